This design comes from an exercise in tuning for small area on the open sky130 flow, not from production work. RTL that was checked went through simulation tests only; none was proved equivalent to the original. Runs are listed by start time; runs that overlapped did not see each other's results, and the first one shown may already differ from the original design. Some runs may be left out. An edit can pass the tests and still lose a function that they never use. Function not checked in run 1: the RTL went through the layout flow alone. The clock cells of runs 17 and 19 to 24 come from the design's own scripts or RTL, not from TritonCTS. The clock input has no modelled driver; a real chip could not lean on it and would need a root buffer or a full tree. Power figures rest on the tool's default switching activity, not on a simulated workload.

==> flow/design.v <==
module PIEZO_reality_and_damedame(RESETN,CLK_1MHZ,A,T,SONG );
input RESETN,CLK_1MHZ,A,T;
output SONG;
reg SONG;
reg BUFF,BUFF2;
reg [10:0] freq,freq2;
reg [31:0] CNT_SOUND,CNT_SOUND2;
integer CLK_COUNT,CLK_COUNT2;
integer scale,scale2;
always @(*)
begin
if(A&&~T)
	SONG = BUFF;
else if(~A&&T)
	SONG = BUFF2;	
else 
	SONG =0;
end
always @( posedge CLK_1MHZ)
begin
	case(scale)
		-2: freq <= 0;
		-1: freq <= 0;
		0: freq <= 1012;	 
		1:	freq <= 1516;	  
		2:	freq <= 955;		  
		3: freq <= 1012;	  
		4: freq <= 1136;	  
		5: freq <= 1275;	  
		6: freq <= 1012;	  
		7: freq <= 0;	     
		8: freq <= 1607;	  
		9: freq <= 955;		  
		10: freq <= 1012;	  
		11: freq <= 1136;	  
		12: freq <= 1275;	  
		13: freq <= 1012;	  
		14: freq <= 675;	  
		15: freq <= 758;	  
		16: freq <= 1012;	  
		17: freq <= 0;	 	  
		18: freq <= 1516;	  
		19: freq <= 1351;	  
		20: freq <= 1275;	  
		21: freq <= 1012;	  
		22: freq <= 1136;	  
		23: freq <= 1204;	  
		24: freq <= 1136;	  
		25: freq <= 0;	  
		26: freq <= 1516;	  
		27: freq <= 758;	  
		28: freq <= 851;	  
		29: freq <= 902;	  
		30: freq <= 851;	  
		31: freq <= 0;	  
		32: freq <= 1275;	  
		33: freq <= 851;	  
		34: freq <= 955;	  
		35: freq <= 1012;	  
		36: freq <= 955;	  
		37: freq <= 1012;	  
		38: freq <= 1136;	  
		39: freq <= 0;	 	  
		40: freq <= 1012;	  
		41: freq <= 1516;	  
		42: freq <= 955;	  
		43: freq <= 1012;	  
		44: freq <= 1136;	  
		45: freq <= 1275;	  
		46: freq <= 1012;	  
		47: freq <= 0;	     
		48: freq <= 1607;	  
		49: freq <= 955;	 
		50: freq <= 1012;	  
		51: freq <= 1136;	  
		52: freq <= 1275;	  
		53: freq <= 1012;	  
		54: freq <= 675;	  
		55: freq <= 758;	  
		56: freq <= 1012;	  
		57: freq <= 0;	 	  
		58: freq <= 1516;	  
		59: freq <= 1351;	  
		60: freq <= 1275;	  
		61: freq <= 1012;	  
		62: freq <= 1136;	  
		63: freq <= 1204;	  
		64: freq <= 1136;	  
		65: freq <= 0;	  
		66: freq <= 1516;	  
		67: freq <= 758;	  
		68: freq <= 851;	  
		69: freq <= 902;	  
		70: freq <= 851;	  
		71: freq <= 0;	  
		72: freq <= 1275;	  
		73: freq <= 851;	  
		74: freq <= 955;	  
		75: freq <= 1012;	  
		76: freq <= 1136;	  
		77: freq <= 1275;	  
		78: freq <= 1275;	  
		79: freq <= 0;       
		default: freq <= 0;
	endcase
	case(scale2)
		-2: freq2 <= 0;
		-1: freq2 <= 0;	 
		0: freq2 <= 955;	  
		1: freq2 <= 851;	  
		2: freq2 <= 955;	  
		3: freq2 <= 758;	  
		4: freq2 <= 758;	  
		5: freq2 <= 758;	  
		6: freq2 <= 758;	  
		7: freq2 <= 758;	  
		8: freq2 <= 0;	  
		8: freq2 <= 0;	  
		9: freq2 <= 955;	  
		10: freq2 <= 955;	  
		11: freq2 <= 1012;	
		12: freq2 <= 1012;	
		13: freq2 <= 1012;	
		14: freq2 <= 1012;	
		15: freq2 <= 955;	 
		16: freq2 <= 955;	 
		17: freq2 <= 851;	 
		18: freq2 <= 851;	 
		19: freq2 <= 1136;	  
		20: freq2 <= 1275;	  
		21: freq2 <= 1275;	 
		22: freq2 <= 1275;	 
		23: freq2 <= 1275;	 
		24: freq2 <= 1275;	 
		25: freq2 <= 1275;	 
		26: freq2 <= 1275;	 
		27: freq2 <= 0;	  
		28: freq2 <= 0;	  
		29: freq2 <= 0;	  
		30: freq2 <= 0;	  
		31: freq2 <= 1275;	  
		32: freq2 <= 1431;	  
		33: freq2 <= 1516;	  
		34: freq2 <= 1431;	  
		35: freq2 <= 1431;	  
		36: freq2 <= 1431;	  
		37: freq2 <= 1431;	  
		38: freq2 <= 1431;	  
		39: freq2 <= 0;	  
		40: freq2 <= 0;	  
		41: freq2 <= 1136;	  
		42: freq2 <= 1136;	  
		43: freq2 <= 1012;	 
		44: freq2 <= 1012;	 
		45: freq2 <= 1012;	 
		46: freq2<= 1012;	 
		47: freq2<= 758;	  
		48: freq2 <= 758;	  
		49: freq2 <= 1012;	 
		50: freq2 <= 1012;	 
		51: freq2 <= 851;	 
		52:	freq2 <= 955;	 
		53:	freq2 <= 955;	 
		54:	freq2 <= 955;	 
		55:	freq2 <= 955;	 
		56:	freq2 <= 955;	 
		57:	freq2 <= 955;	 
		58:	freq2 <= 955;	 
		59:	freq2 <= 0;	  
		60:	freq2 <= 0;	  
		61:	freq2 <= 0;	  
		62:	freq2 <= 0;	  
		63:	freq2 <= 955;	 
		64:	freq2 <= 851;	 
		65:	freq2 <= 955;	 
		66:	freq2 <= 758;	  
		67:	freq2 <= 758;	  
		68:	freq2 <= 758;	  
		69:	freq2 <= 758;	  
		70:	freq2 <= 758;	  
		71:	freq2 <= 0;	  
		72:	freq2 <= 0;	  
		73:	freq2 <= 1136;	  
		74:	freq2 <= 1012;	 
		75:	freq2 <= 955;	 
		76:	freq2 <= 955;	 
		77:	freq2 <= 955;	 
		78:	freq2 <= 955;	 
		79:	freq2 <= 851;	 
		80:	freq2 <= 851;	 
		81:	freq2 <= 851;	 
		82:	freq2 <= 851;	 
		83:	freq2 <= 1275;	  
		84:	freq2 <= 1275;	  
		85:	freq2 <= 851;	 
		86:	freq2 <= 851;	 
		87:	freq2 <= 955;	 
		88:	freq2 <= 955;	 
		89:	freq2 <= 955;	 
		90:	freq2 <= 955;	 
		91:	freq2 <= 955;	 
		92:	freq2 <= 955;	 
		93:	freq2 <= 0;	  
		94:	freq2 <= 0;	  
		95:	freq2<= 0;	  
		96:	freq2<= 0;	  
		97:	freq2 <= 1516;	  
		98:	freq2 <= 1431;	  
		99:	freq2 <= 1275;	  
	100:	freq2 <= 1431;	  
	101:	freq2 <= 955;	 
	102:	freq2 <= 955;	 
	103:	freq2 <= 955;	 
	104:	freq2 <= 955;	 
	105:	freq2 <= 955;	 
	106:	freq2 <= 955;	 
	107:	freq2 <= 0;	  
	108:	freq2 <= 0;	  
	109:	freq2 <= 0;	  
	110:	freq2 <= 0;	  
	111:	freq2 <= 0;	  
	112:	freq2 <= 0;	  
	113:	freq2 <= 1516;	 
	114:	freq2<= 1431;	 
	115:	freq2 <= 1275;	  
	116:	freq2 <= 1431;	  
	117:	freq2 <= 851;	 
	118:	freq2 <= 851;	 
	119:	freq2 <= 851;	 
	120:	freq2 <= 851;	 
	121:	freq2 <= 851;	 
	122:	freq2 <= 851;	 
	123:	freq2 <= 0;	  
	124:	freq2 <= 0;	  
	125:	freq2 <= 0;	  
	126:	freq2 <= 0;	  
	127:	freq2 <= 851;	 
	128:	freq2 <= 955;	 
	129:	freq2 <= 1012;	 
	130:	freq2<= 955;	 
	default: freq <= 0;
	endcase		
end
always @(negedge RESETN or posedge CLK_1MHZ)
begin
	if(RESETN==1'b0)
		begin
				scale <= -2;
				BUFF <= 0;
				CNT_SOUND <= 0;
				CLK_COUNT <= 0;
		end
	else
		begin
			if(A)
				begin
					if( scale== -2 || scale == -1||
						 scale == 1|| scale == 2|| scale == 4|| scale == 5 || scale == 7 ||
						 scale == 8|| scale == 9|| scale == 11|| scale == 12|| scale == 15||
						 scale == 17|| scale == 18|| scale == 19|| scale == 20|| scale == 21||
						 scale ==23|| scale ==25|| scale == 26|| scale == 27|| scale == 29||
						 scale ==31|| scale ==32|| scale ==33|| scale ==35 || scale ==37 ||
						 scale ==41|| scale ==42|| scale == 44|| scale == 45|| scale == 47||
						 scale == 48|| scale == 49|| scale == 51|| scale == 52|| scale == 55||
						 scale ==57|| scale ==58|| scale == 59|| scale == 60|| scale == 61||
						 scale ==63|| scale ==65|| scale == 66|| scale == 67|| scale == 69||
						 scale ==71|| scale ==72|| scale == 73|| scale == 75 )
						 begin
								if( (CLK_COUNT < 300000) )         
									begin
										if(CNT_SOUND >= freq)   
											begin
												CNT_SOUND <= 0;   
												BUFF <= ~BUFF;					
												CLK_COUNT <= CLK_COUNT+1; 
											end				
										else   
											begin
												CNT_SOUND <=CNT_SOUND +1;  
												CLK_COUNT <= CLK_COUNT+1;
											end
									end						
								else  
									begin
										CLK_COUNT <= 0;	
										CNT_SOUND <= 0;	
										scale <= scale + 1;
									end
						end
					else if(scale == 3|| scale == 6|| scale ==10|| scale ==22 || scale ==24 ||
						 scale ==28|| scale ==30|| scale == 34|| scale == 39|| scale == 43||
						 scale == 46|| scale == 50|| scale == 62|| scale == 64|| scale == 68 ||scale == 70||
						 scale ==74|| scale ==77|| scale == 79)
							begin
								if( (CLK_COUNT < 600000) )         
									begin
										if(CNT_SOUND >= freq)   
											begin
												CNT_SOUND <= 0;   
												BUFF <= ~BUFF;					
												CLK_COUNT <= CLK_COUNT+1; 
											end				
										else   
											begin
												CNT_SOUND <=CNT_SOUND +1;  
												CLK_COUNT <= CLK_COUNT+1;
											end
									end						
								else  
									begin
										CLK_COUNT <= 0;	
										CNT_SOUND <= 0;
										scale <= scale + 1;
									end
							end	
					else if(scale == 0|| scale ==14|| scale ==36|| scale ==40 || scale ==54 ||
						 scale ==76)
						 begin
								if( (CLK_COUNT < 900000) )         
									begin
										if(CNT_SOUND >= freq)   
											begin
												CNT_SOUND <= 0;   
												BUFF <= ~BUFF;					
												CLK_COUNT <= CLK_COUNT+1; 
											end				
										else   
											begin
												CNT_SOUND <=CNT_SOUND +1;  
												CLK_COUNT <= CLK_COUNT+1;
											end
									end						
								else  
									begin
										CLK_COUNT <= 0;	
										CNT_SOUND <= 0;	
										scale <= scale + 1;
									end
							end
					else if(scale == 13|| scale ==16|| scale ==38|| scale ==53 || scale ==56 ||
						 scale ==78)
						 begin
								if( (CLK_COUNT < 1200000) )         
									begin
										if(CNT_SOUND >= freq)   
											begin
												CNT_SOUND <= 0;   
												BUFF <= ~BUFF;					
												CLK_COUNT <= CLK_COUNT+1; 
											end				
										else   
											begin
												CNT_SOUND <=CNT_SOUND +1;  
												CLK_COUNT <= CLK_COUNT+1;
											end
									end						
								else  
									begin
										CLK_COUNT <= 0;	
										CNT_SOUND <= 0;	
										scale <= scale + 1;
									end
						 end
					else       
						begin
							scale <= -2;
							BUFF  <= 0;
							CNT_SOUND <= 0;
							CLK_COUNT <= 0;
						end
				end
				else 
					begin
							scale <= -2;
							BUFF  <= 0;
							CNT_SOUND <= 0;
							CLK_COUNT <= 0;
					end
			end
end
always @(negedge RESETN or posedge CLK_1MHZ)
begin
	if(RESETN==1'b0)
		begin
				scale2<= -2;
				BUFF2 <= 0;
				CNT_SOUND2 <= 0;
				CLK_COUNT2 <= 0;
		end
	else
		begin	
			if(T)
				begin
					if(scale2 < 131) 
						begin
							if( (CLK_COUNT2 < 250000) )        
											begin
												if(CNT_SOUND2 >= freq2)   
													begin
														CNT_SOUND2 <= 0;   
														BUFF2 <= ~BUFF2;					
														CLK_COUNT2 <= CLK_COUNT2+1; 
													end				
												else   
													begin
														CNT_SOUND2 <=CNT_SOUND2 +1;  
														CLK_COUNT2 <= CLK_COUNT2+1;
													end
												end						
							else 
								begin
									CLK_COUNT2 <= 0;	
									CNT_SOUND2 <= 0;	
									scale2 <= scale2 + 1;
								end
						end
					else
						begin
							CLK_COUNT2 <= 0;	
							CNT_SOUND2 <= 0;	
							scale2 <= -2;
						end
				end
				else
					begin
						scale2<= -2;
						BUFF2 <= 0;
						CNT_SOUND2 <= 0;
						CLK_COUNT2 <= 0;
					end
	  end
end
endmodule
==> flow/run.sh <==
#!/bin/bash
# synth_recipe.tcl (not shown) runs the flow's synth.tcl, then flattens the netlist and writes it again
# the make line also repeats each setting of config.mk as NAME=value (left out here)
make -C /OpenROAD-flow-scripts/flow DESIGN_CONFIG=/design/flow/config.mk WORK_HOME=/design/flow/orfs CLKGATE_MAP_FILE= SYNTH_SCRIPT=/design/flow/synth_recipe.tcl finish
==> flow/config.mk <==
export PLATFORM = sky130hd
export DESIGN_NAME = PIEZO_reality_and_damedame
export DESIGN_NICKNAME = PIEZO_reality_and_damedame
export VERILOG_FILES = /design/flow/design.v
export SDC_FILE = /design/flow/constraint.sdc
export NUM_CORES = 4
export LEC_CHECK = 0
export CAP_MARGIN = 20
export CORE_MARGIN = 2
export CORE_UTILIZATION = 40
export SLEW_MARGIN = 20
==> flow/constraint.sdc <==
create_clock -name core_clock -period 10.0 [get_ports {CLK_1MHZ}]
set_input_delay 2.0000 -clock core_clock [delete_from_list [all_inputs] [get_ports {CLK_1MHZ}]]
set_output_delay 2.0000 -clock core_clock [all_outputs]
set_load 0.01 [all_outputs]
==> run_results.csv, run 1 <==
group,metric,value,unit
power,power_frac_seq,46.2,%
finish,num_antenna_cells,0,
worst_setup_path,crit_top_cell,"clkdlybuf4s50_1",
finish,stdcell_count,1693,
worst_setup_path,r2r-end,"scale[18]$_DFFE_PN1P_",
synthesis,synth_commonest_cells,"nor2_1 (167), dfrtp_1 (132), nand2_1 (107)",
timing,tightestPinTransition,969,ps
worst_setup_path,cp-end-kind,"output pin",
clock_network,hold_buffers,0,
outcome,status,"no timing/DRC/antenna violations",
min_path,holdPathStages,1,
power,max-vdd-ir-drop,0.000101,V
floorplanning,die_w,175,µm
power,swShare,20.5,%
run,cap_viol_max_count,0,
detailed_routing,drt-initial-drc-count,599,
synthesis,synth.top_cells.by_area,"dfrtp_1 (28%), dfstp_2 (14%), nor2_1 (5.3%), xor2_1 (4.6%), ha_1 (3.6%)",
clock_network,cts_buffers,25,
synthesis,yosys.area.top_type,"dfrtp_1",
synthesis,yosysTopAreaCellShare,28.2,%
global_route,grtUsageMet1,23.6,%
synthesis,syn_avg_cell_area,9.20,µm²
floorplanning,start_util,40.7,%
clock_network,clk_latency,530,ps
timing,min_period,5340,ps
synthesis,ys_types,78,
clock_network,cts.clk_slew.worst_paths,60,ps
floorplanning,fp-row-count,62,
clock_network,cts_tree,"built",
detailed_routing,drc,0,
placed_design,port_buffers,4,
power,comb_power_share,1.7,%
worst_setup_path,reg2reg_depth,11,
detailed_routing,firstDrtPassIters,5,
clock_network,cts-root-buf,"clkbuf_16",
floorplanning,core-area,28800,µm²
worst_setup_path,critPathBufInv,2,
worst_setup_path,r2r_start,"scale[4]$_DFFE_PN1P_",
global_route,use_met2,25.6,%
min_path,min_from,"CLK_COUNT2[0]$_DFF_PN0_",
power,netSwitchingPower,0.396,mW
finish,nets,1328,
global_route,antenna_found_initial,0,
worst_setup_path,cp.depth,4,
global_route,grt_usage,16.2,%
finish,syn_to_final_growth,11.9,%
detailed_routing,vias_per_cell,5.35,
timing,fin_crit_sh,53.4,%
detailed_routing,vias,9065,
timing,rsz0062_at_grt,"no",
synthesis,synth_edf_count,11,
detailed_routing,ant_nets,0,
timing,clock_skew,19.7,ps
min_path,min_to,"CLK_COUNT2[0]$_DFF_PN0_",
synthesis,ys_warn_count,1,
global_route,grt_use_met3,2.20,%
worst_setup_path,worst_path_max_delay_cell,"clkdlybuf4s50_1",
clock_network,cts_resized,0,
timing,report.final.setup_viol,0,
timing,slew_viol_final,0,
synthesis,synth-seq-cells,216,
synthesis,synth_top_flop_cell,"dfrtp_1",
global_route,grt_first_pass_wirelength,42700,µm
min_path,min_path_type,"register to register",
floorplanning,die_h,175,µm
global_route,globalRoute.busiestLayer,"met2",
finish,drive_above_1_share,10.6,%
power,clkPwrFrac,52.1,%
power,p_per_area,148,nW/µm²
placed_design,gp_congestion,0.880,
placed_design,post-dp-hpwl,16400,µm
detailed_routing,wl_per_cell,14.5,µm
floorplanning,die_area,30700,µm²
worst_setup_path,max_stage_delay,570,ps
clock_network,cts.sinks,216,
placed_design,dp.cells,1647,
detailed_routing,routed_wl,24500,µm
clock_network,h-tree-depth,1,
worst_setup_path,cp_data_arrival_time,3340,ps
worst_setup_path,critPathTopFamily,"buffers and inverters",
synthesis,async_flop_share,89.8,%
worst_setup_path,path_class,"input port to output pin",
timing,relSlewSlack,35.3,%
worst_setup_path,critPathLaunchType,"input port",
global_route,grt_pass1_vias,8738,
worst_setup_path,r2r_slack,5570,ps
clock_network,cts_setup_buffers,0,
clock_network,cts_max_path_buffers,3,
power,power_leakage,5.45,nW
global_route,grt-ovfl-total,0,
worst_setup_path,cp.required,8000,ps
synthesis,postSynthCellCount,1274,
floorplanning,io_pins,5,
timing,finalHoldViolCount,0,
timing,fmax,0.187,GHz
synthesis,netlist_area,11700,µm²
worst_setup_path,path_max_fanout,6,
power,internal_power,1.54,mW
timing,tns,0,ps
global_route,grt_max_degree,75,
synthesis,synth_most_common_cell,"nor2_1",
worst_setup_path,worstPathCellList,"clkdlybuf4s50_1 > nand2_1 > o21ai_0 > clkdlybuf4s50_1",
synthesis,yosysSeqAreaShare,46.8,%
layout make-up:
cell class	instances	area [µm²]
fillers	2783	15700
repair buffers	12	104
clock buffers	29	682
well taps	384	480
multi-input cells	984	5930
clock inverters	17	245
flip-flops and latches	216	5480
inverters	51	191
cells by family after synthesis:
logic type,count (synthesis),share of synthesized area [%]
xor+xnor,98,7.33
fa+ha+maj,34,3.63
simple gates,573,24.1
mux,6,0.534
flops,216,46.8
buf+inv,113,3.88
compound gates,233,13.7
other cells,1,0.0320
worst max path at each step:
stage | from | endpoint | slack (ps)
2_1_floorplan | A | SONG | 5700
5_1_grt | A | SONG | 4580
4_1_cts | A | SONG | 4640
3_5_place_dp | A | SONG | 4640
6_report | A | SONG | 4660
3_3_place_gp | A | SONG | 4640
per-layer routing:
metal / vias up / wire [µm]
li1: 4530 / -
met5: - / 0
met3: 33 / 967
met2: 174 / 11000
met4: 0 / 440
met1: 4328 / 12100
registers in the layout (all words and copies together) (netlist names):
register	count
BUFF	1
BUFF2	1
CLK_COUNT	32
CLK_COUNT2	32
CNT_SOUND	32
CNT_SOUND2	32
freq	11
freq2	11
scale	32
scale2	32
per-stage QoR:
step | hold WS (ps) | total power [mW] | util [%] | area (µm²) | setup slack, ps
6_report | 473 | 1.94 | 45.6 | 13100 | 4660
5_1_grt | 496 | 2.01 | 45.6 | 13100 | 4580
4_1_cts | 476 | 1.97 | 45.6 | 13100 | 4640
3_5_place_dp | 465 | 0.945 | 42.4 | 12200 | 4640
3_3_place_gp | 461 | 0.944 | 42.4 | 12200 | 4640
2_1_floorplan | 433 | 0.922 | - | 11900 | 5700
placed cells by master (no fill, tap or decap), drive strengths merged, types with 34 or more instances in the layout:
master	instances
a21oi	40
conb	40
ha	34
nand2	107
xor2	62
inv	53
dfstp	62
dfrtp	132
nor2	168
nand3	85
o21ai	52
xnor2	36
nor4	35
power by group through the flow:
stage / sequential [mW] / combinational, mW / clock, mW
detailed placement: 0.910 / 0.0348 / 0
CTS: 0.895 / 0.0348 / 1.04
floorplan: 0.909 / 0.0128 / 0
finish: 0.895 / 0.0330 / 1.01
global route: 0.896 / 0.0399 / 1.07
global placement: 0.910 / 0.0344 / 0
==> run 2: changes to the inputs <==
==> flow/design.v (replaced) <==
module PIEZO_reality_and_damedame(RESETN, CLK_1MHZ, A, T, SONG);
  input RESETN, CLK_1MHZ, A, T;
  output SONG;
  reg [6:0] p1;
  reg b1, f1, z1;
  reg [18:0] s1;
  reg [1:0] u1;
  reg [10:0] c1;
  reg [7:0] p2;
  reg b2, f2, z2;
  reg [17:0] s2;
  reg [10:0] c2;
  reg [10:0] t1, t2;
  reg r1, r2;
  reg [1:0] k1;
  always @(*) begin
    t1 = 11'd0; r1 = 1'b1; k1 = 2'd0;
    case (p1)
      7'd0: begin t1 = 11'd0; r1 = 1'b1; k1 = 2'd0; end
      7'd1: begin t1 = 11'd0; r1 = 1'b1; k1 = 2'd0; end
      7'd2: begin t1 = 11'd1012; r1 = 1'b0; k1 = 2'd2; end
      7'd3: begin t1 = 11'd1516; r1 = 1'b0; k1 = 2'd0; end
      7'd4: begin t1 = 11'd955; r1 = 1'b0; k1 = 2'd0; end
      7'd5: begin t1 = 11'd1012; r1 = 1'b0; k1 = 2'd1; end
      7'd6: begin t1 = 11'd1136; r1 = 1'b0; k1 = 2'd0; end
      7'd7: begin t1 = 11'd1275; r1 = 1'b0; k1 = 2'd0; end
      7'd8: begin t1 = 11'd1012; r1 = 1'b0; k1 = 2'd1; end
      7'd9: begin t1 = 11'd0; r1 = 1'b1; k1 = 2'd0; end
      7'd10: begin t1 = 11'd1607; r1 = 1'b0; k1 = 2'd0; end
      7'd11: begin t1 = 11'd955; r1 = 1'b0; k1 = 2'd0; end
      7'd12: begin t1 = 11'd1012; r1 = 1'b0; k1 = 2'd1; end
      7'd13: begin t1 = 11'd1136; r1 = 1'b0; k1 = 2'd0; end
      7'd14: begin t1 = 11'd1275; r1 = 1'b0; k1 = 2'd0; end
      7'd15: begin t1 = 11'd1012; r1 = 1'b0; k1 = 2'd3; end
      7'd16: begin t1 = 11'd675; r1 = 1'b0; k1 = 2'd2; end
      7'd17: begin t1 = 11'd758; r1 = 1'b0; k1 = 2'd0; end
      7'd18: begin t1 = 11'd1012; r1 = 1'b0; k1 = 2'd3; end
      7'd19: begin t1 = 11'd0; r1 = 1'b1; k1 = 2'd0; end
      7'd20: begin t1 = 11'd1516; r1 = 1'b0; k1 = 2'd0; end
      7'd21: begin t1 = 11'd1351; r1 = 1'b0; k1 = 2'd0; end
      7'd22: begin t1 = 11'd1275; r1 = 1'b0; k1 = 2'd0; end
      7'd23: begin t1 = 11'd1012; r1 = 1'b0; k1 = 2'd0; end
      7'd24: begin t1 = 11'd1136; r1 = 1'b0; k1 = 2'd1; end
      7'd25: begin t1 = 11'd1204; r1 = 1'b0; k1 = 2'd0; end
      7'd26: begin t1 = 11'd1136; r1 = 1'b0; k1 = 2'd1; end
      7'd27: begin t1 = 11'd0; r1 = 1'b1; k1 = 2'd0; end
      7'd28: begin t1 = 11'd1516; r1 = 1'b0; k1 = 2'd0; end
      7'd29: begin t1 = 11'd758; r1 = 1'b0; k1 = 2'd0; end
      7'd30: begin t1 = 11'd851; r1 = 1'b0; k1 = 2'd1; end
      7'd31: begin t1 = 11'd902; r1 = 1'b0; k1 = 2'd0; end
      7'd32: begin t1 = 11'd851; r1 = 1'b0; k1 = 2'd1; end
      7'd33: begin t1 = 11'd0; r1 = 1'b1; k1 = 2'd0; end
      7'd34: begin t1 = 11'd1275; r1 = 1'b0; k1 = 2'd0; end
      7'd35: begin t1 = 11'd851; r1 = 1'b0; k1 = 2'd0; end
      7'd36: begin t1 = 11'd955; r1 = 1'b0; k1 = 2'd1; end
      7'd37: begin t1 = 11'd1012; r1 = 1'b0; k1 = 2'd0; end
      7'd38: begin t1 = 11'd955; r1 = 1'b0; k1 = 2'd2; end
      7'd39: begin t1 = 11'd1012; r1 = 1'b0; k1 = 2'd0; end
      7'd40: begin t1 = 11'd1136; r1 = 1'b0; k1 = 2'd3; end
      7'd41: begin t1 = 11'd0; r1 = 1'b1; k1 = 2'd1; end
      7'd42: begin t1 = 11'd1012; r1 = 1'b0; k1 = 2'd2; end
      7'd43: begin t1 = 11'd1516; r1 = 1'b0; k1 = 2'd0; end
      7'd44: begin t1 = 11'd955; r1 = 1'b0; k1 = 2'd0; end
      7'd45: begin t1 = 11'd1012; r1 = 1'b0; k1 = 2'd1; end
      7'd46: begin t1 = 11'd1136; r1 = 1'b0; k1 = 2'd0; end
      7'd47: begin t1 = 11'd1275; r1 = 1'b0; k1 = 2'd0; end
      7'd48: begin t1 = 11'd1012; r1 = 1'b0; k1 = 2'd1; end
      7'd49: begin t1 = 11'd0; r1 = 1'b1; k1 = 2'd0; end
      7'd50: begin t1 = 11'd1607; r1 = 1'b0; k1 = 2'd0; end
      7'd51: begin t1 = 11'd955; r1 = 1'b0; k1 = 2'd0; end
      7'd52: begin t1 = 11'd1012; r1 = 1'b0; k1 = 2'd1; end
      7'd53: begin t1 = 11'd1136; r1 = 1'b0; k1 = 2'd0; end
      7'd54: begin t1 = 11'd1275; r1 = 1'b0; k1 = 2'd0; end
      7'd55: begin t1 = 11'd1012; r1 = 1'b0; k1 = 2'd3; end
      7'd56: begin t1 = 11'd675; r1 = 1'b0; k1 = 2'd2; end
      7'd57: begin t1 = 11'd758; r1 = 1'b0; k1 = 2'd0; end
      7'd58: begin t1 = 11'd1012; r1 = 1'b0; k1 = 2'd3; end
      7'd59: begin t1 = 11'd0; r1 = 1'b1; k1 = 2'd0; end
      7'd60: begin t1 = 11'd1516; r1 = 1'b0; k1 = 2'd0; end
      7'd61: begin t1 = 11'd1351; r1 = 1'b0; k1 = 2'd0; end
      7'd62: begin t1 = 11'd1275; r1 = 1'b0; k1 = 2'd0; end
      7'd63: begin t1 = 11'd1012; r1 = 1'b0; k1 = 2'd0; end
      7'd64: begin t1 = 11'd1136; r1 = 1'b0; k1 = 2'd1; end
      7'd65: begin t1 = 11'd1204; r1 = 1'b0; k1 = 2'd0; end
      7'd66: begin t1 = 11'd1136; r1 = 1'b0; k1 = 2'd1; end
      7'd67: begin t1 = 11'd0; r1 = 1'b1; k1 = 2'd0; end
      7'd68: begin t1 = 11'd1516; r1 = 1'b0; k1 = 2'd0; end
      7'd69: begin t1 = 11'd758; r1 = 1'b0; k1 = 2'd0; end
      7'd70: begin t1 = 11'd851; r1 = 1'b0; k1 = 2'd1; end
      7'd71: begin t1 = 11'd902; r1 = 1'b0; k1 = 2'd0; end
      7'd72: begin t1 = 11'd851; r1 = 1'b0; k1 = 2'd1; end
      7'd73: begin t1 = 11'd0; r1 = 1'b1; k1 = 2'd0; end
      7'd74: begin t1 = 11'd1275; r1 = 1'b0; k1 = 2'd0; end
      7'd75: begin t1 = 11'd851; r1 = 1'b0; k1 = 2'd0; end
      7'd76: begin t1 = 11'd955; r1 = 1'b0; k1 = 2'd1; end
      7'd77: begin t1 = 11'd1012; r1 = 1'b0; k1 = 2'd0; end
      7'd78: begin t1 = 11'd1136; r1 = 1'b0; k1 = 2'd2; end
      7'd79: begin t1 = 11'd1275; r1 = 1'b0; k1 = 2'd1; end
      7'd80: begin t1 = 11'd1275; r1 = 1'b0; k1 = 2'd3; end
      7'd81: begin t1 = 11'd0; r1 = 1'b1; k1 = 2'd1; end
      7'd82: begin t1 = 11'd0; r1 = 1'b1; k1 = 2'd0; end
      default: begin t1 = 11'd0; r1 = 1'b1; k1 = 2'd0; end
    endcase
  end
  always @(*) begin
    t2 = 11'd0; r2 = 1'b0;
    case (p2)
      8'd0: begin t2 = 11'd0; r2 = 1'b1; end
      8'd1: begin t2 = 11'd0; r2 = 1'b1; end
      8'd2: begin t2 = 11'd955; r2 = 1'b0; end
      8'd3: begin t2 = 11'd851; r2 = 1'b0; end
      8'd4: begin t2 = 11'd955; r2 = 1'b0; end
      8'd5: begin t2 = 11'd758; r2 = 1'b0; end
      8'd6: begin t2 = 11'd758; r2 = 1'b0; end
      8'd7: begin t2 = 11'd758; r2 = 1'b0; end
      8'd8: begin t2 = 11'd758; r2 = 1'b0; end
      8'd9: begin t2 = 11'd758; r2 = 1'b0; end
      8'd10: begin t2 = 11'd0; r2 = 1'b1; end
      8'd11: begin t2 = 11'd955; r2 = 1'b0; end
      8'd12: begin t2 = 11'd955; r2 = 1'b0; end
      8'd13: begin t2 = 11'd1012; r2 = 1'b0; end
      8'd14: begin t2 = 11'd1012; r2 = 1'b0; end
      8'd15: begin t2 = 11'd1012; r2 = 1'b0; end
      8'd16: begin t2 = 11'd1012; r2 = 1'b0; end
      8'd17: begin t2 = 11'd955; r2 = 1'b0; end
      8'd18: begin t2 = 11'd955; r2 = 1'b0; end
      8'd19: begin t2 = 11'd851; r2 = 1'b0; end
      8'd20: begin t2 = 11'd851; r2 = 1'b0; end
      8'd21: begin t2 = 11'd1136; r2 = 1'b0; end
      8'd22: begin t2 = 11'd1275; r2 = 1'b0; end
      8'd23: begin t2 = 11'd1275; r2 = 1'b0; end
      8'd24: begin t2 = 11'd1275; r2 = 1'b0; end
      8'd25: begin t2 = 11'd1275; r2 = 1'b0; end
      8'd26: begin t2 = 11'd1275; r2 = 1'b0; end
      8'd27: begin t2 = 11'd1275; r2 = 1'b0; end
      8'd28: begin t2 = 11'd1275; r2 = 1'b0; end
      8'd29: begin t2 = 11'd0; r2 = 1'b1; end
      8'd30: begin t2 = 11'd0; r2 = 1'b1; end
      8'd31: begin t2 = 11'd0; r2 = 1'b1; end
      8'd32: begin t2 = 11'd0; r2 = 1'b1; end
      8'd33: begin t2 = 11'd1275; r2 = 1'b0; end
      8'd34: begin t2 = 11'd1431; r2 = 1'b0; end
      8'd35: begin t2 = 11'd1516; r2 = 1'b0; end
      8'd36: begin t2 = 11'd1431; r2 = 1'b0; end
      8'd37: begin t2 = 11'd1431; r2 = 1'b0; end
      8'd38: begin t2 = 11'd1431; r2 = 1'b0; end
      8'd39: begin t2 = 11'd1431; r2 = 1'b0; end
      8'd40: begin t2 = 11'd1431; r2 = 1'b0; end
      8'd41: begin t2 = 11'd0; r2 = 1'b1; end
      8'd42: begin t2 = 11'd0; r2 = 1'b1; end
      8'd43: begin t2 = 11'd1136; r2 = 1'b0; end
      8'd44: begin t2 = 11'd1136; r2 = 1'b0; end
      8'd45: begin t2 = 11'd1012; r2 = 1'b0; end
      8'd46: begin t2 = 11'd1012; r2 = 1'b0; end
      8'd47: begin t2 = 11'd1012; r2 = 1'b0; end
      8'd48: begin t2 = 11'd1012; r2 = 1'b0; end
      8'd49: begin t2 = 11'd758; r2 = 1'b0; end
      8'd50: begin t2 = 11'd758; r2 = 1'b0; end
      8'd51: begin t2 = 11'd1012; r2 = 1'b0; end
      8'd52: begin t2 = 11'd1012; r2 = 1'b0; end
      8'd53: begin t2 = 11'd851; r2 = 1'b0; end
      8'd54: begin t2 = 11'd955; r2 = 1'b0; end
      8'd55: begin t2 = 11'd955; r2 = 1'b0; end
      8'd56: begin t2 = 11'd955; r2 = 1'b0; end
      8'd57: begin t2 = 11'd955; r2 = 1'b0; end
      8'd58: begin t2 = 11'd955; r2 = 1'b0; end
      8'd59: begin t2 = 11'd955; r2 = 1'b0; end
      8'd60: begin t2 = 11'd955; r2 = 1'b0; end
      8'd61: begin t2 = 11'd0; r2 = 1'b1; end
      8'd62: begin t2 = 11'd0; r2 = 1'b1; end
      8'd63: begin t2 = 11'd0; r2 = 1'b1; end
      8'd64: begin t2 = 11'd0; r2 = 1'b1; end
      8'd65: begin t2 = 11'd955; r2 = 1'b0; end
      8'd66: begin t2 = 11'd851; r2 = 1'b0; end
      8'd67: begin t2 = 11'd955; r2 = 1'b0; end
      8'd68: begin t2 = 11'd758; r2 = 1'b0; end
      8'd69: begin t2 = 11'd758; r2 = 1'b0; end
      8'd70: begin t2 = 11'd758; r2 = 1'b0; end
      8'd71: begin t2 = 11'd758; r2 = 1'b0; end
      8'd72: begin t2 = 11'd758; r2 = 1'b0; end
      8'd73: begin t2 = 11'd0; r2 = 1'b1; end
      8'd74: begin t2 = 11'd0; r2 = 1'b1; end
      8'd75: begin t2 = 11'd1136; r2 = 1'b0; end
      8'd76: begin t2 = 11'd1012; r2 = 1'b0; end
      8'd77: begin t2 = 11'd955; r2 = 1'b0; end
      8'd78: begin t2 = 11'd955; r2 = 1'b0; end
      8'd79: begin t2 = 11'd955; r2 = 1'b0; end
      8'd80: begin t2 = 11'd955; r2 = 1'b0; end
      8'd81: begin t2 = 11'd851; r2 = 1'b0; end
      8'd82: begin t2 = 11'd851; r2 = 1'b0; end
      8'd83: begin t2 = 11'd851; r2 = 1'b0; end
      8'd84: begin t2 = 11'd851; r2 = 1'b0; end
      8'd85: begin t2 = 11'd1275; r2 = 1'b0; end
      8'd86: begin t2 = 11'd1275; r2 = 1'b0; end
      8'd87: begin t2 = 11'd851; r2 = 1'b0; end
      8'd88: begin t2 = 11'd851; r2 = 1'b0; end
      8'd89: begin t2 = 11'd955; r2 = 1'b0; end
      8'd90: begin t2 = 11'd955; r2 = 1'b0; end
      8'd91: begin t2 = 11'd955; r2 = 1'b0; end
      8'd92: begin t2 = 11'd955; r2 = 1'b0; end
      8'd93: begin t2 = 11'd955; r2 = 1'b0; end
      8'd94: begin t2 = 11'd955; r2 = 1'b0; end
      8'd95: begin t2 = 11'd0; r2 = 1'b1; end
      8'd96: begin t2 = 11'd0; r2 = 1'b1; end
      8'd97: begin t2 = 11'd0; r2 = 1'b1; end
      8'd98: begin t2 = 11'd0; r2 = 1'b1; end
      8'd99: begin t2 = 11'd1516; r2 = 1'b0; end
      8'd100: begin t2 = 11'd1431; r2 = 1'b0; end
      8'd101: begin t2 = 11'd1275; r2 = 1'b0; end
      8'd102: begin t2 = 11'd1431; r2 = 1'b0; end
      8'd103: begin t2 = 11'd955; r2 = 1'b0; end
      8'd104: begin t2 = 11'd955; r2 = 1'b0; end
      8'd105: begin t2 = 11'd955; r2 = 1'b0; end
      8'd106: begin t2 = 11'd955; r2 = 1'b0; end
      8'd107: begin t2 = 11'd955; r2 = 1'b0; end
      8'd108: begin t2 = 11'd955; r2 = 1'b0; end
      8'd109: begin t2 = 11'd0; r2 = 1'b1; end
      8'd110: begin t2 = 11'd0; r2 = 1'b1; end
      8'd111: begin t2 = 11'd0; r2 = 1'b1; end
      8'd112: begin t2 = 11'd0; r2 = 1'b1; end
      8'd113: begin t2 = 11'd0; r2 = 1'b1; end
      8'd114: begin t2 = 11'd0; r2 = 1'b1; end
      8'd115: begin t2 = 11'd1516; r2 = 1'b0; end
      8'd116: begin t2 = 11'd1431; r2 = 1'b0; end
      8'd117: begin t2 = 11'd1275; r2 = 1'b0; end
      8'd118: begin t2 = 11'd1431; r2 = 1'b0; end
      8'd119: begin t2 = 11'd851; r2 = 1'b0; end
      8'd120: begin t2 = 11'd851; r2 = 1'b0; end
      8'd121: begin t2 = 11'd851; r2 = 1'b0; end
      8'd122: begin t2 = 11'd851; r2 = 1'b0; end
      8'd123: begin t2 = 11'd851; r2 = 1'b0; end
      8'd124: begin t2 = 11'd851; r2 = 1'b0; end
      8'd125: begin t2 = 11'd0; r2 = 1'b1; end
      8'd126: begin t2 = 11'd0; r2 = 1'b1; end
      8'd127: begin t2 = 11'd0; r2 = 1'b1; end
      8'd128: begin t2 = 11'd0; r2 = 1'b1; end
      8'd129: begin t2 = 11'd851; r2 = 1'b0; end
      8'd130: begin t2 = 11'd955; r2 = 1'b0; end
      8'd131: begin t2 = 11'd1012; r2 = 1'b0; end
      8'd132: begin t2 = 11'd955; r2 = 1'b0; end
      8'd133: begin t2 = 11'd0; r2 = 1'b0; end
      default: begin t2 = 11'd0; r2 = 1'b0; end
    endcase
  end
  assign SONG = (A & ~T) ? b1 : ((~A & T) ? b2 : 1'b0);
  wire e1 = (p1 == 7'd82);
  wire w1 = (s1 == 19'd299999);
  wire n1 = ~f1 & w1 & (u1 == k1);
  wire m1 = z1 | (~f1 & (c1 == t1));
  wire e2 = (p2 == 8'd133);
  always @(negedge RESETN or posedge CLK_1MHZ)
    if (!RESETN) begin
      p1 <= 7'd0; b1 <= 1'b0; f1 <= 1'b1;
    end else if (!A || e1) begin
      p1 <= 7'd0; b1 <= 1'b0; f1 <= 1'b1;
    end else begin
      f1 <= n1;
      if (n1) p1 <= p1 + 7'd1;
      else if (m1) b1 <= ~b1;
    end
  always @(posedge CLK_1MHZ) begin
    z1 <= e2 | r1;
    if (f1 || w1) s1 <= 19'd0; else s1 <= s1 + 19'd1;
    if (f1) u1 <= 2'd0; else if (w1) u1 <= u1 + 2'd1;
    if (m1) c1 <= 11'd0; else if (f1) c1 <= 11'd1; else c1 <= c1 + 11'd1;
  end
  wire w2 = (s2 == 18'd249999);
  wire n2 = ~f2 & w2;
  wire m2 = z2 | (~f2 & (c2 == t2));
  always @(negedge RESETN or posedge CLK_1MHZ)
    if (!RESETN) begin
      p2 <= 8'd0; b2 <= 1'b0; f2 <= 1'b1;
    end else if (!T) begin
      p2 <= 8'd0; b2 <= 1'b0; f2 <= 1'b1;
    end else if (e2) begin
      p2 <= 8'd0; f2 <= 1'b1;
    end else begin
      f2 <= n2;
      if (n2) p2 <= p2 + 8'd1;
      else if (m2) b2 <= ~b2;
    end
  always @(posedge CLK_1MHZ) begin
    z2 <= r2;
    if (f2 || w2) s2 <= 18'd0; else s2 <= s2 + 18'd1;
    if (m2) c2 <= 11'd0; else if (f2) c2 <= 11'd1; else c2 <= c2 + 11'd1;
  end
endmodule
==> run_results.csv, run 2 <==
group,metric,value,unit
clock_network,cts_resized,0,
floorplanning,fp-row-count,50,
timing,report.final.setup_viol,0,
floorplanning,die_area,19900,µm²
min_path,min_from,"s2[0]$_SDFF_PP0_",
timing,relSlewSlack,39.9,%
clock_network,hold_buffers,0,
detailed_routing,wl_per_cell,18.2,µm
worst_setup_path,max_stage_delay,680,ps
timing,fin_crit_sh,55.0,%
timing,tightestPinTransition,899,ps
synthesis,synth_commonest_cells,"nor2_1 (98), nand2_1 (66), dfxtp_1 (63)",
worst_setup_path,r2r-end,"b1$_DFFE_PN0P_",
finish,reg_top3,"s1 (19), s2 (18)",
clock_network,cts_setup_buffers,0,
finish,drive_above_1_share,8.40,%
finish,n_fill_cell,1901,
clock_network,cts_tree,"built",
min_path,holdPathStages,1,
global_route,grt-ovfl-total,0,
finish,multi_input_area,5300,µm²
worst_setup_path,path_class,"input port to output pin",
run,cap_viol_max_count,0,
floorplanning,die_h,141,µm
synthesis,synth_most_common_cell,"nor2_1",
global_route,grt_first_pass_wirelength,35100,µm
global_route,grt_max_degree,71,
synthesis,ys_types,90,
placed_design,post-dp-hpwl,14500,µm
detailed_routing,ant_nets,0,
synthesis,yosysSeqAreaShare,23.1,%
worst_setup_path,path_max_fanout,8,
floorplanning,start_util,40.5,%
timing,tns,0,ps
worst_setup_path,critPathBufInv,2,
finish,regArea,1740,µm²
floorplanning,io_pins,5,
placed_design,port_buffers,4,
finish,nets,955,
finish,final_common_cell,"nor2_1",
synthesis,synth_top_flop_cell,"dfxtp_1",
detailed_routing,firstDrtPassIters,7,
finish,syn_to_final_growth,3.74,%
clock_network,h-tree-depth,3,
clock_network,cts.clk_slew.worst_paths,50,ps
clock_network,cts_buffers,9,
synthesis,postSynthCellCount,975,
timing,min_period,5500,ps
timing,rsz0062_at_grt,"no",
synthesis,netlist_area,7530,µm²
outcome,status,"no timing/DRC/antenna violations",
synthesis,async_flop_share,23.2,%
worst_setup_path,worst_path_max_delay_cell,"clkdlybuf4s50_1",
synthesis,synth_edf_count,0,
synthesis,synth-seq-cells,82,
worst_setup_path,r2r_start,"p1[1]$_DFFE_PN0P_",
min_path,min_path_type,"register to register",
synthesis,synth.top_cells.by_area,"dfxtp_1 (17%), dfrtp_1 (5.6%), nor2_1 (4.9%), xor2_1 (4.8%), ha_1 (4.3%)",
timing,slew_viol_final,0,
worst_setup_path,reg2reg_depth,10,
detailed_routing,vias,7267,
worst_setup_path,cp-end-kind,"output pin",
timing,finalHoldViolCount,0,
worst_setup_path,worstPathCellList,"clkdlybuf4s50_1 > nand2_1 > o21ai_0 > clkdlybuf4s50_1",
clock_network,cts-root-buf,"clkbuf_16",
min_path,min_to,"s2[0]$_SDFF_PP0_",
worst_setup_path,cp.required,8000,ps
synthesis,ys_warn_count,1,
placed_design,gp_congestion,0.906,
floorplanning,die_w,141,µm
global_route,antenna_found_initial,0,
synthesis,yosysTopAreaCellShare,16.7,%
detailed_routing,drt-initial-drc-count,945,
worst_setup_path,critPathTopFamily,"buffers and inverters",
finish,num_antenna_cells,0,
synthesis,syn_avg_cell_area,7.72,µm²
global_route,grt_usage,21.4,%
finish,mostFrequentLayoutCells,"nor2_1 (98), nand2_1 (66), dfxtp_1 (63)",
worst_setup_path,critPathLaunchType,"input port",
clock_network,cts_max_path_buffers,2,
detailed_routing,routed_wl,21100,µm
clock_network,clk_latency,340,ps
detailed_routing,vias_per_cell,6.25,
finish,largest_reg_flops,19,
finish,largest_register,"s1",
global_route,grt_pass1_vias,6816,
worst_setup_path,cp_data_arrival_time,3500,ps
worst_setup_path,r2r_slack,5760,ps
floorplanning,core-area,18600,µm²
clock_network,cts.sinks,82,
worst_setup_path,crit_top_cell,"clkdlybuf4s50_1",
synthesis,yosys.area.top_type,"dfxtp_1",
timing,whs,441,ps
detailed_routing,drc,0,
timing,fmax,0.182,GHz
timing,clock_skew,7.58,ps
run 2: cell count changes after synthesis, sizes merged, moves of 27 or more:
| cell | change |
|---|---|
| nor4 | -29 |
| inv | -27 |
| dfstp | -60 |
| nor2 | -69 |
| dfrtp | -115 |
| dfxtp | +52 |
| nand2 | -41 |
| nand3 | -42 |
run 2: final cells by class:
class | instances | area share [%]
Clock inverter | 3 | 0.192
Tap cell | 234 | 3.75
Multi-Input combinational cell | 793 | 67.9
Sequential cell | 82 | 22.3
Clock buffer | 12 | 3.28
Timing Repair Buffer | 12 | 1.28
Inverter | 27 | 1.30
run 2: kinds of logic (layout without fill, tap and decap cells):
group	after synthesis	count (layout)	share of synthesized area [%]
buffers and inverters	100	54	6.46
AO/OA/AOI/OAI	264	264	24.8
flip-flops	82	82	23.1
XOR/XNOR	68	68	7.91
multiplexers	32	32	4.64
AND/OR/NAND/NOR	402	402	28.7
adder cells (fa/ha/maj)	27	27	4.45
run 2: worst max path at each step:
stage / from / to / cells after the start
floorplan: T / SONG / 2
CTS: T / SONG / 4
detailed placement: T / SONG / 4
finish: T / SONG / 4
global route: T / SONG / 4
global placement: T / SONG / 4
run 2: layer usage:
layer  wire (µm)  GRT usage [%]  vias to the layer above  part of all wire [%]
met2        9130           31.4                      328                    43
met3        1870           4.99                       50                   8.8
met1        9560           30.1                     3385                    45
li1            -              -                     3504                     -
met5           0              0                        -                     0
met4         560           8.79                        0                   2.7
run 2: through the flow:
stage	instance area [µm²]	cells	worst slack (ps)	utilization, %
final	7810	1163	4500	42.0
after global routing	7810	1163	4360	42.0
after CTS	7810	1163	4500	42.0
after detailed placement	7540	1148	4510	40.6
after global placement	7540	1148	4500	40.6
after floorplan	7530	975	5690	-
Power of run 2 is not shown: the default activity estimate is doubtful for this run.
==> run 3: changes to the inputs <==
==> flow/flow/run.sh (new file) <==
#!/bin/bash
set -e
bash standard.sh > standard.log 2>&1
==> flow/standard.sh (new file) <==
#!/bin/bash
# synth_recipe.tcl (not shown) runs the flow's synth.tcl, then flattens the netlist and writes it again
# the make line also repeats each setting of config.mk as NAME=value (left out here)
make -C /OpenROAD-flow-scripts/flow DESIGN_CONFIG=/design/flow/config.mk WORK_HOME=/design/flow/orfs CLKGATE_MAP_FILE= SYNTH_SCRIPT=/design/flow/synth_recipe.tcl "${@:-finish}"
removed: flow/run.sh
==> run_results.csv, run 3 <==
group,metric,value,unit
finish,num_antenna_cells,0,
floorplanning,die_h,141,µm
worst_setup_path,worst_path_max_delay_cell,"clkdlybuf4s50_1",
detailed_routing,wl_met1,9560,µm
synthesis,synth_xor_xnor_area_share,7.91,%
timing,tns,0,ps
synthesis,synth_most_common_cell,"nor2_1",
synthesis,ys_warn_count,1,
global_route,grt_max_degree,71,
worst_setup_path,r2r-end,"b1$_DFFE_PN0P_",
synthesis,synth.top_cells.by_area,"dfxtp_1 (17%), dfrtp_1 (5.6%), nor2_1 (4.9%), xor2_1 (4.8%), ha_1 (4.3%)",
detailed_routing,firstDrtPassIters,7,
finish,nets,955,
finish,largest_register,"s1",
finish,reg_top3,"s1 (19), s2 (18)",
worst_setup_path,worstPathCellList,"clkdlybuf4s50_1 > nand2_1 > o21ai_0 > clkdlybuf4s50_1",
detailed_routing,vias_per_cell,6.25,
worst_setup_path,critPathTopFamily,"buffers and inverters",
finish,largest_reg_flops,19,
timing,clock_skew,7.58,ps
detailed_routing,wl_per_cell,18.2,µm
worst_setup_path,critPathBufInv,2,
finish,final_common_cell,"nor2_1",
worst_setup_path,path_class,"input port to output pin",
synthesis,synth-simple-area-share,28.7,%
detailed_routing,drc,0,
placed_design,gp_congestion,0.906,
worst_setup_path,r2r_slack,5760,ps
min_path,min_path_type,"register to register",
timing,slew_viol_final,0,
detailed_routing,wl_met3,1870,µm
worst_setup_path,r2r_start,"p1[1]$_DFFE_PN0P_",
clock_network,cts_setup_buffers,0,
clock_network,cts_resized,0,
worst_setup_path,critPathLaunchType,"input port",
global_route,antenna_found_initial,0,
clock_network,cts_buffers,9,
synthesis,yosys.area.top_type,"dfxtp_1",
worst_setup_path,path_max_fanout,8,
floorplanning,core-area,18600,µm²
synthesis,yosysSeqAreaShare,23.1,%
worst_setup_path,worstSetupEndpoint,"SONG",
synthesis,async_flop_share,23.2,%
placed_design,port_buffers,4,
worst_setup_path,cp_data_arrival_time,3500,ps
clock_network,cts.sinks,82,
floorplanning,io_pins,5,
run,cap_viol_max_count,0,
worst_setup_path,cp-end-kind,"output pin",
timing,fin_crit_sh,55.0,%
placed_design,post-dp-hpwl,14500,µm
detailed_routing,wl_met2,9130,µm
floorplanning,start_util,40.5,%
clock_network,cts.clk_slew.worst_paths,50,ps
floorplanning,die_w,141,µm
worst_setup_path,reg2reg_depth,10,
clock_network,clk_latency,340,ps
detailed_routing,vias,7267,
worst_setup_path,worstSetupStartpoint,"T",
worst_setup_path,crit_top_cell,"clkdlybuf4s50_1",
floorplanning,fp-row-count,50,
outcome,status,"no timing/DRC/antenna violations",
timing,tightestPinTransition,899,ps
timing,min_period,5500,ps
synthesis,ys_types,90,
finish,mostFrequentLayoutCells,"nor2_1 (98), nand2_1 (66), dfxtp_1 (63)",
synthesis,syn_avg_cell_area,7.72,µm²
worst_setup_path,max_stage_delay,680,ps
global_route,grt_usage,21.4,%
clock_network,cts_max_path_buffers,2,
floorplanning,die_area,19900,µm²
clock_network,cts-root-buf,"clkbuf_16",
timing,finalHoldViolCount,0,
detailed_routing,drt-initial-drc-count,945,
synthesis,synth_top_flop_cell,"dfxtp_1",
detailed_routing,routed_wl,21100,µm
timing,fmax,0.182,GHz
global_route,grt_pass1_vias,6816,
worst_setup_path,cp.depth,4,
synthesis,netlist_area,7530,µm²
clock_network,h-tree-depth,3,
synthesis,synth_edf_count,0,
timing,report.final.setup_viol,0,
synthesis,postSynthCellCount,975,
synthesis,synthMuxAreaShare,4.64,%
detailed_routing,highest_layer,"met4",
synthesis,synth_fa_ha_area_share,4.45,%
synthesis,synth_compound_area_share,24.8,%
worst_setup_path,cp.required,8000,ps
finish,drive_above_1_share,8.40,%
synthesis,synth_commonest_cells,"nor2_1 (98), nand2_1 (66), dfxtp_1 (63)",
global_route,grt-ovfl-total,0,
clock_network,cts_tree,"built",
global_route,grt_first_pass_wirelength,35100,µm
synthesis,synth_top_family_by_area,"simple AND/OR/NAND/NOR gates",
synthesis,yosysTopAreaCellShare,16.7,%
timing,relSlewSlack,39.9,%
timing,rsz0062_at_grt,"no",
detailed_routing,ant_nets,0,
clock_network,hold_buffers,0,
synthesis,synth-seq-cells,82,
finish,syn_to_final_growth,3.74,%
finish,final_util,42.0,%
run 3: cell counts after synthesis:
Identical to the previous run, type by type.
run 3: area by class of cell:
| cell class | instances | area, µm² |
|---|---|---|
| inverter | 27 | 101 |
| clock inverter | 3 | 15.0 |
| timing repair buffer | 12 | 100 |
| clock buffer | 12 | 256 |
| multi-input combinational | 793 | 5300 |
| tap | 234 | 293 |
| sequential | 82 | 1740 |
| fill | 1901 | 10800 |
run 3: per-layer routing:
metal / GRT usage [%] / vias up
met3: 4.99 / 50
met4: 8.79 / 0
met2: 31.4 / 328
met1: 30.1 / 3385
li1: - / 3504
met5: 0 / -
run 3: cell families (layout without fill, tap and decap cells):
logic type / after synthesis / count (layout)
buf+inv: 100 / 54
compound gates: 264 / 264
simple gates: 402 / 402
mux: 32 / 32
flops: 82 / 82
xor+xnor: 68 / 68
fa+ha+maj: 27 / 27
run 3: metrics by stage:
| step | setup WS, ps | std cells | area (µm²) | hold slack [ps] |
|---|---|---|---|---|
| 6_report | 4500 | 1163 | 7810 | 441 |
| 5_1_grt | 4360 | 1163 | 7810 | 468 |
| 4_1_cts | 4500 | 1163 | 7810 | 445 |
| 3_5_place_dp | 4510 | 1148 | 7540 | 432 |
| 3_3_place_gp | 4500 | 1148 | 7540 | 425 |
| 2_1_floorplan | 5690 | 975 | 7530 | 413 |
run 3: how the worst min path moves through the flow:
stage                          start               end  slack [ps]  cells past startpoint
finish              s2[0]$_SDFF_PP0_  s2[0]$_SDFF_PP0_         440                      1
global route        s2[0]$_SDFF_PP0_  s2[0]$_SDFF_PP0_         470                      1
CTS                 s2[0]$_SDFF_PP0_  s2[0]$_SDFF_PP0_         440                      1
detailed placement  s2[0]$_SDFF_PP0_  s2[0]$_SDFF_PP0_         430                      1
global placement    s2[0]$_SDFF_PP0_  s2[0]$_SDFF_PP0_         420                      1
floorplan           s1[0]$_SDFF_PP0_  s1[0]$_SDFF_PP0_         410                      1
Power of run 3 is not shown: the default activity estimate is doubtful for this run.
==> run 4: changes to the inputs <==
==> flow/design.v (replaced) <==
module PIEZO_reality_and_damedame(RESETN, CLK_1MHZ, A, T, SONG);
  input RESETN, CLK_1MHZ, A, T;
  output SONG;
  reg h1; reg [5:0] i1; reg b1, f1, z1; reg [18:0] s1; reg [1:0] u1; reg [10:0] c1;
  reg [7:0] p2; reg b2, f2, z2; reg [17:0] s2; reg [10:0] c2;
  reg [3:0] n1id, n2id; reg [1:0] k1;
  reg [10:0] t1, t2; reg r1, r2;
  always @(*) begin
    case ({h1, i1})
      7'd0: begin n1id = 4'd6; k1 = 2'd2; end
      7'd1: begin n1id = 4'd11; k1 = 2'd0; end
      7'd2: begin n1id = 4'd5; k1 = 2'd0; end
      7'd3: begin n1id = 4'd6; k1 = 2'd1; end
      7'd4: begin n1id = 4'd7; k1 = 2'd0; end
      7'd5: begin n1id = 4'd9; k1 = 2'd0; end
      7'd6: begin n1id = 4'd6; k1 = 2'd1; end
      7'd7: begin n1id = 4'd0; k1 = 2'd0; end
      7'd8: begin n1id = 4'd12; k1 = 2'd0; end
      7'd9: begin n1id = 4'd5; k1 = 2'd0; end
      7'd10: begin n1id = 4'd6; k1 = 2'd1; end
      7'd11: begin n1id = 4'd7; k1 = 2'd0; end
      7'd12: begin n1id = 4'd9; k1 = 2'd0; end
      7'd13: begin n1id = 4'd6; k1 = 2'd3; end
      7'd14: begin n1id = 4'd1; k1 = 2'd2; end
      7'd15: begin n1id = 4'd2; k1 = 2'd0; end
      7'd16: begin n1id = 4'd6; k1 = 2'd3; end
      7'd17: begin n1id = 4'd0; k1 = 2'd0; end
      7'd18: begin n1id = 4'd11; k1 = 2'd0; end
      7'd19: begin n1id = 4'd10; k1 = 2'd0; end
      7'd20: begin n1id = 4'd9; k1 = 2'd0; end
      7'd21: begin n1id = 4'd6; k1 = 2'd0; end
      7'd22: begin n1id = 4'd7; k1 = 2'd1; end
      7'd23: begin n1id = 4'd8; k1 = 2'd0; end
      7'd24: begin n1id = 4'd7; k1 = 2'd1; end
      7'd25: begin n1id = 4'd0; k1 = 2'd0; end
      7'd26: begin n1id = 4'd11; k1 = 2'd0; end
      7'd27: begin n1id = 4'd2; k1 = 2'd0; end
      7'd28: begin n1id = 4'd3; k1 = 2'd1; end
      7'd29: begin n1id = 4'd4; k1 = 2'd0; end
      7'd30: begin n1id = 4'd3; k1 = 2'd1; end
      7'd31: begin n1id = 4'd0; k1 = 2'd0; end
      7'd32: begin n1id = 4'd9; k1 = 2'd0; end
      7'd33: begin n1id = 4'd3; k1 = 2'd0; end
      7'd34: begin n1id = 4'd5; k1 = 2'd1; end
      7'd35: begin n1id = 4'd6; k1 = 2'd0; end
      7'd36: begin n1id = 4'd5; k1 = 2'd2; end
      7'd37: begin n1id = 4'd6; k1 = 2'd0; end
      7'd38: begin n1id = 4'd7; k1 = 2'd3; end
      7'd39: begin n1id = 4'd0; k1 = 2'd1; end
      7'd40: begin n1id = 4'd0; k1 = 2'd0; end
      7'd41: begin n1id = 4'd0; k1 = 2'd0; end
      7'd42: begin n1id = 4'd0; k1 = 2'd0; end
      7'd43: begin n1id = 4'd0; k1 = 2'd0; end
      7'd44: begin n1id = 4'd0; k1 = 2'd0; end
      7'd45: begin n1id = 4'd0; k1 = 2'd0; end
      7'd46: begin n1id = 4'd0; k1 = 2'd0; end
      7'd47: begin n1id = 4'd0; k1 = 2'd0; end
      7'd48: begin n1id = 4'd0; k1 = 2'd0; end
      7'd49: begin n1id = 4'd0; k1 = 2'd0; end
      7'd50: begin n1id = 4'd0; k1 = 2'd0; end
      7'd51: begin n1id = 4'd0; k1 = 2'd0; end
      7'd52: begin n1id = 4'd0; k1 = 2'd0; end
      7'd53: begin n1id = 4'd0; k1 = 2'd0; end
      7'd54: begin n1id = 4'd0; k1 = 2'd0; end
      7'd55: begin n1id = 4'd0; k1 = 2'd0; end
      7'd56: begin n1id = 4'd0; k1 = 2'd0; end
      7'd57: begin n1id = 4'd0; k1 = 2'd0; end
      7'd58: begin n1id = 4'd0; k1 = 2'd0; end
      7'd59: begin n1id = 4'd0; k1 = 2'd0; end
      7'd60: begin n1id = 4'd0; k1 = 2'd0; end
      7'd61: begin n1id = 4'd0; k1 = 2'd0; end
      7'd62: begin n1id = 4'd0; k1 = 2'd0; end
      7'd63: begin n1id = 4'd0; k1 = 2'd0; end
      7'd64: begin n1id = 4'd6; k1 = 2'd2; end
      7'd65: begin n1id = 4'd11; k1 = 2'd0; end
      7'd66: begin n1id = 4'd5; k1 = 2'd0; end
      7'd67: begin n1id = 4'd6; k1 = 2'd1; end
      7'd68: begin n1id = 4'd7; k1 = 2'd0; end
      7'd69: begin n1id = 4'd9; k1 = 2'd0; end
      7'd70: begin n1id = 4'd6; k1 = 2'd1; end
      7'd71: begin n1id = 4'd0; k1 = 2'd0; end
      7'd72: begin n1id = 4'd12; k1 = 2'd0; end
      7'd73: begin n1id = 4'd5; k1 = 2'd0; end
      7'd74: begin n1id = 4'd6; k1 = 2'd1; end
      7'd75: begin n1id = 4'd7; k1 = 2'd0; end
      7'd76: begin n1id = 4'd9; k1 = 2'd0; end
      7'd77: begin n1id = 4'd6; k1 = 2'd3; end
      7'd78: begin n1id = 4'd1; k1 = 2'd2; end
      7'd79: begin n1id = 4'd2; k1 = 2'd0; end
      7'd80: begin n1id = 4'd6; k1 = 2'd3; end
      7'd81: begin n1id = 4'd0; k1 = 2'd0; end
      7'd82: begin n1id = 4'd11; k1 = 2'd0; end
      7'd83: begin n1id = 4'd10; k1 = 2'd0; end
      7'd84: begin n1id = 4'd9; k1 = 2'd0; end
      7'd85: begin n1id = 4'd6; k1 = 2'd0; end
      7'd86: begin n1id = 4'd7; k1 = 2'd1; end
      7'd87: begin n1id = 4'd8; k1 = 2'd0; end
      7'd88: begin n1id = 4'd7; k1 = 2'd1; end
      7'd89: begin n1id = 4'd0; k1 = 2'd0; end
      7'd90: begin n1id = 4'd11; k1 = 2'd0; end
      7'd91: begin n1id = 4'd2; k1 = 2'd0; end
      7'd92: begin n1id = 4'd3; k1 = 2'd1; end
      7'd93: begin n1id = 4'd4; k1 = 2'd0; end
      7'd94: begin n1id = 4'd3; k1 = 2'd1; end
      7'd95: begin n1id = 4'd0; k1 = 2'd0; end
      7'd96: begin n1id = 4'd9; k1 = 2'd0; end
      7'd97: begin n1id = 4'd3; k1 = 2'd0; end
      7'd98: begin n1id = 4'd5; k1 = 2'd1; end
      7'd99: begin n1id = 4'd6; k1 = 2'd0; end
      7'd100: begin n1id = 4'd7; k1 = 2'd2; end
      7'd101: begin n1id = 4'd9; k1 = 2'd1; end
      7'd102: begin n1id = 4'd9; k1 = 2'd3; end
      7'd103: begin n1id = 4'd0; k1 = 2'd1; end
      7'd104: begin n1id = 4'd0; k1 = 2'd0; end
      7'd105: begin n1id = 4'd0; k1 = 2'd0; end
      7'd106: begin n1id = 4'd0; k1 = 2'd0; end
      7'd107: begin n1id = 4'd0; k1 = 2'd0; end
      7'd108: begin n1id = 4'd0; k1 = 2'd0; end
      7'd109: begin n1id = 4'd0; k1 = 2'd0; end
      7'd110: begin n1id = 4'd0; k1 = 2'd0; end
      7'd111: begin n1id = 4'd0; k1 = 2'd0; end
      7'd112: begin n1id = 4'd0; k1 = 2'd0; end
      7'd113: begin n1id = 4'd0; k1 = 2'd0; end
      7'd114: begin n1id = 4'd0; k1 = 2'd0; end
      7'd115: begin n1id = 4'd0; k1 = 2'd0; end
      7'd116: begin n1id = 4'd0; k1 = 2'd0; end
      7'd117: begin n1id = 4'd0; k1 = 2'd0; end
      7'd118: begin n1id = 4'd0; k1 = 2'd0; end
      7'd119: begin n1id = 4'd0; k1 = 2'd0; end
      7'd120: begin n1id = 4'd0; k1 = 2'd0; end
      7'd121: begin n1id = 4'd0; k1 = 2'd0; end
      7'd122: begin n1id = 4'd0; k1 = 2'd0; end
      7'd123: begin n1id = 4'd0; k1 = 2'd0; end
      7'd124: begin n1id = 4'd0; k1 = 2'd0; end
      7'd125: begin n1id = 4'd0; k1 = 2'd0; end
      7'd126: begin n1id = 4'd0; k1 = 2'd0; end
      7'd127: begin n1id = 4'd0; k1 = 2'd0; end
    endcase
  end
  always @(*) begin
    case (n1id)
      4'd0: begin r1 = 1'b1; t1 = 11'd0; end   
      4'd1: begin r1 = 1'b0; t1 = 11'd769; end   
      4'd2: begin r1 = 1'b0; t1 = 11'd989; end   
      4'd3: begin r1 = 1'b0; t1 = 11'd168; end   
      4'd4: begin r1 = 1'b0; t1 = 11'd1275; end   
      4'd5: begin r1 = 1'b0; t1 = 11'd992; end   
      4'd6: begin r1 = 1'b0; t1 = 11'd138; end   
      4'd7: begin r1 = 1'b0; t1 = 11'd937; end   
      4'd8: begin r1 = 1'b0; t1 = 11'd490; end   
      4'd9: begin r1 = 1'b0; t1 = 11'd1895; end   
      4'd10: begin r1 = 1'b0; t1 = 11'd1222; end   
      4'd11: begin r1 = 1'b0; t1 = 11'd1524; end   
      4'd12: begin r1 = 1'b0; t1 = 11'd498; end   
      4'd13: begin r1 = 1'b0; t1 = 11'd0; end
      4'd14: begin r1 = 1'b0; t1 = 11'd0; end
      4'd15: begin r1 = 1'b0; t1 = 11'd0; end
    endcase
  end
  always @(*) begin
    case (p2)
      8'd0: n2id = 4'd0;
      8'd1: n2id = 4'd0;
      8'd2: n2id = 4'd3;
      8'd3: n2id = 4'd2;
      8'd4: n2id = 4'd3;
      8'd5: n2id = 4'd1;
      8'd6: n2id = 4'd1;
      8'd7: n2id = 4'd1;
      8'd8: n2id = 4'd1;
      8'd9: n2id = 4'd1;
      8'd10: n2id = 4'd0;
      8'd11: n2id = 4'd3;
      8'd12: n2id = 4'd3;
      8'd13: n2id = 4'd4;
      8'd14: n2id = 4'd4;
      8'd15: n2id = 4'd4;
      8'd16: n2id = 4'd4;
      8'd17: n2id = 4'd3;
      8'd18: n2id = 4'd3;
      8'd19: n2id = 4'd2;
      8'd20: n2id = 4'd2;
      8'd21: n2id = 4'd5;
      8'd22: n2id = 4'd6;
      8'd23: n2id = 4'd6;
      8'd24: n2id = 4'd6;
      8'd25: n2id = 4'd6;
      8'd26: n2id = 4'd6;
      8'd27: n2id = 4'd6;
      8'd28: n2id = 4'd6;
      8'd29: n2id = 4'd0;
      8'd30: n2id = 4'd0;
      8'd31: n2id = 4'd0;
      8'd32: n2id = 4'd0;
      8'd33: n2id = 4'd6;
      8'd34: n2id = 4'd7;
      8'd35: n2id = 4'd8;
      8'd36: n2id = 4'd7;
      8'd37: n2id = 4'd7;
      8'd38: n2id = 4'd7;
      8'd39: n2id = 4'd7;
      8'd40: n2id = 4'd7;
      8'd41: n2id = 4'd0;
      8'd42: n2id = 4'd0;
      8'd43: n2id = 4'd5;
      8'd44: n2id = 4'd5;
      8'd45: n2id = 4'd4;
      8'd46: n2id = 4'd4;
      8'd47: n2id = 4'd4;
      8'd48: n2id = 4'd4;
      8'd49: n2id = 4'd1;
      8'd50: n2id = 4'd1;
      8'd51: n2id = 4'd4;
      8'd52: n2id = 4'd4;
      8'd53: n2id = 4'd2;
      8'd54: n2id = 4'd3;
      8'd55: n2id = 4'd3;
      8'd56: n2id = 4'd3;
      8'd57: n2id = 4'd3;
      8'd58: n2id = 4'd3;
      8'd59: n2id = 4'd3;
      8'd60: n2id = 4'd3;
      8'd61: n2id = 4'd0;
      8'd62: n2id = 4'd0;
      8'd63: n2id = 4'd0;
      8'd64: n2id = 4'd0;
      8'd65: n2id = 4'd3;
      8'd66: n2id = 4'd2;
      8'd67: n2id = 4'd3;
      8'd68: n2id = 4'd1;
      8'd69: n2id = 4'd1;
      8'd70: n2id = 4'd1;
      8'd71: n2id = 4'd1;
      8'd72: n2id = 4'd1;
      8'd73: n2id = 4'd0;
      8'd74: n2id = 4'd0;
      8'd75: n2id = 4'd5;
      8'd76: n2id = 4'd4;
      8'd77: n2id = 4'd3;
      8'd78: n2id = 4'd3;
      8'd79: n2id = 4'd3;
      8'd80: n2id = 4'd3;
      8'd81: n2id = 4'd2;
      8'd82: n2id = 4'd2;
      8'd83: n2id = 4'd2;
      8'd84: n2id = 4'd2;
      8'd85: n2id = 4'd6;
      8'd86: n2id = 4'd6;
      8'd87: n2id = 4'd2;
      8'd88: n2id = 4'd2;
      8'd89: n2id = 4'd3;
      8'd90: n2id = 4'd3;
      8'd91: n2id = 4'd3;
      8'd92: n2id = 4'd3;
      8'd93: n2id = 4'd3;
      8'd94: n2id = 4'd3;
      8'd95: n2id = 4'd0;
      8'd96: n2id = 4'd0;
      8'd97: n2id = 4'd0;
      8'd98: n2id = 4'd0;
      8'd99: n2id = 4'd8;
      8'd100: n2id = 4'd7;
      8'd101: n2id = 4'd6;
      8'd102: n2id = 4'd7;
      8'd103: n2id = 4'd3;
      8'd104: n2id = 4'd3;
      8'd105: n2id = 4'd3;
      8'd106: n2id = 4'd3;
      8'd107: n2id = 4'd3;
      8'd108: n2id = 4'd3;
      8'd109: n2id = 4'd0;
      8'd110: n2id = 4'd0;
      8'd111: n2id = 4'd0;
      8'd112: n2id = 4'd0;
      8'd113: n2id = 4'd0;
      8'd114: n2id = 4'd0;
      8'd115: n2id = 4'd8;
      8'd116: n2id = 4'd7;
      8'd117: n2id = 4'd6;
      8'd118: n2id = 4'd7;
      8'd119: n2id = 4'd2;
      8'd120: n2id = 4'd2;
      8'd121: n2id = 4'd2;
      8'd122: n2id = 4'd2;
      8'd123: n2id = 4'd2;
      8'd124: n2id = 4'd2;
      8'd125: n2id = 4'd0;
      8'd126: n2id = 4'd0;
      8'd127: n2id = 4'd0;
      8'd128: n2id = 4'd0;
      8'd129: n2id = 4'd2;
      8'd130: n2id = 4'd3;
      8'd131: n2id = 4'd4;
      8'd132: n2id = 4'd3;
      8'd133: n2id = 4'd3;
      8'd134: n2id = 4'd0;
      8'd135: n2id = 4'd0;
      8'd136: n2id = 4'd0;
      8'd137: n2id = 4'd0;
      8'd138: n2id = 4'd0;
      8'd139: n2id = 4'd0;
      8'd140: n2id = 4'd0;
      8'd141: n2id = 4'd0;
      8'd142: n2id = 4'd0;
      8'd143: n2id = 4'd0;
      8'd144: n2id = 4'd0;
      8'd145: n2id = 4'd0;
      8'd146: n2id = 4'd0;
      8'd147: n2id = 4'd0;
      8'd148: n2id = 4'd0;
      8'd149: n2id = 4'd0;
      8'd150: n2id = 4'd0;
      8'd151: n2id = 4'd0;
      8'd152: n2id = 4'd0;
      8'd153: n2id = 4'd0;
      8'd154: n2id = 4'd0;
      8'd155: n2id = 4'd0;
      8'd156: n2id = 4'd0;
      8'd157: n2id = 4'd0;
      8'd158: n2id = 4'd0;
      8'd159: n2id = 4'd0;
      8'd160: n2id = 4'd0;
      8'd161: n2id = 4'd0;
      8'd162: n2id = 4'd0;
      8'd163: n2id = 4'd0;
      8'd164: n2id = 4'd0;
      8'd165: n2id = 4'd0;
      8'd166: n2id = 4'd0;
      8'd167: n2id = 4'd0;
      8'd168: n2id = 4'd0;
      8'd169: n2id = 4'd0;
      8'd170: n2id = 4'd0;
      8'd171: n2id = 4'd0;
      8'd172: n2id = 4'd0;
      8'd173: n2id = 4'd0;
      8'd174: n2id = 4'd0;
      8'd175: n2id = 4'd0;
      8'd176: n2id = 4'd0;
      8'd177: n2id = 4'd0;
      8'd178: n2id = 4'd0;
      8'd179: n2id = 4'd0;
      8'd180: n2id = 4'd0;
      8'd181: n2id = 4'd0;
      8'd182: n2id = 4'd0;
      8'd183: n2id = 4'd0;
      8'd184: n2id = 4'd0;
      8'd185: n2id = 4'd0;
      8'd186: n2id = 4'd0;
      8'd187: n2id = 4'd0;
      8'd188: n2id = 4'd0;
      8'd189: n2id = 4'd0;
      8'd190: n2id = 4'd0;
      8'd191: n2id = 4'd0;
      8'd192: n2id = 4'd0;
      8'd193: n2id = 4'd0;
      8'd194: n2id = 4'd0;
      8'd195: n2id = 4'd0;
      8'd196: n2id = 4'd0;
      8'd197: n2id = 4'd0;
      8'd198: n2id = 4'd0;
      8'd199: n2id = 4'd0;
      8'd200: n2id = 4'd0;
      8'd201: n2id = 4'd0;
      8'd202: n2id = 4'd0;
      8'd203: n2id = 4'd0;
      8'd204: n2id = 4'd0;
      8'd205: n2id = 4'd0;
      8'd206: n2id = 4'd0;
      8'd207: n2id = 4'd0;
      8'd208: n2id = 4'd0;
      8'd209: n2id = 4'd0;
      8'd210: n2id = 4'd0;
      8'd211: n2id = 4'd0;
      8'd212: n2id = 4'd0;
      8'd213: n2id = 4'd0;
      8'd214: n2id = 4'd0;
      8'd215: n2id = 4'd0;
      8'd216: n2id = 4'd0;
      8'd217: n2id = 4'd0;
      8'd218: n2id = 4'd0;
      8'd219: n2id = 4'd0;
      8'd220: n2id = 4'd0;
      8'd221: n2id = 4'd0;
      8'd222: n2id = 4'd0;
      8'd223: n2id = 4'd0;
      8'd224: n2id = 4'd0;
      8'd225: n2id = 4'd0;
      8'd226: n2id = 4'd0;
      8'd227: n2id = 4'd0;
      8'd228: n2id = 4'd0;
      8'd229: n2id = 4'd0;
      8'd230: n2id = 4'd0;
      8'd231: n2id = 4'd0;
      8'd232: n2id = 4'd0;
      8'd233: n2id = 4'd0;
      8'd234: n2id = 4'd0;
      8'd235: n2id = 4'd0;
      8'd236: n2id = 4'd0;
      8'd237: n2id = 4'd0;
      8'd238: n2id = 4'd0;
      8'd239: n2id = 4'd0;
      8'd240: n2id = 4'd0;
      8'd241: n2id = 4'd0;
      8'd242: n2id = 4'd0;
      8'd243: n2id = 4'd0;
      8'd244: n2id = 4'd0;
      8'd245: n2id = 4'd0;
      8'd246: n2id = 4'd0;
      8'd247: n2id = 4'd0;
      8'd248: n2id = 4'd0;
      8'd249: n2id = 4'd0;
      8'd250: n2id = 4'd0;
      8'd251: n2id = 4'd0;
      8'd252: n2id = 4'd0;
      8'd253: n2id = 4'd0;
      8'd254: n2id = 4'd0;
      8'd255: n2id = 4'd0;
    endcase
  end
  always @(*) begin
    case (n2id)
      4'd0: begin r2 = 1'b1; t2 = 11'd0; end   
      4'd1: begin r2 = 1'b0; t2 = 11'd989; end   
      4'd2: begin r2 = 1'b0; t2 = 11'd168; end   
      4'd3: begin r2 = 1'b0; t2 = 11'd992; end   
      4'd4: begin r2 = 1'b0; t2 = 11'd138; end   
      4'd5: begin r2 = 1'b0; t2 = 11'd937; end   
      4'd6: begin r2 = 1'b0; t2 = 11'd1895; end   
      4'd7: begin r2 = 1'b0; t2 = 11'd1223; end   
      4'd8: begin r2 = 1'b0; t2 = 11'd1524; end   
      4'd9: begin r2 = 1'b0; t2 = 11'd0; end
      4'd10: begin r2 = 1'b0; t2 = 11'd0; end
      4'd11: begin r2 = 1'b0; t2 = 11'd0; end
      4'd12: begin r2 = 1'b0; t2 = 11'd0; end
      4'd13: begin r2 = 1'b0; t2 = 11'd0; end
      4'd14: begin r2 = 1'b0; t2 = 11'd0; end
      4'd15: begin r2 = 1'b0; t2 = 11'd0; end
    endcase
  end
  assign SONG = (A & ~T) ? b1 : ((~A & T) ? b2 : 1'b0);
  wire e1 = h1 & (i1 == 6'd40);                    
  wire w1 = (s1 == 19'd222116);                  
  wire n1 = ~f1 & w1 & (u1 == k1);                
  wire m1 = z1 | (~f1 & (c1 == t1));               
  wire e2 = (p2 == 8'd133);                         
  always @(negedge RESETN or posedge CLK_1MHZ)
    if (!RESETN) begin
      h1 <= 1'b0; i1 <= 6'd62; b1 <= 1'b0; f1 <= 1'b1;
    end else if (!A || e1) begin
      h1 <= 1'b0; i1 <= 6'd62; b1 <= 1'b0; f1 <= 1'b1;
    end else begin
      f1 <= n1;
      if (n1) begin
        if (!h1 && i1 == 6'd39) begin h1 <= 1'b1; i1 <= 6'd0; end
        else i1 <= i1 + 6'd1;
      end else if (m1) b1 <= ~b1;
    end
  always @(posedge CLK_1MHZ) begin
    z1 <= e2 | r1;
    if (f1 || w1) s1 <= 19'd0; else s1 <= {s1[17:0], ~(s1[18] ^ s1[11])};
    if (f1) u1 <= 2'd0; else if (w1) u1 <= u1 + 2'd1;
    if (m1) c1 <= 11'd0; else if (f1) c1 <= 11'd1; else c1 <= {c1[9:0], ~(c1[10] ^ c1[8])};
  end
  wire w2 = (s2 == 18'd159553);                  
  wire n2 = ~f2 & w2;
  wire m2 = z2 | (~f2 & (c2 == t2));
  always @(negedge RESETN or posedge CLK_1MHZ)
    if (!RESETN) begin
      p2 <= 8'd0; b2 <= 1'b0; f2 <= 1'b1;
    end else if (!T) begin
      p2 <= 8'd0; b2 <= 1'b0; f2 <= 1'b1;
    end else if (e2) begin
      p2 <= 8'd0; f2 <= 1'b1;
    end else begin
      f2 <= n2;
      if (n2) p2 <= p2 + 8'd1;
      else if (m2) b2 <= ~b2;
    end
  always @(posedge CLK_1MHZ) begin
    z2 <= r2;
    if (f2 || w2) s2 <= 18'd0; else s2 <= {s2[16:0], ~(s2[17] ^ s2[10])};
    if (m2) c2 <= 11'd0; else if (f2) c2 <= 11'd1; else c2 <= {c2[9:0], ~(c2[10] ^ c2[8])};
  end
endmodule
==> flow/run.sh (new file) <==
#!/bin/bash
# synth_recipe.tcl (not shown) runs the flow's synth.tcl, then flattens the netlist and writes it again
# the make line also repeats each setting of config.mk as NAME=value (left out here)
make -C /OpenROAD-flow-scripts/flow DESIGN_CONFIG=/design/flow/config.mk WORK_HOME=/design/flow/orfs CLKGATE_MAP_FILE= SYNTH_SCRIPT=/design/flow/synth_recipe.tcl finish
--- a/flow/config.mk
+++ b/flow/config.mk
@@ -5,6 +5,7 @@
 export SDC_FILE = /design/flow/constraint.sdc
 export NUM_CORES = 4
 export LEC_CHECK = 0
+export ABC_AREA = 1
 export CAP_MARGIN = 20
 export CORE_MARGIN = 2
 export CORE_UTILIZATION = 40
removed: flow/flow/run.sh
removed: flow/standard.sh
==> run_results.csv, run 4 <==
group,metric,value,unit
outcome,status,"no timing/DRC/antenna violations",
timing,min_period,5380,ps
synthesis,yosys.area.top_type,"dfxtp_1",
detailed_routing,vias,4663,
finish,largest_reg_flops,19,
clock_network,clk_latency,340,ps
finish,drive_above_1_share,6.95,%
finish,stdcell_count,945,
synthesis,synth_edf_count,0,
power,power_frac_seq,48.2,%
detailed_routing,drt-initial-drc-count,342,
detailed_routing,ant_nets,0,
finish,reg_top3,"s1 (19), s2 (18)",
power,internal_power,0.540,mW
finish,syn_to_final_growth,9.27,%
clock_network,cts.sinks,82,
finish,final_common_cell,"nand2_1",
power,p_per_area,126,nW/µm²
synthesis,yosysTopAreaCellShare,25.1,%
global_route,grt_pass1_vias,4410,
timing,tns,0,ps
global_route,antenna_found_initial,0,
worst_setup_path,cp_data_arrival_time,3380,ps
timing,rsz0062_at_grt,"no",
floorplanning,die_w,116,µm
worst_setup_path,path_class,"input port to output pin",
synthesis,postSynthCellCount,771,
timing,fin_crit_sh,53.8,%
timing,slew_viol_final,0,
finish,num_antenna_cells,0,
run,cap_viol_max_count,0,
clock_network,cts_buffers,9,
clock_network,cts_tree,"built",
detailed_routing,firstDrtPassIters,5,
power,power_leakage,2.57,nW
clock_network,cts_setup_buffers,0,
floorplanning,io_pins,5,
power,comb_power_share,3.7,%
floorplanning,die_h,116,µm
timing,report.final.setup_viol,0,
floorplanning,fp-row-count,40,
synthesis,ys_warn_count,1,
placed_design,post-dp-hpwl,8610,µm
worst_setup_path,cp.required,8000,ps
floorplanning,die_area,13500,µm²
timing,fmax,0.186,GHz
placed_design,dp.cells,929,
timing,clock_skew,5.82,ps
synthesis,async_flop_share,23.2,%
clock_network,cts.clk_slew.worst_paths,60,ps
synthesis,synth.top_cells.by_area,"dfxtp_1 (25%), nand2_1 (15%), nor2_1 (8.7%), inv_1 (8.6%), nand3_1 (7.8%)",
clock_network,h-tree-depth,3,
global_route,grt_max_degree,20,
synthesis,synth_top_flop_cell,"dfxtp_1",
worst_setup_path,cp-end-kind,"output pin",
global_route,grt-ovfl-total,0,
synthesis,synth_most_common_cell,"nand2_1",
detailed_routing,routed_wl,11400,µm
clock_network,cts-root-buf,"clkbuf_16",
detailed_routing,vias_per_cell,4.93,
timing,finalHoldViolCount,0,
worst_setup_path,critPathLaunchType,"input port",
clock_network,cts_resized,0,
timing,relSlewSlack,39.0,%
power,netSwitchingPower,0.153,mW
synthesis,synth_commonest_cells,"nand2_1 (206), nor2_1 (116), inv_1 (115)",
power,max-vdd-ir-drop,0.0000713,V
placed_design,port_buffers,4,
detailed_routing,drc,0,
power,swShare,22.1,%
global_route,grt_usage,18.3,%
synthesis,netlist_area,5020,µm²
synthesis,synth-seq-cells,82,
power,clkPwrFrac,48.1,%
finish,mostFrequentLayoutCells,"nand2_1 (206), nor2_1 (116), inv_1 (115)",
synthesis,syn_avg_cell_area,6.51,µm²
synthesis,ys_types,39,
floorplanning,core-area,12100,µm²
min_path,min_path_type,"register to register",
synthesis,yosysSeqAreaShare,34.8,%
finish,nets,802,
floorplanning,start_util,41.5,%
detailed_routing,wl_per_cell,12.0,µm
finish,largest_register,"s1",
placed_design,gp_congestion,0.858,
global_route,grt_first_pass_wirelength,19800,µm
clock_network,hold_buffers,0,
clock_network,cts_max_path_buffers,2,
worst_setup_path,path_max_fanout,6,
timing,tightestPinTransition,912,ps
[run 4: cell count changes in the layout (fill, tap and decap cells not counted), moves of 22 or more]
cell and change:
xnor2_1 -27, nand2_1 +140, xor2_1 -35, nor2b_1 -22
o21ai_0 -39, nand2b_1 -23, nand3_1 +35, inv_1 +95
[run 4: kinds of logic (layout without fill, tap and decap cells)]
kind of cell | count (synthesis) | count (layout) | share of synthesized area, %
AOI/OAI and AO/OA | 65 | 65 | 7.47
buffers and inverters | 137 | 143 | 11.0
and+or+nand+nor | 455 | 455 | 39.3
xor gates and xnor gates | 6 | 6 | 1.05
DFF | 82 | 82 | 34.8
adders and majority gates | 26 | 26 | 6.48
[run 4: worst paths after layout]
kind / start / end / slack, ps / depth (start not counted)
setup / recovery: T / SONG / 4620 / 5
hold / removal: s2[1]$_SDFF_PP0_ / s2[2]$_SDFF_PP0_ / 420 / 2
setup reg to reg: i1[1]$_DFFE_PN1P_ / c1[4]$_SDFF_PP0_ / 6360 / 21
hold reg to reg: s2[1]$_SDFF_PP0_ / s2[2]$_SDFF_PP0_ / 420 / 2
max in group asynchronous: RESETN / i1[0]$_DFFE_PN0P_ / 7270 / 1
min in group asynchronous: RESETN / b1$_DFFE_PN0P_ / 2180 / 1
[run 4: worst max-delay path: stages]
cell and delay (ps):
clkdlybuf4s50_1 490, inv_1 100, nor2_1 100, o2bb2ai_1 130, clkdlybuf4s50_1 560
[run 4: through the flow]
| stage | utilization [%] | hold WS [ps] | worst slack [ps] | instance area [µm²] | power (mW) |
|---|---|---|---|---|---|
| 2_1_floorplan | - | 408 | 5620 | 5020 | 0.358 |
| 3_3_place_gp | 42.8 | 411 | 4600 | 5180 | 0.367 |
| 3_5_place_dp | 42.8 | 418 | 4610 | 5180 | 0.367 |
| 4_1_cts | 45.3 | 428 | 4610 | 5490 | 0.702 |
| 5_1_grt | 45.3 | 442 | 4550 | 5490 | 0.719 |
| 6_report | 45.3 | 424 | 4620 | 5490 | 0.694 |
[run 4: cell type report]
class,count,area (µm²)
inverters,123,462
clock inverters,6,66.3
multi-input cells,552,2730
fillers,1301,6620
well taps,168,210
clock buffers,10,239
repair buffers,4,40.0
flip-flops and latches,82,1750
[run 4: power groups by stage]
stage	sequential [mW]	combinational, mW	clock [mW]
floorplan	0.340	0.0177	0
finish	0.335	0.0256	0.333
global placement	0.341	0.0257	0
detailed placement	0.341	0.0256	0
global route	0.335	0.0290	0.355
CTS	0.335	0.0258	0.342
[run 4: per-layer routing]
metal	up-vias	track usage [%]	wire [µm]
li1	2437	-	-
met1	2118	25.3	5680
met2	101	28.6	5000
met3	7	3.71	550
met4	0	5.95	134
met5	-	0	0
==> run 5: changes to the inputs <==
==> flow/flow/run.sh (new file) <==
#!/bin/bash
# Standard ORFS layout (standard.sh), with one change: synthesis maps
# the combinational logic with an area-oriented ABC script (flow/abc_area.script)
# in place of ORFS's delay-oriented one. Registers are mapped before ABC runs,
# so they are the standard synthesis's registers.
set -euo pipefail
HERE=$(pwd)
rm -rf "$HERE/scripts_custom"
cp -r "$FLOW_HOME/scripts" "$HERE/scripts_custom"
cp "$HERE/flow/abc_area.script" "$HERE/scripts_custom/abc_area.script"
sed "s|make -C \([^ ]*\) |make -C \1 SCRIPTS_DIR=$HERE/scripts_custom ABC_AREA=1 |" standard.sh > custom.sh
grep -q "SCRIPTS_DIR=$HERE/scripts_custom" custom.sh
bash custom.sh synth > synth.log 2>&1
bash custom.sh > layout.log 2>&1
test -s out/final.def
==> flow/flow/abc_area.script (new file) <==
strash
dc2
balance
rewrite
refactor
balance
rewrite
rewrite -z
balance
refactor -z
rewrite -z
balance
dch -f
amap
==> flow/standard.sh (new file) <==
#!/bin/bash
# synth_recipe.tcl (not shown) runs the flow's synth.tcl, then flattens the netlist and writes it again
# the make line also repeats each setting of config.mk as NAME=value (left out here)
make -C /OpenROAD-flow-scripts/flow DESIGN_CONFIG=/design/flow/config.mk WORK_HOME=/design/flow/orfs CLKGATE_MAP_FILE= SYNTH_SCRIPT=/design/flow/synth_recipe.tcl "${@:-finish}"
removed: flow/run.sh
==> run_results.csv, run 5 <==
group,metric,value,unit
floorplanning,core-area,10700,µm²
finish,reg_top3,"s1 (19), s2 (18)",
power,comb_power_share,1.9,%
finish,final_common_cell,"nor2_1",
timing,min_period,5430,ps
worst_setup_path,reg2reg_depth,21,
power,power_leakage,1.77,nW
timing,slew_viol_final,0,
worst_setup_path,max_stage_delay,530,ps
detailed_routing,firstDrtPassIters,5,
timing,tightestPinTransition,846,ps
placed_design,pre_cts_slack,4560,ps
synthesis,yosys.area.top_type,"dfxtp_1",
clock_network,cts.clk_slew.worst_paths,80,ps
global_route,grt-ovfl-total,0,
synthesis,ys_types,37,
floorplanning,die_area,11700,µm²
synthesis,ys_warn_count,1,
worst_setup_path,worst_path_max_delay_cell,"clkdlybuf4s50_1",
power,p_per_area,124,nW/µm²
min_path,holdPathStages,2,
finish,n_fill_cell,1076,
detailed_routing,ant_nets,0,
clock_network,cts.sinks,82,
power,power_frac_seq,56.3,%
worst_setup_path,crit_top_cell,"clkdlybuf4s50_1",
clock_network,clk_latency,350,ps
clock_network,cts-root-buf,"clkbuf_8",
finish,mostFrequentLayoutCells,"nor2_1 (106), clkinv_1 (77), dfxtp_1 (63)",
worst_setup_path,cp_data_arrival_time,3430,ps
timing,tns,0,ps
worst_setup_path,cp.depth,5,
detailed_routing,vias_per_cell,5.36,
placed_design,gp_congestion,0.903,
detailed_routing,vias,3858,
timing,report.final.setup_viol,0,
synthesis,netlist_area,4330,µm²
detailed_routing,wl_per_cell,13.0,µm
worst_setup_path,critPathLaunchType,"input port",
finish,drive_above_1_share,4.14,%
timing,fin_crit_sh,54.3,%
clock_network,h-tree-depth,3,
timing,fmax,0.184,GHz
clock_network,cts_setup_buffers,0,
placed_design,port_buffers,4,
synthesis,synth.top_cells.by_area,"dfxtp_1 (29%), nor2_1 (9.2%), ha_1 (7.5%), dfrtp_1 (6.9%), clkinv_1 (6.7%)",
timing,fin_ws,4570,ps
floorplanning,start_util,40.5,%
clock_network,cts_resized,0,
global_route,antenna_found_initial,0,
clock_network,cts_tree,"built",
timing,relSlewSlack,43.4,%
synthesis,synth_most_common_cell,"nor2_1",
outcome,status,"no timing/DRC/antenna violations",
synthesis,synth_top_flop_cell,"dfxtp_1",
synthesis,postSynthCellCount,559,
synthesis,syn_avg_cell_area,7.75,µm²
synthesis,yosysSeqAreaShare,40.3,%
worst_setup_path,critPathTopFamily,"buffers and inverters",
worst_setup_path,cp-end-kind,"output pin",
synthesis,async_flop_share,23.2,%
power,max-vdd-ir-drop,0.0000842,V
worst_setup_path,path_class,"input port to output pin",
synthesis,synth_commonest_cells,"nor2_1 (106), clkinv_1 (77), dfxtp_1 (63)",
finish,nets,605,
floorplanning,die_h,108,µm
worst_setup_path,cp.required,8000,ps
finish,largest_reg_flops,19,
power,internal_power,0.459,mW
synthesis,synth-seq-cells,82,
global_route,grt_max_degree,20,
timing,rsz0062_at_grt,"no",
placed_design,post-dp-hpwl,7090,µm
global_route,grt_usage,17.0,%
min_path,min_path_type,"register to register",
power,total_power,0.590,mW
run,cap_viol_max_count,0,
global_route,grt_first_pass_wirelength,16100,µm
floorplanning,io_pins,5,
clock_network,hold_buffers,0,
power,clkPwrFrac,41.8,%
detailed_routing,drc,0,
power,netSwitchingPower,0.131,mW
synthesis,synth_edf_count,0,
detailed_routing,drt-initial-drc-count,228,
floorplanning,die_w,108,µm
worst_setup_path,path_max_fanout,2,
worst_setup_path,critPathBufInv,3,
detailed_routing,routed_wl,9380,µm
finish,syn_to_final_growth,9.99,%
timing,clock_skew,10.8,ps
timing,finalHoldViolCount,0,
global_route,grt_pass1_vias,3545,
floorplanning,fp-row-count,38,
clock_network,cts_buffers,9,
finish,largest_register,"s1",
clock_network,cts_max_path_buffers,2,
synthesis,yosysTopAreaCellShare,29.1,%
power,swShare,22.2,%
finish,num_antenna_cells,0,
worst_setup_path,worstPathCellList,"clkdlybuf4s50_1 > clkinv_1 > nor2_1 > a32o_1 > clkdlybuf4s50_1",
## run 5: cell count changes after synthesis, sizes merged, moves of 7 or more
| cell | delta |
|---|---|
| nor2 | -14 |
| clkinv | +77 |
| buf | -10 |
| a31oi | +13 |
| nor2b | +31 |
| inv | -123 |
| o22a | +8 |
| nand3 | -70 |
| nand2 | -170 |
| a211oi | +8 |
| o21ai | +16 |
| o22ai | +7 |
## run 5: cell families (layout without fill, tap and decap cells)
family,count (synthesis),after routing,synth area share [%]
and+or+nand+nor,227,227,23.5
buffers and inverters,77,98,6.67
adders and majority gates,26,26,7.51
DFF,82,82,40.3
AOI/OAI and AO/OA,147,147,22.1
## run 5: area by class of cell
cell class / count / area [µm²] / area share (%)
Inverter: 77 / 289 / 6.06
Sequential cell: 82 / 1750 / 36.6
Multi-Input combinational cell: 400 / 2300 / 48.2
Timing Repair Buffer: 5 / 47.5 / 0.998
Clock buffer: 10 / 138 / 2.89
Clock inverter: 6 / 72.6 / 1.52
Tap cell: 140 / 175 / 3.68
## run 5: worst register-to-register path, delay by kind of cell (launching register included)
family	cells	cell delay [ps]
compound gates	8	2390
fa+ha+maj	2	760
buf+inv	3	640
flops	1	610
simple gates	8	640
## run 5: final timing paths
| check | slack (ps) | startpoint | to |
|---|---|---|---|
| worst max-delay path | 4570 | A | SONG |
| worst min-delay path | 420 | s1[0]$_SDFF_PP0_ | s1[1]$_SDFF_PP0_ |
| worst max register to register | 4860 | i1[1]$_DFFE_PN1P_ | b1$_DFFE_PN0P_ |
| min in group asynchronous | 2130 | RESETN | h1$_DFFE_PN0P_ |
| worst min register to register | 420 | s1[0]$_SDFF_PP0_ | s1[1]$_SDFF_PP0_ |
| max in group asynchronous | 7350 | RESETN | p2[7]$_DFFE_PN0P_ |
## run 5: power by group through the flow
stage	clock, mW	combinational (mW)	sequential [mW]
2_1_floorplan	0	0.00641	0.339
3_3_place_gp	0	0.0114	0.339
3_5_place_dp	0	0.0116	0.340
4_1_cts	0.256	0.0116	0.332
5_1_grt	0.272	0.0132	0.333
6_report	0.246	0.0113	0.332
## run 5: through the flow
step	cells	hold WS [ps]	area, µm²	utilization (%)
global route	720	447	4770	44.5
CTS	720	425	4770	44.5
detailed placement	704	412	4560	42.6
finish	720	421	4770	44.5
global placement	704	407	4560	42.6
floorplan	559	398	4330	-
## run 5: routing by layer
metal / share of wire, % / up-vias / GRT usage, % / wire, µm
li1: - / 1983 / - / -
met5: 0 / - / 0 / 0
met2: 45 / 99 / 27.3 / 4200
met4: 1.1 / 0 / 4.21 / 100
met3: 5.7 / 15 / 4.76 / 530
met1: 49 / 1761 / 22.8 / 4550
==> run 6: changes to the inputs <==
==> flow/flow/run.sh (replaced) <==
#!/bin/bash
# The standard layout (standard.sh) with two synthesis changes, both in the
# combinational mapping only (registers are mapped before either step, so they
# are the standard synthesis's registers, same names and cell types):
#  - ABC maps with an area-oriented script (flow/abc_area.script) in place of
#    ORFS's delay-oriented one;
#  - Yosys's half/full-adder extraction (extract_fa) is skipped, so ABC sees
#    the adder logic as plain gates.
# Every other step is ORFS's own, run through standard.sh's make command.
set -euo pipefail
HERE=$(pwd)
rm -rf "$HERE/scripts_custom"
cp -r "$FLOW_HOME/scripts" "$HERE/scripts_custom"
cp "$HERE/flow/abc_area.script" "$HERE/scripts_custom/abc_area.script"
awk '/# extract the full adders/ {skip=1} /dont_use_after_adder_step/ {skip=0} !skip' \
  "$FLOW_HOME/scripts/synth.tcl" > "$HERE/scripts_custom/synth.tcl"
! grep -q extract_fa "$HERE/scripts_custom/synth.tcl"
sed "s|make -C \([^ ]*\) |make -C \1 SCRIPTS_DIR=$HERE/scripts_custom ABC_AREA=1 |" standard.sh > custom.sh
grep -q "SCRIPTS_DIR=$HERE/scripts_custom" custom.sh
bash custom.sh synth > synth.log 2>&1
bash custom.sh > layout.log 2>&1
test -s out/final.def
==> run_results.csv, run 6 <==
group,metric,value,unit
finish,num_antenna_cells,0,
clock_network,cts_resized,0,
power,power_leakage,1.53,nW
placed_design,dp.cells,666,
timing,slew_viol_final,0,
power,max-vdd-ir-drop,0.0000869,V
synthesis,yosysTopAreaCellShare,31.9,%
finish,reg_top3,"s1 (19), s2 (18)",
outcome,status,"no timing/DRC/antenna violations",
worst_setup_path,cp.required,8000,ps
worst_setup_path,critPathBufInv,3,
clock_network,cts_max_path_buffers,2,
synthesis,yosysSeqAreaShare,44.2,%
worst_setup_path,cp-end-kind,"output pin",
clock_network,cts_buffers,9,
clock_network,hold_buffers,0,
synthesis,ys_warn_count,1,
placed_design,gp_congestion,0.959,
synthesis,syn_avg_cell_area,7.47,µm²
global_route,grt_pass1_vias,3227,
finish,n_fill_cell,975,
floorplanning,die_w,103,µm
timing,finalHoldViolCount,0,
timing,tns,0,ps
finish,nets,548,
synthesis,synth_most_common_cell,"nor2_1",
finish,largest_register,"s1",
detailed_routing,vias_per_cell,5.37,
finish,syn_to_final_growth,11.0,%
worst_setup_path,critPathLaunchType,"input port",
worst_setup_path,crit_top_cell,"clkdlybuf4s50_1",
clock_network,cts.clk_slew.worst_paths,90,ps
detailed_routing,routed_wl,8730,µm
detailed_routing,wl_per_cell,12.8,µm
power,total_power,0.617,mW
timing,whs,419,ps
finish,stdcell_count,682,
synthesis,yosys.area.top_type,"dfxtp_1",
power,p_per_area,141,nW/µm²
finish,regArea,1750,µm²
clock_network,cts_tree,"built",
finish,drive_above_1_share,4.19,%
global_route,grt_first_pass_wirelength,14800,µm
worst_setup_path,path_max_fanout,3,
clock_network,cts.sinks,82,
global_route,grt_max_degree,20,
global_route,grt_usage,17.3,%
placed_design,port_buffers,4,
timing,tightestPinTransition,870,ps
global_route,grt-ovfl-total,0,
worst_setup_path,reg2reg_depth,20,
synthesis,async_flop_share,23.2,%
finish,final_common_cell,"nor2_1",
finish,mostFrequentLayoutCells,"nor2_1 (138), clkinv_1 (75), dfxtp_1 (63)",
detailed_routing,drc,0,
synthesis,synth_top_flop_cell,"dfxtp_1",
floorplanning,start_util,40.8,%
clock_network,cts_setup_buffers,0,
detailed_routing,ant_nets,0,
synthesis,ys_types,39,
detailed_routing,vias,3662,
timing,report.final.setup_viol,0,
run,cap_viol_max_count,0,
floorplanning,fp-row-count,36,
synthesis,synth.top_cells.by_area,"dfxtp_1 (32%), nor2_1 (13%), dfrtp_1 (7.6%), clkinv_1 (7.1%), nor2b_1 (5.5%)",
synthesis,postSynthCellCount,529,
clock_network,h-tree-depth,3,
timing,fmax,0.188,GHz
synthesis,synth_commonest_cells,"nor2_1 (138), clkinv_1 (75), dfxtp_1 (63)",
detailed_routing,firstDrtPassIters,5,
timing,relSlewSlack,41.2,%
worst_setup_path,worstPathCellList,"clkdlybuf4s50_1 > clkinv_1 > nor2_1 > a32o_1 > clkdlybuf4s50_1",
timing,fin_crit_sh,53.1,%
synthesis,netlist_area,3950,µm²
worst_setup_path,cp_data_arrival_time,3310,ps
placed_design,post-dp-hpwl,6530,µm
timing,rsz0062_at_grt,"no",
min_path,holdPathStages,2,
finish,final_util,45.3,%
floorplanning,core-area,9680,µm²
min_path,min_path_type,"register to register",
synthesis,synth_edf_count,0,
floorplanning,die_area,10700,µm²
min_path,min_to,"s1[7]$_SDFF_PP0_",
min_path,min_from,"s1[6]$_SDFF_PP0_",
worst_setup_path,r2r_slack,5390,ps
finish,largest_reg_flops,19,
detailed_routing,drt-initial-drc-count,205,
floorplanning,io_pins,5,
worst_setup_path,worst_path_max_delay_cell,"clkdlybuf4s50_1",
clock_network,cts-root-buf,"clkbuf_8",
timing,clock_skew,12.5,ps
floorplanning,die_h,103,µm
global_route,antenna_found_initial,0,
finish,multi_input_area,1930,µm²
worst_setup_path,r2r_start,"p2[2]$_DFFE_PN0P_",
worst_setup_path,r2r-end,"b2$_DFFE_PN0P_",
synthesis,synth-seq-cells,82,
clock_network,clk_latency,360,ps
worst_setup_path,max_stage_delay,530,ps
worst_setup_path,path_class,"input port to output pin",
timing,min_period,5310,ps
worst_setup_path,critPathTopFamily,"buffers and inverters",
==> run 6: changes by cell type in the layout (fill, tap and decap cells not counted), moves of 4 or more <==
cell | previous run | this run
o22a_1 | 8 | 2
nor3_1 | 8 | 17
nor2b_1 | 31 | 35
nor2_1 | 106 | 138
o211ai_1 | 8 | 2
a31oi_1 | 15 | 7
ha_1 | 26 | 0
nand2_1 | 46 | 23
o21ai_0 | 35 | 31
==> run 6: cell families after synthesis <==
logic type	share of synthesized area, %
AO/OA/AOI/OAI	20.4
buffers and inverters	7.12
flip-flops	44.2
AND/OR/NAND/NOR	28.3
==> run 6: final cells by class <==
cell class	count	share of cell area, %
multi-input combinational	372	43.9
inverter	75	6.41
clock inverter	7	2.42
sequential	82	39.8
tap	133	3.79
clock buffer	9	2.82
timing repair buffer	4	0.912
==> run 6: worst max path at each step <==
stage                     start  endpoint  slack (ps)  cells after the start
after floorplan               A      SONG        5670                      3
after global placement        A      SONG        4690                      5
after detailed placement      A      SONG        4680                      5
after CTS                     A      SONG        4680                      5
after global routing          A      SONG        4590                      5
final                         A      SONG        4690                      5
==> run 6: metrics by stage <==
stage	cell area [µm²]	worst slack [ps]
2_1_floorplan	3950	5670
3_3_place_gp	4160	4690
3_5_place_dp	4160	4680
4_1_cts	4390	4680
5_1_grt	4390	4590
6_report	4390	4690
==> run 6: where the power goes <==
group / leakage (nW) / internal (mW) / switching (mW)
Clock: 0.117 / 0.145 / 0.128
Sequential: 0.748 / 0.331 / 0.00191
Combinational: 0.663 / 0.00406 / 0.00773
==> run 6: tightest hold or removal path, stage by stage (launching register included) <==
cell	delay, ps
dfxtp_1	310
clkinv_1	50
nor2_1	40
==> run 6: per-layer routing <==
metal / global-route usage, % / vias to the layer above / routed length [µm]
li1: - / 1865 / -
met1: 24.2 / 1643 / 4280
met5: 0 / - / 0
met3: 4.30 / 21 / 540
met4: 5.87 / 0 / 150
met2: 26.2 / 133 / 3760
==> run 7: changes to the inputs <==
--- a/flow/config.mk
+++ b/flow/config.mk
@@ -9,4 +9,7 @@
 export CAP_MARGIN = 20
 export CORE_MARGIN = 2
 export CORE_UTILIZATION = 40
+export CTS_BUF_LIST = sky130_fd_sc_hd__clkbuf_8
+export CTS_CLUSTER_DIAMETER = 80
+export CTS_CLUSTER_SIZE = 20
 export SLEW_MARGIN = 20
==> run_results.csv, run 7 <==
group,metric,value,unit
finish,largest_register,"s1",
synthesis,synth_edf_count,0,
worst_setup_path,critPathLaunchType,"input port",
global_route,antenna_found_initial,0,
worst_setup_path,cp.required,8000,ps
clock_network,cts.sinks,82,
timing,fmax,0.188,GHz
synthesis,synth_most_common_cell,"nor2_1",
placed_design,dp.cells,666,
run,cap_viol_max_count,0,
timing,relSlewSlack,41.2,%
finish,regArea,1750,µm²
clock_network,cts_buffers,9,
floorplanning,io_pins,5,
detailed_routing,routed_wl,8730,µm
synthesis,synth-seq-cells,82,
placed_design,post-dp-hpwl,6530,µm
finish,num_antenna_cells,0,
detailed_routing,firstDrtPassIters,5,
finish,nets,548,
clock_network,clk_latency,360,ps
worst_setup_path,r2r_slack,5390,ps
clock_network,cts_tree,"built",
worst_setup_path,max_stage_delay,530,ps
detailed_routing,wl_per_cell,12.8,µm
synthesis,netlist_area,3950,µm²
global_route,grt-ovfl-total,0,
detailed_routing,drt-initial-drc-count,205,
synthesis,yosysTopAreaCellShare,31.9,%
global_route,grt_first_pass_wirelength,14800,µm
synthesis,synth_top_flop_cell,"dfxtp_1",
worst_setup_path,worst_path_max_delay_cell,"clkdlybuf4s50_1",
finish,reg_top3,"s1 (19), s2 (18)",
worst_setup_path,worstPathCellList,"clkdlybuf4s50_1 > clkinv_1 > nor2_1 > a32o_1 > clkdlybuf4s50_1",
finish,syn_to_final_growth,11.0,%
timing,tns,0,ps
synthesis,ys_types,39,
power,max-vdd-ir-drop,0.0000869,V
synthesis,yosysSeqAreaShare,44.2,%
synthesis,syn_avg_cell_area,7.47,µm²
timing,finalHoldViolCount,0,
worst_setup_path,critPathTopFamily,"buffers and inverters",
detailed_routing,ant_nets,0,
placed_design,gp_congestion,0.959,
global_route,grt_pass1_vias,3227,
timing,rsz0062_at_grt,"no",
power,p_per_area,141,nW/µm²
detailed_routing,vias_per_cell,5.37,
finish,multi_input_area,1930,µm²
worst_setup_path,path_max_fanout,3,
timing,clock_skew,12.5,ps
synthesis,async_flop_share,23.2,%
detailed_routing,vias,3662,
finish,final_common_cell,"nor2_1",
global_route,grt_usage,17.3,%
worst_setup_path,path_class,"input port to output pin",
floorplanning,start_util,40.8,%
timing,min_period,5310,ps
global_route,grt_max_degree,20,
worst_setup_path,crit_top_cell,"clkdlybuf4s50_1",
clock_network,cts_max_path_buffers,2,
synthesis,synth_commonest_cells,"nor2_1 (138), clkinv_1 (75), dfxtp_1 (63)",
synthesis,synth.top_cells.by_area,"dfxtp_1 (32%), nor2_1 (13%), dfrtp_1 (7.6%), clkinv_1 (7.1%), nor2b_1 (5.5%)",
finish,drive_above_1_share,4.19,%
floorplanning,die_h,103,µm
placed_design,port_buffers,4,
timing,report.final.setup_viol,0,
finish,mostFrequentLayoutCells,"nor2_1 (138), clkinv_1 (75), dfxtp_1 (63)",
finish,n_fill_cell,975,
power,power_leakage,1.53,nW
timing,slew_viol_final,0,
floorplanning,die_area,10700,µm²
clock_network,hold_buffers,0,
worst_setup_path,critPathBufInv,3,
clock_network,cts-root-buf,"clkbuf_8",
synthesis,postSynthCellCount,529,
synthesis,ys_warn_count,1,
clock_network,cts_setup_buffers,0,
outcome,status,"no timing/DRC/antenna violations",
min_path,min_path_type,"register to register",
synthesis,yosys.area.top_type,"dfxtp_1",
timing,fin_crit_sh,53.1,%
clock_network,cts_resized,0,
clock_network,cts.clk_slew.worst_paths,90,ps
floorplanning,die_w,103,µm
worst_setup_path,cp-end-kind,"output pin",
detailed_routing,drc,0,
timing,tightestPinTransition,870,ps
finish,largest_reg_flops,19,
finish,stdcell_count,682,
floorplanning,fp-row-count,36,
clock_network,h-tree-depth,3,
floorplanning,core-area,9680,µm²
worst_setup_path,cp_data_arrival_time,3310,ps
run 7: cell counts after synthesis:
No cell type changed its count.
run 7: area by class of cell:
cell class              count  area share (%)
clock buffers               9            2.82
clock inverters             7            2.42
inverters                  75            6.41
multi-input cells         372            43.9
flip-flops and latches     82            39.8
well taps                 133            3.79
repair buffers              4           0.912
run 7: power breakdown:
group          switching [mW]  internal [mW]  leakage (nW)
Clock                   0.128          0.145         0.117
Sequential            0.00191          0.331         0.748
Combinational         0.00773        0.00406         0.663
run 7: kinds of logic after synthesis:
family	Yosys count	share of synthesized area [%]
flops	82	44.2
simple gates	247	28.3
compound gates	125	20.4
buf+inv	75	7.12
run 7: per-layer routing:
| metal | global-route usage (%) | vias up | part of all wire [%] |
|---|---|---|---|
| met4 | 5.87 | 0 | 1.7 |
| met2 | 26.2 | 133 | 43 |
| met5 | 0 | - | 0 |
| met1 | 24.2 | 1643 | 49 |
| met3 | 4.30 | 21 | 6.2 |
| li1 | - | 1865 | - |
run 7: final timing paths:
kind	from	to	cells past startpoint
max reg2reg	p2[2]$_DFFE_PN0P_	b2$_DFFE_PN0P_	20
min in group asynchronous	RESETN	i1[0]$_DFFE_PN0P_	1
max in group asynchronous	RESETN	p2[6]$_DFFE_PN0P_	1
min	s1[6]$_SDFF_PP0_	s1[7]$_SDFF_PP0_	2
max	A	SONG	5
min reg2reg	s1[6]$_SDFF_PP0_	s1[7]$_SDFF_PP0_	2
run 7: worst reg2reg max path, delay by kind of cell (launching register included):
kind                   cells  cell delay, ps
AND/OR/NAND/NOR            7            1130
buffers and inverters      3             690
AO/OA/AOI/OAI             10            2180
flip-flops                 1             510
run 7: stage by stage:
step | util (%) | setup slack, ps | area (µm²) | total power [mW] | hold slack [ps]
floorplan | - | 5670 | 3950 | 0.346 | 398
global placement | 42.9 | 4690 | 4160 | 0.352 | 406
detailed placement | 42.9 | 4680 | 4160 | 0.352 | 413
CTS | 45.3 | 4680 | 4390 | 0.626 | 426
global route | 45.3 | 4590 | 4390 | 0.642 | 452
finish | 45.3 | 4690 | 4390 | 0.617 | 419
==> run 8: changes to the inputs <==
--- a/flow/flow/run.sh
+++ b/flow/flow/run.sh
@@ -6,6 +6,8 @@
 #    ORFS's delay-oriented one;
 #  - Yosys's half/full-adder extraction (extract_fa) is skipped, so ABC sees
 #    the adder logic as plain gates.
+# and one layout change: clock tree synthesis runs with the arguments in
+# flow/cts_args.txt (no dummy loads on the clock tree's leaves).
 # Every other step is ORFS's own, run through standard.sh's make command.
 set -euo pipefail
 HERE=$(pwd)
@@ -15,7 +17,8 @@
 awk '/# extract the full adders/ {skip=1} /dont_use_after_adder_step/ {skip=0} !skip' \
   "$FLOW_HOME/scripts/synth.tcl" > "$HERE/scripts_custom/synth.tcl"
 ! grep -q extract_fa "$HERE/scripts_custom/synth.tcl"
-sed "s|make -C \([^ ]*\) |make -C \1 SCRIPTS_DIR=$HERE/scripts_custom ABC_AREA=1 |" standard.sh > custom.sh
+CTS_ARGS=$(cat "$HERE/flow/cts_args.txt")
+sed "s|make -C \([^ ]*\) |make -C \1 SCRIPTS_DIR=$HERE/scripts_custom ABC_AREA=1 CTS_ARGS='$CTS_ARGS' |" standard.sh > custom.sh
 grep -q "SCRIPTS_DIR=$HERE/scripts_custom" custom.sh
 bash custom.sh synth > synth.log 2>&1
 bash custom.sh > layout.log 2>&1
==> flow/flow/cts_args.txt (new file) <==
-sink_clustering_enable -repair_clock_nets -dont_use_dummy_load -sink_clustering_size 30 -sink_clustering_max_diameter 150 -buf_list sky130_fd_sc_hd__clkbuf_8
--- a/flow/config.mk
+++ b/flow/config.mk
@@ -9,7 +9,4 @@
 export CAP_MARGIN = 20
 export CORE_MARGIN = 2
 export CORE_UTILIZATION = 40
-export CTS_BUF_LIST = sky130_fd_sc_hd__clkbuf_8
-export CTS_CLUSTER_DIAMETER = 80
-export CTS_CLUSTER_SIZE = 20
 export SLEW_MARGIN = 20
==> run_results.csv, run 8 <==
group,metric,value,unit
finish,fin_area,4280,µm²
floorplanning,fp-row-count,36,
detailed_routing,firstDrtPassIters,5,
power,total_power,0.523,mW
clock_network,cts.sinks,82,
synthesis,synth.top_cells.by_area,"dfxtp_1 (32%), nor2_1 (13%), dfrtp_1 (7.6%), clkinv_1 (7.1%), nor2b_1 (5.5%)",
clock_network,cts_buffers,9,
worst_setup_path,cp.required,8000,ps
finish,multi_input_area,1930,µm²
timing,slew_viol_final,0,
synthesis,syn_avg_cell_area,7.47,µm²
synthesis,ys_warn_count,1,
finish,num_antenna_cells,0,
finish,syn_to_final_growth,8.36,%
detailed_routing,vias_per_cell,5.38,
worst_setup_path,critPathTopFamily,"buffers and inverters",
global_route,grt_first_pass_wirelength,14700,µm
synthesis,async_flop_share,23.2,%
synthesis,yosysSeqAreaShare,44.2,%
worst_setup_path,crit_top_cell,"clkdlybuf4s50_1",
finish,mostFrequentLayoutCells,"nor2_1 (138), clkinv_1 (75), dfxtp_1 (63)",
synthesis,ys_types,39,
worst_setup_path,cp_data_arrival_time,3310,ps
power,power_leakage,1.48,nW
finish,n_fill_cell,986,
global_route,antenna_found_initial,0,
worst_setup_path,reg2reg_depth,21,
outcome,status,"no timing/DRC/antenna violations",
placed_design,dpl_cell_area,4160,µm²
floorplanning,io_pins,5,
min_path,min_to,"s1[7]$_SDFF_PP0_",
timing,report.final.setup_viol,0,
detailed_routing,wl_met2,3750,µm
worst_setup_path,max_stage_delay,530,ps
timing,min_period,5310,ps
synthesis,netlist_area,3950,µm²
synthesis,yosys.area.top_type,"dfxtp_1",
power,p_per_area,122,nW/µm²
placed_design,port_buffers,4,
clock_network,cts_tree,"built",
power,max-vdd-ir-drop,0.0000808,V
finish,reg_top3,"s1 (19), s2 (18)",
placed_design,gp_congestion,0.959,
placed_design,post-dp-hpwl,6530,µm
timing,rsz0062_at_grt,"no",
timing,tns,0,ps
min_path,min_path_type,"register to register",
finish,regArea,1750,µm²
worst_setup_path,worstSetupStartpoint,"A",
detailed_routing,drt-initial-drc-count,194,
detailed_routing,routed_wl,8670,µm
worst_setup_path,worst_path_max_delay_cell,"clkdlybuf4s50_1",
timing,finalHoldViolCount,0,
worst_setup_path,r2r-end,"c1[7]$_SDFF_PP0_",
synthesis,yosysTopAreaCellShare,31.9,%
worst_setup_path,r2r_start,"i1[1]$_DFFE_PN1P_",
run,cap_viol_max_count,0,
synthesis,synth_commonest_cells,"nor2_1 (138), clkinv_1 (75), dfxtp_1 (63)",
detailed_routing,ant_nets,0,
finish,largest_register,"s1",
finish,final_util,44.2,%
worst_setup_path,worstPathCellList,"clkdlybuf4s50_1 > clkinv_1 > nor2_1 > a32o_1 > clkdlybuf4s50_1",
worst_setup_path,path_class,"input port to output pin",
detailed_routing,wl_per_cell,12.8,µm
clock_network,cts_max_path_buffers,2,
timing,clock_skew,27.1,ps
detailed_routing,highest_layer,"met4",
min_path,holdPathStages,2,
finish,nets,548,
detailed_routing,drc,0,
floorplanning,start_util,40.8,%
detailed_routing,wl_met1,4280,µm
finish,stdcell_count,675,
finish,final_common_cell,"nor2_1",
min_path,min_from,"s1[6]$_SDFF_PP0_",
synthesis,postSynthCellCount,529,
placed_design,pre_cts_slack,4680,ps
finish,drive_above_1_share,2.95,%
clock_network,hold_buffers,0,
global_route,grt_usage,17.2,%
clock_network,clk_latency,350,ps
synthesis,synth-seq-cells,82,
placed_design,dp.cells,666,
global_route,grt_pass1_vias,3219,
worst_setup_path,cp-end-kind,"output pin",
timing,relSlewSlack,42.0,%
synthesis,synth_top_flop_cell,"dfxtp_1",
synthesis,synth_edf_count,0,
clock_network,cts-root-buf,"clkbuf_8",
timing,whs,405,ps
worst_setup_path,r2r_slack,5420,ps
floorplanning,die_area,10700,µm²
timing,fmax,0.188,GHz
timing,fin_ws,4690,ps
global_route,grt-ovfl-total,0,
clock_network,cts_setup_buffers,0,
clock_network,cts_resized,0,
global_route,grt_max_degree,20,
worst_setup_path,critPathBufInv,3,
floorplanning,die_h,103,µm
finish,largest_reg_flops,19,
floorplanning,die_w,103,µm
worst_setup_path,critPathLaunchType,"input port",
synthesis,synth_most_common_cell,"nor2_1",
worst_setup_path,path_max_fanout,3,
detailed_routing,vias,3634,
clock_network,h-tree-depth,3,
timing,tightestPinTransition,857,ps
detailed_routing,wl_met3,518,µm
floorplanning,core-area,9680,µm²
timing,fin_crit_sh,53.1,%
clock_network,cts.clk_slew.worst_paths,90,ps
## run 8: cell counts after synthesis
Identical to the previous run, type by type.
## run 8: final cells by class
type                            count  area share [%]
Clock buffer                        9            2.89
Multi-Input combinational cell    372            45.0
Inverter                           75            6.57
Sequential cell                    82            40.8
Tap cell                          133            3.89
Timing Repair Buffer                4           0.935
## run 8: logic make-up after synthesis
| logic type | share of synthesized area, % |
|---|---|
| AND/OR/NAND/NOR | 28.3 |
| AO/OA/AOI/OAI | 20.4 |
| flip-flops | 44.2 |
| buffers and inverters | 7.12 |
## run 8: worst register-to-register path, stage by stage, from the launching register on
cell and delay, ps:
dfstp_2 580, clkinv_1 120, nor2_1 330, nor2_1 180, nor2_1 170, a21oi_1 60
nor2_1 100, nor3_1 50, a21oi_1 370, clkinv_1 200, nor2_1 220, clkinv_1 150
nor2_1 170, clkinv_1 100, o211ai_1 140, a21oi_1 100, a2111oi_0 320, nand3_1 120
a2111oi_0 360, a21oi_1 210, nand2_1 300, nor2b_1 80
## run 8: layer usage
metal	up-vias	global-route usage [%]
met5	-	0
met2	128	26.0
met4	0	5.57
met1	1637	24.2
met3	18	4.30
li1	1851	-
## run 8: worst max-delay path by stage
stage	endpoint	cells past startpoint	slack, ps
2_1_floorplan	SONG	3	5670
3_3_place_gp	SONG	5	4690
3_5_place_dp	SONG	5	4680
4_1_cts	SONG	5	4680
5_1_grt	SONG	5	4590
6_report	SONG	5	4690
## run 8: power breakdown
group,switching [mW],internal (mW)
combinational,0.00766,0.00406
sequential,0.00192,0.331
clock,0.0980,0.0804
==> run 9: changes to the inputs <==
==> flow/flow/cts_args.txt (replaced) <==
-sink_clustering_enable -repair_clock_nets -dont_use_dummy_load
==> run_results.csv, run 9 <==
group,metric,value,unit
outcome,status,"no timing/DRC/antenna violations",
placed_design,pre_cts_slack,4680,ps
detailed_routing,wl_per_cell,12.8,µm
floorplanning,fp-row-count,36,
timing,fmax,0.188,GHz
synthesis,synth.top_cells.by_area,"dfxtp_1 (32%), nor2_1 (13%), dfrtp_1 (7.6%), clkinv_1 (7.1%), nor2b_1 (5.5%)",
finish,mostFrequentLayoutCells,"nor2_1 (138), clkinv_1 (75), dfxtp_1 (63)",
placed_design,post-dp-hpwl,6530,µm
clock_network,cts_tree,"built",
clock_network,cts.sinks,82,
worst_setup_path,path_class,"input port to output pin",
placed_design,port_buffers,4,
floorplanning,die_h,103,µm
synthesis,yosys.area.top_type,"dfxtp_1",
worst_setup_path,path_max_fanout,3,
clock_network,cts_buffers,9,
worst_setup_path,cp_data_arrival_time,3310,ps
placed_design,dpl_cell_area,4160,µm²
clock_network,hold_buffers,0,
floorplanning,die_w,103,µm
clock_network,h-tree-depth,3,
timing,relSlewSlack,42.0,%
detailed_routing,routed_wl,8670,µm
finish,reg_top3,"s1 (19), s2 (18)",
finish,largest_reg_flops,19,
synthesis,synth_top_flop_cell,"dfxtp_1",
placed_design,gp_congestion,0.959,
timing,min_period,5310,ps
floorplanning,core-area,9680,µm²
global_route,grt-ovfl-total,0,
finish,final_common_cell,"nor2_1",
synthesis,ys_types,39,
timing,slew_viol_final,0,
timing,finalHoldViolCount,0,
worst_setup_path,cp.required,8000,ps
synthesis,synth_edf_count,0,
clock_network,cts-root-buf,"clkbuf_8",
floorplanning,die_area,10700,µm²
global_route,antenna_found_initial,0,
worst_setup_path,worstSetupStartpoint,"A",
min_path,min_from,"s1[6]$_SDFF_PP0_",
clock_network,cts_resized,0,
synthesis,synth_most_common_cell,"nor2_1",
floorplanning,io_pins,5,
floorplanning,start_util,40.8,%
synthesis,yosysTopAreaCellShare,31.9,%
detailed_routing,vias_per_cell,5.38,
finish,final_util,44.2,%
run,cap_viol_max_count,0,
global_route,grt_usage,17.2,%
detailed_routing,ant_nets,0,
synthesis,ys_warn_count,1,
power,max-vdd-ir-drop,0.0000808,V
power,power_leakage,1.48,nW
finish,fin_area,4280,µm²
worst_setup_path,critPathLaunchType,"input port",
synthesis,yosysSeqAreaShare,44.2,%
finish,n_fill_cell,986,
timing,tightestPinTransition,857,ps
min_path,min_path_type,"register to register",
finish,nets,548,
synthesis,synth-seq-cells,82,
timing,fin_crit_sh,53.1,%
clock_network,cts_setup_buffers,0,
global_route,grt_pass1_vias,3219,
global_route,grt_max_degree,20,
clock_network,clk_latency,350,ps
timing,rsz0062_at_grt,"no",
detailed_routing,firstDrtPassIters,5,
detailed_routing,drt-initial-drc-count,194,
finish,largest_register,"s1",
power,p_per_area,122,nW/µm²
finish,num_antenna_cells,0,
synthesis,synth_commonest_cells,"nor2_1 (138), clkinv_1 (75), dfxtp_1 (63)",
detailed_routing,vias,3634,
clock_network,cts_max_path_buffers,2,
worst_setup_path,cp-end-kind,"output pin",
finish,drive_above_1_share,2.95,%
timing,fin_ws,4690,ps
synthesis,postSynthCellCount,529,
global_route,grt_first_pass_wirelength,14700,µm
timing,tns,0,ps
finish,syn_to_final_growth,8.36,%
clock_network,cts.clk_slew.worst_paths,90,ps
worst_setup_path,r2r_start,"i1[1]$_DFFE_PN1P_",
synthesis,netlist_area,3950,µm²
power,total_power,0.523,mW
timing,clock_skew,27.1,ps
synthesis,async_flop_share,23.2,%
timing,report.final.setup_viol,0,
detailed_routing,drc,0,
synthesis,syn_avg_cell_area,7.47,µm²
run 9: cell counts after synthesis:
Identical to the previous run, type by type.
run 9: final timing paths:
check                                         end  slack [ps]  depth (start not counted)
worst max register to register   c1[7]$_SDFF_PP0_        5420                         21
max in group asynchronous       p2[6]$_DFFE_PN0P_        7350                          1
worst min register to register   s1[7]$_SDFF_PP0_         400                          2
worst min-delay path             s1[7]$_SDFF_PP0_         400                          2
worst max-delay path                         SONG        4690                          5
min in group asynchronous       i1[0]$_DFFE_PN0P_        2120                          1
run 9: where the power goes:
group / internal (mW) / total (mW) / leakage [nW] / switching (mW)
sequential: 0.331 / 0.333 / 0.748 / 0.00192
clock: 0.0804 / 0.178 / 0.0647 / 0.0980
combinational: 0.00406 / 0.0117 / 0.663 / 0.00766
total: 0.415 / 0.523 / 1.48 / 0.108
run 9: layer usage:
layer	share of wire [%]	vias up	routed length, µm	global-route usage, %
li1	-	1851	-	-
met1	49	1637	4280	24.2
met2	43	128	3750	26.0
met3	6.0	18	518	4.30
met4	1.5	0	128	5.57
met5	0	-	0	0
run 9: final cells by class:
cell class / count / area (µm²) / share of cell area [%]
multi-input combinational: 372 / 1930 / 45.0
sequential: 82 / 1750 / 40.8
inverter: 75 / 282 / 6.57
tap: 133 / 166 / 3.89
clock buffer: 9 / 124 / 2.89
timing repair buffer: 4 / 40.0 / 0.935
run 9: through the flow:
stage | hold slack, ps | cells
finish | 405 | 675
global route | 439 | 675
CTS | 411 | 675
detailed placement | 413 | 666
global placement | 406 | 666
floorplan | 398 | 529
run 9: critical path: stages:
cell	delay (ps)
clkdlybuf4s50_1	460
clkinv_1	90
nor2_1	110
a32o_1	130
clkdlybuf4s50_1	530
run 9: cell families after synthesis:
kind of cell | after synthesis | synth area share (%)
AO/OA/AOI/OAI | 125 | 20.4
buffers and inverters | 75 | 7.12
flip-flops | 82 | 44.2
AND/OR/NAND/NOR | 247 | 28.3
==> run 10: changes to the inputs <==
==> flow/flow/cts_args.txt (replaced) <==
-sink_clustering_enable -repair_clock_nets -dont_use_dummy_load -sink_clustering_size 40 -sink_clustering_max_diameter 200 -sink_clustering_levels 1 -buf_list sky130_fd_sc_hd__clkbuf_16
==> run_results.csv, run 10 <==
group,metric,value,unit
outcome,status,"no timing/DRC/antenna violations",
detailed_routing,drc,0,
power,power_leakage,1.52,nW
global_route,antenna_found_initial,0,
finish,final_common_cell,"nor2_1",
detailed_routing,vias_per_cell,5.40,
synthesis,synthMuxAreaShare,0,%
synthesis,ys_types,39,
synthesis,netlist_area,3950,µm²
timing,clock_skew,16.7,ps
synthesis,synth_compound_area_share,20.4,%
placed_design,post-dp-hpwl,6530,µm
worst_setup_path,cp-end-kind,"output pin",
timing,rsz0062_at_grt,"no",
worst_setup_path,path_class,"input port to output pin",
clock_network,cts_buffers,9,
timing,slew_viol_final,0,
finish,mostFrequentLayoutCells,"nor2_1 (138), clkinv_1 (75), dfxtp_1 (63)",
detailed_routing,vias,3642,
floorplanning,start_util,40.8,%
finish,syn_to_final_growth,10.9,%
synthesis,synth_top_flop_cell,"dfxtp_1",
worst_setup_path,cp.required,8000,ps
min_path,min_path_type,"register to register",
detailed_routing,wl_per_cell,12.9,µm
timing,report.final.setup_viol,0,
finish,largest_reg_flops,19,
synthesis,yosys.area.top_type,"dfxtp_1",
synthesis,synth_xor_xnor_area_share,0,%
floorplanning,fp-row-count,36,
timing,fmax,0.188,GHz
clock_network,cts_setup_buffers,0,
run,cap_viol_max_count,0,
finish,drive_above_1_share,2.95,%
worst_setup_path,path_max_fanout,3,
power,total_power,0.611,mW
power,p_per_area,139,nW/µm²
timing,fin_crit_sh,53.1,%
synthesis,synth_top_family_by_area,"simple AND/OR/NAND/NOR gates",
placed_design,gp_congestion,0.959,
synthesis,synth-seq-cells,82,
floorplanning,die_area,10700,µm²
floorplanning,core-area,9680,µm²
synthesis,yosysTopAreaCellShare,31.9,%
global_route,grt_first_pass_wirelength,14800,µm
power,max-vdd-ir-drop,0.0000995,V
synthesis,ys_warn_count,1,
clock_network,cts.clk_slew.worst_paths,60,ps
clock_network,cts_resized,0,
finish,num_antenna_cells,0,
timing,tns,0,ps
synthesis,yosysSeqAreaShare,44.2,%
clock_network,cts_max_path_buffers,2,
global_route,grt_max_degree,20,
finish,largest_register,"s1",
synthesis,syn_avg_cell_area,7.47,µm²
finish,final_util,45.3,%
global_route,grt-ovfl-total,0,
timing,min_period,5310,ps
global_route,grt_usage,17.3,%
clock_network,hold_buffers,0,
timing,finalHoldViolCount,0,
finish,nets,548,
floorplanning,die_w,103,µm
detailed_routing,firstDrtPassIters,5,
clock_network,h-tree-depth,3,
placed_design,dpl_cell_area,4160,µm²
synthesis,synth_commonest_cells,"nor2_1 (138), clkinv_1 (75), dfxtp_1 (63)",
timing,tightestPinTransition,868,ps
synthesis,synth.top_cells.by_area,"dfxtp_1 (32%), nor2_1 (13%), dfrtp_1 (7.6%), clkinv_1 (7.1%), nor2b_1 (5.5%)",
floorplanning,io_pins,5,
finish,fin_area,4380,µm²
clock_network,clk_latency,340,ps
clock_network,cts-root-buf,"clkbuf_16",
synthesis,synth_fa_ha_area_share,0,%
placed_design,port_buffers,4,
synthesis,synth-simple-area-share,28.3,%
clock_network,cts.sinks,82,
worst_setup_path,critPathLaunchType,"input port",
clock_network,cts_tree,"built",
timing,relSlewSlack,41.3,%
synthesis,postSynthCellCount,529,
global_route,grt_pass1_vias,3233,
detailed_routing,drt-initial-drc-count,193,
detailed_routing,routed_wl,8690,µm
floorplanning,die_h,103,µm
synthesis,synth_most_common_cell,"nor2_1",
synthesis,synth_edf_count,0,
finish,reg_top3,"s1 (19), s2 (18)",
worst_setup_path,cp_data_arrival_time,3310,ps
synthesis,async_flop_share,23.2,%
detailed_routing,ant_nets,0,
[run 10: changes by cell type in the layout (fill, tap and decap cells not counted)]
cell / before / now
clkbuf_16: 0 / 9
clkbuf_8: 9 / 0
[run 10: power breakdown]
part | total [mW] | internal, mW | switching [mW]
Clock | 0.266 | 0.158 | 0.109
Combinational | 0.0118 | 0.00406 | 0.00770
Sequential | 0.333 | 0.331 | 0.00193
[run 10: cell type report]
class,count,area (µm²)
well taps,133,166
flip-flops and latches,82,1750
repair buffers,4,40.0
clock buffers,9,225
inverters,75,282
multi-input cells,372,1930
fillers,968,5300
[run 10: metal layers]
layer / share of wire, % / routed length, µm / global-route usage (%) / vias up
met4: 1.7 / 150 / 6.17 / 0
met5: 0 / 0 / 0 / -
li1: - / - / - / 1862
met3: 5.5 / 476 / 4.30 / 18
met1: 50 / 4320 / 24.1 / 1635
met2: 43 / 3740 / 26.2 / 127
[run 10: kinds of logic after synthesis]
family | count (synthesis)
AO/OA/AOI/OAI | 125
buffers and inverters | 75
AND/OR/NAND/NOR | 247
flip-flops | 82
[run 10: final timing paths]
| check | from | endpoint | slack [ps] | depth (start not counted) |
|---|---|---|---|---|
| max | A | SONG | 4690 | 5 |
| min | s1[6]$_SDFF_PP0_ | s1[7]$_SDFF_PP0_ | 410 | 2 |
| max reg2reg | p2[2]$_DFFE_PN0P_ | b2$_DFFE_PN0P_ | 5430 | 20 |
| min reg2reg | s1[6]$_SDFF_PP0_ | s1[7]$_SDFF_PP0_ | 410 | 2 |
| max in group asynchronous | RESETN | p2[6]$_DFFE_PN0P_ | 7340 | 1 |
| min in group asynchronous | RESETN | i1[0]$_DFFE_PN0P_ | 2150 | 1 |
[run 10: through the flow]
step | instances | hold slack [ps] | setup WS (ps)
2_1_floorplan | 529 | 398 | 5670
3_3_place_gp | 666 | 406 | 4690
3_5_place_dp | 666 | 413 | 4680
4_1_cts | 675 | 416 | 4680
5_1_grt | 675 | 443 | 4590
6_report | 675 | 408 | 4690
[run 10: worst max-delay path, cell delays in order]
cell and delay, ps:
clkdlybuf4s50_1 460, clkinv_1 90, nor2_1 110, a32o_1 130, clkdlybuf4s50_1 530
==> run 11: changes to the inputs <==
==> flow/flow/cts_args.txt (replaced) <==
-repair_clock_nets -dont_use_dummy_load
==> run_results.csv, run 11 <==
group,metric,value,unit
worst_setup_path,r2r_slack,5420,ps
finish,n_fill_cell,986,
global_route,globalRoute.busiestLayer,"met2",
clock_network,cts_resized,0,
synthesis,synth_commonest_cells,"nor2_1 (138), clkinv_1 (75), dfxtp_1 (63)",
worst_setup_path,cp.required,8000,ps
min_path,holdPathStages,2,
placed_design,dpl_cell_area,4160,µm²
placed_design,pre_cts_slack,4680,ps
finish,reg_top3,"s1 (19), s2 (18)",
global_route,grtUsageMet1,24.2,%
worst_setup_path,max_stage_delay,530,ps
detailed_routing,firstDrtPassIters,5,
synthesis,yosysTopAreaCellShare,31.9,%
synthesis,ys_types,39,
synthesis,postSynthCellCount,529,
clock_network,cts.sinks,82,
min_path,min_to,"s1[7]$_SDFF_PP0_",
finish,final_util,44.2,%
timing,fmax,0.188,GHz
global_route,use_met2,26.0,%
floorplanning,die_area,10700,µm²
detailed_routing,drc,0,
finish,largest_register,"s1",
synthesis,syn_avg_cell_area,7.47,µm²
detailed_routing,vias,3634,
timing,tightestPinTransition,857,ps
global_route,grt_usage,17.2,%
finish,multi_input_area,1930,µm²
synthesis,netlist_area,3950,µm²
detailed_routing,vias_per_cell,5.38,
finish,final_common_cell,"nor2_1",
finish,drive_above_1_share,2.95,%
worst_setup_path,worst_path_max_delay_cell,"clkdlybuf4s50_1",
global_route,antenna_found_initial,0,
timing,fin_crit_sh,53.1,%
placed_design,port_buffers,4,
finish,stdcell_count,675,
placed_design,gp_congestion,0.959,
floorplanning,core-area,9680,µm²
detailed_routing,ant_nets,0,
timing,report.final.setup_viol,0,
synthesis,synth.top_cells.by_area,"dfxtp_1 (32%), nor2_1 (13%), dfrtp_1 (7.6%), clkinv_1 (7.1%), nor2b_1 (5.5%)",
finish,syn_to_final_growth,8.36,%
synthesis,yosysSeqAreaShare,44.2,%
detailed_routing,routed_wl,8670,µm
placed_design,dp.cells,666,
clock_network,cts-root-buf,"clkbuf_8",
floorplanning,die_w,103,µm
global_route,grt_pass1_vias,3219,
finish,fin_area,4280,µm²
floorplanning,die_h,103,µm
worst_setup_path,cp_data_arrival_time,3310,ps
finish,mostFrequentLayoutCells,"nor2_1 (138), clkinv_1 (75), dfxtp_1 (63)",
global_route,grt-ovfl-total,0,
detailed_routing,drt-initial-drc-count,194,
worst_setup_path,path_class,"input port to output pin",
timing,slew_viol_final,0,
global_route,grt_max_degree,20,
min_path,min_path_type,"register to register",
clock_network,cts_buffers,9,
power,netSwitchingPower,0.108,mW
worst_setup_path,crit_top_cell,"clkdlybuf4s50_1",
synthesis,synth_most_common_cell,"nor2_1",
synthesis,synth-seq-cells,82,
outcome,status,"no timing/DRC/antenna violations",
placed_design,post-dp-hpwl,6530,µm
floorplanning,fp-row-count,36,
timing,clock_skew,27.1,ps
clock_network,cts_max_path_buffers,2,
global_route,grt_use_met3,4.30,%
clock_network,cts_tree,"built",
worst_setup_path,worstPathCellList,"clkdlybuf4s50_1 > clkinv_1 > nor2_1 > a32o_1 > clkdlybuf4s50_1",
power,comb_power_share,2.2,%
finish,nets,548,
min_path,min_from,"s1[6]$_SDFF_PP0_",
worst_setup_path,cp-end-kind,"output pin",
synthesis,yosys.area.top_type,"dfxtp_1",
power,total_power,0.523,mW
timing,min_period,5310,ps
power,p_per_area,122,nW/µm²
clock_network,cts.clk_slew.worst_paths,90,ps
power,max-vdd-ir-drop,0.0000808,V
synthesis,ys_warn_count,1,
detailed_routing,wl_per_cell,12.8,µm
run,cap_viol_max_count,0,
power,internal_power,0.415,mW
floorplanning,io_pins,5,
worst_setup_path,critPathLaunchType,"input port",
timing,tns,0,ps
clock_network,hold_buffers,0,
power,power_leakage,1.48,nW
floorplanning,start_util,40.8,%
worst_setup_path,r2r_start,"i1[1]$_DFFE_PN1P_",
timing,whs,405,ps
timing,fin_ws,4690,ps
timing,rsz0062_at_grt,"no",
synthesis,synth_top_flop_cell,"dfxtp_1",
power,clkPwrFrac,34.1,%
clock_network,clk_latency,350,ps
power,power_frac_seq,63.6,%
clock_network,cts_setup_buffers,0,
worst_setup_path,r2r-end,"c1[7]$_SDFF_PP0_",
clock_network,h-tree-depth,3,
finish,regArea,1750,µm²
finish,largest_reg_flops,19,
worst_setup_path,reg2reg_depth,21,
timing,relSlewSlack,42.0,%
finish,num_antenna_cells,0,
synthesis,async_flop_share,23.2,%
global_route,grt_first_pass_wirelength,14700,µm
timing,finalHoldViolCount,0,
worst_setup_path,path_max_fanout,3,
synthesis,synth_edf_count,0,
power,swShare,20.6,%
[run 11: cell families after synthesis]
kind of cell / share of synthesized area (%)
simple gates: 28.3
compound gates: 20.4
flops: 44.2
buf+inv: 7.12
[run 11: final cells by class]
| cell class | instances | share of cell area, % |
|---|---|---|
| flip-flops and latches | 82 | 40.8 |
| repair buffers | 4 | 0.935 |
| clock buffers | 9 | 2.89 |
| inverters | 75 | 6.57 |
| multi-input cells | 372 | 45.0 |
| well taps | 133 | 3.89 |
[run 11: power by group through the flow]
stage                     combinational, mW  sequential, mW  clock (mW)
final                                0.0117           0.333       0.178
after detailed placement             0.0119           0.340           0
after floorplan                     0.00684           0.339           0
after CTS                            0.0120           0.333       0.186
after global placement               0.0118           0.340           0
after global routing                 0.0137           0.333       0.201
[run 11: metal layers]
metal	part of all wire, %	vias to the layer above
met2	43	128
met5	0	-
met3	6.0	18
li1	-	1851
met4	1.5	0
met1	49	1637
[run 11: how the worst max path moves through the flow]
stage / slack, ps / cells past startpoint / start / end
after floorplan: 5670 / 3 / A / SONG
after global placement: 4690 / 5 / A / SONG
after detailed placement: 4680 / 5 / A / SONG
after CTS: 4680 / 5 / A / SONG
after global routing: 4590 / 5 / A / SONG
final: 4690 / 5 / A / SONG
[run 11: critical path: cells and delay by family]
| kind | cells | cell delay, ps |
|---|---|---|
| AOI/OAI and AO/OA | 1 | 130 |
| buffers and inverters | 3 | 1080 |
| and+or+nand+nor | 1 | 110 |
==> run 12: changes to the inputs <==
==> flow/flow/abc_area.script (replaced) <==
strash
dc2
balance
rewrite
refactor
balance
rewrite
rewrite -z
balance
refactor -z
rewrite -z
balance
&get -n
&deepsyn -T 60
&put
balance
rewrite
refactor
balance
rewrite
rewrite -z
balance
refactor -z
rewrite -z
balance
dch -f
amap
==> flow/flow/cts_args.txt (replaced) <==
-sink_clustering_enable -repair_clock_nets -dont_use_dummy_load
==> run_results.csv, run 12 <==
group,metric,value,unit
timing,fin_crit_sh,53.6,%
detailed_routing,wl_met2,3400,µm
clock_network,cts_setup_buffers,0,
finish,reg_top3,"s1 (19), s2 (18)",
synthesis,synth.top_cells.by_area,"dfxtp_1 (33%), nor2_1 (13%), dfrtp_1 (7.8%), clkinv_1 (7.4%), dfstp_2 (4.8%)",
global_route,grt_max_degree,20,
finish,n_fill_cell,981,
detailed_routing,vias_per_cell,5.22,
finish,final_common_cell,"nor2_1",
finish,drive_above_1_share,3.02,%
worst_setup_path,critPathLaunchType,"input port",
clock_network,cts_tree,"built",
floorplanning,start_util,41.5,%
synthesis,synth_most_common_cell,"nor2_1",
detailed_routing,drc,0,
timing,tns,0,ps
clock_network,cts_buffers,9,
finish,final_util,45.0,%
min_path,min_path_type,"register to register",
floorplanning,fp-row-count,35,
synthesis,syn_avg_cell_area,7.47,µm²
timing,rsz0062_at_grt,"no",
timing,report.final.setup_viol,0,
worst_setup_path,r2r-end,"c1[4]$_SDFF_PP0_",
clock_network,clk_latency,360,ps
timing,slew_viol_final,0,
timing,finalHoldViolCount,0,
synthesis,postSynthCellCount,516,
synthesis,synth-seq-cells,82,
global_route,grt_usage,16.5,%
worst_setup_path,cp-end-kind,"output pin",
finish,nets,535,
worst_setup_path,r2r_start,"i1[0]$_DFFE_PN0P_",
global_route,grt_first_pass_wirelength,13800,µm
synthesis,ys_warn_count,1,
timing,fmax,0.186,GHz
detailed_routing,wl_per_cell,12.3,µm
worst_setup_path,cp_data_arrival_time,3360,ps
timing,clock_skew,39.7,ps
detailed_routing,firstDrtPassIters,4,
clock_network,cts_max_path_buffers,2,
detailed_routing,vias,3437,
floorplanning,core-area,9280,µm²
worst_setup_path,reg2reg_depth,19,
placed_design,port_buffers,4,
outcome,status,"no timing/DRC/antenna violations",
synthesis,synth_commonest_cells,"nor2_1 (130), clkinv_1 (76), dfxtp_1 (63)",
timing,tightestPinTransition,865,ps
worst_setup_path,path_class,"input port to output pin",
synthesis,synth_edf_count,0,
min_path,min_to,"c1[0]$_SDFF_PP0_",
finish,syn_to_final_growth,8.44,%
finish,mostFrequentLayoutCells,"nor2_1 (130), clkinv_1 (76), dfxtp_1 (63)",
synthesis,yosysSeqAreaShare,45.3,%
detailed_routing,wl_met1,4250,µm
floorplanning,die_area,10400,µm²
finish,stdcell_count,658,
detailed_routing,wl_met3,355,µm
clock_network,h-tree-depth,3,
placed_design,dp.cells,649,
worst_setup_path,r2r_slack,5340,ps
synthesis,netlist_area,3850,µm²
placed_design,post-dp-hpwl,6100,µm
min_path,min_from,"z1$_DFF_P_",
synthesis,synth_top_flop_cell,"dfxtp_1",
power,max-vdd-ir-drop,0.0000634,V
detailed_routing,highest_layer,"met4",
detailed_routing,ant_nets,0,
global_route,antenna_found_initial,0,
synthesis,yosys.area.top_type,"dfxtp_1",
finish,largest_register,"s1",
synthesis,async_flop_share,23.2,%
detailed_routing,drt-initial-drc-count,170,
min_path,holdPathStages,1,
floorplanning,die_w,102,µm
synthesis,yosysTopAreaCellShare,32.7,%
power,p_per_area,128,nW/µm²
clock_network,hold_buffers,0,
global_route,grt_pass1_vias,3053,
timing,relSlewSlack,41.8,%
power,power_leakage,1.48,nW
power,total_power,0.537,mW
clock_network,cts.sinks,82,
floorplanning,io_pins,5,
worst_setup_path,path_max_fanout,3,
global_route,grt-ovfl-total,0,
placed_design,gp_congestion,0.876,
clock_network,cts.clk_slew.worst_paths,100,ps
worst_setup_path,cp.required,8000,ps
finish,largest_reg_flops,19,
finish,num_antenna_cells,0,
run,cap_viol_max_count,0,
clock_network,cts-root-buf,"clkbuf_8",
synthesis,ys_types,37,
timing,min_period,5360,ps
detailed_routing,routed_wl,8120,µm
clock_network,cts_resized,0,
floorplanning,die_h,102,µm
-- run 12: critical path: stages --
cell and delay, ps:
clkdlybuf4s50_1 490, clkinv_1 100, nor2_1 110, a32o_1 140
clkdlybuf4s50_1 530
-- run 12: through the flow --
| stage | worst slack (ps) | cell area, µm² | hold slack (ps) |
|---|---|---|---|
| detailed placement | 4640 | 4060 | 408 |
| global placement | 4640 | 4060 | 410 |
| finish | 4640 | 4180 | 415 |
| global route | 4550 | 4180 | 426 |
| floorplan | 5670 | 3850 | 398 |
| CTS | 4630 | 4180 | 413 |
-- run 12: cells by family after synthesis --
family,count (synthesis),share of synthesized area (%)
flip-flops,82,45.3
buffers and inverters,76,7.40
AND/OR/NAND/NOR,237,27.4
AO/OA/AOI/OAI,121,19.9
-- run 12: per-layer routing --
layer / up-vias / global-route usage [%]
met3: 12 / 3.69
met4: 0 / 5.74
li1: 1797 / -
met5: - / 0
met2: 77 / 24.7
met1: 1551 / 23.6
-- run 12: final cells by class --
cell class / instances / area (µm²) / share of cell area [%]
multi-input cells: 358 / 1820 / 43.6
repair buffers: 4 / 40.0 / 0.958
well taps: 129 / 161 / 3.86
flip-flops and latches: 82 / 1750 / 41.8
inverters: 76 / 285 / 6.82
clock buffers: 9 / 124 / 2.96
-- run 12: worst max path at each step --
stage | slack [ps] | end | depth (start not counted) | start
2_1_floorplan | 5670 | SONG | 3 | A
3_3_place_gp | 4640 | SONG | 5 | A
3_5_place_dp | 4640 | SONG | 5 | A
4_1_cts | 4630 | SONG | 5 | A
5_1_grt | 4550 | SONG | 5 | A
6_report | 4640 | SONG | 5 | A
-- run 12: where the power goes --
group          internal, mW  switching (mW)  total (mW)
clock network        0.0805           0.103       0.184
registers             0.331         0.00266       0.334
logic               0.00632          0.0128      0.0191
==> run 13: changes to the inputs <==
--- a/flow/design.v
+++ b/flow/design.v
@@ -140,18 +140,18 @@
   always @(*) begin
     case (n1id)
       4'd0: begin r1 = 1'b1; t1 = 11'd0; end   
-      4'd1: begin r1 = 1'b0; t1 = 11'd769; end   
-      4'd2: begin r1 = 1'b0; t1 = 11'd989; end   
-      4'd3: begin r1 = 1'b0; t1 = 11'd168; end   
-      4'd4: begin r1 = 1'b0; t1 = 11'd1275; end   
-      4'd5: begin r1 = 1'b0; t1 = 11'd992; end   
-      4'd6: begin r1 = 1'b0; t1 = 11'd138; end   
-      4'd7: begin r1 = 1'b0; t1 = 11'd937; end   
-      4'd8: begin r1 = 1'b0; t1 = 11'd490; end   
-      4'd9: begin r1 = 1'b0; t1 = 11'd1895; end   
-      4'd10: begin r1 = 1'b0; t1 = 11'd1222; end   
-      4'd11: begin r1 = 1'b0; t1 = 11'd1524; end   
-      4'd12: begin r1 = 1'b0; t1 = 11'd498; end   
+      4'd1: begin r1 = 1'b0; t1 = 11'd427; end   
+      4'd2: begin r1 = 1'b0; t1 = 11'd375; end   
+      4'd3: begin r1 = 1'b0; t1 = 11'd514; end   
+      4'd4: begin r1 = 1'b0; t1 = 11'd1617; end   
+      4'd5: begin r1 = 1'b0; t1 = 11'd330; end   
+      4'd6: begin r1 = 1'b0; t1 = 11'd544; end   
+      4'd7: begin r1 = 1'b0; t1 = 11'd259; end   
+      4'd8: begin r1 = 1'b0; t1 = 11'd832; end   
+      4'd9: begin r1 = 1'b0; t1 = 11'd1485; end   
+      4'd10: begin r1 = 1'b0; t1 = 11'd1644; end   
+      4'd11: begin r1 = 1'b0; t1 = 11'd1886; end   
+      4'd12: begin r1 = 1'b0; t1 = 11'd856; end   
       4'd13: begin r1 = 1'b0; t1 = 11'd0; end
       4'd14: begin r1 = 1'b0; t1 = 11'd0; end
       4'd15: begin r1 = 1'b0; t1 = 11'd0; end
@@ -420,14 +420,14 @@
   always @(*) begin
     case (n2id)
       4'd0: begin r2 = 1'b1; t2 = 11'd0; end   
-      4'd1: begin r2 = 1'b0; t2 = 11'd989; end   
-      4'd2: begin r2 = 1'b0; t2 = 11'd168; end   
-      4'd3: begin r2 = 1'b0; t2 = 11'd992; end   
-      4'd4: begin r2 = 1'b0; t2 = 11'd138; end   
-      4'd5: begin r2 = 1'b0; t2 = 11'd937; end   
-      4'd6: begin r2 = 1'b0; t2 = 11'd1895; end   
-      4'd7: begin r2 = 1'b0; t2 = 11'd1223; end   
-      4'd8: begin r2 = 1'b0; t2 = 11'd1524; end   
+      4'd1: begin r2 = 1'b0; t2 = 11'd375; end   
+      4'd2: begin r2 = 1'b0; t2 = 11'd514; end   
+      4'd3: begin r2 = 1'b0; t2 = 11'd330; end   
+      4'd4: begin r2 = 1'b0; t2 = 11'd544; end   
+      4'd5: begin r2 = 1'b0; t2 = 11'd259; end   
+      4'd6: begin r2 = 1'b0; t2 = 11'd1485; end   
+      4'd7: begin r2 = 1'b0; t2 = 11'd1645; end   
+      4'd8: begin r2 = 1'b0; t2 = 11'd1886; end   
       4'd9: begin r2 = 1'b0; t2 = 11'd0; end
       4'd10: begin r2 = 1'b0; t2 = 11'd0; end
       4'd11: begin r2 = 1'b0; t2 = 11'd0; end
@@ -439,10 +439,12 @@
   end
   assign SONG = (A & ~T) ? b1 : ((~A & T) ? b2 : 1'b0);
   wire e1 = h1 & (i1 == 6'd40);                    
-  wire w1 = (s1 == 19'd222116);                  
+  wire w1 = (s1 == 19'd16690);                  
   wire n1 = ~f1 & w1 & (u1 == k1);                
   wire m1 = z1 | (~f1 & (c1 == t1));               
   wire e2 = (p2 == 8'd133);                         
+  wire l1 = w1 | f1;
+  wire g1 = m1 | f1;
   always @(negedge RESETN or posedge CLK_1MHZ)
     if (!RESETN) begin
       h1 <= 1'b0; i1 <= 6'd62; b1 <= 1'b0; f1 <= 1'b1;
@@ -457,13 +459,16 @@
     end
   always @(posedge CLK_1MHZ) begin
     z1 <= e2 | r1;
-    if (f1 || w1) s1 <= 19'd0; else s1 <= {s1[17:0], ~(s1[18] ^ s1[11])};
+    s1 <= l1 ? 19'd0 : {~s1[17:0], (s1[18] ^ s1[12])};
     if (f1) u1 <= 2'd0; else if (w1) u1 <= u1 + 2'd1;
-    if (m1) c1 <= 11'd0; else if (f1) c1 <= 11'd1; else c1 <= {c1[9:0], ~(c1[10] ^ c1[8])};
+    c1[10:1] <= g1 ? 10'b0101010101 : ~c1[9:0];
+    c1[0] <= m1 ? 1'b0 : (f1 ? 1'b1 : ~(c1[10] ^ c1[8]));
   end
-  wire w2 = (s2 == 18'd159553);                  
+  wire w2 = (s2 == 18'd19070);                  
   wire n2 = ~f2 & w2;
   wire m2 = z2 | (~f2 & (c2 == t2));
+  wire l2 = w2 | f2;
+  wire g2 = m2 | f2;
   always @(negedge RESETN or posedge CLK_1MHZ)
     if (!RESETN) begin
       p2 <= 8'd0; b2 <= 1'b0; f2 <= 1'b1;
@@ -478,7 +483,8 @@
     end
   always @(posedge CLK_1MHZ) begin
     z2 <= r2;
-    if (f2 || w2) s2 <= 18'd0; else s2 <= {s2[16:0], ~(s2[17] ^ s2[10])};
-    if (m2) c2 <= 11'd0; else if (f2) c2 <= 11'd1; else c2 <= {c2[9:0], ~(c2[10] ^ c2[8])};
+    s2 <= l2 ? 18'd0 : {~s2[16:0], (s2[17] ^ s2[10])};
+    c2[10:1] <= g2 ? 10'b0101010101 : ~c2[9:0];
+    c2[0] <= m2 ? 1'b0 : (f2 ? 1'b1 : ~(c2[10] ^ c2[8]));
   end
 endmodule
==> run_results.csv, run 13 <==
group,metric,value,unit
detailed_routing,firstDrtPassIters,5,
clock_network,cts_tree,"built",
synthesis,ys_warn_count,1,
synthesis,synth_edf_count,0,
timing,tns,0,ps
detailed_routing,routed_wl,8020,µm
synthesis,synth_top_flop_cell,"dfxtp_1",
finish,mostFrequentLayoutCells,"nor2_1 (146), dfxtp_1 (63), clkinv_1 (44)",
global_route,antenna_found_initial,0,
timing,tightestPinTransition,874,ps
clock_network,cts_setup_buffers,0,
synthesis,postSynthCellCount,485,
synthesis,async_flop_share,23.2,%
floorplanning,start_util,40.6,%
clock_network,clk_latency,350,ps
timing,clock_skew,24.2,ps
detailed_routing,wl_per_cell,13.2,µm
worst_setup_path,max_stage_delay,550,ps
synthesis,yosysSeqAreaShare,47.2,%
worst_setup_path,path_class,"input port to output pin",
finish,syn_to_final_growth,8.18,%
worst_setup_path,cp.required,8000,ps
finish,largest_register,"s1",
synthesis,synth_most_common_cell,"nor2_1",
timing,report.final.setup_viol,0,
floorplanning,core-area,9110,µm²
timing,finalHoldViolCount,0,
finish,nets,504,
timing,fmax,0.190,GHz
timing,slew_viol_final,0,
clock_network,cts_buffers,9,
synthesis,synth.top_cells.by_area,"dfxtp_1 (34%), nor2_1 (15%), dfrtp_1 (8.1%), dfstp_2 (5.0%), clkinv_1 (4.5%)",
power,max-vdd-ir-drop,0.0000605,V
global_route,grt_usage,17.0,%
min_path,min_path_type,"register to register",
clock_network,hold_buffers,0,
run,cap_viol_max_count,0,
global_route,grt_first_pass_wirelength,13900,µm
synthesis,netlist_area,3700,µm²
floorplanning,die_h,100,µm
detailed_routing,drc,0,
clock_network,cts_resized,0,
worst_setup_path,worstPathCellList,"clkdlybuf4s50_1 > a22oi_1 > a21oi_1 > clkdlybuf4s50_1",
timing,relSlewSlack,41.5,%
synthesis,ys_types,40,
worst_setup_path,path_max_fanout,3,
synthesis,synth_commonest_cells,"nor2_1 (146), dfxtp_1 (63), clkinv_1 (44)",
power,total_power,0.544,mW
floorplanning,die_area,10000,µm²
finish,largest_reg_flops,19,
global_route,grt_pass1_vias,3104,
synthesis,yosys.area.top_type,"dfxtp_1",
worst_setup_path,worst_path_max_delay_cell,"clkdlybuf4s50_1",
outcome,status,"no timing/DRC/antenna violations",
worst_setup_path,crit_top_cell,"clkdlybuf4s50_1",
finish,final_common_cell,"nor2_1",
worst_setup_path,cp_data_arrival_time,3270,ps
clock_network,cts_max_path_buffers,2,
synthesis,yosysTopAreaCellShare,34.1,%
clock_network,h-tree-depth,3,
detailed_routing,vias,3345,
floorplanning,fp-row-count,35,
worst_setup_path,cp-end-kind,"output pin",
clock_network,cts-root-buf,"clkbuf_8",
floorplanning,die_w,100,µm
worst_setup_path,critPathLaunchType,"input port",
timing,rsz0062_at_grt,"no",
clock_network,cts.clk_slew.worst_paths,90,ps
power,power_leakage,1.46,nW
synthesis,synth-seq-cells,82,
detailed_routing,drt-initial-drc-count,159,
global_route,grt_max_degree,20,
clock_network,cts.sinks,82,
finish,num_antenna_cells,0,
worst_setup_path,critPathTopFamily,"buffers and inverters",
timing,min_period,5270,ps
finish,drive_above_1_share,3.21,%
worst_setup_path,critPathBufInv,2,
detailed_routing,ant_nets,0,
placed_design,port_buffers,4,
floorplanning,io_pins,5,
detailed_routing,vias_per_cell,5.49,
placed_design,gp_congestion,0.933,
placed_design,post-dp-hpwl,5960,µm
power,p_per_area,136,nW/µm²
timing,fin_crit_sh,52.7,%
synthesis,syn_avg_cell_area,7.63,µm²
global_route,grt-ovfl-total,0,
finish,reg_top3,"s1 (19), s2 (18)",
==> run 13: cell count changes in the layout (fill, tap and decap cells not counted), moves of 5 or more <==
cell / change
nor2b_1: -25
clkinv_1: -32
nand3_1: +10
nor3_1: +8
nand2_1: +5
a21oi_1: -16
nor2_1: +16
==> run 13: path summary, 6_finish.rpt <==
| kind | start | to | slack (ps) | cells after the start |
|---|---|---|---|---|
| min reg2reg | s2[15]$_SDFF_PP0_ | s2[16]$_SDFF_PP0_ | 400 | 1 |
| max | T | SONG | 4730 | 4 |
| min | s2[15]$_SDFF_PP0_ | s2[16]$_SDFF_PP0_ | 400 | 1 |
| min in group asynchronous | RESETN | p2[5]$_DFFE_PN0P_ | 2150 | 1 |
| max in group asynchronous | RESETN | i1[0]$_DFFE_PN0P_ | 7290 | 1 |
| max reg2reg | p2[1]$_DFFE_PN0P_ | b2$_DFFE_PN0P_ | 4960 | 21 |
==> run 13: area by class of cell <==
type                       count  area, µm²
fill                         933       5110
multi-input combinational    359       1790
sequential                    82       1750
inverter                      44        165
tap                          111        139
clock buffer                   9        124
timing repair buffer           4       40.0
==> run 13: cells by family after synthesis <==
family / count (synthesis) / share of synthesized area (%)
AND/OR/NAND/NOR: 251 / 29.4
AO/OA/AOI/OAI: 104 / 18.1
flip-flops: 82 / 47.2
buffers and inverters: 44 / 4.46
XOR/XNOR: 4 / 0.947
==> run 13: report_power, final <==
group / leakage, nW / switching [mW] / internal [mW]
clock: 0.0647 / 0.100 / 0.0805
combinational: 0.640 / 0.00992 / 0.00673
sequential: 0.759 / 0.00663 / 0.340
total: 1.46 / 0.117 / 0.427
==> run 13: metal layers <==
layer | GRT usage, % | vias to the layer above | wire length [µm] | part of all wire [%]
li1 | - | 1726 | - | -
met1 | 23.4 | 1511 | 4020 | 50
met2 | 25.8 | 83 | 3470 | 43
met3 | 3.34 | 25 | 332 | 4.1
met4 | 7.59 | 0 | 195 | 2.4
met5 | 0 | - | 0 | 0
==> run 13: metrics by stage <==
stage | area (µm²) | hold WS, ps | std cells | setup slack (ps) | utilization (%)
2_1_floorplan | 3700 | 384 | 485 | 5730 | -
3_3_place_gp | 3880 | 390 | 600 | 4750 | 42.6
3_5_place_dp | 3880 | 395 | 600 | 4730 | 42.6
4_1_cts | 4000 | 401 | 609 | 4720 | 43.9
5_1_grt | 4000 | 410 | 609 | 4600 | 43.9
6_report | 4000 | 395 | 609 | 4730 | 43.9
==> run 14: changes to the inputs <==
==> flow/flow/abc_area.script (replaced) <==
strash
dc2
balance
rewrite
refactor
balance
rewrite
rewrite -z
balance
refactor -z
rewrite -z
balance
dch -f
amap
==> flow/flow/cts_args.txt (replaced) <==
-sink_clustering_enable -repair_clock_nets -dont_use_dummy_load -root_buf sky130_fd_sc_hd__clkbuf_8 -buf_list sky130_fd_sc_hd__clkbuf_4
==> run_results.csv, run 14 <==
group,metric,value,unit
synthesis,synth_fa_ha_area_share,0,%
global_route,grt_pass1_vias,3293,
worst_setup_path,worstPathCellList,"clkdlybuf4s50_1 > clkinv_1 > nor2_1 > a32o_1 > clkdlybuf4s50_1",
synthesis,yosysTopAreaCellShare,32.8,%
timing,fmax,0.187,GHz
finish,reg_top3,"s1 (19), s2 (18)",
clock_network,h-tree-depth,3,
timing,min_period,5350,ps
timing,whs,401,ps
global_route,antenna_found_initial,0,
global_route,grt_max_degree,20,
clock_network,cts_setup_buffers,0,
synthesis,ys_warn_count,1,
finish,fin_area,4180,µm²
floorplanning,io_pins,5,
global_route,grt_usage,18.1,%
worst_setup_path,cp-end-kind,"output pin",
synthesis,yosysSeqAreaShare,45.4,%
placed_design,port_buffers,4,
global_route,grt-ovfl-total,0,
worst_setup_path,cp_data_arrival_time,3350,ps
synthesis,synth.top_cells.by_area,"dfxtp_1 (33%), nor2_1 (14%), dfrtp_1 (7.8%), clkinv_1 (5.3%), dfstp_2 (4.8%)",
power,p_per_area,130,nW/µm²
synthesis,synth_compound_area_share,20.7,%
min_path,min_path_type,"register to register",
worst_setup_path,path_class,"input port to output pin",
synthesis,synth_top_flop_cell,"dfxtp_1",
power,power_leakage,1.47,nW
synthesis,async_flop_share,23.2,%
timing,slew_viol_final,0,
synthesis,synth_top_family_by_area,"simple AND/OR/NAND/NOR gates",
clock_network,hold_buffers,0,
worst_setup_path,worst_path_max_delay_cell,"clkdlybuf4s50_1",
power,max-vdd-ir-drop,0.0000821,V
worst_setup_path,r2r_slack,5430,ps
placed_design,post-dp-hpwl,6540,µm
global_route,grt_first_pass_wirelength,15100,µm
worst_setup_path,cp.required,8000,ps
run,cap_viol_max_count,0,
finish,largest_register,"s1",
detailed_routing,ant_nets,0,
synthesis,synth_most_common_cell,"nor2_1",
timing,finalHoldViolCount,0,
clock_network,cts.sinks,82,
worst_setup_path,crit_top_cell,"clkdlybuf4s50_1",
synthesis,netlist_area,3840,µm²
finish,num_antenna_cells,0,
detailed_routing,firstDrtPassIters,4,
detailed_routing,routed_wl,8730,µm
finish,largest_reg_flops,19,
synthesis,synthMuxAreaShare,0,%
synthesis,synth_edf_count,0,
clock_network,cts_resized,0,
timing,rsz0062_at_grt,"no",
placed_design,gp_congestion,0.912,
timing,tns,0,ps
floorplanning,die_h,102,µm
finish,mostFrequentLayoutCells,"nor2_1 (148), dfxtp_1 (63), clkinv_1 (54)",
synthesis,synth-seq-cells,82,
finish,drive_above_1_share,3.25,%
timing,relSlewSlack,35.1,%
clock_network,cts_max_path_buffers,2,
clock_network,clk_latency,340,ps
floorplanning,die_w,102,µm
worst_setup_path,max_stage_delay,530,ps
timing,tightestPinTransition,970,ps
worst_setup_path,critPathLaunchType,"input port",
clock_network,cts.clk_slew.worst_paths,70,ps
detailed_routing,wl_per_cell,13.4,µm
outcome,status,"no timing/DRC/antenna violations",
timing,clock_skew,24.8,ps
synthesis,ys_types,41,
floorplanning,core-area,9280,µm²
synthesis,synth-simple-area-share,27.7,%
finish,final_common_cell,"nor2_1",
floorplanning,die_area,10400,µm²
floorplanning,start_util,41.4,%
clock_network,cts_buffers,9,
clock_network,cts-root-buf,"clkbuf_8",
detailed_routing,vias,3586,
clock_network,cts_tree,"built",
synthesis,synth_commonest_cells,"nor2_1 (148), dfxtp_1 (63), clkinv_1 (54)",
worst_setup_path,path_max_fanout,2,
detailed_routing,drc,0,
placed_design,dpl_cell_area,4050,µm²
timing,report.final.setup_viol,0,
synthesis,yosys.area.top_type,"dfxtp_1",
finish,nets,529,
synthesis,syn_avg_cell_area,7.55,µm²
synthesis,synth_xor_xnor_area_share,0.911,%
finish,syn_to_final_growth,8.66,%
floorplanning,fp-row-count,35,
detailed_routing,drt-initial-drc-count,195,
detailed_routing,vias_per_cell,5.50,
timing,fin_crit_sh,53.5,%
synthesis,postSynthCellCount,509,
==> run 14: area by class of cell <==
cell class                      count  area (µm²)
Clock buffer                        9         124
Multi-Input combinational cell    373        1900
Tap cell                          129         161
Inverter                           54         203
Sequential cell                    82        1750
Timing Repair Buffer                5        47.5
Fill cell                         968        5110
==> run 14: worst max-delay path: cells and delay by family <==
kind,cells,cell delay (ps)
buffers and inverters,3,1120
AO/OA/AOI/OAI,1,130
AND/OR/NAND/NOR,1,110
==> run 14: routing by layer <==
layer / share of wire [%] / GRT usage [%] / up-vias
met4: 1.6 / 6.77 / 0
met2: 42 / 27.0 / 105
met5: 0 / 0 / -
li1: - / - / 1814
met1: 52 / 26.4 / 1654
met3: 4.7 / 2.67 / 13
==> run 14: power by group <==
| group | total [mW] | switching [mW] | internal [mW] | leakage, nW |
|---|---|---|---|---|
| Sequential | 0.347 | 0.00649 | 0.340 | 0.759 |
| Clock | 0.180 | 0.0990 | 0.0805 | 0.0647 |
| Combinational | 0.0178 | 0.0106 | 0.00718 | 0.645 |
==> run 14: final timing paths <==
check,cells after the start,end,from
hold reg to reg,1,s1[7]$_SDFF_PP0_,s1[6]$_SDFF_PP0_
setup / recovery,5,SONG,A
max in group asynchronous,1,p2[7]$_DFFE_PN0P_,RESETN
setup reg to reg,20,b2$_DFFE_PN0P_,p2[2]$_DFFE_PN0P_
hold / removal,1,s1[7]$_SDFF_PP0_,s1[6]$_SDFF_PP0_
min in group asynchronous,1,i1[0]$_DFFE_PN0P_,RESETN
==> run 14: cell families (layout without fill, tap and decap cells) <==
logic type | Yosys count | count (layout)
buffers and inverters | 54 | 68
DFF | 82 | 82
xor gates and xnor gates | 4 | 4
AOI/OAI and AO/OA | 122 | 122
and+or+nand+nor | 247 | 247
==> run 14: through the flow <==
stage	worst slack (ps)	util (%)	total power, mW	cells
after floorplan	5690	-	0.363	509
after global placement	4680	43.7	0.371	643
after detailed placement	4660	43.7	0.372	643
after CTS	4650	45.0	0.551	652
after global routing	4590	45.0	0.569	652
final	4650	45.0	0.544	652
==> run 15: changes to the inputs <==
==> flow/flow/cts_args.txt (replaced) <==
-sink_clustering_enable -repair_clock_nets -dont_use_dummy_load -sink_clustering_size 50 -sink_clustering_max_diameter 500 -wire_unit 100
==> run_results.csv, run 15 <==
group,metric,value,unit
global_route,grt_max_degree,20,
finish,regArea,1750,µm²
placed_design,pre_cts_slack,4660,ps
worst_setup_path,cp-end-kind,"output pin",
worst_setup_path,cp_data_arrival_time,3350,ps
global_route,grt_usage,17.7,%
worst_setup_path,critPathTopFamily,"buffers and inverters",
global_route,grt_pass1_vias,3352,
timing,tightestPinTransition,946,ps
worst_setup_path,reg2reg_depth,17,
floorplanning,core-area,9280,µm²
placed_design,post-dp-hpwl,6540,µm
clock_network,cts.clk_slew.worst_paths,50,ps
worst_setup_path,crit_top_cell,"clkdlybuf4s50_1",
floorplanning,die_area,10400,µm²
synthesis,yosys.area.top_type,"dfxtp_1",
timing,fin_crit_sh,53.5,%
timing,rsz0062_at_grt,"no",
synthesis,netlist_area,3840,µm²
clock_network,hold_buffers,0,
synthesis,synth_top_flop_cell,"dfxtp_1",
worst_setup_path,path_max_fanout,2,
detailed_routing,wl_per_cell,13.3,µm
synthesis,synth-seq-cells,82,
timing,fmax,0.187,GHz
synthesis,synth_most_common_cell,"nor2_1",
worst_setup_path,r2r_slack,5390,ps
timing,slew_viol_final,0,
run,cap_viol_max_count,0,
clock_network,cts_resized,0,
floorplanning,die_h,102,µm
placed_design,port_buffers,4,
synthesis,synth.top_cells.by_area,"dfxtp_1 (33%), nor2_1 (14%), dfrtp_1 (7.8%), clkinv_1 (5.3%), dfstp_2 (4.8%)",
synthesis,ys_warn_count,1,
finish,final_common_cell,"nor2_1",
clock_network,h-tree-depth,3,
timing,clock_skew,19.4,ps
floorplanning,die_w,102,µm
worst_setup_path,path_class,"input port to output pin",
finish,nets,533,
finish,drive_above_1_share,3.98,%
finish,reg_top3,"s1 (19), s2 (18)",
min_path,holdPathStages,1,
finish,n_fill_cell,942,
worst_setup_path,critPathBufInv,3,
min_path,min_path_type,"register to register",
floorplanning,start_util,41.4,%
timing,report.final.setup_viol,0,
detailed_routing,routed_wl,8730,µm
global_route,grt_first_pass_wirelength,15200,µm
power,max-vdd-ir-drop,0.0000957,V
power,p_per_area,160,nW/µm²
floorplanning,io_pins,5,
clock_network,cts_setup_buffers,0,
power,power_leakage,1.56,nW
worst_setup_path,critPathLaunchType,"input port",
detailed_routing,drc,0,
worst_setup_path,worstPathCellList,"clkdlybuf4s50_1 > clkinv_1 > nor2_1 > a32o_1 > clkdlybuf4s50_1",
finish,largest_register,"s1",
detailed_routing,vias,3601,
placed_design,dpl_cell_area,4050,µm²
timing,relSlewSlack,36.8,%
placed_design,dp.cells,643,
clock_network,cts_tree,"built",
clock_network,clk_latency,420,ps
power,total_power,0.700,mW
synthesis,ys_types,41,
synthesis,yosysTopAreaCellShare,32.8,%
synthesis,yosysSeqAreaShare,45.4,%
finish,mostFrequentLayoutCells,"nor2_1 (148), dfxtp_1 (63), clkinv_1 (54)",
clock_network,cts-root-buf,"clkbuf_8",
worst_setup_path,r2r_start,"i1[0]$_DFFE_PN0P_",
worst_setup_path,worst_path_max_delay_cell,"clkdlybuf4s50_1",
finish,syn_to_final_growth,13.6,%
clock_network,cts.sinks,82,
detailed_routing,vias_per_cell,5.49,
min_path,min_to,"s1[7]$_SDFF_PP0_",
finish,largest_reg_flops,19,
finish,stdcell_count,656,
global_route,antenna_found_initial,0,
finish,multi_input_area,1900,µm²
clock_network,cts_buffers,13,
global_route,grt-ovfl-total,0,
detailed_routing,firstDrtPassIters,5,
timing,min_period,5350,ps
synthesis,syn_avg_cell_area,7.55,µm²
timing,finalHoldViolCount,0,
synthesis,synth_edf_count,0,
placed_design,gp_congestion,0.912,
floorplanning,fp-row-count,35,
synthesis,synth_commonest_cells,"nor2_1 (148), dfxtp_1 (63), clkinv_1 (54)",
clock_network,cts_max_path_buffers,3,
worst_setup_path,r2r-end,"b1$_DFFE_PN0P_",
outcome,status,"no timing/DRC/antenna violations",
min_path,min_from,"s1[6]$_SDFF_PP0_",
synthesis,postSynthCellCount,509,
timing,fin_ws,4650,ps
worst_setup_path,cp.required,8000,ps
synthesis,async_flop_share,23.2,%
finish,fin_area,4370,µm²
detailed_routing,drt-initial-drc-count,201,
finish,num_antenna_cells,0,
detailed_routing,ant_nets,0,
timing,tns,0,ps
worst_setup_path,max_stage_delay,530,ps
==> run 15: metal layers <==
layer	global-route usage (%)	vias up	share of wire [%]
li1	-	1820	-
met1	26.5	1662	50
met2	27.2	113	44
met3	2.26	6	5.5
met4	4.62	0	0.76
met5	0	-	0
==> run 15: worst max-delay path by stage <==
stage,from,end,slack (ps),cells after the start
after detailed placement,A,SONG,4660,5
after CTS,A,SONG,4650,5
after global routing,A,SONG,4590,5
final,A,SONG,4650,5
after floorplan,A,SONG,5690,3
after global placement,A,SONG,4680,5
==> run 15: worst reg2reg max path, cell delays in order (launching register included) <==
cell      delay [ps]
dfrtp_1          450
clkinv_1         220
nor2_1           490
nor2_1           100
nor2_1           150
a21oi_1           90
o32ai_1          490
clkinv_1         390
a21oi_1          280
nor2_1           100
a221oi_1         280
o221ai_1         160
a2111o_1         310
nor4_1           350
nor2_1           200
nor2_1           230
nor2_1            60
a211oi_1         160
==> run 15: layout make-up <==
cell class	count	share of cell area, %
tap	129	3.70
multi-input combinational	373	43.4
timing repair buffer	5	1.09
inverter	54	4.64
clock buffer	13	7.19
sequential	82	40.0
==> run 15: power by group <==
group / switching [mW] / internal (mW)
clock: 0.117 / 0.218
combinational: 0.0105 / 0.00719
sequential: 0.00651 / 0.341
==> run 15: cells by family (layout without fill, tap and decap cells) <==
family	after synthesis	after routing	synth area share, %
AND/OR/NAND/NOR	247	247	27.7
AO/OA/AOI/OAI	122	122	20.7
flip-flops	82	82	45.4
buffers and inverters	54	72	5.27
XOR/XNOR	4	4	0.911
==> run 15: per-stage QoR <==
| step | hold slack [ps] | utilization [%] |
|---|---|---|
| after global placement | 391 | 43.7 |
| after floorplan | 384 | - |
| after CTS | 403 | 47.0 |
| after detailed placement | 396 | 43.7 |
| final | 401 | 47.0 |
| after global routing | 412 | 47.0 |
==> run 16: changes to the inputs <==
==> flow/flow/cts_args.txt (replaced) <==
-sink_clustering_enable -repair_clock_nets -dont_use_dummy_load -sink_buffer_max_cap_derate 1.0 -buf_list sky130_fd_sc_hd__clkbuf_16
==> run_results.csv, run 16 <==
group,metric,value,unit
outcome,status,"no timing/DRC/antenna violations",
worst_setup_path,cp-end-kind,"output pin",
synthesis,synth_edf_count,0,
min_path,min_path_type,"register to register",
finish,regArea,1750,µm²
power,internal_power,0.506,mW
floorplanning,die_h,102,µm
timing,fin_ws,4650,ps
finish,largest_reg_flops,19,
global_route,globalRoute.busiestLayer,"met2",
synthesis,synth-seq-cells,82,
finish,n_fill_cell,944,
timing,fin_crit_sh,53.5,%
finish,largest_register,"s1",
synthesis,synth_commonest_cells,"nor2_1 (148), dfxtp_1 (63), clkinv_1 (54)",
power,swShare,19.8,%
power,max-vdd-ir-drop,0.0000957,V
clock_network,hold_buffers,0,
power,clkPwrFrac,42.1,%
finish,reg_top3,"s1 (19), s2 (18)",
synthesis,syn_avg_cell_area,7.55,µm²
run,cap_viol_max_count,0,
finish,multi_input_area,1900,µm²
clock_network,cts.clk_slew.worst_paths,60,ps
clock_network,cts_resized,0,
placed_design,port_buffers,4,
synthesis,netlist_area,3840,µm²
synthesis,yosysTopAreaCellShare,32.8,%
detailed_routing,drt-initial-drc-count,186,
detailed_routing,routed_wl,8740,µm
clock_network,cts-root-buf,"clkbuf_16",
global_route,grt_max_degree,20,
global_route,grtUsageMet1,26.4,%
global_route,antenna_found_initial,0,
global_route,grt-ovfl-total,0,
timing,rsz0062_at_grt,"no",
floorplanning,core-area,9280,µm²
worst_setup_path,path_class,"input port to output pin",
detailed_routing,ant_nets,0,
global_route,grt_pass1_vias,3282,
detailed_routing,wl_per_cell,13.4,µm
clock_network,cts_buffers,9,
synthesis,synth_most_common_cell,"nor2_1",
clock_network,cts_tree,"built",
detailed_routing,vias_per_cell,5.49,
floorplanning,fp-row-count,35,
placed_design,gp_congestion,0.912,
placed_design,dp.cells,643,
synthesis,synth_top_flop_cell,"dfxtp_1",
worst_setup_path,worstPathCellList,"clkdlybuf4s50_1 > clkinv_1 > nor2_1 > a32o_1 > clkdlybuf4s50_1",
timing,finalHoldViolCount,0,
finish,num_antenna_cells,0,
timing,slew_viol_final,0,
floorplanning,start_util,41.4,%
floorplanning,io_pins,5,
detailed_routing,firstDrtPassIters,4,
finish,syn_to_final_growth,11.3,%
worst_setup_path,cp.required,8000,ps
worst_setup_path,cp_data_arrival_time,3350,ps
synthesis,yosys.area.top_type,"dfxtp_1",
finish,mostFrequentLayoutCells,"nor2_1 (148), dfxtp_1 (63), clkinv_1 (54)",
timing,tns,0,ps
synthesis,synth.top_cells.by_area,"dfxtp_1 (33%), nor2_1 (14%), dfrtp_1 (7.8%), clkinv_1 (5.3%), dfstp_2 (4.8%)",
finish,final_common_cell,"nor2_1",
clock_network,cts_setup_buffers,0,
detailed_routing,drc,0,
worst_setup_path,worst_path_max_delay_cell,"clkdlybuf4s50_1",
timing,fmax,0.187,GHz
finish,drive_above_1_share,3.25,%
floorplanning,die_w,102,µm
timing,min_period,5350,ps
timing,relSlewSlack,34.7,%
clock_network,cts_max_path_buffers,2,
power,power_leakage,1.51,nW
timing,report.final.setup_viol,0,
clock_network,h-tree-depth,3,
finish,nets,529,
timing,tightestPinTransition,977,ps
power,power_frac_seq,55.0,%
placed_design,pre_cts_slack,4660,ps
global_route,grt_usage,18.0,%
power,comb_power_share,2.8,%
synthesis,postSynthCellCount,509,
detailed_routing,vias,3579,
synthesis,ys_warn_count,1,
placed_design,post-dp-hpwl,6540,µm
finish,stdcell_count,652,
global_route,grt_use_met3,3.49,%
timing,clock_skew,16.5,ps
worst_setup_path,max_stage_delay,530,ps
floorplanning,die_area,10400,µm²
worst_setup_path,crit_top_cell,"clkdlybuf4s50_1",
clock_network,clk_latency,330,ps
synthesis,ys_types,41,
power,p_per_area,147,nW/µm²
global_route,grt_first_pass_wirelength,15100,µm
global_route,use_met2,27.1,%
worst_setup_path,critPathLaunchType,"input port",
synthesis,yosysSeqAreaShare,45.4,%
clock_network,cts.sinks,82,
worst_setup_path,path_max_fanout,2,
synthesis,async_flop_share,23.2,%
power,netSwitchingPower,0.125,mW
## run 16: logic make-up after synthesis
kind of cell	count (synthesis)	synth area share (%)
DFF	82	45.4
xor gates and xnor gates	4	0.911
AOI/OAI and AO/OA	122	20.7
and+or+nand+nor	247	27.7
buffers and inverters	54	5.27
## run 16: metal layers
metal / vias up / wire length [µm]
li1: 1819 / -
met1: 1641 / 4490
met2: 108 / 3680
met3: 11 / 459
met4: 0 / 115
met5: - / 0
## run 16: path summary, 6_finish.rpt
path                                        start                end  slack, ps  cells after the start
worst max register to register  i1[0]$_DFFE_PN0P_     b1$_DFFE_PN0P_       5420                     17
min in group asynchronous                  RESETN  i1[0]$_DFFE_PN0P_       2230                      1
max in group asynchronous                  RESETN  p2[7]$_DFFE_PN0P_       7170                      1
worst min register to register  s1[14]$_SDFF_PP0_  s1[15]$_SDFF_PP0_        400                      1
worst max-delay path                            A               SONG       4650                      5
worst min-delay path            s1[14]$_SDFF_PP0_  s1[15]$_SDFF_PP0_        400                      1
## run 16: area by class of cell
type | count | area share, %
clock buffers | 9 | 5.26
inverters | 54 | 4.74
multi-input cells | 373 | 44.3
flip-flops and latches | 82 | 40.8
well taps | 129 | 3.77
repair buffers | 5 | 1.11
## run 16: power by group through the flow
stage / clock network, mW / logic (mW) / registers, mW
3_5_place_dp: 0 / 0.0183 / 0.354
2_1_floorplan: 0 / 0.0115 / 0.352
6_report: 0.266 / 0.0178 / 0.347
3_3_place_gp: 0 / 0.0177 / 0.353
5_1_grt: 0.287 / 0.0208 / 0.349
4_1_cts: 0.273 / 0.0184 / 0.347
## run 16: per-stage QoR
step | cell area [µm²] | util [%] | power, mW | hold slack, ps
after floorplan | 3840 | - | 0.363 | 384
after global placement | 4050 | 43.7 | 0.371 | 391
after detailed placement | 4050 | 43.7 | 0.372 | 396
after CTS | 4280 | 46.1 | 0.639 | 404
after global routing | 4280 | 46.1 | 0.657 | 419
final | 4280 | 46.1 | 0.631 | 400
## run 16: worst max-delay path, delay by kind of cell
family / cells / cell delay (ps)
buf+inv: 3 / 1120
compound gates: 1 / 130
simple gates: 1 / 110
==> run 17: changes to the inputs <==
--- a/flow/flow/run.sh
+++ b/flow/flow/run.sh
@@ -6,8 +6,10 @@
 #    ORFS's delay-oriented one;
 #  - Yosys's half/full-adder extraction (extract_fa) is skipped, so ABC sees
 #    the adder logic as plain gates.
-# and one layout change: clock tree synthesis runs with the arguments in
-# flow/cts_args.txt (no dummy loads on the clock tree's leaves).
+# and one layout change: the clock tree is flow/clock_buffer.tcl (the clock
+# port drives three clkbuf_8 cells, each driving a third of the flip-flops)
+# in place of TritonCTS's H-tree; the rest of ORFS's CTS step (timing
+# repair, legalisation) runs as usual.
 # Every other step is ORFS's own, run through standard.sh's make command.
 set -euo pipefail
 HERE=$(pwd)
@@ -17,8 +19,12 @@
 awk '/# extract the full adders/ {skip=1} /dont_use_after_adder_step/ {skip=0} !skip' \
   "$FLOW_HOME/scripts/synth.tcl" > "$HERE/scripts_custom/synth.tcl"
 ! grep -q extract_fa "$HERE/scripts_custom/synth.tcl"
-CTS_ARGS=$(cat "$HERE/flow/cts_args.txt")
-sed "s|make -C \([^ ]*\) |make -C \1 SCRIPTS_DIR=$HERE/scripts_custom ABC_AREA=1 CTS_ARGS='$CTS_ARGS' |" standard.sh > custom.sh
+# clock tree: flow/clock_buffer.tcl in place of TritonCTS's clock_tree_synthesis
+grep -q '^log_cmd clock_tree_synthesis {\*}\$cts_args$' "$FLOW_HOME/scripts/cts.tcl"
+sed "s|^log_cmd clock_tree_synthesis {\*}\$cts_args$|source $HERE/flow/clock_buffer.tcl|" \
+  "$FLOW_HOME/scripts/cts.tcl" > "$HERE/scripts_custom/cts.tcl"
+grep -q "source $HERE/flow/clock_buffer.tcl" "$HERE/scripts_custom/cts.tcl"
+sed "s|make -C \([^ ]*\) |make -C \1 SCRIPTS_DIR=$HERE/scripts_custom ABC_AREA=1 |" standard.sh > custom.sh
 grep -q "SCRIPTS_DIR=$HERE/scripts_custom" custom.sh
 bash custom.sh synth > synth.log 2>&1
 bash custom.sh > layout.log 2>&1
==> flow/flow/clock_buffer.tcl (new file) <==
# Clock buffering in place of TritonCTS's H-tree, for this small design: the
# clock port drives nx * ny clock buffers; the flip-flops are split into an
# nx-by-ny grid of equal-sized groups (by x, then by y within each column) and
# each group is driven by one buffer placed at the group's centroid.
set nx 2
set ny 2
set bufcell sky130_fd_sc_hd__buf_12
set block [ord::get_db_block]
set db [ord::get_db]
set clk_port_net [$block findNet CLK_1MHZ]
set master [$db findMaster $bufcell]
set sinks {}
foreach it [$clk_port_net getITerms] {
  set xy [$it getAvgXY]
  lappend sinks [list [lindex $xy 1] [lindex $xy 2] $it]
}
set sinks [lsort -real -index 0 $sinks]
set n [llength $sinks]
puts "clock_buffer: $n sinks, [expr {$nx * $ny}] x $bufcell"
set b 0
for {set i 0} {$i < $nx} {incr i} {
  set col [lrange $sinks [expr {$i * $n / $nx}] [expr {($i + 1) * $n / $nx - 1}]]
  set col [lsort -real -index 1 $col]
  set m [llength $col]
  for {set j 0} {$j < $ny} {incr j} {
    set grp [lrange $col [expr {$j * $m / $ny}] [expr {($j + 1) * $m / $ny - 1}]]
    set inst [odb::dbInst_create $block $master "clkbuf_${b}_CLK_1MHZ"]
    set net [odb::dbNet_create $block "clknet_${b}_CLK_1MHZ"]
    $net setSigType CLOCK
    set sx 0; set sy 0
    foreach s $grp {
      set it [lindex $s 2]
      $it disconnect
      $it connect $net
      set sx [expr {$sx + [lindex $s 0]}]
      set sy [expr {$sy + [lindex $s 1]}]
    }
    [$inst findITerm A] connect $clk_port_net
    [$inst findITerm X] connect $net
    $inst setLocation [expr {int($sx / [llength $grp])}] [expr {int($sy / [llength $grp])}]
    $inst setPlacementStatus PLACED
    incr b
  }
}
$clk_port_net setSigType CLOCK
set_propagated_clock [all_clocks]
removed: flow/flow/cts_args.txt
==> run_results.csv, run 17 <==
group,metric,value,unit
timing,rsz0062_at_grt,"no",
floorplanning,fp-row-count,35,
synthesis,synth_most_common_cell,"nor2_1",
synthesis,yosysSeqAreaShare,45.4,%
synthesis,syn_avg_cell_area,7.55,µm²
run,cap_viol_max_count,0,
worst_setup_path,cp-end-kind,"output pin",
floorplanning,die_h,102,µm
power,swShare,18.9,%
synthesis,netlist_area,3840,µm²
detailed_routing,drc,0,
detailed_routing,firstDrtPassIters,5,
outcome,status,"no timing/DRC/antenna violations",
global_route,grt_usage,17.0,%
worst_setup_path,path_max_fanout,2,
timing,report.final.setup_viol,0,
worst_setup_path,cp.required,8000,ps
detailed_routing,vias,3569,
finish,mostFrequentLayoutCells,"nor2_1 (148), dfxtp_1 (63), clkinv_1 (54)",
synthesis,synth.top_cells.by_area,"dfxtp_1 (33%), nor2_1 (14%), dfrtp_1 (7.8%), clkinv_1 (5.3%), dfstp_2 (4.8%)",
placed_design,dpl_cell_area,4050,µm²
floorplanning,start_util,41.4,%
timing,fin_crit_sh,53.5,%
global_route,grt_pass1_vias,3241,
power,comb_power_share,3.5,%
global_route,grt-ovfl-total,0,
clock_network,cts.clk_slew.worst_paths,80,ps
global_route,grt_first_pass_wirelength,15000,µm
timing,tightestPinTransition,955,ps
power,clkPwrFrac,28.3,%
synthesis,postSynthCellCount,509,
finish,final_common_cell,"nor2_1",
synthesis,synth-seq-cells,82,
synthesis,ys_warn_count,1,
finish,syn_to_final_growth,7.52,%
global_route,grt_max_degree,22,
placed_design,post-dp-hpwl,6540,µm
finish,multi_input_area,1900,µm²
power,p_per_area,123,nW/µm²
placed_design,gp_congestion,0.912,
finish,n_fill_cell,971,
detailed_routing,drt-initial-drc-count,199,
floorplanning,die_w,102,µm
worst_setup_path,critPathLaunchType,"input port",
floorplanning,core-area,9280,µm²
synthesis,ys_types,41,
synthesis,synth_edf_count,0,
finish,largest_register,"s1",
detailed_routing,wl_per_cell,13.4,µm
worst_setup_path,path_class,"input port to output pin",
power,max-vdd-ir-drop,0.000110,V
synthesis,synth_commonest_cells,"nor2_1 (148), dfxtp_1 (63), clkinv_1 (54)",
power,power_leakage,1.44,nW
clock_network,hold_buffers,0,
timing,min_period,5350,ps
global_route,antenna_found_initial,0,
floorplanning,io_pins,5,
finish,num_antenna_cells,0,
power,power_frac_seq,68.2,%
timing,fmax,0.187,GHz
clock_network,cts_resized,0,
synthesis,yosys.area.top_type,"dfxtp_1",
finish,regArea,1750,µm²
worst_setup_path,cp_data_arrival_time,3350,ps
timing,tns,0,ps
timing,finalHoldViolCount,0,
timing,clock_skew,11.2,ps
placed_design,port_buffers,4,
timing,relSlewSlack,36.1,%
timing,slew_viol_final,0,
detailed_routing,vias_per_cell,5.52,
synthesis,synth_top_flop_cell,"dfxtp_1",
detailed_routing,ant_nets,0,
finish,drive_above_1_share,2.32,%
floorplanning,die_area,10400,µm²
finish,reg_top3,"s1 (19), s2 (18)",
power,internal_power,0.413,mW
finish,nets,524,
synthesis,yosysTopAreaCellShare,32.8,%
min_path,min_path_type,"register to register",
clock_network,cts_setup_buffers,0,
detailed_routing,routed_wl,8650,µm
synthesis,async_flop_share,23.2,%
finish,largest_reg_flops,19,
power,netSwitchingPower,0.0959,mW
clock_network,clk_latency,120,ps
finish,fin_area,4130,µm²
[run 17: path summary, 6_finish.rpt]
check | end | depth (start not counted) | slack [ps] | start
worst max-delay path | SONG | 5 | 4650 | A
worst min register to register | s1[15]$_SDFF_PP0_ | 1 | 410 | s1[14]$_SDFF_PP0_
max in group asynchronous | b2$_DFFE_PN0P_ | 1 | 7020 | RESETN
worst max register to register | b1$_DFFE_PN0P_ | 16 | 5400 | i1[2]$_DFFE_PN1P_
worst min-delay path | s1[15]$_SDFF_PP0_ | 1 | 410 | s1[14]$_SDFF_PP0_
min in group asynchronous | i1[0]$_DFFE_PN0P_ | 1 | 2400 | RESETN
[run 17: cell families (layout without fill, tap and decap cells)]
kind of cell | Yosys count | in the layout | share of synthesized area, %
buffers and inverters | 54 | 63 | 5.27
DFF | 82 | 82 | 45.4
AOI/OAI and AO/OA | 122 | 122 | 20.7
xor gates and xnor gates | 4 | 4 | 0.911
and+or+nand+nor | 247 | 247 | 27.7
[run 17: layout make-up]
| type | count | share of cell area, % |
|---|---|---|
| plain buffers | 4 | 1.94 |
| inverters | 54 | 4.90 |
| multi-input cells | 373 | 45.9 |
| flip-flops and latches | 82 | 42.2 |
| well taps | 129 | 3.90 |
| repair buffers | 5 | 1.15 |
[run 17: critical path, stage by stage]
cell,delay (ps)
clkdlybuf4s50_1,500
clkinv_1,90
nor2_1,110
a32o_1,130
clkdlybuf4s50_1,530
[run 17: layer usage]
layer  part of all wire [%]  vias to the layer above  global-route usage [%]
li1                       -                     1807                       -
met2                     43                      103                    27.2
met3                    4.8                       10                   0.958
met5                      0                        -                       0
met4                    1.1                        0                    2.05
met1                     51                     1649                    26.2
[run 17: per-stage QoR]
step	worst slack [ps]	power, mW	instances	hold slack [ps]	util (%)
final	4650	0.508	647	406	44.5
after global routing	4590	0.531	647	423	44.5
after CTS	4650	0.516	647	407	44.5
after detailed placement	4660	0.372	643	396	43.7
after global placement	4680	0.371	643	391	43.7
after floorplan	5690	0.363	509	384	-
[run 17: power by group through the flow]
stage	clock network, mW	logic (mW)	registers, mW
floorplan	0	0.0115	0.352
global placement	0	0.0177	0.353
detailed placement	0	0.0183	0.354
CTS	0.150	0.0184	0.347
global route	0.162	0.0208	0.348
finish	0.144	0.0177	0.347
==> run 18: changes to the inputs <==
==> flow/design.v (replaced) <==
module PIEZO_reality_and_damedame(RESETN, CLK_1MHZ, A, T, SONG);
  input RESETN, CLK_1MHZ, A, T;
  output SONG;
  reg h1; reg [5:0] i1; reg b1, f1, z1; reg [18:0] s1; reg [1:0] u1; reg [10:0] c1;
  reg [7:0] p2; reg b2, f2, z2; reg [17:0] s2; reg [10:0] c2;
  reg [3:0] n1id, n2id; reg [1:0] k1;
  reg [10:0] t1, t2; reg r1, r2;
  always @(*) begin
    case ({h1, i1})
      7'd0: begin n1id = 4'd5; k1 = 2'd2; end
      7'd1: begin n1id = 4'd8; k1 = 2'd0; end
      7'd2: begin n1id = 4'd9; k1 = 2'd0; end
      7'd3: begin n1id = 4'd5; k1 = 2'd1; end
      7'd4: begin n1id = 4'd1; k1 = 2'd0; end
      7'd5: begin n1id = 4'd11; k1 = 2'd0; end
      7'd6: begin n1id = 4'd5; k1 = 2'd1; end
      7'd7: begin n1id = 4'd0; k1 = 2'd0; end
      7'd8: begin n1id = 4'd12; k1 = 2'd0; end
      7'd9: begin n1id = 4'd9; k1 = 2'd0; end
      7'd10: begin n1id = 4'd5; k1 = 2'd1; end
      7'd11: begin n1id = 4'd1; k1 = 2'd0; end
      7'd12: begin n1id = 4'd11; k1 = 2'd0; end
      7'd13: begin n1id = 4'd5; k1 = 2'd3; end
      7'd14: begin n1id = 4'd3; k1 = 2'd2; end
      7'd15: begin n1id = 4'd4; k1 = 2'd0; end
      7'd16: begin n1id = 4'd5; k1 = 2'd3; end
      7'd17: begin n1id = 4'd0; k1 = 2'd0; end
      7'd18: begin n1id = 4'd8; k1 = 2'd0; end
      7'd19: begin n1id = 4'd10; k1 = 2'd0; end
      7'd20: begin n1id = 4'd11; k1 = 2'd0; end
      7'd21: begin n1id = 4'd5; k1 = 2'd0; end
      7'd22: begin n1id = 4'd1; k1 = 2'd1; end
      7'd23: begin n1id = 4'd13; k1 = 2'd0; end
      7'd24: begin n1id = 4'd1; k1 = 2'd1; end
      7'd25: begin n1id = 4'd0; k1 = 2'd0; end
      7'd26: begin n1id = 4'd8; k1 = 2'd0; end
      7'd27: begin n1id = 4'd4; k1 = 2'd0; end
      7'd28: begin n1id = 4'd7; k1 = 2'd1; end
      7'd29: begin n1id = 4'd2; k1 = 2'd0; end
      7'd30: begin n1id = 4'd7; k1 = 2'd1; end
      7'd31: begin n1id = 4'd0; k1 = 2'd0; end
      7'd32: begin n1id = 4'd11; k1 = 2'd0; end
      7'd33: begin n1id = 4'd7; k1 = 2'd0; end
      7'd34: begin n1id = 4'd9; k1 = 2'd1; end
      7'd35: begin n1id = 4'd5; k1 = 2'd0; end
      7'd36: begin n1id = 4'd9; k1 = 2'd2; end
      7'd37: begin n1id = 4'd5; k1 = 2'd0; end
      7'd38: begin n1id = 4'd1; k1 = 2'd3; end
      7'd39: begin n1id = 4'd0; k1 = 2'd1; end
      7'd40: begin n1id = 4'd0; k1 = 2'd0; end
      7'd41: begin n1id = 4'd0; k1 = 2'd0; end
      7'd42: begin n1id = 4'd0; k1 = 2'd0; end
      7'd43: begin n1id = 4'd0; k1 = 2'd0; end
      7'd44: begin n1id = 4'd0; k1 = 2'd0; end
      7'd45: begin n1id = 4'd0; k1 = 2'd0; end
      7'd46: begin n1id = 4'd0; k1 = 2'd0; end
      7'd47: begin n1id = 4'd0; k1 = 2'd0; end
      7'd48: begin n1id = 4'd0; k1 = 2'd0; end
      7'd49: begin n1id = 4'd0; k1 = 2'd0; end
      7'd50: begin n1id = 4'd0; k1 = 2'd0; end
      7'd51: begin n1id = 4'd0; k1 = 2'd0; end
      7'd52: begin n1id = 4'd0; k1 = 2'd0; end
      7'd53: begin n1id = 4'd0; k1 = 2'd0; end
      7'd54: begin n1id = 4'd0; k1 = 2'd0; end
      7'd55: begin n1id = 4'd0; k1 = 2'd0; end
      7'd56: begin n1id = 4'd0; k1 = 2'd0; end
      7'd57: begin n1id = 4'd0; k1 = 2'd0; end
      7'd58: begin n1id = 4'd0; k1 = 2'd0; end
      7'd59: begin n1id = 4'd0; k1 = 2'd0; end
      7'd60: begin n1id = 4'd0; k1 = 2'd0; end
      7'd61: begin n1id = 4'd0; k1 = 2'd0; end
      7'd62: begin n1id = 4'd0; k1 = 2'd0; end
      7'd63: begin n1id = 4'd0; k1 = 2'd0; end
      7'd64: begin n1id = 4'd5; k1 = 2'd2; end
      7'd65: begin n1id = 4'd8; k1 = 2'd0; end
      7'd66: begin n1id = 4'd9; k1 = 2'd0; end
      7'd67: begin n1id = 4'd5; k1 = 2'd1; end
      7'd68: begin n1id = 4'd1; k1 = 2'd0; end
      7'd69: begin n1id = 4'd11; k1 = 2'd0; end
      7'd70: begin n1id = 4'd5; k1 = 2'd1; end
      7'd71: begin n1id = 4'd0; k1 = 2'd0; end
      7'd72: begin n1id = 4'd12; k1 = 2'd0; end
      7'd73: begin n1id = 4'd9; k1 = 2'd0; end
      7'd74: begin n1id = 4'd5; k1 = 2'd1; end
      7'd75: begin n1id = 4'd1; k1 = 2'd0; end
      7'd76: begin n1id = 4'd11; k1 = 2'd0; end
      7'd77: begin n1id = 4'd5; k1 = 2'd3; end
      7'd78: begin n1id = 4'd3; k1 = 2'd2; end
      7'd79: begin n1id = 4'd4; k1 = 2'd0; end
      7'd80: begin n1id = 4'd5; k1 = 2'd3; end
      7'd81: begin n1id = 4'd0; k1 = 2'd0; end
      7'd82: begin n1id = 4'd8; k1 = 2'd0; end
      7'd83: begin n1id = 4'd10; k1 = 2'd0; end
      7'd84: begin n1id = 4'd11; k1 = 2'd0; end
      7'd85: begin n1id = 4'd5; k1 = 2'd0; end
      7'd86: begin n1id = 4'd1; k1 = 2'd1; end
      7'd87: begin n1id = 4'd13; k1 = 2'd0; end
      7'd88: begin n1id = 4'd1; k1 = 2'd1; end
      7'd89: begin n1id = 4'd0; k1 = 2'd0; end
      7'd90: begin n1id = 4'd8; k1 = 2'd0; end
      7'd91: begin n1id = 4'd4; k1 = 2'd0; end
      7'd92: begin n1id = 4'd7; k1 = 2'd1; end
      7'd93: begin n1id = 4'd2; k1 = 2'd0; end
      7'd94: begin n1id = 4'd7; k1 = 2'd1; end
      7'd95: begin n1id = 4'd0; k1 = 2'd0; end
      7'd96: begin n1id = 4'd11; k1 = 2'd0; end
      7'd97: begin n1id = 4'd7; k1 = 2'd0; end
      7'd98: begin n1id = 4'd9; k1 = 2'd1; end
      7'd99: begin n1id = 4'd5; k1 = 2'd0; end
      7'd100: begin n1id = 4'd1; k1 = 2'd2; end
      7'd101: begin n1id = 4'd11; k1 = 2'd1; end
      7'd102: begin n1id = 4'd11; k1 = 2'd3; end
      7'd103: begin n1id = 4'd0; k1 = 2'd1; end
      7'd104: begin n1id = 4'd0; k1 = 2'd0; end
      7'd105: begin n1id = 4'd0; k1 = 2'd0; end
      7'd106: begin n1id = 4'd0; k1 = 2'd0; end
      7'd107: begin n1id = 4'd0; k1 = 2'd0; end
      7'd108: begin n1id = 4'd0; k1 = 2'd0; end
      7'd109: begin n1id = 4'd0; k1 = 2'd0; end
      7'd110: begin n1id = 4'd0; k1 = 2'd0; end
      7'd111: begin n1id = 4'd0; k1 = 2'd0; end
      7'd112: begin n1id = 4'd0; k1 = 2'd0; end
      7'd113: begin n1id = 4'd0; k1 = 2'd0; end
      7'd114: begin n1id = 4'd0; k1 = 2'd0; end
      7'd115: begin n1id = 4'd0; k1 = 2'd0; end
      7'd116: begin n1id = 4'd0; k1 = 2'd0; end
      7'd117: begin n1id = 4'd0; k1 = 2'd0; end
      7'd118: begin n1id = 4'd0; k1 = 2'd0; end
      7'd119: begin n1id = 4'd0; k1 = 2'd0; end
      7'd120: begin n1id = 4'd0; k1 = 2'd0; end
      7'd121: begin n1id = 4'd0; k1 = 2'd0; end
      7'd122: begin n1id = 4'd0; k1 = 2'd0; end
      7'd123: begin n1id = 4'd0; k1 = 2'd0; end
      7'd124: begin n1id = 4'd0; k1 = 2'd0; end
      7'd125: begin n1id = 4'd0; k1 = 2'd0; end
      7'd126: begin n1id = 4'd0; k1 = 2'd0; end
      7'd127: begin n1id = 4'd0; k1 = 2'd0; end
    endcase
  end
  always @(*) begin
    case (n1id)
      4'd0: begin r1 = 1'b1; t1 = 11'd375; end   
      4'd1: begin r1 = 1'b0; t1 = 11'd259; end   
      4'd2: begin r1 = 1'b0; t1 = 11'd1617; end   
      4'd3: begin r1 = 1'b0; t1 = 11'd427; end   
      4'd4: begin r1 = 1'b0; t1 = 11'd375; end   
      4'd5: begin r1 = 1'b0; t1 = 11'd544; end   
      4'd6: begin r1 = 1'b0; t1 = 11'd0; end
      4'd7: begin r1 = 1'b0; t1 = 11'd514; end   
      4'd8: begin r1 = 1'b0; t1 = 11'd1886; end   
      4'd9: begin r1 = 1'b0; t1 = 11'd330; end   
      4'd10: begin r1 = 1'b0; t1 = 11'd1644; end   
      4'd11: begin r1 = 1'b0; t1 = 11'd1485; end   
      4'd12: begin r1 = 1'b0; t1 = 11'd856; end   
      4'd13: begin r1 = 1'b0; t1 = 11'd832; end   
      4'd14: begin r1 = 1'b0; t1 = 11'd0; end
      4'd15: begin r1 = 1'b0; t1 = 11'd0; end
    endcase
  end
  always @(*) begin
    case (p2)
      8'd0: n2id = 4'd2;
      8'd1: n2id = 4'd2;
      8'd2: n2id = 4'd0;
      8'd3: n2id = 4'd4;
      8'd4: n2id = 4'd0;
      8'd5: n2id = 4'd1;
      8'd6: n2id = 4'd1;
      8'd7: n2id = 4'd1;
      8'd8: n2id = 4'd1;
      8'd9: n2id = 4'd1;
      8'd10: n2id = 4'd2;
      8'd11: n2id = 4'd0;
      8'd12: n2id = 4'd0;
      8'd13: n2id = 4'd5;
      8'd14: n2id = 4'd5;
      8'd15: n2id = 4'd5;
      8'd16: n2id = 4'd5;
      8'd17: n2id = 4'd0;
      8'd18: n2id = 4'd0;
      8'd19: n2id = 4'd4;
      8'd20: n2id = 4'd4;
      8'd21: n2id = 4'd3;
      8'd22: n2id = 4'd6;
      8'd23: n2id = 4'd6;
      8'd24: n2id = 4'd6;
      8'd25: n2id = 4'd6;
      8'd26: n2id = 4'd6;
      8'd27: n2id = 4'd6;
      8'd28: n2id = 4'd6;
      8'd29: n2id = 4'd2;
      8'd30: n2id = 4'd2;
      8'd31: n2id = 4'd2;
      8'd32: n2id = 4'd2;
      8'd33: n2id = 4'd6;
      8'd34: n2id = 4'd7;
      8'd35: n2id = 4'd15;
      8'd36: n2id = 4'd7;
      8'd37: n2id = 4'd7;
      8'd38: n2id = 4'd7;
      8'd39: n2id = 4'd7;
      8'd40: n2id = 4'd7;
      8'd41: n2id = 4'd2;
      8'd42: n2id = 4'd2;
      8'd43: n2id = 4'd3;
      8'd44: n2id = 4'd3;
      8'd45: n2id = 4'd5;
      8'd46: n2id = 4'd5;
      8'd47: n2id = 4'd5;
      8'd48: n2id = 4'd5;
      8'd49: n2id = 4'd1;
      8'd50: n2id = 4'd1;
      8'd51: n2id = 4'd5;
      8'd52: n2id = 4'd5;
      8'd53: n2id = 4'd4;
      8'd54: n2id = 4'd0;
      8'd55: n2id = 4'd0;
      8'd56: n2id = 4'd0;
      8'd57: n2id = 4'd0;
      8'd58: n2id = 4'd0;
      8'd59: n2id = 4'd0;
      8'd60: n2id = 4'd0;
      8'd61: n2id = 4'd2;
      8'd62: n2id = 4'd2;
      8'd63: n2id = 4'd2;
      8'd64: n2id = 4'd2;
      8'd65: n2id = 4'd0;
      8'd66: n2id = 4'd4;
      8'd67: n2id = 4'd0;
      8'd68: n2id = 4'd1;
      8'd69: n2id = 4'd1;
      8'd70: n2id = 4'd1;
      8'd71: n2id = 4'd1;
      8'd72: n2id = 4'd1;
      8'd73: n2id = 4'd2;
      8'd74: n2id = 4'd2;
      8'd75: n2id = 4'd3;
      8'd76: n2id = 4'd5;
      8'd77: n2id = 4'd0;
      8'd78: n2id = 4'd0;
      8'd79: n2id = 4'd0;
      8'd80: n2id = 4'd0;
      8'd81: n2id = 4'd4;
      8'd82: n2id = 4'd4;
      8'd83: n2id = 4'd4;
      8'd84: n2id = 4'd4;
      8'd85: n2id = 4'd6;
      8'd86: n2id = 4'd6;
      8'd87: n2id = 4'd4;
      8'd88: n2id = 4'd4;
      8'd89: n2id = 4'd0;
      8'd90: n2id = 4'd0;
      8'd91: n2id = 4'd0;
      8'd92: n2id = 4'd0;
      8'd93: n2id = 4'd0;
      8'd94: n2id = 4'd0;
      8'd95: n2id = 4'd2;
      8'd96: n2id = 4'd2;
      8'd97: n2id = 4'd2;
      8'd98: n2id = 4'd2;
      8'd99: n2id = 4'd15;
      8'd100: n2id = 4'd7;
      8'd101: n2id = 4'd6;
      8'd102: n2id = 4'd7;
      8'd103: n2id = 4'd0;
      8'd104: n2id = 4'd0;
      8'd105: n2id = 4'd0;
      8'd106: n2id = 4'd0;
      8'd107: n2id = 4'd0;
      8'd108: n2id = 4'd0;
      8'd109: n2id = 4'd2;
      8'd110: n2id = 4'd2;
      8'd111: n2id = 4'd2;
      8'd112: n2id = 4'd2;
      8'd113: n2id = 4'd2;
      8'd114: n2id = 4'd2;
      8'd115: n2id = 4'd15;
      8'd116: n2id = 4'd7;
      8'd117: n2id = 4'd6;
      8'd118: n2id = 4'd7;
      8'd119: n2id = 4'd4;
      8'd120: n2id = 4'd4;
      8'd121: n2id = 4'd4;
      8'd122: n2id = 4'd4;
      8'd123: n2id = 4'd4;
      8'd124: n2id = 4'd4;
      8'd125: n2id = 4'd2;
      8'd126: n2id = 4'd2;
      8'd127: n2id = 4'd2;
      8'd128: n2id = 4'd2;
      8'd129: n2id = 4'd4;
      8'd130: n2id = 4'd0;
      8'd131: n2id = 4'd5;
      8'd132: n2id = 4'd0;
      8'd133: n2id = 4'd0;
      8'd134: n2id = 4'd0;
      8'd135: n2id = 4'd0;
      8'd136: n2id = 4'd0;
      8'd137: n2id = 4'd0;
      8'd138: n2id = 4'd0;
      8'd139: n2id = 4'd0;
      8'd140: n2id = 4'd0;
      8'd141: n2id = 4'd0;
      8'd142: n2id = 4'd0;
      8'd143: n2id = 4'd0;
      8'd144: n2id = 4'd0;
      8'd145: n2id = 4'd0;
      8'd146: n2id = 4'd0;
      8'd147: n2id = 4'd0;
      8'd148: n2id = 4'd0;
      8'd149: n2id = 4'd0;
      8'd150: n2id = 4'd0;
      8'd151: n2id = 4'd0;
      8'd152: n2id = 4'd0;
      8'd153: n2id = 4'd0;
      8'd154: n2id = 4'd0;
      8'd155: n2id = 4'd0;
      8'd156: n2id = 4'd0;
      8'd157: n2id = 4'd0;
      8'd158: n2id = 4'd0;
      8'd159: n2id = 4'd0;
      8'd160: n2id = 4'd0;
      8'd161: n2id = 4'd0;
      8'd162: n2id = 4'd0;
      8'd163: n2id = 4'd0;
      8'd164: n2id = 4'd0;
      8'd165: n2id = 4'd0;
      8'd166: n2id = 4'd0;
      8'd167: n2id = 4'd0;
      8'd168: n2id = 4'd0;
      8'd169: n2id = 4'd0;
      8'd170: n2id = 4'd0;
      8'd171: n2id = 4'd0;
      8'd172: n2id = 4'd0;
      8'd173: n2id = 4'd0;
      8'd174: n2id = 4'd0;
      8'd175: n2id = 4'd0;
      8'd176: n2id = 4'd0;
      8'd177: n2id = 4'd0;
      8'd178: n2id = 4'd0;
      8'd179: n2id = 4'd0;
      8'd180: n2id = 4'd0;
      8'd181: n2id = 4'd0;
      8'd182: n2id = 4'd0;
      8'd183: n2id = 4'd0;
      8'd184: n2id = 4'd0;
      8'd185: n2id = 4'd0;
      8'd186: n2id = 4'd0;
      8'd187: n2id = 4'd0;
      8'd188: n2id = 4'd0;
      8'd189: n2id = 4'd0;
      8'd190: n2id = 4'd0;
      8'd191: n2id = 4'd0;
      8'd192: n2id = 4'd0;
      8'd193: n2id = 4'd0;
      8'd194: n2id = 4'd0;
      8'd195: n2id = 4'd0;
      8'd196: n2id = 4'd0;
      8'd197: n2id = 4'd0;
      8'd198: n2id = 4'd0;
      8'd199: n2id = 4'd0;
      8'd200: n2id = 4'd0;
      8'd201: n2id = 4'd0;
      8'd202: n2id = 4'd0;
      8'd203: n2id = 4'd0;
      8'd204: n2id = 4'd0;
      8'd205: n2id = 4'd0;
      8'd206: n2id = 4'd0;
      8'd207: n2id = 4'd0;
      8'd208: n2id = 4'd0;
      8'd209: n2id = 4'd0;
      8'd210: n2id = 4'd0;
      8'd211: n2id = 4'd0;
      8'd212: n2id = 4'd0;
      8'd213: n2id = 4'd0;
      8'd214: n2id = 4'd0;
      8'd215: n2id = 4'd0;
      8'd216: n2id = 4'd0;
      8'd217: n2id = 4'd0;
      8'd218: n2id = 4'd0;
      8'd219: n2id = 4'd0;
      8'd220: n2id = 4'd0;
      8'd221: n2id = 4'd0;
      8'd222: n2id = 4'd0;
      8'd223: n2id = 4'd0;
      8'd224: n2id = 4'd0;
      8'd225: n2id = 4'd0;
      8'd226: n2id = 4'd0;
      8'd227: n2id = 4'd0;
      8'd228: n2id = 4'd0;
      8'd229: n2id = 4'd0;
      8'd230: n2id = 4'd0;
      8'd231: n2id = 4'd0;
      8'd232: n2id = 4'd0;
      8'd233: n2id = 4'd0;
      8'd234: n2id = 4'd0;
      8'd235: n2id = 4'd0;
      8'd236: n2id = 4'd0;
      8'd237: n2id = 4'd0;
      8'd238: n2id = 4'd0;
      8'd239: n2id = 4'd0;
      8'd240: n2id = 4'd0;
      8'd241: n2id = 4'd0;
      8'd242: n2id = 4'd0;
      8'd243: n2id = 4'd0;
      8'd244: n2id = 4'd0;
      8'd245: n2id = 4'd0;
      8'd246: n2id = 4'd0;
      8'd247: n2id = 4'd0;
      8'd248: n2id = 4'd0;
      8'd249: n2id = 4'd0;
      8'd250: n2id = 4'd0;
      8'd251: n2id = 4'd0;
      8'd252: n2id = 4'd0;
      8'd253: n2id = 4'd0;
      8'd254: n2id = 4'd0;
      8'd255: n2id = 4'd0;
    endcase
  end
  always @(*) begin
    case (n2id)
      4'd0: begin r2 = 1'b0; t2 = 11'd330; end   
      4'd1: begin r2 = 1'b0; t2 = 11'd375; end   
      4'd2: begin r2 = 1'b1; t2 = 11'd0; end   
      4'd3: begin r2 = 1'b0; t2 = 11'd259; end   
      4'd4: begin r2 = 1'b0; t2 = 11'd514; end   
      4'd5: begin r2 = 1'b0; t2 = 11'd544; end   
      4'd6: begin r2 = 1'b0; t2 = 11'd1485; end   
      4'd7: begin r2 = 1'b0; t2 = 11'd1645; end   
      4'd8: begin r2 = 1'b0; t2 = 11'd0; end
      4'd9: begin r2 = 1'b0; t2 = 11'd0; end
      4'd10: begin r2 = 1'b0; t2 = 11'd0; end
      4'd11: begin r2 = 1'b0; t2 = 11'd0; end
      4'd12: begin r2 = 1'b0; t2 = 11'd0; end
      4'd13: begin r2 = 1'b0; t2 = 11'd0; end
      4'd14: begin r2 = 1'b0; t2 = 11'd0; end
      4'd15: begin r2 = 1'b0; t2 = 11'd1886; end   
    endcase
  end
  assign SONG = (A & ~T) ? b1 : ((~A & T) ? b2 : 1'b0);
  wire e1 = h1 & (i1 == 6'd40);                    
  wire w1 = (s1 == 19'd16690);                  
  wire n1 = ~f1 & w1 & (u1 == k1);                
  wire m1 = z1 | (~f1 & (c1 == t1));               
  wire e2 = (p2 == 8'd133);                         
  wire l1 = w1 | f1;
  wire g1 = m1 | f1;
  always @(negedge RESETN or posedge CLK_1MHZ)
    if (!RESETN) begin
      h1 <= 1'b0; i1 <= 6'd62; b1 <= 1'b0; f1 <= 1'b1;
    end else if (!A || e1) begin
      h1 <= 1'b0; i1 <= 6'd62; b1 <= 1'b0; f1 <= 1'b1;
    end else begin
      f1 <= n1;
      if (n1) begin
        if (!h1 && i1 == 6'd39) begin h1 <= 1'b1; i1 <= 6'd0; end
        else i1 <= i1 + 6'd1;
      end else if (m1) b1 <= ~b1;
    end
  always @(posedge CLK_1MHZ) begin
    z1 <= e2 | r1;
    s1 <= l1 ? 19'd0 : {~s1[17:0], (s1[18] ^ s1[12])};
    if (f1) u1 <= 2'd0; else if (w1) u1 <= u1 + 2'd1;
    c1[10:1] <= g1 ? 10'b0101010101 : ~c1[9:0];
    c1[0] <= m1 ? 1'b0 : (f1 ? 1'b1 : ~(c1[10] ^ c1[8]));
  end
  wire w2 = (s2 == 18'd19070);                  
  wire n2 = ~f2 & w2;
  wire m2 = z2 | (~f2 & (c2 == t2));
  wire l2 = w2 | f2;
  wire g2 = m2 | f2;
  always @(negedge RESETN or posedge CLK_1MHZ)
    if (!RESETN) begin
      p2 <= 8'd0; b2 <= 1'b0; f2 <= 1'b1;
    end else if (!T) begin
      p2 <= 8'd0; b2 <= 1'b0; f2 <= 1'b1;
    end else if (e2) begin
      p2 <= 8'd0; f2 <= 1'b1;
    end else begin
      f2 <= n2;
      if (n2) p2 <= p2 + 8'd1;
      else if (m2) b2 <= ~b2;
    end
  always @(posedge CLK_1MHZ) begin
    z2 <= r2;
    s2 <= l2 ? 18'd0 : {~s2[16:0], (s2[17] ^ s2[10])};
    c2[10:1] <= g2 ? 10'b0101010101 : ~c2[9:0];
    c2[0] <= m2 ? 1'b0 : (f2 ? 1'b1 : ~(c2[10] ^ c2[8]));
  end
endmodule
==> flow/flow/run.sh (replaced) <==
#!/bin/bash
# The standard layout (standard.sh) with two synthesis changes, both in the
# combinational mapping only (registers are mapped before either step, so they
# are the standard synthesis's registers, same names and cell types):
#  - ABC maps with an area-oriented script (flow/abc_area.script) in place of
#    ORFS's delay-oriented one;
#  - Yosys's half/full-adder extraction (extract_fa) is skipped, so ABC sees
#    the adder logic as plain gates.
# and one layout change: clock tree synthesis runs with the arguments in
# flow/cts_args.txt (no dummy loads on the clock tree's leaves).
# Every other step is ORFS's own, run through standard.sh's make command.
set -euo pipefail
HERE=$(pwd)
rm -rf "$HERE/scripts_custom"
cp -r "$FLOW_HOME/scripts" "$HERE/scripts_custom"
cp "$HERE/flow/abc_area.script" "$HERE/scripts_custom/abc_area.script"
awk '/# extract the full adders/ {skip=1} /dont_use_after_adder_step/ {skip=0} !skip' \
  "$FLOW_HOME/scripts/synth.tcl" > "$HERE/scripts_custom/synth.tcl"
! grep -q extract_fa "$HERE/scripts_custom/synth.tcl"
CTS_ARGS=$(cat "$HERE/flow/cts_args.txt")
sed "s|make -C \([^ ]*\) |make -C \1 SCRIPTS_DIR=$HERE/scripts_custom ABC_AREA=1 CTS_ARGS='$CTS_ARGS' |" standard.sh > custom.sh
grep -q "SCRIPTS_DIR=$HERE/scripts_custom" custom.sh
bash custom.sh synth > synth.log 2>&1
bash custom.sh > layout.log 2>&1
test -s out/final.def
==> flow/flow/abc_area.script (replaced) <==
strash
dc2
balance
rewrite
refactor
balance
rewrite
rewrite -z
balance
refactor -z
rewrite -z
balance
&get -n
&deepsyn -T 60
&put
balance
rewrite
refactor
balance
rewrite
rewrite -z
balance
refactor -z
rewrite -z
balance
&get -n
&deepsyn -T 60 -S 7
&put
dch -f
amap
==> flow/flow/cts_args.txt (new file) <==
-sink_clustering_enable -repair_clock_nets -dont_use_dummy_load
removed: flow/flow/clock_buffer.tcl
==> run_results.csv, run 18 <==
group,metric,value,unit
power,power_frac_seq,63.9,%
floorplanning,die_area,9800,µm²
synthesis,synth_fa_ha_area_share,0,%
synthesis,synth.top_cells.by_area,"dfxtp_1 (35%), nor2_1 (14%), dfrtp_1 (8.3%), clkinv_1 (5.5%), dfstp_2 (5.1%)",
worst_setup_path,worstPathCellList,"clkdlybuf4s50_1 > clkinv_1 > o32ai_1 > clkdlybuf4s50_1",
synthesis,synthMuxAreaShare,0,%
clock_network,cts_tree,"built",
global_route,antenna_found_initial,0,
timing,tightestPinTransition,915,ps
synthesis,synth_compound_area_share,19.5,%
finish,nets,485,
placed_design,gp_congestion,0.907,
worst_setup_path,cp_data_arrival_time,3440,ps
global_route,grt_first_pass_wirelength,13100,µm
clock_network,cts_setup_buffers,0,
timing,rsz0062_at_grt,"no",
worst_setup_path,cp-end-kind,"output pin",
global_route,grt_usage,16.4,%
global_route,grt_max_degree,20,
detailed_routing,routed_wl,7640,µm
finish,final_common_cell,"nor2_1",
synthesis,synth_most_common_cell,"nor2_1",
synthesis,ys_types,41,
power,max-vdd-ir-drop,0.0000833,V
placed_design,dp.cells,578,
timing,relSlewSlack,38.2,%
clock_network,hold_buffers,0,
clock_network,cts_resized,0,
finish,n_fill_cell,878,
synthesis,ys_warn_count,1,
finish,reg_top3,"s1 (19), s2 (18)",
worst_setup_path,cp.required,8000,ps
worst_setup_path,max_stage_delay,580,ps
timing,min_period,5440,ps
power,comb_power_share,3.1,%
floorplanning,io_pins,5,
floorplanning,start_util,41.4,%
clock_network,cts.sinks,82,
detailed_routing,ant_nets,0,
power,power_leakage,1.43,nW
clock_network,cts.clk_slew.worst_paths,90,ps
power,p_per_area,139,nW/µm²
timing,report.final.setup_viol,0,
timing,whs,384,ps
detailed_routing,vias,3205,
floorplanning,die_w,99.0,µm
worst_setup_path,critPathLaunchType,"input port",
synthesis,yosys.area.top_type,"dfxtp_1",
timing,fin_crit_sh,54.4,%
synthesis,synth_xor_xnor_area_share,0.485,%
detailed_routing,drt-initial-drc-count,140,
finish,mostFrequentLayoutCells,"nor2_1 (130), dfxtp_1 (63), clkinv_1 (53)",
min_path,min_path_type,"register to register",
synthesis,async_flop_share,23.2,%
global_route,grt_pass1_vias,2947,
finish,num_antenna_cells,0,
timing,slew_viol_final,0,
synthesis,yosysSeqAreaShare,48.3,%
detailed_routing,vias_per_cell,5.46,
synthesis,synth_top_family_by_area,"simple AND/OR/NAND/NOR gates",
clock_network,cts_buffers,9,
worst_setup_path,critPathTopFamily,"buffers and inverters",
timing,tns,0,ps
timing,finalHoldViolCount,0,
synthesis,yosysTopAreaCellShare,34.9,%
worst_setup_path,path_max_fanout,3,
synthesis,synth_edf_count,0,
detailed_routing,drc,0,
timing,fmax,0.184,GHz
synthesis,syn_avg_cell_area,7.75,µm²
detailed_routing,wl_per_cell,13.0,µm
finish,syn_to_final_growth,8.28,%
finish,drive_above_1_share,3.34,%
placed_design,post-dp-hpwl,5740,µm
synthesis,netlist_area,3610,µm²
worst_setup_path,worst_path_max_delay_cell,"clkdlybuf4s50_1",
floorplanning,core-area,8720,µm²
power,clkPwrFrac,33.0,%
clock_network,cts-root-buf,"clkbuf_8",
global_route,grt-ovfl-total,0,
worst_setup_path,path_class,"input port to output pin",
clock_network,cts_max_path_buffers,2,
power,internal_power,0.427,mW
synthesis,synth_commonest_cells,"nor2_1 (130), dfxtp_1 (63), clkinv_1 (53)",
clock_network,h-tree-depth,3,
floorplanning,die_h,99.0,µm
synthesis,postSynthCellCount,466,
power,total_power,0.543,mW
power,netSwitchingPower,0.115,mW
timing,clock_skew,31.5,ps
finish,largest_register,"s1",
clock_network,clk_latency,350,ps
power,swShare,21.3,%
worst_setup_path,critPathBufInv,3,
worst_setup_path,crit_top_cell,"clkdlybuf4s50_1",
finish,stdcell_count,587,
finish,largest_reg_flops,19,
run,cap_viol_max_count,0,
outcome,status,"no timing/DRC/antenna violations",
floorplanning,fp-row-count,34,
synthesis,synth-simple-area-share,26.2,%
detailed_routing,firstDrtPassIters,5,
synthesis,synth-seq-cells,82,
placed_design,port_buffers,4,
synthesis,synth_top_flop_cell,"dfxtp_1",
[run 18: cell types whose count changed after synthesis, sizes merged, moves of 4 or more]
cell   before  now
a31oi      11    6
nor3       20   11
nor2      148  130
o21ai      33   29
nand2      35   30
o22ai      10   15
[run 18: power groups by stage]
stage / Sequential (mW) / Clock [mW] / Combinational [mW]
floorplan: 0.352 / 0 / 0.0113
global placement: 0.353 / 0 / 0.0170
detailed placement: 0.354 / 0 / 0.0176
CTS: 0.347 / 0.187 / 0.0176
global route: 0.348 / 0.200 / 0.0196
finish: 0.347 / 0.179 / 0.0171
[run 18: final cells by class]
type | instances | area, µm² | area share, %
inverter | 53 | 199 | 5.09
timing repair buffer | 4 | 40.0 | 1.02
clock buffer | 9 | 124 | 3.17
multi-input combinational | 331 | 1670 | 42.6
tap | 108 | 135 | 3.46
sequential | 82 | 1750 | 44.6
[run 18: path summary, 6_finish.rpt]
| path | start | end | slack, ps | depth (start not counted) |
|---|---|---|---|---|
| setup / recovery | A | SONG | 4560 | 4 |
| hold / removal | s2[0]$_SDFF_PP0_ | s2[1]$_SDFF_PP0_ | 380 | 1 |
| setup reg to reg | i1[1]$_DFFE_PN1P_ | b1$_DFFE_PN0P_ | 5440 | 20 |
| hold reg to reg | s2[0]$_SDFF_PP0_ | s2[1]$_SDFF_PP0_ | 380 | 1 |
| max in group asynchronous | RESETN | p2[1]$_DFFE_PN0P_ | 7280 | 1 |
| min in group asynchronous | RESETN | b2$_DFFE_PN0P_ | 2150 | 1 |
[run 18: metrics by stage]
step                      setup WS [ps]  area, µm²  utilization [%]
final                              4560       3910             44.8
after global placement             4570       3790             43.4
after detailed placement           4530       3790             43.4
after CTS                          4530       3910             44.8
after floorplan                    5520       3610                -
after global routing               4490       3910             44.8
[run 18: worst reg2reg max path: stages, from the launching register on]
cell and delay [ps]:
dfstp_2 590, nor2_1 100, nor2_1 170, clkinv_1 100, nor3_1 290, a21oi_1 100
nor2_1 150, o41ai_1 130, a211oi_1 250, nor2_1 70, o22ai_1 270, clkinv_1 190
nor2b_1 310, o22ai_1 140, a221oi_1 260, o21ai_0 120, nor4_1 350, a41oi_1 420
nor2_1 250, nor2_1 60, a211oi_1 160
[run 18: logic make-up (layout without fill, tap and decap cells)]
family	after synthesis	after routing
xor gates and xnor gates	2	2
AOI/OAI and AO/OA	112	112
buffers and inverters	53	66
DFF	82	82
and+or+nand+nor	217	217
[run 18: metal layers]
metal	wire length [µm]	track usage, %	vias to the layer above
met2	3320	24.2	74
li1	-	-	1648
met4	131	7.80	0
met3	353	4.61	16
met1	3840	22.1	1467
met5	0	0	-
==> run 19: changes to the inputs <==
==> flow/design.v: back to that of run 13 <==
--- a/flow/flow/run.sh
+++ b/flow/flow/run.sh
@@ -6,8 +6,10 @@
 #    ORFS's delay-oriented one;
 #  - Yosys's half/full-adder extraction (extract_fa) is skipped, so ABC sees
 #    the adder logic as plain gates.
-# and one layout change: clock tree synthesis runs with the arguments in
-# flow/cts_args.txt (no dummy loads on the clock tree's leaves).
+# and one layout change: the clock tree is flow/clock_buffer.tcl (the clock
+# port drives three clkbuf_8 cells, each driving a third of the flip-flops)
+# in place of TritonCTS's H-tree; the rest of ORFS's CTS step (timing
+# repair, legalisation) runs as usual.
 # Every other step is ORFS's own, run through standard.sh's make command.
 set -euo pipefail
 HERE=$(pwd)
@@ -17,8 +19,12 @@
 awk '/# extract the full adders/ {skip=1} /dont_use_after_adder_step/ {skip=0} !skip' \
   "$FLOW_HOME/scripts/synth.tcl" > "$HERE/scripts_custom/synth.tcl"
 ! grep -q extract_fa "$HERE/scripts_custom/synth.tcl"
-CTS_ARGS=$(cat "$HERE/flow/cts_args.txt")
-sed "s|make -C \([^ ]*\) |make -C \1 SCRIPTS_DIR=$HERE/scripts_custom ABC_AREA=1 CTS_ARGS='$CTS_ARGS' |" standard.sh > custom.sh
+# clock tree: flow/clock_buffer.tcl in place of TritonCTS's clock_tree_synthesis
+grep -q '^log_cmd clock_tree_synthesis {\*}\$cts_args$' "$FLOW_HOME/scripts/cts.tcl"
+sed "s|^log_cmd clock_tree_synthesis {\*}\$cts_args$|source $HERE/flow/clock_buffer.tcl|" \
+  "$FLOW_HOME/scripts/cts.tcl" > "$HERE/scripts_custom/cts.tcl"
+grep -q "source $HERE/flow/clock_buffer.tcl" "$HERE/scripts_custom/cts.tcl"
+sed "s|make -C \([^ ]*\) |make -C \1 SCRIPTS_DIR=$HERE/scripts_custom ABC_AREA=1 |" standard.sh > custom.sh
 grep -q "SCRIPTS_DIR=$HERE/scripts_custom" custom.sh
 bash custom.sh synth > synth.log 2>&1
 bash custom.sh > layout.log 2>&1
==> flow/flow/abc_area.script (replaced) <==
strash
dc2
balance
rewrite
refactor
balance
rewrite
rewrite -z
balance
refactor -z
rewrite -z
balance
dch -f
amap
==> flow/flow/clock_buffer.tcl (new file) <==
# Clock buffering in place of TritonCTS's H-tree, for this small design: the
# clock port drives nx * ny clock buffers; the flip-flops are split into an
# nx-by-ny grid of equal-sized groups (by x, then by y within each column) and
# each group is driven by one buffer placed at the group's centroid.
set nx 3
set ny 1
set bufcell sky130_fd_sc_hd__buf_12
set block [ord::get_db_block]
set db [ord::get_db]
set clk_port_net [$block findNet CLK_1MHZ]
set master [$db findMaster $bufcell]
set sinks {}
foreach it [$clk_port_net getITerms] {
  set xy [$it getAvgXY]
  lappend sinks [list [lindex $xy 1] [lindex $xy 2] $it]
}
set sinks [lsort -real -index 0 $sinks]
set n [llength $sinks]
puts "clock_buffer: $n sinks, [expr {$nx * $ny}] x $bufcell"
set b 0
for {set i 0} {$i < $nx} {incr i} {
  set col [lrange $sinks [expr {$i * $n / $nx}] [expr {($i + 1) * $n / $nx - 1}]]
  set col [lsort -real -index 1 $col]
  set m [llength $col]
  for {set j 0} {$j < $ny} {incr j} {
    set grp [lrange $col [expr {$j * $m / $ny}] [expr {($j + 1) * $m / $ny - 1}]]
    set inst [odb::dbInst_create $block $master "clkbuf_${b}_CLK_1MHZ"]
    set net [odb::dbNet_create $block "clknet_${b}_CLK_1MHZ"]
    $net setSigType CLOCK
    set sx 0; set sy 0
    foreach s $grp {
      set it [lindex $s 2]
      $it disconnect
      $it connect $net
      set sx [expr {$sx + [lindex $s 0]}]
      set sy [expr {$sy + [lindex $s 1]}]
    }
    [$inst findITerm A] connect $clk_port_net
    [$inst findITerm X] connect $net
    $inst setLocation [expr {int($sx / [llength $grp])}] [expr {int($sy / [llength $grp])}]
    $inst setPlacementStatus PLACED
    incr b
  }
}
$clk_port_net setSigType CLOCK
set_propagated_clock [all_clocks]
removed: flow/flow/cts_args.txt
==> run_results.csv, run 19 <==
group,metric,value,unit
floorplanning,die_h,102,µm
finish,nets,523,
timing,clock_skew,16.6,ps
detailed_routing,vias,3574,
global_route,antenna_found_initial,0,
placed_design,gp_congestion,0.912,
timing,rsz0062_at_grt,"no",
worst_setup_path,worstPathCellList,"clkdlybuf4s50_1 > clkinv_1 > nor2_1 > a32o_1 > clkdlybuf4s50_1",
worst_setup_path,cp.required,8000,ps
floorplanning,die_w,102,µm
finish,num_antenna_cells,0,
detailed_routing,drc,0,
placed_design,post-dp-hpwl,6540,µm
worst_setup_path,worst_path_max_delay_cell,"clkdlybuf4s50_1",
worst_setup_path,critPathBufInv,3,
outcome,status,"no timing/DRC/antenna violations",
timing,tns,0,ps
synthesis,synth_edf_count,0,
synthesis,ys_warn_count,1,
placed_design,port_buffers,4,
worst_setup_path,crit_top_cell,"clkdlybuf4s50_1",
global_route,grt_pass1_vias,3248,
timing,fmax,0.187,GHz
clock_network,cts.clk_slew.worst_paths,90,ps
worst_setup_path,path_class,"input port to output pin",
synthesis,yosys.area.top_type,"dfxtp_1",
floorplanning,fp-row-count,35,
clock_network,hold_buffers,0,
finish,syn_to_final_growth,7.00,%
power,p_per_area,120,nW/µm²
synthesis,synth_top_flop_cell,"dfxtp_1",
worst_setup_path,max_stage_delay,530,ps
power,power_leakage,1.43,nW
synthesis,yosysSeqAreaShare,45.4,%
timing,whs,408,ps
detailed_routing,ant_nets,0,
global_route,grt_usage,17.0,%
finish,regArea,1750,µm²
run,cap_viol_max_count,0,
detailed_routing,drt-initial-drc-count,208,
detailed_routing,firstDrtPassIters,5,
global_route,grt_max_degree,29,
synthesis,yosysTopAreaCellShare,32.8,%
synthesis,synth_most_common_cell,"nor2_1",
worst_setup_path,critPathLaunchType,"input port",
synthesis,syn_avg_cell_area,7.55,µm²
finish,final_util,44.3,%
floorplanning,die_area,10400,µm²
min_path,min_from,"s1[14]$_SDFF_PP0_",
floorplanning,start_util,41.4,%
clock_network,cts_setup_buffers,0,
worst_setup_path,worstSetupStartpoint,"A",
finish,multi_input_area,1900,µm²
timing,report.final.setup_viol,0,
timing,fin_crit_sh,53.5,%
synthesis,synth-seq-cells,82,
placed_design,pre_cts_slack,4660,ps
global_route,grt_first_pass_wirelength,15000,µm
power,max-vdd-ir-drop,0.000137,V
clock_network,clk_latency,140,ps
global_route,grt-ovfl-total,0,
synthesis,synth_commonest_cells,"nor2_1 (148), dfxtp_1 (63), clkinv_1 (54)",
detailed_routing,routed_wl,8620,µm
timing,finalHoldViolCount,0,
detailed_routing,vias_per_cell,5.53,
timing,min_period,5350,ps
synthesis,synth.top_cells.by_area,"dfxtp_1 (33%), nor2_1 (14%), dfrtp_1 (7.8%), clkinv_1 (5.3%), dfstp_2 (4.8%)",
worst_setup_path,critPathTopFamily,"buffers and inverters",
finish,largest_reg_flops,19,
min_path,min_path_type,"register to register",
worst_setup_path,cp_data_arrival_time,3350,ps
synthesis,postSynthCellCount,509,
worst_setup_path,path_max_fanout,2,
finish,mostFrequentLayoutCells,"nor2_1 (148), dfxtp_1 (63), clkinv_1 (54)",
synthesis,netlist_area,3840,µm²
timing,slew_viol_final,0,
timing,relSlewSlack,36.7,%
floorplanning,core-area,9280,µm²
detailed_routing,wl_per_cell,13.3,µm
finish,drive_above_1_share,2.13,%
timing,fin_ws,4650,ps
worst_setup_path,r2r_start,"i1[2]$_DFFE_PN1P_",
timing,tightestPinTransition,946,ps
worst_setup_path,cp-end-kind,"output pin",
synthesis,ys_types,41,
clock_network,cts_resized,0,
finish,largest_register,"s1",
finish,reg_top3,"s1 (19), s2 (18)",
finish,n_fill_cell,975,
power,total_power,0.492,mW
finish,final_common_cell,"nor2_1",
synthesis,async_flop_share,23.2,%
floorplanning,io_pins,5,
run 19: changes by cell type in the layout (fill, tap and decap cells not counted), sizes merged, moves of 4 or more:
cell    delta
nor2      +18
clkbuf     -9
nand2      +5
nor3       +9
o21ai      +4
a31oi      +5
buf        +4
o22ai      -5
run 19: final cells by class:
class,count,area share [%]
multi-input cells,373,46.1
flip-flops and latches,82,42.4
inverters,54,4.93
well taps,129,3.92
plain buffers,3,1.46
repair buffers,5,1.16
run 19: kinds of logic after synthesis:
family          Yosys count  share of synthesized area (%)
simple gates            247                           27.7
compound gates          122                           20.7
flops                    82                           45.4
buf+inv                  54                           5.27
xor+xnor                  4                          0.911
run 19: path summary, 6_finish.rpt:
| path | to | slack (ps) | depth (start not counted) |
|---|---|---|---|
| setup / recovery | SONG | 4650 | 5 |
| hold / removal | s1[15]$_SDFF_PP0_ | 410 | 1 |
| setup reg to reg | b1$_DFFE_PN0P_ | 5380 | 17 |
| hold reg to reg | s1[15]$_SDFF_PP0_ | 410 | 1 |
| max in group asynchronous | p2[5]$_DFFE_PN0P_ | 7060 | 1 |
| min in group asynchronous | i1[0]$_DFFE_PN0P_ | 2370 | 1 |
run 19: report_power, final:
group / switching, mW / leakage, nW / internal (mW)
Sequential: 0.00645 / 0.759 / 0.340
Combinational: 0.0105 / 0.645 / 0.00718
Clock: 0.0790 / 0.0282 / 0.0490
Total: 0.0959 / 1.43 / 0.396
run 19: metrics by stage:
step / cells / area (µm²)
after floorplan: 509 / 3840
after global placement: 643 / 4050
after detailed placement: 643 / 4050
after CTS: 646 / 4110
after global routing: 646 / 4110
final: 646 / 4110
run 19: routing by layer:
layer  wire (µm)  GRT usage (%)
met1        4330           26.2
met2        3810           27.7
met3         409          0.547
met4          62           1.54
met5           0              0
run 19: worst reg2reg max path: cells and delay by family (launching register included):
kind,cells,cell delay (ps)
AOI/OAI and AO/OA,7,1780
buffers and inverters,2,520
DFF,1,610
and+or+nand+nor,8,1640
==> run 20: changes to the inputs <==
--- a/flow/flow/clock_buffer.tcl
+++ b/flow/flow/clock_buffer.tcl
@@ -2,9 +2,9 @@
 # clock port drives nx * ny clock buffers; the flip-flops are split into an
 # nx-by-ny grid of equal-sized groups (by x, then by y within each column) and
 # each group is driven by one buffer placed at the group's centroid.
-set nx 3
-set ny 1
-set bufcell sky130_fd_sc_hd__buf_12
+set nx 2
+set ny 2
+set bufcell sky130_fd_sc_hd__buf_8
 set block [ord::get_db_block]
 set db [ord::get_db]
 set clk_port_net [$block findNet CLK_1MHZ]
==> run_results.csv, run 20 <==
group,metric,value,unit
outcome,status,"no timing/DRC/antenna violations",
floorplanning,die_h,102,µm
detailed_routing,vias_per_cell,5.53,
synthesis,synth_most_common_cell,"nor2_1",
synthesis,synth_commonest_cells,"nor2_1 (148), dfxtp_1 (63), clkinv_1 (54)",
power,total_power,0.489,mW
power,p_per_area,119,nW/µm²
timing,fin_crit_sh,53.5,%
detailed_routing,drt-initial-drc-count,200,
detailed_routing,vias,3576,
power,power_leakage,1.43,nW
finish,num_antenna_cells,0,
worst_setup_path,max_stage_delay,530,ps
worst_setup_path,path_max_fanout,2,
worst_setup_path,critPathBufInv,3,
global_route,grt_first_pass_wirelength,15000,µm
floorplanning,die_area,10400,µm²
worst_setup_path,path_class,"input port to output pin",
timing,fmax,0.187,GHz
timing,relSlewSlack,36.2,%
finish,reg_top3,"s1 (19), s2 (18)",
synthesis,postSynthCellCount,509,
synthesis,async_flop_share,23.2,%
floorplanning,core-area,9280,µm²
synthesis,ys_types,41,
finish,drive_above_1_share,2.32,%
synthesis,yosysTopAreaCellShare,32.8,%
worst_setup_path,crit_top_cell,"clkdlybuf4s50_1",
floorplanning,fp-row-count,35,
worst_setup_path,reg2reg_depth,16,
power,max-vdd-ir-drop,0.000106,V
placed_design,gp_congestion,0.912,
synthesis,synth_top_flop_cell,"dfxtp_1",
worst_setup_path,cp-end-kind,"output pin",
min_path,min_path_type,"register to register",
run,cap_viol_max_count,0,
detailed_routing,routed_wl,8670,µm
worst_setup_path,worst_path_max_delay_cell,"clkdlybuf4s50_1",
finish,largest_register,"s1",
synthesis,netlist_area,3840,µm²
synthesis,synth_edf_count,0,
finish,final_common_cell,"nor2_1",
synthesis,synth.top_cells.by_area,"dfxtp_1 (33%), nor2_1 (14%), dfrtp_1 (7.8%), clkinv_1 (5.3%), dfstp_2 (4.8%)",
min_path,min_from,"s2[5]$_SDFF_PP0_",
finish,syn_to_final_growth,7.00,%
synthesis,synth-seq-cells,82,
detailed_routing,wl_per_cell,13.4,µm
clock_network,cts.clk_slew.worst_paths,120,ps
worst_setup_path,r2r-end,"b1$_DFFE_PN0P_",
timing,finalHoldViolCount,0,
synthesis,yosys.area.top_type,"dfxtp_1",
synthesis,yosysSeqAreaShare,45.4,%
timing,min_period,5350,ps
clock_network,clk_latency,140,ps
synthesis,syn_avg_cell_area,7.55,µm²
finish,nets,524,
worst_setup_path,r2r_slack,5400,ps
floorplanning,start_util,41.4,%
timing,tightestPinTransition,954,ps
global_route,grt_pass1_vias,3241,
finish,final_util,44.3,%
worst_setup_path,cp_data_arrival_time,3350,ps
global_route,antenna_found_initial,0,
clock_network,hold_buffers,0,
clock_network,cts_setup_buffers,0,
worst_setup_path,r2r_start,"i1[2]$_DFFE_PN1P_",
detailed_routing,ant_nets,0,
worst_setup_path,worstPathCellList,"clkdlybuf4s50_1 > clkinv_1 > nor2_1 > a32o_1 > clkdlybuf4s50_1",
synthesis,ys_warn_count,1,
timing,rsz0062_at_grt,"no",
global_route,grt_usage,17.0,%
min_path,min_to,"s2[6]$_SDFF_PP0_",
worst_setup_path,critPathLaunchType,"input port",
clock_network,cts_resized,0,
finish,mostFrequentLayoutCells,"nor2_1 (148), dfxtp_1 (63), clkinv_1 (54)",
timing,report.final.setup_viol,0,
timing,slew_viol_final,0,
global_route,grt_max_degree,22,
detailed_routing,firstDrtPassIters,7,
placed_design,port_buffers,4,
timing,clock_skew,14.7,ps
min_path,holdPathStages,1,
floorplanning,io_pins,5,
detailed_routing,drc,0,
placed_design,post-dp-hpwl,6540,µm
worst_setup_path,cp.required,8000,ps
worst_setup_path,critPathTopFamily,"buffers and inverters",
global_route,grt-ovfl-total,0,
floorplanning,die_w,102,µm
finish,largest_reg_flops,19,
timing,tns,0,ps
==> run 20: logic make-up after synthesis <==
kind of cell    count (synthesis)  synth area share [%]
buf+inv                        54                  5.27
flops                          82                  45.4
compound gates                122                  20.7
xor+xnor                        4                 0.911
simple gates                  247                  27.7
==> run 20: how the worst max path moves through the flow <==
stage | depth (start not counted) | from | end
floorplan | 3 | A | SONG
global placement | 5 | A | SONG
detailed placement | 5 | A | SONG
CTS | 5 | A | SONG
global route | 5 | A | SONG
finish | 5 | A | SONG
==> run 20: per-layer routing <==
metal / vias up / GRT usage [%] / routed length [µm]
met3: 14 / 0.958 / 427
met4: 0 / 2.05 / 111
met2: 104 / 27.2 / 3710
li1: 1807 / - / -
met5: - / 0 / 0
met1: 1651 / 26.2 / 4420
==> run 20: final cells by class <==
cell class | count | area [µm²]
Tap cell | 129 | 161
Sequential cell | 82 | 1750
Buffer | 4 | 60.1
Multi-Input combinational cell | 373 | 1900
Timing Repair Buffer | 5 | 47.5
Fill cell | 976 | 5170
Inverter | 54 | 203
==> run 20: report_power, final <==
part | internal, mW | total [mW] | switching, mW
registers | 0.340 | 0.347 | 0.00654
clock network | 0.0460 | 0.125 | 0.0791
logic | 0.00718 | 0.0177 | 0.0105
==> run 20: worst register-to-register path: cells and delay by family, from the launching register on <==
family                 cells  cell delay, ps
buffers and inverters      2             520
DFF                        1             610
AOI/OAI and AO/OA          6            1720
and+or+nand+nor            8            1680
==> run 20: stage by stage <==
step / cell area (µm²) / setup slack (ps) / hold WS [ps] / instances
3_5_place_dp: 4050 / 4660 / 396 / 643
6_report: 4110 / 4650 / 407 / 647
4_1_cts: 4110 / 4650 / 411 / 647
2_1_floorplan: 3840 / 5690 / 384 / 509
3_3_place_gp: 4050 / 4680 / 391 / 643
5_1_grt: 4110 / 4590 / 428 / 647
==> run 21: changes to the inputs <==
==> flow/design.v: back to that of run 18 <==
--- a/flow/flow/run.sh
+++ b/flow/flow/run.sh
@@ -6,10 +6,13 @@
 #    ORFS's delay-oriented one;
 #  - Yosys's half/full-adder extraction (extract_fa) is skipped, so ABC sees
 #    the adder logic as plain gates.
-# and one layout change: the clock tree is flow/clock_buffer.tcl (the clock
-# port drives three clkbuf_8 cells, each driving a third of the flip-flops)
-# in place of TritonCTS's H-tree; the rest of ORFS's CTS step (timing
-# repair, legalisation) runs as usual.
+# and two layout changes:
+#  - the clock tree is flow/clock_buffer.tcl (the clock port drives four
+#    buf_12 cells, each driving a quarter of the flip-flops) in place of
+#    TritonCTS's H-tree; the rest of ORFS's CTS step (timing repair,
+#    legalisation) runs as usual;
+#  - the port buffers that ORFS inserts on every input and output are buf_1
+#    cells (BUFFER_PORTS_ARGS) rather than the cell buffer_ports picks.
 # Every other step is ORFS's own, run through standard.sh's make command.
 set -euo pipefail
 HERE=$(pwd)
@@ -24,7 +27,7 @@
 sed "s|^log_cmd clock_tree_synthesis {\*}\$cts_args$|source $HERE/flow/clock_buffer.tcl|" \
   "$FLOW_HOME/scripts/cts.tcl" > "$HERE/scripts_custom/cts.tcl"
 grep -q "source $HERE/flow/clock_buffer.tcl" "$HERE/scripts_custom/cts.tcl"
-sed "s|make -C \([^ ]*\) |make -C \1 SCRIPTS_DIR=$HERE/scripts_custom ABC_AREA=1 |" standard.sh > custom.sh
+sed "s|make -C \([^ ]*\) |make -C \1 SCRIPTS_DIR=$HERE/scripts_custom ABC_AREA=1 BUFFER_PORTS_ARGS='-buffer_cell sky130_fd_sc_hd__buf_1' |" standard.sh > custom.sh
 grep -q "SCRIPTS_DIR=$HERE/scripts_custom" custom.sh
 bash custom.sh synth > synth.log 2>&1
 bash custom.sh > layout.log 2>&1
==> flow/flow/abc_area.script (replaced) <==
strash
dc2
balance
rewrite
refactor
balance
rewrite
rewrite -z
balance
refactor -z
rewrite -z
balance
&get -n
&deepsyn -T 60
&put
balance
rewrite
refactor
balance
rewrite
rewrite -z
balance
refactor -z
rewrite -z
balance
&get -n
&deepsyn -T 60 -S 7
&put
dch -f
amap
--- a/flow/flow/clock_buffer.tcl
+++ b/flow/flow/clock_buffer.tcl
@@ -4,7 +4,7 @@
 # each group is driven by one buffer placed at the group's centroid.
 set nx 2
 set ny 2
-set bufcell sky130_fd_sc_hd__buf_8
+set bufcell sky130_fd_sc_hd__buf_12
 set block [ord::get_db_block]
 set db [ord::get_db]
 set clk_port_net [$block findNet CLK_1MHZ]
==> run_results.csv, run 21 <==
group,metric,value,unit
worst_setup_path,cp-end-kind,"output pin",
timing,min_period,4670,ps
synthesis,synth.top_cells.by_area,"dfxtp_1 (35%), nor2_1 (14%), dfrtp_1 (8.3%), clkinv_1 (5.5%), dfstp_2 (5.1%)",
synthesis,ys_types,41,
floorplanning,die_w,99.0,µm
run,cap_viol_max_count,0,
worst_setup_path,crit_top_cell,"buf_1",
detailed_routing,ant_nets,0,
floorplanning,io_pins,5,
outcome,status,"no timing/DRC/antenna violations",
timing,tightestPinTransition,957,ps
detailed_routing,wl_per_cell,13.1,µm
synthesis,yosysSeqAreaShare,48.3,%
global_route,grt_usage,15.6,%
synthesis,synth_edf_count,0,
placed_design,port_buffers,4,
power,power_leakage,1.40,nW
timing,tns,0,ps
min_path,min_path_type,"register to register",
synthesis,synth_commonest_cells,"nor2_1 (130), dfxtp_1 (63), clkinv_1 (53)",
worst_setup_path,worst_path_max_delay_cell,"o32ai_1",
finish,largest_reg_flops,19,
synthesis,synth-seq-cells,82,
finish,reg_top3,"s1 (19), s2 (18)",
finish,n_fill_cell,875,
floorplanning,start_util,41.4,%
detailed_routing,drt-initial-drc-count,153,
worst_setup_path,cp.required,8000,ps
worst_setup_path,path_class,"input port to output pin",
clock_network,cts.clk_slew.worst_paths,80,ps
worst_setup_path,critPathTopFamily,"buffers and inverters",
worst_setup_path,critPathLaunchType,"input port",
clock_network,hold_buffers,0,
finish,nets,480,
detailed_routing,firstDrtPassIters,5,
timing,relSlewSlack,35.4,%
floorplanning,die_h,99.0,µm
timing,fin_ws,5330,ps
worst_setup_path,worstPathCellList,"buf_1 > clkinv_1 > o32ai_1 > buf_1",
floorplanning,core-area,8720,µm²
floorplanning,fp-row-count,34,
timing,rsz0062_at_grt,"no",
power,p_per_area,132,nW/µm²
timing,report.final.setup_viol,0,
global_route,grt_pass1_vias,3034,
synthesis,netlist_area,3610,µm²
timing,clock_skew,9.62,ps
synthesis,postSynthCellCount,466,
detailed_routing,vias,3181,
global_route,grt_max_degree,22,
synthesis,ys_warn_count,1,
timing,fin_crit_sh,46.7,%
synthesis,syn_avg_cell_area,7.75,µm²
worst_setup_path,r2r_slack,5390,ps
worst_setup_path,critPathBufInv,3,
finish,largest_register,"s1",
power,max-vdd-ir-drop,0.0000700,V
placed_design,gp_congestion,0.896,
timing,whs,404,ps
worst_setup_path,max_stage_delay,290,ps
synthesis,async_flop_share,23.2,%
finish,mostFrequentLayoutCells,"nor2_1 (130), dfxtp_1 (63), clkinv_1 (53)",
worst_setup_path,cp_data_arrival_time,2670,ps
detailed_routing,drc,0,
finish,drive_above_1_share,2.53,%
clock_network,cts_resized,0,
synthesis,yosys.area.top_type,"dfxtp_1",
floorplanning,die_area,9800,µm²
detailed_routing,routed_wl,7600,µm
finish,num_antenna_cells,0,
worst_setup_path,path_max_fanout,3,
global_route,antenna_found_initial,0,
global_route,grt_first_pass_wirelength,13500,µm
placed_design,post-dp-hpwl,5780,µm
placed_design,pre_cts_slack,5340,ps
clock_network,cts_setup_buffers,0,
timing,slew_viol_final,0,
timing,fmax,0.214,GHz
detailed_routing,vias_per_cell,5.47,
finish,syn_to_final_growth,6.41,%
synthesis,synth_most_common_cell,"nor2_1",
clock_network,clk_latency,120,ps
timing,finalHoldViolCount,0,
synthesis,yosysTopAreaCellShare,34.9,%
global_route,grt-ovfl-total,0,
synthesis,synth_top_flop_cell,"dfxtp_1",
finish,final_common_cell,"nor2_1",
-- run 21: cell count changes after synthesis, moves of 4 or more --
cell     before  now
nor2_1      148  130
o22ai_1      10   15
a31oi_1      11    6
nand2_1      35   30
nor3_1       20   11
o21ai_0      33   29
-- run 21: where the power goes --
part | switching (mW) | leakage, nW | internal, mW
clock network | 0.0782 | 0.0376 | 0.0650
logic | 0.0101 | 0.603 | 0.00590
registers | 0.00660 | 0.759 | 0.340
total | 0.0949 | 1.40 | 0.411
-- run 21: final cells by class --
class / count / area, µm² / share of cell area [%]
repair buffers: 4 / 16.3 / 0.423
inverters: 53 / 199 / 5.18
flip-flops and latches: 82 / 1750 / 45.4
well taps: 108 / 135 / 3.52
multi-input cells: 331 / 1670 / 43.4
plain buffers: 4 / 80.1 / 2.08
-- run 21: stage by stage --
stage	utilization (%)	total power, mW	cells	area [µm²]
after detailed placement	43.1	0.370	578	3760
after global placement	43.1	0.369	578	3760
final	44.1	0.506	582	3840
after floorplan	-	0.363	466	3610
after global routing	44.1	0.529	582	3840
after CTS	44.0	0.513	582	3840
-- run 21: path summary, 6_finish.rpt --
| path | startpoint | cells after the start | endpoint |
|---|---|---|---|
| max | A | 4 | SONG |
| min | s1[11]$_SDFF_PP0_ | 1 | s1[12]$_SDFF_PP0_ |
| max reg2reg | p2[1]$_DFFE_PN0P_ | 21 | c2[4]$_SDFF_PP0_ |
| min reg2reg | s1[11]$_SDFF_PP0_ | 1 | s1[12]$_SDFF_PP0_ |
| max in group asynchronous | RESETN | 1 | i1[4]$_DFFE_PN1P_ |
| min in group asynchronous | RESETN | 1 | p2[3]$_DFFE_PN0P_ |
-- run 21: cell families after synthesis --
kind of cell    count (synthesis)  share of synthesized area [%]
xor+xnor                        2                          0.485
compound gates                112                           19.5
flops                          82                           48.3
buf+inv                        53                           5.51
simple gates                  217                           26.2
-- run 21: per-layer routing --
metal	routed length (µm)	share of wire [%]	GRT usage (%)
met1	3830	50	22.8
met2	3310	44	25.5
met3	335	4.4	1.13
met4	127	1.7	2.95
met5	0	0	0
==> run 22: changes to the inputs <==
--- a/flow/flow/run.sh
+++ b/flow/flow/run.sh
@@ -7,8 +7,8 @@
 #  - Yosys's half/full-adder extraction (extract_fa) is skipped, so ABC sees
 #    the adder logic as plain gates.
 # and two layout changes:
-#  - the clock tree is flow/clock_buffer.tcl (the clock port drives four
-#    buf_12 cells, each driving a quarter of the flip-flops) in place of
+#  - the clock tree is flow/clock_buffer.tcl (the clock port drives three
+#    buf_12 cells, each driving a third of the flip-flops) in place of
 #    TritonCTS's H-tree; the rest of ORFS's CTS step (timing repair,
 #    legalisation) runs as usual;
 #  - the port buffers that ORFS inserts on every input and output are buf_1
==> flow/flow/abc_area.script (replaced) <==
strash
dc2
balance
rewrite
refactor
balance
rewrite
rewrite -z
balance
refactor -z
rewrite -z
balance
&get -n
&deepsyn -T 60 -S 3
&put
balance
rewrite
refactor
balance
rewrite
rewrite -z
balance
refactor -z
rewrite -z
balance
&get -n
&deepsyn -T 60 -S 11
&put
dch -f
amap
--- a/flow/flow/clock_buffer.tcl
+++ b/flow/flow/clock_buffer.tcl
@@ -2,8 +2,8 @@
 # clock port drives nx * ny clock buffers; the flip-flops are split into an
 # nx-by-ny grid of equal-sized groups (by x, then by y within each column) and
 # each group is driven by one buffer placed at the group's centroid.
-set nx 2
-set ny 2
+set nx 3
+set ny 1
 set bufcell sky130_fd_sc_hd__buf_12
 set block [ord::get_db_block]
 set db [ord::get_db]
==> run_results.csv, run 22 <==
group,metric,value,unit
outcome,status,"no timing/DRC/antenna violations",
synthesis,yosysSeqAreaShare,48.5,%
clock_network,hold_buffers,0,
detailed_routing,wl_per_cell,13.2,µm
timing,fmax,0.210,GHz
synthesis,yosysTopAreaCellShare,35.0,%
worst_setup_path,cp.required,10060,ps
clock_network,clk_latency,140,ps
finish,num_antenna_cells,0,
finish,multi_input_area,1680,µm²
clock_network,cts_setup_buffers,0,
synthesis,syn_avg_cell_area,7.90,µm²
synthesis,postSynthCellCount,456,
finish,reg_top3,"s1 (19), s2 (18)",
synthesis,async_flop_share,23.2,%
global_route,grt_pass1_vias,3014,
global_route,grt_max_degree,29,
placed_design,gp_congestion,0.927,
detailed_routing,highest_layer,"met4",
floorplanning,fp-row-count,34,
finish,n_fill_cell,863,
synthesis,yosys.area.top_type,"dfxtp_1",
finish,fin_area,3810,µm²
worst_setup_path,worst_path_max_delay_cell,"or4_1",
finish,nets,469,
detailed_routing,drt-initial-drc-count,189,
worst_setup_path,max_stage_delay,420,ps
worst_setup_path,worstPathCellList,"clkinv_1 > nor2_1 > nor2_1 > o21ai_0 > o41a_1 > a311oi_1 > or4_1 > o311ai_0 > o21ai_0 > nor2_1 > clkinv_1 > o22ai_1 > xor2_1 > a211oi_1 > o2111ai_1 > nor4_1 > a31oi_1 > nor2_1 > nor2_1 > a211oi_1",
finish,final_common_cell,"nor2_1",
timing,rsz0062_at_grt,"no",
placed_design,port_buffers,4,
floorplanning,start_util,41.3,%
floorplanning,die_h,98.9,µm
timing,tightestPinTransition,962,ps
floorplanning,core-area,8720,µm²
timing,min_period,4760,ps
timing,fin_crit_sh,47.6,%
finish,final_util,43.7,%
synthesis,synth_top_flop_cell,"dfxtp_1",
power,p_per_area,129,nW/µm²
finish,mostFrequentLayoutCells,"nor2_1 (128), dfxtp_1 (63), clkinv_1 (47)",
finish,stdcell_count,571,
clock_network,cts.clk_slew.worst_paths,110,ps
synthesis,ys_warn_count,1,
global_route,antenna_found_initial,0,
finish,drive_above_1_share,2.38,%
synthesis,netlist_area,3600,µm²
finish,largest_register,"s1",
worst_setup_path,cp-end-kind,"register",
synthesis,synth_commonest_cells,"nor2_1 (128), dfxtp_1 (63), clkinv_1 (47)",
worst_setup_path,path_max_fanout,8,
detailed_routing,ant_nets,0,
floorplanning,die_w,98.9,µm
placed_design,post-dp-hpwl,5860,µm
floorplanning,die_area,9780,µm²
placed_design,dpl_cell_area,3750,µm²
power,power_leakage,1.33,nW
detailed_routing,drc,0,
run,cap_viol_max_count,0,
timing,slew_viol_final,0,
min_path,min_path_type,"register to register",
worst_setup_path,cp_data_arrival_time,4820,ps
global_route,grt_first_pass_wirelength,13500,µm
floorplanning,io_pins,5,
detailed_routing,wl_met1,3710,µm
detailed_routing,wl_met2,3470,µm
worst_setup_path,path_class,"register to register",
placed_design,dp.cells,568,
timing,report.final.setup_viol,0,
timing,finalHoldViolCount,0,
global_route,grt_usage,15.7,%
timing,tns,0,ps
synthesis,synth_edf_count,0,
detailed_routing,wl_met3,302,µm
global_route,grt-ovfl-total,0,
finish,regArea,1750,µm²
worst_setup_path,crit_top_cell,"nor2_1",
detailed_routing,firstDrtPassIters,5,
clock_network,cts_resized,0,
timing,relSlewSlack,35.1,%
finish,syn_to_final_growth,5.87,%
synthesis,synth.top_cells.by_area,"dfxtp_1 (35%), nor2_1 (13%), dfrtp_1 (8.3%), dfstp_2 (5.1%), clkinv_1 (4.9%)",
worst_setup_path,critPathLaunchType,"register",
synthesis,synth_most_common_cell,"nor2_1",
synthesis,ys_types,44,
detailed_routing,vias,3180,
power,max-vdd-ir-drop,0.000109,V
timing,clock_skew,10.6,ps
finish,largest_reg_flops,19,
detailed_routing,routed_wl,7560,µm
detailed_routing,vias_per_cell,5.57,
synthesis,synth-seq-cells,82,
-- run 22: critical path, delay by kind of cell, from the launching register on --
kind,cells,cell delay (ps)
buffers and inverters,2,310
and+or+nand+nor,7,1740
xor gates and xnor gates,1,100
DFF,1,410
AOI/OAI and AO/OA,10,2130
-- run 22: through the flow --
step	power, mW	hold WS [ps]	setup slack [ps]
final	0.490	407	5240
after global routing	0.512	427	4750
after CTS	0.497	412	5340
after detailed placement	0.371	397	5370
after global placement	0.370	388	5420
after floorplan	0.364	383	5700
-- run 22: cell type report --
cell class	count	share of cell area (%)
Inverter	47	4.63
Multi-Input combinational cell	327	44.0
Timing Repair Buffer	4	0.427
Tap cell	108	3.54
Buffer	3	1.58
Sequential cell	82	45.8
-- run 22: final timing paths --
kind | startpoint | endpoint | slack (ps) | cells after the start
worst max-delay path | p2[1]$_DFFE_PN0P_ | b2$_DFFE_PN0P_ | 5240 | 20
worst min-delay path | s2[14]$_SDFF_PP0_ | s2[15]$_SDFF_PP0_ | 410 | 1
worst max register to register | p2[1]$_DFFE_PN0P_ | b2$_DFFE_PN0P_ | 5240 | 20
worst min register to register | s2[14]$_SDFF_PP0_ | s2[15]$_SDFF_PP0_ | 410 | 1
max in group asynchronous | RESETN | i1[5]$_DFFE_PN1P_ | 7860 | 1
min in group asynchronous | RESETN | p2[1]$_DFFE_PN0P_ | 1790 | 1
-- run 22: cell families after synthesis --
logic type	synth area share, %
flip-flops	48.5
AO/OA/AOI/OAI	19.2
AND/OR/NAND/NOR	26.2
XOR/XNOR	1.22
buffers and inverters	4.90
-- run 22: report_power, final --
group,switching (mW),internal (mW),leakage (nW)
Combinational,0.0105,0.00595,0.547
Sequential,0.00669,0.340,0.759
Clock,0.0780,0.0490,0.0282
Total,0.0952,0.395,1.33
-- run 22: per-layer routing --
layer / GRT usage [%] / vias to the layer above
li1: - / 1627
met1: 22.9 / 1458
met2: 26.3 / 85
met3: 0.993 / 10
met4: 2.11 / 0
met5: 0 / -
==> run 23: changes to the inputs <==
--- a/flow/design.v
+++ b/flow/design.v
@@ -1,8 +1,10 @@
 module PIEZO_reality_and_damedame(RESETN, CLK_1MHZ, A, T, SONG);
   input RESETN, CLK_1MHZ, A, T;
   output SONG;
-  reg h1; reg [5:0] i1; reg b1, f1, z1; reg [18:0] s1; reg [1:0] u1; reg [10:0] c1;
-  reg [7:0] p2; reg b2, f2, z2; reg [17:0] s2; reg [10:0] c2;
+  reg h1; reg [5:0] j1; reg b1, g1n, z1; reg [18:0] s1; reg [1:0] u1; reg [10:0] c1;
+  reg [7:0] p2; reg b2, g2n, z2; reg [17:0] s2; reg [10:0] c2;
+  wire [5:0] i1 = j1 ^ 6'd62;
+  wire f1 = ~g1n, f2 = ~g2n;
   reg [3:0] n1id, n2id; reg [1:0] k1;
   reg [10:0] t1, t2; reg r1, r2;
   always @(*) begin
@@ -438,23 +440,23 @@
     endcase
   end
   assign SONG = (A & ~T) ? b1 : ((~A & T) ? b2 : 1'b0);
-  wire e1 = h1 & (i1 == 6'd40);                    
-  wire w1 = (s1 == 19'd16690);                  
+  wire e1 = h1 & i1[5] & i1[3];                    
+  wire w1 = ~s1[18] & ~s1[17] & ~s1[16] & ~s1[15] & s1[14] & ~s1[13] & ~s1[11] & ~s1[9] & s1[8] & ~s1[7] & ~s1[6] & s1[5] & s1[4] & ~s1[3] & s1[1] & ~s1[0];
   wire n1 = ~f1 & w1 & (u1 == k1);                
   wire m1 = z1 | (~f1 & (c1 == t1));               
-  wire e2 = (p2 == 8'd133);                         
+  wire e2 = p2[7] & p2[2] & p2[0];                  
   wire l1 = w1 | f1;
   wire g1 = m1 | f1;
   always @(negedge RESETN or posedge CLK_1MHZ)
     if (!RESETN) begin
-      h1 <= 1'b0; i1 <= 6'd62; b1 <= 1'b0; f1 <= 1'b1;
+      h1 <= 1'b0; j1 <= 6'd0; b1 <= 1'b0; g1n <= 1'b0;
     end else if (!A || e1) begin
-      h1 <= 1'b0; i1 <= 6'd62; b1 <= 1'b0; f1 <= 1'b1;
+      h1 <= 1'b0; j1 <= 6'd0; b1 <= 1'b0; g1n <= 1'b0;
     end else begin
-      f1 <= n1;
+      g1n <= ~n1;
       if (n1) begin
-        if (!h1 && i1 == 6'd39) begin h1 <= 1'b1; i1 <= 6'd0; end
-        else i1 <= i1 + 6'd1;
+        if (!h1 && i1[5] && !i1[4] && i1[2:0] == 3'd7) begin h1 <= 1'b1; j1 <= 6'd62; end   
+        else j1 <= (i1 + 6'd1) ^ 6'd62;
       end else if (m1) b1 <= ~b1;
     end
   always @(posedge CLK_1MHZ) begin
@@ -471,13 +473,13 @@
   wire g2 = m2 | f2;
   always @(negedge RESETN or posedge CLK_1MHZ)
     if (!RESETN) begin
-      p2 <= 8'd0; b2 <= 1'b0; f2 <= 1'b1;
+      p2 <= 8'd0; b2 <= 1'b0; g2n <= 1'b0;
     end else if (!T) begin
-      p2 <= 8'd0; b2 <= 1'b0; f2 <= 1'b1;
+      p2 <= 8'd0; b2 <= 1'b0; g2n <= 1'b0;
     end else if (e2) begin
-      p2 <= 8'd0; f2 <= 1'b1;
+      p2 <= 8'd0; g2n <= 1'b0;
     end else begin
-      f2 <= n2;
+      g2n <= ~n2;
       if (n2) p2 <= p2 + 8'd1;
       else if (m2) b2 <= ~b2;
     end
==> run_results.csv, run 23 <==
group,metric,value,unit
power,comb_power_share,3.0,%
worst_setup_path,r2r_slack,5200,ps
synthesis,synth_most_common_cell,"nor2_1",
detailed_routing,wl_per_cell,13.0,µm
worst_setup_path,cp.required,10050,ps
run,cap_viol_max_count,0,
global_route,grt_pass1_vias,2894,
placed_design,port_buffers,4,
synthesis,yosys.area.top_type,"dfxtp_1",
synthesis,ys_types,42,
clock_network,clk_latency,140,ps
global_route,antenna_found_initial,0,
power,swShare,19.5,%
min_path,min_path_type,"register to register",
worst_setup_path,worst_path_max_delay_cell,"o21ai_0",
global_route,grt_usage,15.6,%
power,power_leakage,1.38,nW
synthesis,synth_top_flop_cell,"dfxtp_1",
floorplanning,die_h,98.6,µm
finish,largest_reg_flops,19,
floorplanning,io_pins,5,
global_route,grtUsageMet1,22.6,%
detailed_routing,drc,0,
finish,nets,473,
placed_design,dp.cells,572,
synthesis,syn_avg_cell_area,7.78,µm²
floorplanning,die_area,9720,µm²
placed_design,post-dp-hpwl,5770,µm
finish,final_common_cell,"nor2_1",
global_route,use_met2,26.7,%
power,netSwitchingPower,0.0955,mW
finish,syn_to_final_growth,5.91,%
timing,fmax,0.208,GHz
synthesis,synth-seq-cells,82,
floorplanning,core-area,8680,µm²
global_route,grt_first_pass_wirelength,13300,µm
worst_setup_path,cp_data_arrival_time,4850,ps
finish,reg_top3,"s1 (19), s2 (18)",
detailed_routing,routed_wl,7480,µm
clock_network,cts_setup_buffers,0,
synthesis,netlist_area,3580,µm²
finish,regArea,1740,µm²
synthesis,synth_commonest_cells,"nor2_1 (127), dfxtp_1 (63), clkinv_1 (47)",
timing,tightestPinTransition,818,ps
synthesis,yosysTopAreaCellShare,35.3,%
floorplanning,die_w,98.6,µm
global_route,grt-ovfl-total,0,
timing,tns,0,ps
finish,multi_input_area,1660,µm²
finish,num_antenna_cells,0,
worst_setup_path,cp-end-kind,"register",
finish,fin_area,3790,µm²
synthesis,async_flop_share,23.2,%
timing,finalHoldViolCount,0,
synthesis,synth_edf_count,0,
finish,stdcell_count,575,
power,internal_power,0.394,mW
synthesis,postSynthCellCount,460,
finish,largest_register,"s1",
placed_design,gp_congestion,0.908,
power,clkPwrFrac,26.2,%
floorplanning,start_util,41.2,%
worst_setup_path,path_max_fanout,9,
detailed_routing,vias,3129,
clock_network,hold_buffers,0,
finish,drive_above_1_share,0.857,%
power,p_per_area,129,nW/µm²
placed_design,dpl_cell_area,3730,µm²
global_route,grt_max_degree,29,
finish,mostFrequentLayoutCells,"nor2_1 (127), dfxtp_1 (63), clkinv_1 (47)",
timing,slew_viol_final,0,
timing,fin_crit_sh,48.0,%
detailed_routing,vias_per_cell,5.44,
power,max-vdd-ir-drop,0.0000856,V
global_route,grt_use_met3,0.993,%
worst_setup_path,max_stage_delay,620,ps
clock_network,cts_resized,0,
timing,min_period,4800,ps
synthesis,synth.top_cells.by_area,"dfxtp_1 (35%), nor2_1 (13%), dfrtp_1 (13%), clkinv_1 (4.9%), o21ai_0 (4.8%)",
outcome,status,"no timing/DRC/antenna violations",
power,power_frac_seq,70.8,%
synthesis,ys_warn_count,1,
timing,rsz0062_at_grt,"no",
clock_network,cts.clk_slew.worst_paths,110,ps
finish,n_fill_cell,888,
detailed_routing,drt-initial-drc-count,111,
detailed_routing,ant_nets,0,
floorplanning,fp-row-count,34,
detailed_routing,firstDrtPassIters,4,
worst_setup_path,worstPathCellList,"clkinv_1 > nor2_1 > clkinv_1 > nor2_1 > nor2_1 > a21oi_1 > clkinv_1 > o21ai_0 > nor2_1 > nor3_1 > a21oi_1 > o21ai_0 > clkinv_1 > nor2_1 > nor2_1 > o21a_1 > nor3_1 > nand3_1 > a2111oi_0 > a41oi_1 > clkinv_1 > a21oi_1 > a311oi_1",
timing,clock_skew,15.2,ps
worst_setup_path,path_class,"register to register",
worst_setup_path,critPathLaunchType,"register",
timing,relSlewSlack,45.5,%
worst_setup_path,critPathBufInv,5,
synthesis,yosysSeqAreaShare,48.5,%
worst_setup_path,critPathTopFamily,"compound AO/OA/AOI/OAI gates",
worst_setup_path,crit_top_cell,"nor2_1",
global_route,globalRoute.busiestLayer,"met2",
timing,report.final.setup_viol,0,
## run 23: kinds of logic (layout without fill, tap and decap cells)
| group | Yosys count | after routing | share of synthesized area, % |
|---|---|---|---|
| compound gates | 117 | 117 | 20.7 |
| xor+xnor | 1 | 1 | 0.245 |
| flops | 82 | 82 | 48.5 |
| buf+inv | 47 | 54 | 4.93 |
| simple gates | 213 | 213 | 25.6 |
## run 23: worst paths after layout
kind                              startpoint                end  cells after the start
max                        p2[2]$_DFFE_PN0P_     b2$_DFFE_PN0P_                     23
min                        s1[10]$_SDFF_PP0_  s1[11]$_SDFF_PP0_                      1
max reg2reg                p2[2]$_DFFE_PN0P_     b2$_DFFE_PN0P_                     23
min reg2reg                s1[10]$_SDFF_PP0_  s1[11]$_SDFF_PP0_                      1
max in group asynchronous             RESETN      g1n$_DFF_PN0_                      1
min in group asynchronous             RESETN  p2[1]$_DFFE_PN0P_                      1
## run 23: layout make-up
cell class | instances | area share, %
sequential | 82 | 45.8
timing repair buffer | 4 | 0.429
multi-input combinational | 331 | 43.9
tap | 108 | 3.57
inverter | 47 | 4.66
buffer | 3 | 1.59
## run 23: metrics by stage
| stage | hold WS, ps | utilization, % | power [mW] | setup slack, ps |
|---|---|---|---|---|
| floorplan | 368 | - | 0.362 | 5700 |
| global placement | 371 | 42.9 | 0.368 | 5470 |
| detailed placement | 377 | 42.9 | 0.369 | 5310 |
| CTS | 391 | 43.6 | 0.497 | 5250 |
| global route | 414 | 43.7 | 0.513 | 4400 |
| finish | 388 | 43.7 | 0.489 | 5200 |
## run 23: metal layers
layer  part of all wire [%]  up-vias  wire (µm)
li1                       -     1622          -
met1                     49     1448       3660
met2                     47       57       3510
met3                    3.5        2        261
met4                   0.49        0         37
met5                      0        -          0
## run 23: power groups by stage
stage / clock network [mW] / registers [mW] / logic [mW]
final: 0.128 / 0.346 / 0.0145
after detailed placement: 0 / 0.354 / 0.0149
after global placement: 0 / 0.354 / 0.0143
after global routing: 0.148 / 0.348 / 0.0171
after floorplan: 0 / 0.352 / 0.0102
after CTS: 0.135 / 0.346 / 0.0149
==> run 24: changes to the inputs <==
--- a/flow/design.v
+++ b/flow/design.v
@@ -32,13 +32,13 @@
       7'd20: begin n1id = 4'd11; k1 = 2'd0; end
       7'd21: begin n1id = 4'd5; k1 = 2'd0; end
       7'd22: begin n1id = 4'd1; k1 = 2'd1; end
-      7'd23: begin n1id = 4'd13; k1 = 2'd0; end
+      7'd23: begin n1id = 4'd2; k1 = 2'd0; end
       7'd24: begin n1id = 4'd1; k1 = 2'd1; end
       7'd25: begin n1id = 4'd0; k1 = 2'd0; end
       7'd26: begin n1id = 4'd8; k1 = 2'd0; end
       7'd27: begin n1id = 4'd4; k1 = 2'd0; end
       7'd28: begin n1id = 4'd7; k1 = 2'd1; end
-      7'd29: begin n1id = 4'd2; k1 = 2'd0; end
+      7'd29: begin n1id = 4'd13; k1 = 2'd0; end
       7'd30: begin n1id = 4'd7; k1 = 2'd1; end
       7'd31: begin n1id = 4'd0; k1 = 2'd0; end
       7'd32: begin n1id = 4'd11; k1 = 2'd0; end
@@ -96,13 +96,13 @@
       7'd84: begin n1id = 4'd11; k1 = 2'd0; end
       7'd85: begin n1id = 4'd5; k1 = 2'd0; end
       7'd86: begin n1id = 4'd1; k1 = 2'd1; end
-      7'd87: begin n1id = 4'd13; k1 = 2'd0; end
+      7'd87: begin n1id = 4'd2; k1 = 2'd0; end
       7'd88: begin n1id = 4'd1; k1 = 2'd1; end
       7'd89: begin n1id = 4'd0; k1 = 2'd0; end
       7'd90: begin n1id = 4'd8; k1 = 2'd0; end
       7'd91: begin n1id = 4'd4; k1 = 2'd0; end
       7'd92: begin n1id = 4'd7; k1 = 2'd1; end
-      7'd93: begin n1id = 4'd2; k1 = 2'd0; end
+      7'd93: begin n1id = 4'd13; k1 = 2'd0; end
       7'd94: begin n1id = 4'd7; k1 = 2'd1; end
       7'd95: begin n1id = 4'd0; k1 = 2'd0; end
       7'd96: begin n1id = 4'd11; k1 = 2'd0; end
@@ -143,7 +143,7 @@
     case (n1id)
       4'd0: begin r1 = 1'b1; t1 = 11'd375; end   
       4'd1: begin r1 = 1'b0; t1 = 11'd259; end   
-      4'd2: begin r1 = 1'b0; t1 = 11'd1617; end   
+      4'd2: begin r1 = 1'b0; t1 = 11'd832; end   
       4'd3: begin r1 = 1'b0; t1 = 11'd427; end   
       4'd4: begin r1 = 1'b0; t1 = 11'd375; end   
       4'd5: begin r1 = 1'b0; t1 = 11'd544; end   
@@ -154,7 +154,7 @@
       4'd10: begin r1 = 1'b0; t1 = 11'd1644; end   
       4'd11: begin r1 = 1'b0; t1 = 11'd1485; end   
       4'd12: begin r1 = 1'b0; t1 = 11'd856; end   
-      4'd13: begin r1 = 1'b0; t1 = 11'd832; end   
+      4'd13: begin r1 = 1'b0; t1 = 11'd1617; end   
       4'd14: begin r1 = 1'b0; t1 = 11'd0; end
       4'd15: begin r1 = 1'b0; t1 = 11'd0; end
     endcase
==> run_results.csv, run 24 <==
group,metric,value,unit
outcome,status,"no timing/DRC/antenna violations",
global_route,grt_first_pass_wirelength,12800,µm
synthesis,synth_edf_count,0,
timing,clock_skew,10.3,ps
clock_network,hold_buffers,0,
floorplanning,io_pins,5,
global_route,grt-ovfl-total,0,
power,power_leakage,1.38,nW
placed_design,post-dp-hpwl,5630,µm
synthesis,yosysTopAreaCellShare,35.4,%
synthesis,async_flop_share,23.2,%
placed_design,gp_congestion,0.929,
finish,nets,469,
placed_design,port_buffers,4,
detailed_routing,ant_nets,0,
worst_setup_path,max_stage_delay,480,ps
floorplanning,core-area,8680,µm²
global_route,grt_usage,15.0,%
floorplanning,fp-row-count,34,
worst_setup_path,r2r-end,"b2$_DFFE_PN0P_",
placed_design,dp.cells,568,
floorplanning,start_util,41.1,%
min_path,min_to,"s1[11]$_SDFF_PP0_",
timing,tns,0,ps
synthesis,synth_commonest_cells,"nor2_1 (119), dfxtp_1 (63), clkinv_1 (49)",
power,p_per_area,130,nW/µm²
run,cap_viol_max_count,0,
worst_setup_path,reg2reg_depth,19,
worst_setup_path,critPathBufInv,4,
finish,mostFrequentLayoutCells,"nor2_1 (119), dfxtp_1 (63), clkinv_1 (49)",
finish,stdcell_count,571,
worst_setup_path,cp.required,10040,ps
detailed_routing,drc,0,
power,max-vdd-ir-drop,0.000176,V
floorplanning,die_h,98.4,µm
floorplanning,die_w,98.4,µm
timing,finalHoldViolCount,0,
synthesis,syn_avg_cell_area,7.81,µm²
worst_setup_path,path_max_fanout,7,
finish,syn_to_final_growth,5.93,%
detailed_routing,firstDrtPassIters,4,
worst_setup_path,critPathTopFamily,"compound AO/OA/AOI/OAI gates",
detailed_routing,drt-initial-drc-count,136,
synthesis,synth_top_flop_cell,"dfxtp_1",
clock_network,clk_latency,140,ps
detailed_routing,routed_wl,7320,µm
worst_setup_path,cp_data_arrival_time,4590,ps
finish,largest_reg_flops,19,
worst_setup_path,worstPathCellList,"clkinv_1 > nor2_1 > clkinv_1 > nor2_1 > nand2_1 > nand2_1 > a221oi_1 > o32a_1 > nor2_1 > clkinv_1 > nor2_1 > o21bai_1 > o22ai_1 > nor2_1 > a21oi_1 > nor3_1 > a21oi_1 > clkinv_1 > a311oi_1",
min_path,min_from,"s1[10]$_SDFF_PP0_",
timing,fin_crit_sh,45.4,%
timing,rsz0062_at_grt,"no",
floorplanning,die_area,9680,µm²
synthesis,yosys.area.top_type,"dfxtp_1",
worst_setup_path,r2r_slack,5460,ps
synthesis,netlist_area,3560,µm²
finish,reg_top3,"s1 (19), s2 (18)",
finish,largest_register,"s1",
finish,final_util,43.5,%
synthesis,synth-seq-cells,82,
synthesis,yosysSeqAreaShare,48.7,%
worst_setup_path,r2r_start,"p2[1]$_DFFE_PN0P_",
worst_setup_path,cp-end-kind,"register",
worst_setup_path,worst_path_max_delay_cell,"a21oi_1",
clock_network,cts_resized,0,
global_route,grt_max_degree,29,
finish,final_common_cell,"nor2_1",
synthesis,ys_types,38,
timing,slew_viol_final,0,
global_route,grt_pass1_vias,2896,
synthesis,postSynthCellCount,456,
finish,num_antenna_cells,0,
global_route,antenna_found_initial,0,
timing,tightestPinTransition,919,ps
finish,regArea,1740,µm²
clock_network,cts_setup_buffers,0,
synthesis,synth_most_common_cell,"nor2_1",
synthesis,ys_warn_count,1,
timing,fmax,0.220,GHz
timing,relSlewSlack,38.7,%
timing,report.final.setup_viol,0,
worst_setup_path,critPathLaunchType,"register",
worst_setup_path,path_class,"register to register",
detailed_routing,vias,3089,
finish,n_fill_cell,918,
timing,min_period,4540,ps
finish,multi_input_area,1640,µm²
power,total_power,0.490,mW
finish,drive_above_1_share,0.864,%
min_path,holdPathStages,1,
detailed_routing,wl_per_cell,12.8,µm
min_path,min_path_type,"register to register",
synthesis,synth.top_cells.by_area,"dfxtp_1 (35%), dfrtp_1 (13%), nor2_1 (13%), clkinv_1 (5.2%), o21ai_0 (4.5%)",
worst_setup_path,crit_top_cell,"nor2_1",
clock_network,cts.clk_slew.worst_paths,100,ps
detailed_routing,vias_per_cell,5.41,
-- run 24: cell types whose count changed after synthesis, sizes merged, moves of 3 or more --
cell	previous run	this run
a21oi	27	21
a221oi	1	4
nor2	127	119
nor3	16	24
o211ai	4	1
o22ai	11	16
-- run 24: worst max path at each step --
| stage | to | cells past startpoint | start |
|---|---|---|---|
| 4_1_cts | SONG | 5 | T |
| 3_5_place_dp | SONG | 5 | T |
| 5_1_grt | b2$_DFFE_PN0P_ | 19 | p2[1]$_DFFE_PN0P_ |
| 2_1_floorplan | SONG | 2 | T |
| 6_report | b2$_DFFE_PN0P_ | 19 | p2[1]$_DFFE_PN0P_ |
| 3_3_place_gp | SONG | 5 | T |
-- run 24: logic make-up after synthesis --
family,after synthesis,share of synthesized area [%]
AOI/OAI and AO/OA,111,19.6
xor gates and xnor gates,3,0.737
buffers and inverters,49,5.16
DFF,82,48.7
and+or+nand+nor,211,25.8
-- run 24: final cells by class --
class | instances | share of cell area (%)
Sequential cell | 82 | 46.0
Tap cell | 108 | 3.58
Timing Repair Buffer | 4 | 0.431
Buffer | 3 | 1.59
Inverter | 49 | 4.87
Multi-Input combinational cell | 325 | 43.5
-- run 24: per-layer routing --
layer	part of all wire (%)	vias up	GRT usage [%]	wire, µm
met2	46	46	26.1	3370
li1	-	1613	-	-
met5	0	-	0	0
met3	2.5	6	0.787	185
met1	51	1424	21.3	3700
met4	0.75	0	1.48	55
-- run 24: power by group --
| part | internal [mW] | total (mW) | switching, mW |
|---|---|---|---|
| clock | 0.0490 | 0.129 | 0.0800 |
| combinational | 0.00540 | 0.0144 | 0.00903 |
| sequential | 0.339 | 0.346 | 0.00686 |
-- run 24: through the flow --
| step | hold slack (ps) | area [µm²] | setup slack (ps) |
|---|---|---|---|
| 3_5_place_dp | 376 | 3710 | 5480 |
| 3_3_place_gp | 372 | 3710 | 5510 |
| 4_1_cts | 392 | 3770 | 5480 |
| 2_1_floorplan | 368 | 3560 | 5700 |
| 5_1_grt | 399 | 3770 | 5030 |
| 6_report | 390 | 3770 | 5460 |

## afterwards: timing with drivers on the ports
No port has a modelled driver above. Below, the same layouts with a new extraction and two added sets of constraints.
Step 1 (the two cells are an assumption about what drives the block):
set clk [get_ports {CLK_1MHZ}]
set_driving_cell -lib_cell sky130_fd_sc_hd__clkbuf_16 $clk
set_driving_cell -lib_cell sky130_fd_sc_hd__buf_2 [delete_from_list [all_inputs] $clk]
Step 2 times the ports against the registers' clock, not the clock port: input delays grow and output delays shrink by t, the midpoint of the rising clock arrivals with the driver on.
Three values: ideal, step 1, step 2; two values: the first two.
run | t, ns | slack for setup (ns) | hold slack, ns | worst data-port slew with drivers (ns)
run 1 | 0.567 | 4.660 / 4.637 / 4.637 | 0.473 / 0.473 / 0.473 | 0.04
run 2 | 0.370 | 4.501 / 4.459 / 4.459 | 0.441 / 0.441 / 0.441 | 0.04
run 3 | 0.370 | 4.501 / 4.459 / 4.459 | 0.441 / 0.441 / 0.441 | 0.04
run 4 | 0.372 | 4.619 / 4.595 / 4.595 | 0.424 / 0.424 / 0.424 | 0.05
run 5 | 0.380 | 4.571 / 4.538 / 4.538 | 0.421 / 0.421 / 0.421 | 0.03
run 6 | 0.381 | 4.693 / 4.664 / 4.664 | 0.419 / 0.419 / 0.419 | 0.03
run 7 | 0.381 | 4.693 / 4.664 / 4.664 | 0.419 / 0.419 / 0.419 | 0.03
run 8 | 0.365 | 4.693 / 4.664 / 4.664 | 0.405 / 0.405 / 0.405 | 0.03
run 9 | 0.365 | 4.693 / 4.664 / 4.664 | 0.405 / 0.405 / 0.405 | 0.03
run 10 | 0.360 | 4.693 / 4.664 / 4.664 | 0.408 / 0.408 / 0.408 | 0.03
run 11 | 0.365 | 4.693 / 4.664 / 4.664 | 0.405 / 0.405 / 0.405 | 0.03
run 12 | 0.373 | 4.636 / 4.611 / 4.611 | 0.415 / 0.415 / 0.415 | 0.03
run 13 | 0.368 | 4.731 / 4.706 / 4.706 | 0.395 / 0.395 / 0.395 | 0.03
run 14 | 0.362 | 4.647 / 4.622 / 4.622 | 0.401 / 0.401 / 0.401 | 0.03
run 15 | 0.443 | 4.647 / 4.622 / 4.622 | 0.401 / 0.401 / 0.401 | 0.03
run 16 | 0.352 | 4.647 / 4.622 / 4.622 | 0.400 / 0.400 / 0.400 | 0.03
run 17 | 0.198 | 4.647 / 4.622 / 4.622 | 0.406 / 0.406 / 0.406 | 0.03
run 18 | 0.365 | 4.556 / 4.528 / 4.528 | 0.384 / 0.384 / 0.384 | 0.03
run 19 | 0.199 | 4.647 / 4.622 / 4.622 | 0.408 / 0.408 / 0.408 | 0.03
run 20 | 0.203 | 4.647 / 4.622 / 4.622 | 0.407 / 0.407 / 0.407 | 0.03
run 21 | 0.197 | 5.332 / 5.309 / 5.309 | 0.404 / 0.404 / 0.404 | 0.03
run 22 | 0.197 | 5.237 / 5.237 / 5.237 | 0.407 / 0.407 / 0.407 | 0.03
run 23 | 0.202 | 5.201 / 5.201 / 5.201 | 0.388 / 0.387 / 0.387 | 0.03
run 24 | 0.201 | 5.457 / 5.453 / 5.453 | 0.390 / 0.390 / 0.390 | 0.03
After both steps every run listed still meets setup and hold.
